What follows belongs to an exercise in optimizing a design on an open flow for small area and a short achievable clock period; a production flow would make more cautious choices.
RTL that was checked went through simulation tests only; none was proved equivalent to the original.
Runs are listed by start time; runs that overlapped did not see each other's results, and the first one shown may already differ from the original design.
The series may have gaps, and a smaller design here may also do less where the tests do not look.
Only the layout flow was run in runs 1 to 6 and 14; the RTL was not checked for function there.
No activity file was given, so power comes from the tool's default toggle rates.

===== flow/run.sh =====
#!/bin/bash
# synth_recipe.tcl (not shown) runs the flow's synth.tcl, then flattens the netlist and writes it again
# the make line also repeats each setting of config.mk as NAME=value (left out here)
make -C /OpenROAD-flow-scripts/flow DESIGN_CONFIG=/design/flow/config.mk WORK_HOME=/design/flow/orfs CLKGATE_MAP_FILE= SYNTH_SCRIPT=/design/flow/synth_recipe.tcl finish

===== flow/config.mk =====
export PLATFORM = sky130hd
export DESIGN_NAME = FlexiPacketEngine
export DESIGN_NICKNAME = FlexiPacketEngine
export VERILOG_FILES = /design/flow/design.v
export SDC_FILE = /design/flow/constraint.sdc
export NUM_CORES = 4
export LEC_CHECK = 0
export CAP_MARGIN = 20
export CORE_MARGIN = 2
export CORE_UTILIZATION = 20
export PLACE_DENSITY = 0.4
export SLEW_MARGIN = 20

===== flow/constraint.sdc =====
create_clock -name core_clock -period 7.0 [get_ports {clk}]
set_input_delay 1.4000 -clock core_clock [delete_from_list [all_inputs] [get_ports {clk}]]
set_output_delay 1.4000 -clock core_clock [all_outputs]
set_load 0.01 [all_outputs]

===== flow/design.v =====
module FlexiPacketEngine(
input clk,
input resetn,
input validIn,
input [31:0] dataIn,
input lastIn,
output reg validOut,
output reg [31:0] dataOut,
output reg lastOut
);
localparam DEPTH = 100;                
reg [32*DEPTH-1:0] line;               
reg [6:0]  cnt;                        
reg [6:0]  rem;                        
reg [15:0] seq;
reg        st_hdr, st_pay, st_rep1, st_rep2, st_ftr;
reg [99:1] sel;                        
wire rx       = ~(st_hdr | st_pay | st_rep1 | st_rep2 | st_ftr);
wire pay_next = st_hdr | (st_pay & (rem != 7'd1));
always @(posedge clk)
	line <= {line[32*DEPTH-33:0], dataIn};
integer j;
always @(posedge clk) begin
	for (j = 1; j <= 99; j = j + 1)
		sel[j] <= (cnt == j) & pay_next;
end
reg [31:0] tap;
always @(*) begin
	tap = 32'h0;
	for (j = 1; j <= 99; j = j + 1)
		tap = tap | ({32{sel[j]}} & line[32*(j+1)-1 -: 32]);
end
always @(posedge clk or negedge resetn) begin
	if (!resetn) begin
		cnt      <= 7'd0;
		rem      <= 7'd0;
		seq      <= 16'h0001;
		st_hdr   <= 1'b0;
		st_pay   <= 1'b0;
		st_rep1  <= 1'b0;
		st_rep2  <= 1'b0;
		st_ftr   <= 1'b0;
		validOut <= 1'b0;
		lastOut  <= 1'b0;
		dataOut  <= 32'h0;
	end else begin
		if (rx)
			cnt <= validIn ? cnt + 7'd1 : 7'd0;
		if (st_hdr)
			rem <= cnt;
		else if (st_pay)
			rem <= rem - 7'd1;
		if (st_ftr)
			seq <= seq + 16'h0001;
		st_hdr   <= rx & validIn & lastIn;
		st_pay   <= pay_next;
		st_rep1  <= st_pay & (rem == 7'd1);
		st_rep2  <= st_rep1;
		st_ftr   <= st_rep2;
		validOut <= ~rx;
		lastOut  <= st_ftr;
		dataOut  <= ({32{st_hdr}} & {seq, 9'b0, cnt})
		          | ({32{st_pay}} & tap)
		          | ({32{st_rep1 | st_rep2}} & dataOut)
		          | {32{st_ftr}};
	end
end
endmodule

==> qor.yml, run 1 <==
cells_and_area:
  final_cell_mix: "dfxtp_1 (3200), a22oi_1 (783), a22o_1 (397), a221oi_1 (397), clkbuf_16 (355)"
  utilization_pct: 24.6
  drive_gt1_share_pct: 11.7
  synthToLayoutAreaGrowth_pct: 22.8
  n_fill_cell: 44400
  final_common_cell: "dfxtp_1"
  fin_nets: 6279
setup_path:
  path_delay_family: "flip-flops"
  crit_buf_inv: 1
  crit_required_ns: 5.60
  cp.arrival_ns: 2.24
  critPathMaxStageDelay_ns: 0.67
  critPathSlowestCell: "dfrtp_1"
  crit_chain: "clkdlybuf4s50_1"
  crit_path_end_kind: "output port"
  critPathKind: "flip-flop to output port"
  crit_fanout: 2
  cp-start-kind: "flip-flop"
power_and_ir_drop:
  power_leakage_nw: 39.2
  finalPower_mw: 41.3
  vdd_drop_max_mv: 0.215
  power_density_nw_per_um2: 390
clock_tree:
  cts_setup_buffers: 0
  clk_pin_slew_ns: 0.06
  cts_tree: "built"
  root_buffer: "clkbuf_16"
  clk_path_buf_depth: 4
  clk_latency_ns: 0.95
  postCtsHoldBufs: 0
  cts_buffers: 346
  cts_resized: 0
  cts_sinks: 3368
  htreeDepth: 5
routing:
  num_vias: 58700
  drc: 0
  first_iter_violations: 8599
  viasPerCell: 4.80
  ant_nets: 0
  routed_wl_um: 433000
  first_pass_iters: 6
  wl_per_cell_um: 35.4
die:
  die_x_um: 661
  die_h_um: 661
  start_util_pct: 20.0
  core_um2: 430000
  die-area_um2: 437000
  fp-row-count: 241
  design.portCount: 70
grt:
  busiest_layer: "met2"
  grt_pass1_wl_um: 561000
  grt_pass1_vias: 58200
  grtUsageMet2_pct: 30.4
  met1_usage_pct: 24.6
  grtUsageTotal_pct: 19.1
  antenna_found_initial: 37
  grt_max_degree: 50
  grtUsageMet3_pct: 3.81
  grt-ovfl-total: 0
logic_synthesis:
  synth_top_area_cell: "dfxtp_1"
  yosysWarningCount: 1
  ys.flop_type: "dfxtp_1"
  yosys_register_bits: 3368
  synth.net_count: 6084
  synth_edf_count: 0
  synth_area_per_cell_um2: 14.3
  yosys-top-cells-area: "dfxtp_1 (77%), a22oi_1 (6.8%), a221oi_1 (4.0%)"
  synth_cells: 6041
  seq_area_frac_synth_pct: 78.6
  syn_area_um2: 86300
  synthArstFlopShare_pct: 2.05
  synth_cell_types: 42
  yosysTopAreaCellShare_pct: 76.6
sta:
  grt_setup_unrepaired: "false"
  min_period_ns: 3.64
  max_slew.worst_pin.slew_ns: 1.29
  fin_setup_tns_ns: 0
  setup_viol: 0
  finalMaxSlewViolations: 0
  max_slew_margin_pct: 14.2
  hold_viol_final: 0
  finClkSkew_ns: 0.0604
  fmax_ghz: 0.275
  timing.final.crit_share_pct: 52.0
job:
  drv_cap: 0
place:
  gp_congestion: 0.890
  portBuffers: 69
  dp_hpwl_um: 257000
worst_hold_path:
  hold_path.class: "flip-flop to flip-flop"
run_status:
  status: "complete, no violations"
## flip-flops by register name, indices dropped and copies added (netlist names), 7 cells and up
| register | count |
|---|---|
| rem | 7 |
| dataOut | 32 |
| seq | 16 |
| line | 3200 |
| sel | 99 |
| cnt | 7 |
## worst paths after layout
path	from	end	slack (ns)	cells past startpoint
worst max-delay path	dataOut[31]	dataOut[31]	3.36	1
worst max register to register	st_ftr	cnt[4]	4.10	6
worst min register to register	line[27]	line[59]	0.32	0
worst min-delay path	line[27]	line[59]	0.32	0
min in group asynchronous	resetn	dataOut[10]	0.45	1
max in group asynchronous	resetn	st_hdr	5.18	2
## cell families (layout without fill, tap and decap cells)
| kind of cell | Yosys count | count (layout) | synth area share, % |
|---|---|---|---|
| flip-flops | 3368 | 3368 | 78.6 |
| AO/OA/AOI/OAI | 1684 | 1684 | 15.6 |
| AND/OR/NAND/NOR | 624 | 624 | 3.96 |
| buffers and inverters | 334 | 801 | 1.49 |
| XOR/XNOR | 21 | 21 | 0.213 |
| adder cells (fa/ha/maj) | 7 | 7 | 0.102 |
| multiplexers | 3 | 3 | 0.0377 |
| other | 0 | 21 | 0 |
## layout make-up
class | count | area, µm² | share of cell area [%]
sequential | 3368 | 68100 | 64.4
antenna | 21 | 52.6 | 0.0496
multi-input combinational | 2339 | 17200 | 16.2
timing repair buffer | 173 | 1470 | 1.39
clock inverter | 121 | 1690 | 1.59
tap | 5710 | 7140 | 6.75
inverter | 8 | 30.0 | 0.0284
clock buffer | 499 | 10200 | 9.59
## routing by layer
metal	routed length, µm	vias to the layer above
li1	-	23300
met1	177000	30300
met2	193000	4004
met3	37200	1113
met4	25700	2
met5	10	-
## per-stage QoR
| stage | instance area [µm²] | hold WS [ns] | instances | setup slack [ns] |
|---|---|---|---|---|
| global placement | 94000 | 0.316 | 11600 | 4.15 |
| global route | 106000 | 0.320 | 12200 | 3.32 |
| finish | 106000 | 0.318 | 12200 | 3.36 |
| CTS | 106000 | 0.321 | 12200 | 3.32 |
| detailed placement | 94000 | 0.312 | 11600 | 4.18 |
| floorplan | 86300 | 0.310 | 6041 | 5.14 |
## synthesized netlist by cell type, drive strengths merged, types with 2 or more instances
library cell	count
xor2	6
nand4	277
ha	7
dfrtp	68
o31ai	3
a21oi	41
nand2b	3
a21o	2
a31oi	32
o21ai	14
mux2	2
or2	2
nand3	66
nand3b	5
dfxtp	3299
and3	4
nand2	29
nor2	132
nor2b	24
inv	8
a21boi	6
a222oi	9
nor4	58
xnor2	15
a221oi	397
buf	69
a22o	397
clkbuf	257
a22oi	783
nor3	22
## where the power goes
group,switching (mW),internal [mW],total [mW]
clock network,7.98,11.3,19.3
logic,0.967,0.537,1.50
registers,0.775,19.8,20.6
==> run 2, diff against run 1 <==
--- a/flow/config.mk
+++ b/flow/config.mk
@@ -9,4 +9,4 @@
 export CORE_MARGIN = 2
-export CORE_UTILIZATION = 20
-export PLACE_DENSITY = 0.4
+export CORE_UTILIZATION = 60
+export PLACE_DENSITY = 0.7
 export SLEW_MARGIN = 20
==> run 2 against run 1 <==
  * Die area shrank 66%
  * Area after synthesis is the same
  * Clock power shrank about 10%
  * Hold slack lost 0.0043 ns
  * Clock skew shrank 0.017 ns
  * Highest routed layer unchanged
==> qor.yml, run 2 <==
clock_tree:
  cts_resized: 0  # unchanged
  clk_pin_slew_ns: 0.07  # was 0.06 ns
  cts_buffers: 316  # was 346
  cts_setup_buffers: 0  # unchanged
  clk_path_buf_depth: 4  # unchanged
  htreeDepth: 5  # unchanged
  postCtsHoldBufs: 0  # unchanged
  cts_tree: "built"  # unchanged
  cts_sinks: 3368  # unchanged
  root_buffer: "clkbuf_16"  # unchanged
  clk_latency_ns: 0.96  # was 0.95 ns
cells_and_area:
  reg_top3: "line: 3200 flops, sel: 99 flops, dataOut: 32 flops"  # unchanged
  largest_reg_flops: 3200  # unchanged
  final_cell_mix: "dfxtp_1 (3200), a22oi_1 (783), a22o_1 (397), a221oi_1 (397), clkbuf_16 (325)"  # was dfxtp_1 (3200), a22oi_1 (783), a22o_1 (397), a221oi_1 (397), clkbuf_16 (355)
  regMostFlops: "line"  # unchanged
  drive_gt1_share_pct: 10.2  # was 11.7%
  final_cells: 8342  # was 12200
  fin_nets: 6191  # was 6279
  final_common_cell: "dfxtp_1"  # unchanged
  utilization_pct: 69.4  # was 24.6%
  synthToLayoutAreaGrowth_pct: 15.2  # was 22.8%
logic_synthesis:
  synth_top_area_cell: "dfxtp_1"  # unchanged
  synth_area_per_cell_um2: 14.3  # unchanged
  yosysWarningCount: 1  # unchanged
  synth.net_count: 6084  # unchanged
  synth_cell_types: 42  # unchanged
  synth_most_common_cell: "dfxtp_1"  # unchanged
  synth_edf_count: 0  # unchanged
  yosysTopAreaCellShare_pct: 76.6  # unchanged
  syn_area_um2: 86300  # unchanged
  yosys-top-cells-area: "dfxtp_1 (77%), a22oi_1 (6.8%), a221oi_1 (4.0%)"  # unchanged
  ys_top_cells_by_count: "dfxtp_1 (3299), a22oi_1 (783), a221oi_1 (397), a22o_1 (397), nand4_1 (277)"  # unchanged
  yosys_register_bits: 3368  # unchanged
  synthArstFlopShare_pct: 2.05  # unchanged
  ys.flop_type: "dfxtp_1"  # unchanged
  synth_cells: 6041  # unchanged
  seq_area_frac_synth_pct: 78.6  # unchanged
sta:
  grt_setup_unrepaired: "false"  # unchanged
  finalMaxSlewViolations: 0  # unchanged
  setup_viol: 0  # unchanged
  timing.final.crit_share_pct: 50.9  # was 52.0%
  max_slew.worst_pin.slew_ns: 1.37  # was 1.29 ns
  fmax_ghz: 0.281  # was 0.275 GHz
  max_slew_margin_pct: 8.48  # was 14.2%
  finClkSkew_ns: 0.0438  # was 0.0604 ns
  worst_slack_ns: 3.44  # was 3.36 ns
  timing.hold.ws_ns: 0.314  # was 0.318 ns
  hold_viol_final: 0  # unchanged
  min_period_ns: 3.56  # was 3.64 ns
  fin_setup_tns_ns: 0  # unchanged
place:
  pre_cts_ws_ns: 4.21  # was 4.18 ns
  placed_cells: 7730  # was 11600
  gp_congestion: 0.969  # was 0.890
  dp_hpwl_um: 177000  # was 257000 µm
  portBuffers: 69  # unchanged
die:
  fp-row-count: 139  # was 241
  die_x_um: 383  # was 661 µm
  core_um2: 143000  # was 430000 µm²
  die_h_um: 383  # was 661 µm
  die-area_um2: 147000  # was 437000 µm²
  design.portCount: 70  # unchanged
  start_util_pct: 60.3  # was 20.0%
power_and_ir_drop:
  combPwrFrac_pct: 3.6  # about the same
  pwr-share-clk_pct: 44.1  # was 46.6%
  seqPwrFrac_pct: 52.3  # was 49.7%
  internal_power_mw: 30.3  # was 31.6 mW
  power_leakage_nw: 38.2  # was 39.2 nW
  vdd_drop_max_mv: 0.255  # was 0.215 mV
  power_density_nw_per_um2: 394  # was 390 nW/µm²
  power_switching_mw: 8.80  # was 9.72 mW
  swShare_pct: 22.5  # was 23.5%
setup_path:
  critPathKind: "flip-flop to output port"  # unchanged
  crit_required_ns: 5.60  # about the same
  r2r_slack_ns: 3.99  # was 4.10 ns
  cp-start-kind: "flip-flop"  # unchanged
  cp.arrival_ns: 2.16  # was 2.24 ns
  worst_r2r_path_depth: 6  # unchanged
  path_delay_family: "buffers and inverters"  # was flip-flops
  crit_fanout: 2  # unchanged
  critPathMaxStageDelay_ns: 0.63  # was 0.67 ns
  crit_buf_inv: 1  # unchanged
  crit_chain: "clkdlybuf4s50_1"  # unchanged
  critPathSlowestCell: "clkdlybuf4s50_1"  # was dfrtp_1
  cp_num_cells: 1  # unchanged
  crit_path_end_kind: "output port"  # unchanged
routing:
  ant_nets: 0  # unchanged
  first_pass_iters: 12  # was 6
  drc: 0  # unchanged
  num_vias: 61900  # was 58700
  routed_wl_um: 351000  # was 433000 µm
  wl_per_cell_um: 42.0  # was 35.4 µm
  viasPerCell: 7.42  # was 4.80
  first_iter_violations: 12300  # was 8599
grt:
  grtUsageTotal_pct: 46.7  # was 19.1%
  grt-ovfl-total: 0  # unchanged
  antenna_found_initial: 21  # was 37
  grt_max_degree: 51  # was 50
  grt_pass1_wl_um: 465000  # was 561000 µm
  grt_pass1_vias: 58600  # was 58200
worst_hold_path:
  hold_path.class: "flip-flop to flip-flop"  # unchanged
  hold_depth: 0  # unchanged
run_status:
  status: "complete, no violations"  # unchanged
job:
  drv_cap: 0  # unchanged
run 2: cell counts after synthesis:
No cell type changed its count.
run 2: worst paths after layout:
kind,from,end
setup / recovery,dataOut[31],dataOut[31]
hold / removal,line[1888],line[1920]
setup reg to reg,st_ftr,cnt[5]
hold reg to reg,line[1888],line[1920]
max in group asynchronous,resetn,st_ftr
min in group asynchronous,resetn,dataOut[0]
run 2: layer usage:
layer	vias to the layer above	wire length, µm	global-route usage (%)
met3	1826	62900	22.2
li1	23100	-	-
met5	-	115	0.992
met2	6918	139000	62.1
met1	30000	122000	59.9
met4	10	26800	31.1
run 2: cells by family (layout without fill, tap and decap cells):
kind of cell	count (synthesis)	after routing	synth area share, %
XOR/XNOR	21	21	0.213
other	0	54	0
flip-flops	3368	3368	78.6
multiplexers	3	3	0.0377
adder cells (fa/ha/maj)	7	7	0.102
buffers and inverters	334	678	1.49
AO/OA/AOI/OAI	1684	1684	15.6
AND/OR/NAND/NOR	624	624	3.96
run 2: layout make-up:
class	count	area, µm²
diodes	54	135
well taps	1903	2380
multi-input cells	2339	17200
fillers	9588	43800
clock buffers	444	9170
repair buffers	115	1090
clock inverters	111	1210
flip-flops and latches	3368	68100
inverters	8	30.0
run 2: stage by stage:
stage | power [mW] | area (µm²)
after floorplan | 21.2 | 86300
after global placement | 22.1 | 88800
after detailed placement | 22.1 | 88800
after CTS | 38.9 | 99200
after global routing | 39.8 | 99200
final | 39.1 | 99400
run 2: power by group through the flow:
stage	Clock (mW)	Sequential [mW]	Combinational (mW)
floorplan	0	20.5	0.714
global placement	0	20.8	1.30
detailed placement	0	20.8	1.32
CTS	17.1	20.4	1.34
global route	17.9	20.4	1.44
finish	17.3	20.5	1.41
==> run 3, diff against run 2 <==
--- a/flow/design.v
+++ b/flow/design.v
@@ -22,11 +22,25 @@
 integer j;
-always @(posedge clk) begin
+always @(*) begin
 	for (j = 1; j <= 99; j = j + 1)
-		sel[j] <= (cnt == j) & pay_next;
+		sel[j] = (cnt == j) & st_pay;
 end
+wire [32*33-1:0] grp_n;                
+genvar g, b;
+generate
+	for (g = 0; g < 33; g = g + 1) begin : grp
+		for (b = 0; b < 32; b = b + 1) begin : bt
+			FlexiPacketEngine_aoi222 u (
+				.a1(sel[3*g+1]), .a2(line[32*(3*g+1)+b]),
+				.b1(sel[3*g+2]), .b2(line[32*(3*g+2)+b]),
+				.c1(sel[3*g+3]), .c2(line[32*(3*g+3)+b]),
+				.y(grp_n[32*g+b]));
+		end
+	end
+endgenerate
 reg [31:0] tap;
+integer k;
 always @(*) begin
 	tap = 32'h0;
-	for (j = 1; j <= 99; j = j + 1)
-		tap = tap | ({32{sel[j]}} & line[32*(j+1)-1 -: 32]);
+	for (k = 0; k < 33; k = k + 1)
+		tap = tap | ~grp_n[32*k +: 32];
 end
@@ -68 +82,7 @@
 endmodule
+module FlexiPacketEngine_aoi222(
+input a1, input a2, input b1, input b2, input c1, input c2,
+output y
+);
+assign y = ~((a1 & a2) | (b1 & b2) | (c1 & c2));
+endmodule
--- a/flow/config.mk
+++ b/flow/config.mk
@@ -9,4 +9,9 @@
 export CORE_MARGIN = 2
-export CORE_UTILIZATION = 60
-export PLACE_DENSITY = 0.7
+export CORE_UTILIZATION = 55
+export CTS_BUF_LIST = sky130_fd_sc_hd__clkbuf_16
+export CTS_CLUSTER_DIAMETER = 50
+export CTS_CLUSTER_SIZE = 24
+export PLACE_DENSITY = 0.65
 export SLEW_MARGIN = 20
+export SYNTH_HIERARCHICAL = 1
+export SYNTH_MINIMUM_KEEP_SIZE = 0
==> run 3 against run 2 <==
  * Wire length is 34% lower
  * Utilization shrank 6.9 points
  * Worst setup slack got worse by 1.0 ns
  * Still clean
  * Critical path type is now flip-flop to flip-flop
==> qor.yml, run 3 <==
cells_and_area:
  fin_area_um2: 91000  # was 99400 µm²
  final_cell_mix: "dfxtp_1 (3200), a222oi_1 (1056), nand4_1 (230), clkbuf_16 (191), buf_4 (107)"  # was dfxtp_1 (3200), a22oi_1 (783), a22o_1 (397), a221oi_1 (397), clkbuf_16 (325)
  regMostFlops: "line"  # unchanged
  fin_nets: 5422  # was 6191
  synthToLayoutAreaGrowth_pct: 12.9  # was 15.2%
  final_cells: 7451  # was 8342
  final_common_cell: "dfxtp_1"  # unchanged
  largest_reg_flops: 3200  # unchanged
  reg_top3: "line: 3200 flops, dataOut: 32 flops, seq: 16 flops"  # was line: 3200 flops, sel: 99 flops, dataOut: 32 flops
  drive_gt1_share_pct: 9.66  # was 10.2%
power_and_ir_drop:
  combPwrFrac_pct: 3.7  # was 3.6%
  power_leakage_nw: 34.8  # was 38.2 nW
  pwr-share-clk_pct: 36.8  # was 44.1%
  internal_power_mw: 25.3  # was 30.3 mW
  power_switching_mw: 7.67  # was 8.80 mW
  swShare_pct: 23.3  # was 22.5%
  seqPwrFrac_pct: 59.5  # was 52.3%
  power_density_nw_per_um2: 362  # was 394 nW/µm²
  vdd_drop_max_mv: 0.292  # was 0.255 mV
setup_path:
  crit_path_end_kind: "flip-flop"  # was output port
  r2r-start: "cnt[4]"  # was st_ftr
  crit_chain: "nand3b_1, nor2_2, buf_4, a222oi_1, nand4_1, nor4_1, nand3_1, a221o_1"  # was clkdlybuf4s50_1
  reg2reg_to: "dataOut[13]"  # was cnt[5]
  worst_r2r_path_depth: 8  # was 6
  critPathSlowestCell: "nor4_1"  # was clkdlybuf4s50_1
  r2r_slack_ns: 2.42  # was 3.99 ns
  crit_required_ns: 7.73  # was 5.60 ns
  cp.arrival_ns: 5.32  # was 2.16 ns
  critPathMaxStageDelay_ns: 0.94  # was 0.63 ns
  critPathKind: "flip-flop to flip-flop"  # was flip-flop to output port
  cp-start-kind: "flip-flop"  # unchanged
  crit_fanout: 22  # was 2
clock_tree:
  cts_tree: "built"  # unchanged
  cts_resized: 0  # unchanged
  htreeDepth: 4  # was 5
  cts_buffers: 188  # was 316
  postCtsHoldBufs: 0  # unchanged
  root_buffer: "clkbuf_16"  # unchanged
  clk_path_buf_depth: 3  # was 4
  cts_sinks: 3269  # was 3368
  clk_pin_slew_ns: 0.09  # was 0.07 ns
  clk_latency_ns: 0.86  # was 0.96 ns
  cts_setup_buffers: 0  # unchanged
logic_synthesis:
  synth_edf_count: 0  # unchanged
  ys.flop_type: "dfxtp_1"  # unchanged
  yosys_register_bits: 3269  # was 3368
  yosysTopAreaCellShare_pct: 79.5  # was 76.6%
  synth_cells: 5048  # was 6041
  ys_top_cells_by_count: "dfxtp_1 (3200), a222oi_1 (1056), nand4_1 (230), nor2_1 (105), dfrtp_1 (68)"  # was dfxtp_1 (3299), a22oi_1 (783), a221oi_1 (397), a22o_1 (397), nand4_1 (277)
  synth_area_per_cell_um2: 16.0  # was 14.3 µm²
  synth_cell_types: 40  # was 42
  yosysWarningCount: 7  # was 1
  yosys-top-cells-area: "dfxtp_1 (80%), a222oi_1 (13%), dfrtp_1 (2.1%)"  # was dfxtp_1 (77%), a22oi_1 (6.8%), a221oi_1 (4.0%)
  synth_most_common_cell: "dfxtp_1"  # unchanged
  synth.net_count: 5091  # was 6084
  synthArstFlopShare_pct: 2.11  # was 2.05%
  synth_top_area_cell: "dfxtp_1"  # unchanged
  syn_area_um2: 80600  # was 86300 µm²
  seq_area_frac_synth_pct: 81.7  # was 78.6%
routing:
  ant_nets: 0  # unchanged
  num_vias: 49300  # was 61900
  first_iter_violations: 10500  # was 12300
  wl_per_cell_um: 30.9  # was 42.0 µm
  drc: 0  # unchanged
  routed_wl_um: 230000  # was 351000 µm
  first_pass_iters: 13  # was 12
  viasPerCell: 6.62  # was 7.42
place:
  gp_congestion: 0.904  # was 0.969
  portBuffers: 69  # unchanged
  placed_cells: 7106  # was 7730
  pre_cts_ws_ns: 2.68  # was 4.21 ns
  dp_hpwl_um: 151000  # was 177000 µm
  placed_area_um2: 84600  # was 88800 µm²
grt:
  grt_pass1_vias: 45400  # was 58600
  grt_pass1_wl_um: 329000  # was 465000 µm
  grt-ovfl-total: 0  # unchanged
  grt_max_degree: 57  # was 51
  antenna_found_initial: 16  # was 21
  grtUsageTotal_pct: 29.8  # was 46.7%
sta:
  fmax_ghz: 0.218  # was 0.281 GHz
  setup_viol: 0  # unchanged
  max_slew.worst_pin.slew_ns: 1.21  # was 1.37 ns
  grt_setup_unrepaired: "false"  # unchanged
  worst_slack_ns: 2.42  # was 3.44 ns
  finalMaxSlewViolations: 0  # unchanged
  timing.hold.ws_ns: 0.308  # was 0.314 ns
  timing.final.crit_share_pct: 65.5  # was 50.9%
  hold_viol_final: 0  # unchanged
  max_slew_margin_pct: 19.5  # was 8.48%
  min_period_ns: 4.58  # was 3.56 ns
  fin_setup_tns_ns: 0  # unchanged
  finClkSkew_ns: 0.0383  # was 0.0438 ns
worst_hold_path:
  hold_depth: 0  # unchanged
  hold_start: "line[31]"  # was line[1888]
  hold_path.class: "flip-flop to flip-flop"  # unchanged
  hold_end: "line[63]"  # was line[1920]
die:
  core_um2: 146000  # was 143000 µm²
  die_x_um: 387  # was 383 µm
  die_h_um: 387  # was 383 µm
  design.portCount: 70  # unchanged
  start_util_pct: 55.3  # was 60.3%
  fp-row-count: 140  # was 139
  die-area_um2: 150000  # was 147000 µm²
job:
  drv_cap: 0  # unchanged
run_status:
  status: "complete, no violations"  # unchanged
## run 3: cell count changes after synthesis, sizes merged, moves of 31 or more
cell	before	now
dfxtp	3299	3200
a22oi	783	0
buf	69	14
a21oi	41	0
a22o	397	0
a221oi	397	23
nor4	58	23
a31oi	32	1
a222oi	9	1056
or4	0	46
nand4	277	230
clkbuf	257	20
## run 3: worst max-delay path: cells and delay by family, from the launching register on
family,cells,cell delay (ns)
flops,1,0.53
compound gates,2,1.00
buf+inv,1,0.34
simple gates,5,2.58
## run 3: cell type report
| cell class | count | area, µm² |
|---|---|---|
| clock buffer | 191 | 4780 |
| sequential | 3269 | 65800 |
| multi-input combinational | 1737 | 14900 |
| clock inverter | 149 | 1620 |
| fill | 10800 | 54600 |
| inverter | 8 | 30.0 |
| tap | 1917 | 2400 |
| timing repair buffer | 175 | 1480 |
| antenna | 5 | 12.5 |
## run 3: cell families (layout without fill, tap and decap cells)
group           after synthesis  in the layout  synth area share [%]
xor+xnor                     21             21                 0.228
mux                           2              2                0.0280
buf+inv                      42            523                 0.213
other cells                   0              5                     0
flops                      3269           3269                  81.7
fa+ha+maj                     7              7                 0.109
simple gates                574            574                  3.97
compound gates             1133           1133                  13.8
## run 3: worst max-delay path by stage
| stage | startpoint | end | depth (start not counted) |
|---|---|---|---|
| 4_1_cts | cnt[4] | dataOut[13] | 8 |
| 6_report | cnt[4] | dataOut[13] | 8 |
| 3_5_place_dp | cnt[4] | dataOut[13] | 8 |
| 2_1_floorplan | cnt[6] | dataOut[16] | 10 |
| 3_3_place_gp | cnt[4] | dataOut[13] | 8 |
| 5_1_grt | cnt[4] | dataOut[13] | 8 |
## run 3: power groups by stage
stage / sequential, mW / combinational [mW] / clock [mW]
6_report: 19.6 / 1.23 / 12.1
5_1_grt: 19.6 / 1.28 / 13.0
4_1_cts: 19.6 / 1.18 / 12.3
3_5_place_dp: 20.0 / 1.18 / 0
3_3_place_gp: 20.0 / 1.17 / 0
2_1_floorplan: 19.8 / 0.572 / 0
## run 3: per-stage QoR
step	power, mW	util, %
after CTS	33.0	62.5
after floorplan	20.4	-
after global routing	33.9	62.5
after global placement	21.2	58.1
after detailed placement	21.2	58.1
final	32.9	62.5
## run 3: modules after synthesis (local to each module, per instance)
| module | cell area [µm²] | flops+latches | cells inside | times used |
|---|---|---|---|---|
| FlexiPacketEngine | 70000 | 3269 | 3992 | 1 |
| FlexiPacketEngine_aoi222 | 10.0 | 0 | 1 | 1056 |
## run 3: per-layer routing
metal | wire, µm | GRT usage [%] | part of all wire, %
met4 | 4600 | 6.82 | 2.0
met3 | 28700 | 7.84 | 12
met5 | 27 | 0 | 0.012
met1 | 103000 | 46.8 | 45
met2 | 93800 | 40.8 | 41
==> run 4, diff against run 3 <==
--- a/flow/config.mk
+++ b/flow/config.mk
@@ -14,2 +14,3 @@
 export PLACE_DENSITY = 0.65
+export SETUP_SLACK_MARGIN = 4.3
 export SLEW_MARGIN = 20
==> run 4 against run 3 <==
  * Cell count increased by 1.6%
  * Combinational power increased by 42%
  * Synthesized cell count unchanged
  * Sequential share of layout area decreased by 1.8 points
  * Cell area increased by 2.6%
  * Register-to-register slack improved by 0.85 ns
  * Global-route usage about the same
  * Critical endpoint is now dataOut[14]
  * Largest cell class unchanged
  * Largest power group unchanged
==> qor.yml, run 4 <==
logic_synthesis:
  ys_top_cells_by_count: "dfxtp_1 (3200), a222oi_1 (1056), nand4_1 (230), nor2_1 (105), dfrtp_1 (68)"  # unchanged
  synthAdderAreaFrac_pct: 0.109  # unchanged
  synth_edf_count: 0  # unchanged
  seq_area_frac_synth_pct: 81.7  # unchanged
  synth_top_area_cell: "dfxtp_1"  # unchanged
  synthArstFlopShare_pct: 2.11  # unchanged
  yosysWarningCount: 7  # unchanged
  synthMuxAreaShare_pct: 0.0280  # unchanged
  synth_cell_types: 40  # unchanged
  yosys-top-cells-area: "dfxtp_1 (80%), a222oi_1 (13%), dfrtp_1 (2.1%)"  # unchanged
  synth_compound_area_share_pct: 13.8  # unchanged
  synth_simple_gate_area_share_pct: 3.97  # unchanged
  synth_area_per_cell_um2: 16.0  # unchanged
  ys.flop_type: "dfxtp_1"  # unchanged
  syn_area_um2: 80600  # unchanged
  synth_most_common_cell: "dfxtp_1"  # unchanged
  synth-xor-area-share_pct: 0.228  # unchanged
  synth.net_count: 5091  # unchanged
  synth_cells: 5048  # unchanged
  yosys_register_bits: 3269  # unchanged
  yosysTopAreaCellShare_pct: 79.5  # unchanged
  synth_top_family_by_area: "compound AO/OA/AOI/OAI gates"  # unchanged
place:
  dp_hpwl_um: 153000  # was 151000 µm
  portBuffers: 69  # unchanged
  placed_area_um2: 84700  # was 84600 µm²
  gp_congestion: 0.962  # was 0.904
die:
  die-area_um2: 150000  # unchanged
  die_x_um: 387  # unchanged
  core_um2: 146000  # unchanged
  die_h_um: 387  # unchanged
  fp-row-count: 140  # unchanged
  design.portCount: 70  # unchanged
  start_util_pct: 55.3  # unchanged
power_and_ir_drop:
  power_switching_mw: 7.81  # was 7.67 mW
  internal_power_mw: 25.7  # was 25.3 mW
  swShare_pct: 23.3  # about the same
  power_leakage_nw: 35.8  # was 34.8 nW
  seqPwrFrac_pct: 58.4  # was 59.5%
  pwr-share-clk_pct: 36.3  # was 36.8%
  power_density_nw_per_um2: 359  # was 362 nW/µm²
  combPwrFrac_pct: 5.2  # was 3.7%
  vdd_drop_max_mv: 0.272  # was 0.292 mV
routing:
  routed_wl_um: 232000  # was 230000 µm
  first_pass_iters: 11  # was 13
  wl_per_cell_um: 30.7  # was 30.9 µm
  num_vias: 50000  # was 49300
  first_iter_violations: 10900  # was 10500
  drc: 0  # unchanged
  ant_nets: 0  # unchanged
  viasPerCell: 6.60  # was 6.62
cells_and_area:
  utilization_pct: 64.1  # was 62.5%
  fin_nets: 5550  # was 5422
  largest_reg_flops: 3200  # unchanged
  fin_area_um2: 93300  # was 91000 µm²
  reg_top3: "line: 3200 flops, dataOut: 32 flops, seq: 16 flops"  # unchanged
  final_cell_mix: "dfxtp_1 (3200), a222oi_1 (1056), nand4_1 (230), clkbuf_16 (198), buf_4 (151)"  # was dfxtp_1 (3200), a222oi_1 (1056), nand4_1 (230), clkbuf_16 (191), buf_4 (107)
  n_fill_cell: 10500  # was 10800
  synthToLayoutAreaGrowth_pct: 15.8  # was 12.9%
  multi_input_area_um2: 15600  # was 14900 µm²
  final_common_cell: "dfxtp_1"  # unchanged
  drive_gt1_share_pct: 14.4  # was 9.66%
  regMostFlops: "line"  # unchanged
  seqCellArea_um2: 65800  # about the same
sta:
  timing.final.crit_share_pct: 53.4  # was 65.5%
  finalMaxSlewViolations: 0  # unchanged
  finClkSkew_ns: 0.0304  # was 0.0383 ns
  fmax_ghz: 0.268  # was 0.218 GHz
  fin_setup_tns_ns: 0  # unchanged
  max_slew_margin_pct: 11.2  # was 19.5%
  hold_viol_final: 0  # unchanged
  timing.hold.ws_ns: 0.327  # was 0.308 ns
  grt_setup_unrepaired: "true"  # was false
  min_period_ns: 3.74  # was 4.58 ns
  max_slew.worst_pin.slew_ns: 1.33  # was 1.21 ns
  setup_viol: 0  # unchanged
setup_path:
  crit_required_ns: 7.72  # was 7.73 ns
  crit_fanout: 32  # was 22
  critPathSlowestCell: "a222oi_1"  # was nor4_1
  cp_num_cells: 9  # was 8
  r2r_slack_ns: 3.26  # was 2.42 ns
  crit_path_end_kind: "flip-flop"  # unchanged
  cp-start-kind: "flip-flop"  # unchanged
  crit_buf_inv: 2  # was 1
  reg2reg_to: "dataOut[14]"  # was dataOut[13]
  crit_top_cell: "buf_12"
  cp.arrival_ns: 4.45  # was 5.32 ns
  critPathMaxStageDelay_ns: 0.99  # was 0.94 ns
  r2r-start: "cnt[5]"  # was cnt[4]
  path_delay_family: "simple AND/OR/NAND/NOR gates"  # unchanged
  critPathKind: "flip-flop to flip-flop"  # unchanged
  crit_chain: "nand3b_1, buf_12, nor2_2, buf_12, a222oi_1, nand4_1, nor4_4, nand3_1, a221o_1"  # was nand3b_1, nor2_2, buf_4, a222oi_1, nand4_1, nor4_1, nand3_1, a221o_1
  worst_r2r_path_depth: 9  # was 8
grt:
  grt-ovfl-total: 0  # unchanged
  antenna_found_initial: 20  # was 16
  grt_max_degree: 61  # was 57
  grt_pass1_wl_um: 329000  # about the same
  grt_pass1_vias: 46400  # was 45400
  grtUsageTotal_pct: 29.9  # was 29.8%
worst_hold_path:
  hold_path.class: "flip-flop to flip-flop"  # unchanged
  hold_depth: 0  # unchanged
  hold_start: "line[14]"  # was line[31]
  hold_end: "line[46]"  # was line[63]
clock_tree:
  root_buffer: "clkbuf_16"  # unchanged
  postCtsHoldBufs: 0  # unchanged
  cts_sinks: 3269  # unchanged
  clk_path_buf_depth: 3  # unchanged
  clk_pin_slew_ns: 0.09  # about the same
  cts_buffers: 188  # unchanged
  cts_tree: "built"  # unchanged
  clk_latency_ns: 0.83  # was 0.86 ns
  htreeDepth: 4  # unchanged
run_status:
  status: "complete, no violations"  # unchanged
job:
  drv_cap: 0  # unchanged
## run 4: power groups by stage
stage | clock network, mW | registers [mW] | logic (mW)
after floorplan | 0 | 19.8 | 0.594
after global placement | 0 | 20.0 | 1.15
after detailed placement | 0 | 20.0 | 1.17
after CTS | 12.3 | 19.6 | 1.53
after global routing | 13.0 | 19.6 | 1.79
final | 12.2 | 19.6 | 1.75
## run 4: area by class of cell
cell class	count	share of cell area, %
Antenna cell	4	0.0107
Inverter	8	0.0375
Timing Repair Buffer	303	3.30
Tap cell	1917	2.57
Sequential cell	3269	70.5
Clock buffer	195	5.23
Clock inverter	137	1.60
Multi-Input combinational cell	1737	16.7
## run 4: logic make-up after synthesis
kind of cell / Yosys count
AOI/OAI and AO/OA: 1133
xor gates and xnor gates: 21
adders and majority gates: 7
buffers and inverters: 42
DFF: 3269
muxes: 2
and+or+nand+nor: 574
## run 4: worst max path at each step
| stage | start | to | slack [ns] |
|---|---|---|---|
| 6_report | cnt[5] | dataOut[14] | 3.26 |
| 2_1_floorplan | cnt[6] | dataOut[16] | 4.34 |
| 5_1_grt | cnt[1] | dataOut[14] | 3.15 |
| 3_3_place_gp | cnt[5] | dataOut[14] | 2.31 |
| 4_1_cts | cnt[0] | dataOut[14] | 3.49 |
| 3_5_place_dp | st_pay | dataOut[15] | 2.55 |
## run 4: Yosys stat by module (local to each module, per instance)
| module | flops+latches | cell area (µm²) |
|---|---|---|
| FlexiPacketEngine_aoi222 | 0 | 10.0 |
| FlexiPacketEngine | 3269 | 70000 |
## run 4: worst reg2reg max path: cells and delay by family (launching register included)
kind / cells / cell delay, ns
buf+inv: 2 / 0.38
compound gates: 2 / 1.34
flops: 1 / 0.45
simple gates: 5 / 1.46
## run 4: repair_timing
item,4_1_cts,5_1_grt
resized for setup,388,66
endpoints found under the setup margin,67,66
gates cloned,6,3
pin swaps,143,149
setup buffers,83,26
## run 4: metal layers
layer  GRT usage (%)  wire (µm)  up-vias
met5               0         61        -
met4            7.44       6040       12
met3            8.24      29900      367
met2            42.1      96100     2981
met1            45.3     100000    25100
li1                -          -    21600
## run 4: per-stage QoR
step	setup WS, ns	std cells	total power [mW]
2_1_floorplan	4.34	5048	20.4
3_3_place_gp	2.31	7110	21.1
3_5_place_dp	2.55	7113	21.2
4_1_cts	3.49	7534	33.4
5_1_grt	3.15	7566	34.4
6_report	3.26	7570	33.5
==> run 5, diff against run 4 <==
--- a/flow/design.v
+++ b/flow/design.v
@@ -22,5 +22,5 @@
 integer j;
-always @(*) begin
+always @(posedge clk) begin
 	for (j = 1; j <= 99; j = j + 1)
-		sel[j] = (cnt == j) & st_pay;
+		sel[j] <= (cnt == j) & pay_next;
 end
--- a/flow/config.mk
+++ b/flow/config.mk
@@ -14,3 +14,3 @@
 export PLACE_DENSITY = 0.65
-export SETUP_SLACK_MARGIN = 4.3
+export SETUP_SLACK_MARGIN = 3.0
 export SLEW_MARGIN = 20
==> run 5 against run 4 <==
  * Die area increased by 2.6%
  * Global-route usage decreased by 0.63 points
  * First-iteration DRC count decreased by 2.7%
  * Flip-flop and latch count increased by 99
  * Non-clock buffer count decreased by 116
  * Largest power group unchanged
==> qor.yml, run 5 <==
setup_path:
  worst_r2r_path_depth: 6  # was 9
  crit_fanout: 26  # was 32
  r2r-start: "sel[46]"  # was cnt[5]
  crit_start: "sel[46]"  # was cnt[5]
  cp-start-kind: "flip-flop"  # unchanged
  endpoint: "dataOut[20]"  # was dataOut[14]
  critPathKind: "flip-flop to flip-flop"  # unchanged
  crit_path_end_kind: "flip-flop"  # unchanged
  crit_required_ns: 7.68  # was 7.72 ns
  cp.arrival_ns: 4.35  # was 4.45 ns
  reg2reg_to: "dataOut[20]"  # was dataOut[14]
  r2r_slack_ns: 3.34  # was 3.26 ns
sta:
  finalMaxSlewViolations: 0  # unchanged
  fin_setup_tns_ns: 0  # unchanged
  fmax_ghz: 0.273  # was 0.268 GHz
  hold_viol_final: 0  # unchanged
  grt_setup_unrepaired: "false"  # was true
  finClkSkew_ns: 0.0303  # was 0.0304 ns
  timing.final.crit_share_pct: 52.3  # was 53.4%
  min_period_ns: 3.66  # was 3.74 ns
  max_slew.worst_pin.slew_ns: 1.20  # was 1.33 ns
  max_slew_margin_pct: 19.5  # was 11.2%
  setup_viol: 0  # unchanged
logic_synthesis:
  seq_area_frac_synth_pct: 81.9  # was 81.7%
  synth_cells: 5161  # was 5048
  ys.flop_type: "dfxtp_1"  # unchanged
  synth_most_common_cell: "dfxtp_1"  # unchanged
  synth_area_per_cell_um2: 16.0  # about the same
  synth.net_count: 5204  # was 5091
  syn_area_um2: 82700  # was 80600 µm²
  synth_top_area_cell: "dfxtp_1"  # unchanged
  synth_edf_count: 0  # unchanged
  yosysWarningCount: 7  # unchanged
  ys_top_cells_by_count: "dfxtp_1 (3299), a222oi_1 (1056), nand4_1 (228), nor2_1 (82), nand2_1 (79)"  # was dfxtp_1 (3200), a222oi_1 (1056), nand4_1 (230), nor2_1 (105), dfrtp_1 (68)
  synth_cell_types: 46  # was 40
  synthArstFlopShare_pct: 2.05  # was 2.11%
  yosysTopAreaCellShare_pct: 79.9  # was 79.5%
  yosys-top-cells-area: "dfxtp_1 (80%), a222oi_1 (13%), dfrtp_1 (2.1%)"  # unchanged
  yosys_register_bits: 3368  # was 3269
clock_tree:
  clk_path_buf_depth: 3  # unchanged
  clk_latency_ns: 0.84  # was 0.83 ns
  postCtsHoldBufs: 0  # unchanged
  htreeDepth: 4  # unchanged
  root_buffer: "clkbuf_16"  # unchanged
  cts_buffers: 193  # was 188
  cts_sinks: 3368  # was 3269
  cts_resized: 0  # was 388
  cts_setup_buffers: 0  # was 83
  cts_tree: "built"  # unchanged
  clk_pin_slew_ns: 0.08  # was 0.09 ns
cells_and_area:
  reg_top3: "line: 3200 flops, sel: 99 flops, dataOut: 32 flops"  # was line: 3200 flops, dataOut: 32 flops, seq: 16 flops
  synthToLayoutAreaGrowth_pct: 12.6  # was 15.8%
  drive_gt1_share_pct: 8.08  # was 14.4%
  regMostFlops: "line"  # unchanged
  fin_area_um2: 93100  # was 93300 µm²
  largest_reg_flops: 3200  # unchanged
  fin_nets: 5552  # was 5550
  final_cell_mix: "dfxtp_1 (3299), a222oi_1 (1056), nand4_1 (228), clkbuf_16 (196), buf_4 (115)"  # was dfxtp_1 (3200), a222oi_1 (1056), nand4_1 (230), clkbuf_16 (198), buf_4 (151)
  final_common_cell: "dfxtp_1"  # unchanged
power_and_ir_drop:
  power_density_nw_per_um2: 365  # was 359 nW/µm²
  power_switching_mw: 8.01  # was 7.81 mW
  seqPwrFrac_pct: 59.2  # was 58.4%
  combPwrFrac_pct: 4.4  # was 5.2%
  finalPower_mw: 34.0  # was 33.5 mW
  pwr-share-clk_pct: 36.3  # about the same
  power_leakage_nw: 35.7  # was 35.8 nW
  swShare_pct: 23.5  # was 23.3%
  vdd_drop_max_mv: 0.272  # about the same
  internal_power_mw: 26.0  # was 25.7 mW
die:
  fp-row-count: 142  # was 140
  die_x_um: 392  # was 387 µm
  start_util_pct: 55.3  # about the same
  die_h_um: 392  # was 387 µm
  core_um2: 150000  # was 146000 µm²
  die-area_um2: 153000  # was 150000 µm²
  design.portCount: 70  # unchanged
grt:
  grtUsageTotal_pct: 29.2  # was 29.9%
  grt_pass1_vias: 46800  # was 46400
  grt_pass1_wl_um: 328000  # was 329000 µm
  grt-ovfl-total: 0  # unchanged
  grt_max_degree: 54  # was 61
  antenna_found_initial: 27  # was 20
place:
  portBuffers: 69  # unchanged
  dp_hpwl_um: 153000  # about the same
  gp_congestion: 0.922  # was 0.962
  placed_area_um2: 86600  # was 84700 µm²
routing:
  first_pass_iters: 13  # was 11
  first_iter_violations: 10600  # was 10900
  num_vias: 50100  # was 50000
  viasPerCell: 6.52  # was 6.60
  wl_per_cell_um: 29.9  # was 30.7 µm
  ant_nets: 0  # unchanged
  routed_wl_um: 229000  # was 232000 µm
  drc: 0  # unchanged
run_status:
  status: "complete, no violations"  # unchanged
worst_hold_path:
  hold_path.class: "flip-flop to flip-flop"  # unchanged
job:
  drv_cap: 0  # unchanged
-- run 5: layout make-up --
type	count	area, µm²
clock buffer	196	4900
tap	2016	2520
antenna	9	22.5
multi-input combinational	1749	14700
timing repair buffer	187	1570
fill	11200	56500
clock inverter	147	1590
inverter	10	37.5
sequential	3368	67800
-- run 5: how the worst min path moves through the flow --
stage / startpoint / end / slack [ns] / cells past startpoint
after detailed placement: line[6] / line[38] / 0.31 / 0
after CTS: line[6] / line[38] / 0.33 / 0
after global routing: line[16] / line[48] / 0.33 / 0
final: line[10] / line[42] / 0.33 / 0
after floorplan: line[0] / line[32] / 0.31 / 0
after global placement: line[31] / line[63] / 0.31 / 0
-- run 5: metrics by stage --
stage / hold slack (ns) / cells / setup WS, ns / util (%)
2_1_floorplan: 0.310 / 5161 / 5.10 / -
3_3_place_gp: 0.312 / 7325 / 3.44 / 57.9
3_5_place_dp: 0.312 / 7326 / 3.66 / 57.9
4_1_cts: 0.331 / 7669 / 3.61 / 62.2
5_1_grt: 0.331 / 7673 / 3.53 / 62.2
6_report: 0.330 / 7682 / 3.34 / 62.3
-- run 5: Yosys stat by module, one instance, submodules excluded --
module                    cells inside  cell area [µm²]
FlexiPacketEngine                 4105            72100
FlexiPacketEngine_aoi222             1             10.0
-- run 5: routing by layer --
| metal | GRT usage [%] | wire (µm) |
|---|---|---|
| met1 | 44.5 | 100000 |
| met2 | 40.8 | 94000 |
| met3 | 8.55 | 29600 |
| met4 | 7.03 | 5470 |
| met5 | 0 | 55 |
-- run 5: cell families (layout without fill, tap and decap cells) --
logic type               count (synthesis)  in the layout  synth area share, %
adder cells (fa/ha/maj)                  7              7                0.106
AO/OA/AOI/OAI                         1135           1135                 13.5
flip-flops                            3368           3368                 81.9
AND/OR/NAND/NOR                        583            583                 3.92
multiplexers                             3              3               0.0393
buffers and inverters                   44            540                0.286
other                                    0              9                    0
XOR/XNOR                                21             21                0.222
-- run 5: power groups by stage --
stage	clock network, mW	logic, mW	registers (mW)
floorplan	0	0.687	20.5
global placement	0	1.43	20.6
detailed placement	0	1.45	20.6
CTS	12.5	1.45	20.1
global route	13.3	1.55	20.2
finish	12.4	1.51	20.2
-- run 5: worst max-delay path: stages (launching register included) --
cell and delay, ns:
dfxtp_1 0.39, buf_4 0.27, a222oi_1 0.77, nand4_1 0.27, or4_1 0.75, nor3_1 0.89
o21ai_0 0.16
==> run 6, diff against run 5 <==
--- a/flow/config.mk
+++ b/flow/config.mk
@@ -14,3 +14,3 @@
 export PLACE_DENSITY = 0.65
-export SETUP_SLACK_MARGIN = 3.0
+export SETUP_SLACK_MARGIN = 4.0
 export SLEW_MARGIN = 20
==> run 6 against run 5 <==
  * Clock power about the same
  * Flip-flop and latch count is the same
  * Clock skew decreased by 0.00054 ns
  * Worst setup slack better by 0.54 ns
  * Combinational power up 3%
  * Critical path depth unchanged
  * Power rose by 0.16%
  * First-iteration DRC count decreased by 1.7%
  * Non-clock buffer count grew 7
  * Critical path type unchanged
==> qor.yml, run 6 <==
routing:
  routed_wl_um: 229000  # about the same
  first_iter_violations: 10400  # was 10600
  wl_met3_um: 29100  # was 29600 µm
  drc: 0  # unchanged
  num_vias: 50000  # was 50100
  dr_wl_met2_um: 94500  # was 94000 µm
  ant_nets: 0  # unchanged
  viasPerCell: 6.50  # was 6.52
  first_pass_iters: 13  # unchanged
  top_layer_used: "met5"  # unchanged
  drt-met1-wl_um: 101000  # was 100000 µm
  wl_per_cell_um: 29.8  # was 29.9 µm
grt:
  grt-ovfl-total: 0  # unchanged
  grt_pass1_vias: 46800  # about the same
  antenna_found_initial: 26  # was 27
  grt_max_degree: 54  # unchanged
  grt_pass1_wl_um: 328000  # about the same
  grtUsageTotal_pct: 29.3  # was 29.2%
sta:
  min_period_ns: 3.13  # was 3.66 ns
  hold_viol_final: 0  # unchanged
  max_slew_margin_pct: 25.9  # was 19.5%
  setup_viol: 0  # unchanged
  grt_setup_unrepaired: "false"  # unchanged
  fmax_ghz: 0.320  # was 0.273 GHz
  max_slew.worst_pin.slew_ns: 1.11  # was 1.20 ns
  timing.final.crit_share_pct: 44.7  # was 52.3%
  finalMaxSlewViolations: 0  # unchanged
  finClkSkew_ns: 0.0297  # was 0.0303 ns
  fin_setup_tns_ns: 0  # unchanged
clock_tree:
  clk_latency_ns: 0.84  # about the same
  clk_path_buf_depth: 3  # unchanged
  htreeDepth: 4  # unchanged
  cts_buffers: 193  # unchanged
  clk_pin_slew_ns: 0.09  # was 0.08 ns
  cts_tree: "built"  # unchanged
  root_buffer: "clkbuf_16"  # unchanged
  cts_sinks: 3368  # unchanged
setup_path:
  crit_chain: "buf_4, a222oi_1, nand4_1, nor4_1, nand3_1, a221o_1"  # was buf_4, a222oi_1, nand4_1, or4_1, nor3_1, o21ai_0
  crit_fanout: 23  # was 26
  crit_path_end_kind: "flip-flop"  # unchanged
  cp.arrival_ns: 3.86  # was 4.35 ns
  crit_buf_inv: 1  # unchanged
  r2r_slack_ns: 3.87  # was 3.34 ns
  critPathMaxStageDelay_ns: 0.84  # was 0.89 ns
  critPathKind: "flip-flop to flip-flop"  # unchanged
  crit_required_ns: 7.73  # was 7.68 ns
  critPathSlowestCell: "nor4_1"  # was nor3_1
  path_delay_family: "simple AND/OR/NAND/NOR gates"  # unchanged
  cp-start-kind: "flip-flop"  # unchanged
worst_hold_path:
  hold_path.class: "flip-flop to flip-flop"  # unchanged
die:
  fp-row-count: 142  # unchanged
  design.portCount: 70  # unchanged
  core_um2: 150000  # unchanged
  die-area_um2: 153000  # unchanged
  die_h_um: 392  # unchanged
  die_x_um: 392  # unchanged
  start_util_pct: 55.3  # unchanged
logic_synthesis:
  yosysTopAreaCellShare_pct: 79.9  # unchanged
  ys_top_cells_by_count: "dfxtp_1 (3299), a222oi_1 (1056), nand4_1 (228), nor2_1 (82), nand2_1 (79)"  # unchanged
  seq_area_frac_synth_pct: 81.9  # unchanged
  yosysWarningCount: 7  # unchanged
  synthArstFlopShare_pct: 2.05  # unchanged
  syn_area_um2: 82700  # unchanged
  ys.flop_type: "dfxtp_1"  # unchanged
  yosys-top-cells-area: "dfxtp_1 (80%), a222oi_1 (13%), dfrtp_1 (2.1%)"  # unchanged
  synth_most_common_cell: "dfxtp_1"  # unchanged
  synth.net_count: 5204  # unchanged
  synth_cells: 5161  # unchanged
  synth_edf_count: 0  # unchanged
  synth_top_area_cell: "dfxtp_1"  # unchanged
  yosys_register_bits: 3368  # unchanged
  synth_area_per_cell_um2: 16.0  # unchanged
  synth_cell_types: 46  # unchanged
cells_and_area:
  drive_gt1_share_pct: 8.85  # was 8.08%
  final_cell_mix: "dfxtp_1 (3299), a222oi_1 (1056), nand4_1 (228), clkbuf_16 (196), buf_4 (122)"  # was dfxtp_1 (3299), a222oi_1 (1056), nand4_1 (228), clkbuf_16 (196), buf_4 (115)
  largest_reg_flops: 3200  # unchanged
  synthToLayoutAreaGrowth_pct: 12.8  # was 12.6%
  reg_top3: "line: 3200 flops, sel: 99 flops, dataOut: 32 flops"  # unchanged
  fin_nets: 5559  # was 5552
  regMostFlops: "line"  # unchanged
  final_common_cell: "dfxtp_1"  # unchanged
  multi_input_area_um2: 14900  # was 14700 µm²
  n_fill_cell: 11200  # about the same
  seqCellArea_um2: 67800  # about the same
power_and_ir_drop:
  finalPower_mw: 34.1  # was 34.0 mW
  vdd_drop_max_mv: 0.270  # was 0.272 mV
  power_leakage_nw: 35.9  # was 35.7 nW
  power_density_nw_per_um2: 365  # about the same
run_status:
  status: "complete, no violations"  # unchanged
place:
  dp_hpwl_um: 153000  # unchanged
  portBuffers: 69  # unchanged
  gp_congestion: 0.922  # unchanged
job:
  drv_cap: 0  # unchanged
[run 6: cell families after synthesis]
family | share of synthesized area, %
AO/OA/AOI/OAI | 13.5
multiplexers | 0.0393
XOR/XNOR | 0.222
flip-flops | 81.9
buffers and inverters | 0.286
adder cells (fa/ha/maj) | 0.106
AND/OR/NAND/NOR | 3.92
[run 6: timing repair]
item / 4_1_cts / 5_1_grt
gates resized for setup: 80 / 16
pin swaps: 3 / 11
hold buffers: 0 / 0
endpoints found under the hold margin: 0 / 0
buffers inserted: 7 / 1
endpoints found under the setup margin: 45 / 15
[run 6: per-module statistics from Yosys, one instance, submodules excluded]
module                    cells inside  flip-flops and latches
FlexiPacketEngine                 4105                    3368
FlexiPacketEngine_aoi222             1                       0
[run 6: final cells by class]
cell class | instances | share of cell area [%]
Antenna cell | 12 | 0.0322
Multi-Input combinational cell | 1749 | 15.9
Inverter | 10 | 0.0402
Clock inverter | 147 | 1.70
Timing Repair Buffer | 194 | 1.70
Sequential cell | 3368 | 72.6
Clock buffer | 196 | 5.26
Tap cell | 2016 | 2.70
[run 6: metal layers]
layer | up-vias | track usage [%]
met5 | - | 0
met4 | 8 | 7.13
met3 | 274 | 8.57
met2 | 2789 | 40.8
met1 | 25200 | 44.5
li1 | 21700 | -
[run 6: worst paths after layout]
| path | start | depth (start not counted) | to |
|---|---|---|---|
| max | sel[74] | 6 | dataOut[12] |
| min | line[10] | 0 | line[42] |
| max reg2reg | sel[74] | 6 | dataOut[12] |
| min reg2reg | line[10] | 0 | line[42] |
| max in group asynchronous | resetn | 2 | dataOut[22] |
| min in group asynchronous | resetn | 1 | dataOut[12] |
[run 6: through the flow]
stage | utilization (%) | instances | hold WS, ns | setup WS, ns | cell area, µm²
after detailed placement | 57.9 | 7326 | 0.312 | 3.66 | 86600
after global routing | 62.4 | 7680 | 0.331 | 4.00 | 93300
final | 62.4 | 7692 | 0.330 | 3.87 | 93300
after global placement | 57.9 | 7325 | 0.312 | 3.44 | 86600
after floorplan | - | 5161 | 0.310 | 5.10 | 82700
after CTS | 62.3 | 7676 | 0.331 | 3.93 | 93200
[run 6: report_power, final]
| group | switching [mW] | internal [mW] | total [mW] | leakage (nW) |
|---|---|---|---|---|
| combinational | 1.05 | 0.502 | 1.56 | 4.60 |
| sequential | 0.408 | 19.7 | 20.2 | 28.1 |
| clock | 6.58 | 5.80 | 12.4 | 3.14 |
==> run 7, diff against run 6 <==
--- a/flow/design.v
+++ b/flow/design.v
@@ -10,3 +10,3 @@
 );
-localparam DEPTH = 100;                
+localparam DEPTH = 99;                 
 reg [32*DEPTH-1:0] line;               
@@ -16,11 +16,11 @@
 reg        st_hdr, st_pay, st_rep1, st_rep2, st_ftr;
-reg [99:1] sel;                        
+reg [31:0] part0, part1, part2;        
 wire rx       = ~(st_hdr | st_pay | st_rep1 | st_rep2 | st_ftr);
-wire pay_next = st_hdr | (st_pay & (rem != 7'd1));
 always @(posedge clk)
 	line <= {line[32*DEPTH-33:0], dataIn};
+reg [99:1] sel;
 integer j;
-always @(posedge clk) begin
+always @(*) begin
 	for (j = 1; j <= 99; j = j + 1)
-		sel[j] <= (cnt == j) & pay_next;
+		sel[j] = (cnt == j);
 end
@@ -32,5 +32,5 @@
 			FlexiPacketEngine_aoi222 u (
-				.a1(sel[3*g+1]), .a2(line[32*(3*g+1)+b]),
-				.b1(sel[3*g+2]), .b2(line[32*(3*g+2)+b]),
-				.c1(sel[3*g+3]), .c2(line[32*(3*g+3)+b]),
+				.a1(sel[3*g+1]), .a2(line[32*(3*g)+b]),
+				.b1(sel[3*g+2]), .b2(line[32*(3*g+1)+b]),
+				.c1(sel[3*g+3]), .c2(line[32*(3*g+2)+b]),
 				.y(grp_n[32*g+b]));
@@ -39,9 +39,20 @@
 endgenerate
-reg [31:0] tap;
+reg [31:0] or0, or1, or2;
 integer k;
 always @(*) begin
-	tap = 32'h0;
-	for (k = 0; k < 33; k = k + 1)
-		tap = tap | ~grp_n[32*k +: 32];
+	or0 = 32'h0;
+	or1 = 32'h0;
+	or2 = 32'h0;
+	for (k = 0; k < 11; k = k + 1) begin
+		or0 = or0 | ~grp_n[32*k +: 32];
+		or1 = or1 | ~grp_n[32*(k+11) +: 32];
+		or2 = or2 | ~grp_n[32*(k+22) +: 32];
+	end
 end
+always @(posedge clk) begin
+	part0 <= or0;
+	part1 <= or1;
+	part2 <= or2;
+end
+wire [31:0] tap = part0 | part1 | part2;
 always @(posedge clk or negedge resetn) begin
@@ -69,3 +80,3 @@
 		st_hdr   <= rx & validIn & lastIn;
-		st_pay   <= pay_next;
+		st_pay   <= st_hdr | (st_pay & (rem != 7'd1));
 		st_rep1  <= st_pay & (rem == 7'd1);
--- a/flow/config.mk
+++ b/flow/config.mk
@@ -14,3 +14,3 @@
 export PLACE_DENSITY = 0.65
-export SETUP_SLACK_MARGIN = 4.0
+export SETUP_SLACK_MARGIN = 4.3
 export SLEW_MARGIN = 20
==> run 7 against run 6 <==
  * Cell area down 0.47%
  * Area after synthesis down 1.2%
  * Critical endpoint is now dataOut[9]
  * Clock skew up 0.016 ns
  * Wire length down 2.9%
  * Register-to-register slack better by 0.43 ns
==> qor.yml, run 7 <==
run_status:
  status: "complete, no violations"  # unchanged
setup_path:
  critPathSlowestCell: "dfrtp_1"  # was nor4_1
  r2r-start: "cnt[0]"  # was sel[74]
  cp-start-kind: "flip-flop"  # unchanged
  r2r_slack_ns: 4.30  # was 3.87 ns
  worst_r2r_path_depth: 9  # was 6
  critPathMaxStageDelay_ns: 0.45  # was 0.84 ns
  crit_buf_inv: 1  # unchanged
  crit_path_end_kind: "output port"  # was flip-flop
  critPathKind: "flip-flop to output port"  # was flip-flop to flip-flop
  path_delay_family: "flip-flops"  # was simple AND/OR/NAND/NOR gates
  cp.arrival_ns: 1.48  # was 3.86 ns
  crit_required_ns: 5.60  # was 7.73 ns
  crit_fanout: 2  # was 23
  reg2reg_to: "part1[15]"  # was dataOut[12]
  crit_chain: "buf_2"  # was buf_4, a222oi_1, nand4_1, nor4_1, nand3_1, a221o_1
grt:
  grtUsageTotal_pct: 28.7  # was 29.3%
  grt_pass1_wl_um: 323000  # was 328000 µm
  grt-ovfl-total: 0  # unchanged
  grt_max_degree: 70  # was 54
  grt_pass1_vias: 48300  # was 46800
  antenna_found_initial: 6  # was 26
sta:
  finClkSkew_ns: 0.0459  # was 0.0297 ns
  max_slew_margin_pct: 27.5  # was 25.9%
  worst_slack_ns: 4.12  # was 3.87 ns
  finalMaxSlewViolations: 0  # unchanged
  grt_setup_unrepaired: "true"  # was false
  setup_viol: 0  # unchanged
  fmax_ghz: 0.348  # was 0.320 GHz
  hold_viol_final: 0  # unchanged
  min_period_ns: 2.88  # was 3.13 ns
  fin_setup_tns_ns: 0  # unchanged
  timing.final.crit_share_pct: 41.1  # was 44.7%
  max_slew.worst_pin.slew_ns: 1.08  # was 1.11 ns
clock_tree:
  htreeDepth: 4  # unchanged
  clk_path_buf_depth: 3  # unchanged
  cts_buffers: 190  # was 193
  root_buffer: "clkbuf_16"  # unchanged
  clk_latency_ns: 0.86  # was 0.84 ns
  clk_pin_slew_ns: 0.09  # about the same
  cts_tree: "built"  # unchanged
  cts_sinks: 3333  # was 3368
cells_and_area:
  synthToLayoutAreaGrowth_pct: 13.6  # was 12.8%
  regMostFlops: "line"  # unchanged
  drive_gt1_share_pct: 11.0  # was 8.85%
  final_cell_mix: "dfxtp_1 (3264), a222oi_1 (1056), nand4_1 (291), clkbuf_16 (190), nor2_1 (104)"  # was dfxtp_1 (3299), a222oi_1 (1056), nand4_1 (228), clkbuf_16 (196), buf_4 (122)
  fin_nets: 5546  # was 5559
  fin_area_um2: 92900  # was 93300 µm²
  largest_reg_flops: 3168  # was 3200
  n_fill_cell: 10900  # was 11200
  final_cells: 7577  # was 7692
  final_common_cell: "dfxtp_1"  # unchanged
routing:
  viasPerCell: 6.52  # was 6.50
  routed_wl_um: 223000  # was 229000 µm
  drc: 0  # unchanged
  num_vias: 49400  # was 50000
  wl_per_cell_um: 29.4  # was 29.8 µm
  first_iter_violations: 8704  # was 10400
  first_pass_iters: 12  # was 13
  ant_nets: 0  # unchanged
die:
  fp-row-count: 141  # was 142
  design.portCount: 70  # unchanged
  die-area_um2: 152000  # was 153000 µm²
  start_util_pct: 55.3  # about the same
  core_um2: 148000  # was 150000 µm²
  die_x_um: 389  # was 392 µm
  die_h_um: 389  # was 392 µm
logic_synthesis:
  synth.net_count: 5181  # was 5204
  ys.flop_type: "dfxtp_1"  # unchanged
  syn_area_um2: 81700  # was 82700 µm²
  synth_edf_count: 0  # unchanged
  synth_most_common_cell: "dfxtp_1"  # unchanged
  seq_area_frac_synth_pct: 82.1  # was 81.9%
  yosys-top-cells-area: "dfxtp_1 (80%), a222oi_1 (13%), nand4_1 (2.2%)"  # was dfxtp_1 (80%), a222oi_1 (13%), dfrtp_1 (2.1%)
  synth_top_area_cell: "dfxtp_1"  # unchanged
  synthArstFlopShare_pct: 2.07  # was 2.05%
  synth_cells: 5138  # was 5161
  synth_cell_types: 38  # was 46
  yosys_register_bits: 3333  # was 3368
  yosysTopAreaCellShare_pct: 80.0  # was 79.9%
  ys_top_cells_by_count: "dfxtp_1 (3264), a222oi_1 (1056), nand4_1 (291), nor2_1 (204), dfrtp_1 (68)"  # was dfxtp_1 (3299), a222oi_1 (1056), nand4_1 (228), nor2_1 (82), nand2_1 (79)
  yosysWarningCount: 7  # unchanged
  synth_area_per_cell_um2: 15.9  # was 16.0 µm²
worst_hold_path:
  hold_depth: 0  # unchanged
  hold_start: "line[1386]"  # was line[10]
  hold_path.class: "flip-flop to flip-flop"  # unchanged
  hold_end: "line[1418]"  # was line[42]
power_and_ir_drop:
  power_density_nw_per_um2: 364  # was 365 nW/µm²
  vdd_drop_max_mv: 0.246  # was 0.270 mV
  power_leakage_nw: 35.3  # was 35.9 nW
place:
  placed_cells: 7212  # was 7326
  gp_congestion: 0.831  # was 0.922
  pre_cts_ws_ns: 3.91  # was 3.66 ns
  portBuffers: 69  # unchanged
  placed_area_um2: 85900  # was 86600 µm²
  dp_hpwl_um: 122000  # was 153000 µm
job:
  drv_cap: 0  # unchanged
run 7: report_power, final:
group | internal, mW | leakage [nW] | switching, mW
logic | 0.514 | 4.31 | 0.794
clock network | 5.79 | 3.15 | 6.54
registers | 19.7 | 27.8 | 0.527
run 7: logic make-up after synthesis:
| group | Yosys count | share of synthesized area, % |
|---|---|---|
| XOR/XNOR | 21 | 0.225 |
| flip-flops | 3333 | 82.1 |
| AND/OR/NAND/NOR | 595 | 3.79 |
| multiplexers | 2 | 0.0276 |
| AO/OA/AOI/OAI | 1142 | 13.6 |
| adder cells (fa/ha/maj) | 7 | 0.107 |
| buffers and inverters | 38 | 0.193 |
run 7: cell type report:
| cell class | count | area (µm²) | share of cell area (%) |
|---|---|---|---|
| timing repair buffer | 202 | 1780 | 1.92 |
| clock inverter | 142 | 1730 | 1.86 |
| tap | 1930 | 2410 | 2.60 |
| antenna | 4 | 10.0 | 0.0108 |
| clock buffer | 190 | 4750 | 5.12 |
| multi-input combinational | 1767 | 15100 | 16.2 |
| inverter | 9 | 33.8 | 0.0364 |
| sequential | 3333 | 67100 | 72.2 |
run 7: what timing repair did:
action,CTS,global route
gates resized for setup,188,61
setup endpoints to repair,129,130
pin swaps,9,15
hold buffers,0,0
setup buffers,18,11
run 7: how the worst max path moves through the flow:
stage | start | endpoint | cells past startpoint
3_5_place_dp | cnt[4] | part1[8] | 5
4_1_cts | dataOut[12] | dataOut[12] | 1
5_1_grt | dataOut[14] | dataOut[14] | 1
2_1_floorplan | cnt[6] | part0[0] | 7
3_3_place_gp | cnt[4] | part1[13] | 5
6_report | dataOut[9] | dataOut[9] | 1
run 7: stage by stage:
stage / power (mW) / hold slack [ns] / util, %
2_1_floorplan: 21.0 / 0.330 / -
6_report: 33.8 / 0.324 / 62.9
3_3_place_gp: 21.8 / 0.331 / 58.1
4_1_cts: 33.9 / 0.321 / 62.7
3_5_place_dp: 21.8 / 0.335 / 58.1
5_1_grt: 34.8 / 0.332 / 62.9
run 7: per-layer routing:
metal | track usage (%) | part of all wire (%) | vias to the layer above | wire length (µm)
met5 | 0.191 | 0.0036 | - | 8
met3 | 5.19 | 9.7 | 419 | 21600
li1 | - | - | 21600 | -
met2 | 45.3 | 45 | 2409 | 101000
met4 | 10.3 | 3.7 | 2 | 8190
met1 | 39.6 | 41 | 25000 | 92200
run 7: Yosys stat by module (local to each module, per instance):
module,flip-flops and latches,times used
FlexiPacketEngine,3333,1
FlexiPacketEngine_aoi222,0,1056
==> run 8, diff against run 7 <==
==> flow/flow/run.sh (new file) <==
#!/bin/bash
# Standard ORFS layout with three changes: ports buffered with buf_4 (not the
# delay buffer buffer_ports picks by default), timing repair free to change a
# cell's footprint, and clock tree synthesis without dummy loads.
set -euo pipefail
bash standard.sh \
  "BUFFER_PORTS_ARGS=-buffer_cell sky130_fd_sc_hd__buf_4" \
  "MATCH_CELL_FOOTPRINT=0" \
  "CTS_ARGS=-sink_clustering_enable -repair_clock_nets -dont_use_dummy_load -sink_clustering_size 24 -sink_clustering_max_diameter 50 -buf_list sky130_fd_sc_hd__clkbuf_16" \
  finish > standard_flow.log 2>&1
==> flow/standard.sh (new file) <==
#!/bin/bash
# synth_recipe.tcl (not shown) runs the flow's synth.tcl, then flattens the netlist and writes it again
# the make line also repeats each setting of config.mk as NAME=value (left out here)
make -C /OpenROAD-flow-scripts/flow DESIGN_CONFIG=/design/flow/config.mk WORK_HOME=/design/flow/orfs CLKGATE_MAP_FILE= SYNTH_SCRIPT=/design/flow/synth_recipe.tcl "${@:-finish}"
--- a/flow/config.mk
+++ b/flow/config.mk
@@ -10,5 +10,2 @@
 export CORE_UTILIZATION = 55
-export CTS_BUF_LIST = sky130_fd_sc_hd__clkbuf_16
-export CTS_CLUSTER_DIAMETER = 50
-export CTS_CLUSTER_SIZE = 24
 export PLACE_DENSITY = 0.65
removed: flow/run.sh
==> run 8 against run 7 <==
  * Wire length down 0.16%
  * Clock skew up 0.042 ns
  * Clock power down 15%
  * Sequential power about the same
  * Critical endpoint is now dataOut[14]
  * Largest cell class unchanged
  * Largest power group unchanged
==> qor.yml, run 8 <==
run_status:
  status: "complete, no violations"  # unchanged
sta:
  fin_setup_tns_ns: 0  # unchanged
  fmax_ghz: 0.355  # was 0.348 GHz
  hold_viol_final: 0  # unchanged
  min_period_ns: 2.82  # was 2.88 ns
  worst_slack_ns: 4.18  # was 4.12 ns
  setup_viol: 0  # unchanged
  max_slew.worst_pin.slew_ns: 1.22  # was 1.08 ns
  timing.final.crit_share_pct: 40.3  # was 41.1%
  grt_setup_unrepaired: "true"  # unchanged
  finalMaxSlewViolations: 0  # unchanged
  max_slew_margin_pct: 18.2  # was 27.5%
  finClkSkew_ns: 0.0881  # was 0.0459 ns
logic_synthesis:
  yosys_register_bits: 3333  # unchanged
  synth_edf_count: 0  # unchanged
  synthArstFlopShare_pct: 2.07  # unchanged
  synth_cell_types: 38  # unchanged
  synth_area_per_cell_um2: 15.9  # unchanged
  synth_most_common_cell: "dfxtp_1"  # unchanged
  ys_top_cells_by_count: "dfxtp_1 (3264), a222oi_1 (1056), nand4_1 (291), nor2_1 (204), dfrtp_1 (68)"  # unchanged
  yosysWarningCount: 7  # unchanged
  yosysTopAreaCellShare_pct: 80.0  # unchanged
  synth_top_area_cell: "dfxtp_1"  # unchanged
  yosys-top-cells-area: "dfxtp_1 (80%), a222oi_1 (13%), nand4_1 (2.2%)"  # unchanged
  synth_cells: 5138  # unchanged
  ys.flop_type: "dfxtp_1"  # unchanged
  synth.net_count: 5181  # unchanged
  syn_area_um2: 81700  # unchanged
  seq_area_frac_synth_pct: 82.1  # unchanged
worst_hold_path:
  hold_start: "line[2919]"  # was line[1386]
  hold_path.class: "flip-flop to flip-flop"  # unchanged
clock_tree:
  cts_tree: "built"  # unchanged
  htreeDepth: 4  # unchanged
  cts_sinks: 3333  # unchanged
  clk_pin_slew_ns: 0.09  # about the same
  clk_latency_ns: 0.84  # was 0.86 ns
  clk_path_buf_depth: 3  # unchanged
  postCtsHoldBufs: 0  # unchanged
  root_buffer: "clkbuf_16"  # unchanged
  cts_buffers: 192  # was 190
grt:
  grtUsageTotal_pct: 28.7  # about the same
  antenna_found_initial: 4  # was 6
  grt-ovfl-total: 0  # unchanged
  grt_max_degree: 50  # was 70
  grt_pass1_vias: 48100  # was 48300
  grt_pass1_wl_um: 323000  # about the same
setup_path:
  crit_fanout: 2  # unchanged
  crit_buf_inv: 1  # unchanged
  cp.arrival_ns: 1.42  # was 1.48 ns
  r2r-start: "cnt[5]"  # was cnt[0]
  crit_path_end_kind: "output port"  # unchanged
  crit_chain: "buf_6"  # was buf_2
  critPathKind: "flip-flop to output port"  # unchanged
  path_delay_family: "flip-flops"  # unchanged
  critPathSlowestCell: "dfrtp_2"  # was dfrtp_1
  critPathMaxStageDelay_ns: 0.47  # was 0.45 ns
  crit_start: "dataOut[14]"  # was dataOut[9]
  cp-start-kind: "flip-flop"  # unchanged
  crit_required_ns: 5.60  # about the same
cells_and_area:
  antennaDiodeCount: 0  # was 4
  final_common_cell: "dfxtp_1"  # unchanged
  synthToLayoutAreaGrowth_pct: 11.8  # was 13.6%
  drive_gt1_share_pct: 9.91  # was 11.0%
  final_cell_mix: "dfxtp_1 (3264), a222oi_1 (1056), nand4_1 (291), clkbuf_16 (192), buf_4 (140)"  # was dfxtp_1 (3264), a222oi_1 (1056), nand4_1 (291), clkbuf_16 (190), nor2_1 (104)
  n_fill_cell: 11000  # was 10900
  largest_reg_flops: 3168  # unchanged
  regMostFlops: "line"  # unchanged
  fin_nets: 5564  # was 5546
power_and_ir_drop:
  power_density_nw_per_um2: 351  # was 364 nW/µm²
  vdd_drop_max_mv: 0.260  # was 0.246 mV
  finalPower_mw: 32.1  # was 33.8 mW
  power_leakage_nw: 34.6  # was 35.3 nW
routing:
  wl_per_cell_um: 29.9  # was 29.4 µm
  viasPerCell: 6.61  # was 6.52
  ant_nets: 0  # unchanged
  routed_wl_um: 222000  # was 223000 µm
  first_iter_violations: 9082  # was 8704
  top_layer_used: "met5"  # unchanged
  wl_met3_um: 21200  # was 21600 µm
  dr_wl_met2_um: 101000  # about the same
  first_pass_iters: 11  # was 12
  drt-met1-wl_um: 92300  # was 92200 µm
  drc: 0  # unchanged
  num_vias: 49200  # was 49400
die:
  fp-row-count: 141  # unchanged
  die_h_um: 389  # unchanged
  die-area_um2: 152000  # unchanged
  start_util_pct: 55.3  # unchanged
  core_um2: 148000  # unchanged
  die_x_um: 389  # unchanged
  design.portCount: 70  # unchanged
job:
  drv_cap: 0  # unchanged
place:
  portBuffers: 69  # unchanged
  pre_cts_ws_ns: 3.77  # was 3.91 ns
  dp_hpwl_um: 124000  # was 122000 µm
  gp_congestion: 0.827  # was 0.831
## run 8: cell counts after synthesis
No cell type changed its count.
## run 8: final cells by class
cell class	instances	area [µm²]	share of cell area, %
tap	1930	2410	2.64
inverter	9	33.8	0.0370
sequential	3333	67100	73.4
clock buffer	192	4800	5.26
timing repair buffer	218	1930	2.12
multi-input combinational	1767	15100	16.5
## run 8: per-layer routing
metal	up-vias	track usage (%)
met5	-	0
met4	2	9.90
li1	21400	-
met2	2363	45.3
met1	25000	39.7
met3	452	5.50
## run 8: per-module statistics from Yosys (local to each module, per instance)
module | cells | times used | flops+latches | area [µm²]
FlexiPacketEngine_aoi222 | 1 | 1056 | 0 | 10.0
FlexiPacketEngine | 4082 | 1 | 3333 | 71200
## run 8: cell families (layout without fill, tap and decap cells)
family          count (synthesis)  count (layout)  synth area share [%]
buf+inv                        38             419                 0.193
mux                             2               2                0.0276
compound gates               1142            1142                  13.6
fa+ha+maj                       7               7                 0.107
xor+xnor                       21              21                 0.225
flops                        3333            3333                  82.1
simple gates                  595             595                  3.79
## run 8: worst register-to-register path, cell delays in order, from the launching register on
cell and delay, ns:
dfrtp_1 0.59, nor2_1 0.14, nand2_4 0.33, nor2_2 0.09, buf_6 0.26, a222oi_1 0.61, nand4_1 0.18, nor2_1 0.18
nand4_1 0.13
## run 8: through the flow
step	utilization, %	hold slack [ns]	instance area, µm²	instances
2_1_floorplan	-	0.330	81800	5138
3_3_place_gp	58.1	0.331	85700	7218
3_5_place_dp	58.1	0.335	85700	7218
4_1_cts	61.6	0.269	91000	7428
5_1_grt	61.9	0.269	91400	7449
6_report	61.9	0.271	91400	7449
## run 8: what timing repair did
action | CTS | global route
pin swaps | 4 | 21
resized for setup | 90 | 43
buffers inserted | 18 | 20
endpoints found under the setup margin | 130 | 130
## run 8: path summary, 6_finish.rpt
kind                                    end  slack (ns)  cells past startpoint
worst max-delay path            dataOut[14]        4.18                      1
worst min-delay path             line[2951]        0.27                      0
worst max register to register    part2[13]        4.29                      8
worst min register to register   line[2951]        0.27                      0
max in group asynchronous            cnt[0]        5.43                      2
min in group asynchronous            seq[2]        0.50                      1
## run 8: power by group
| group | internal, mW | switching (mW) | leakage, nW |
|---|---|---|---|
| sequential | 19.7 | 0.504 | 27.8 |
| combinational | 0.595 | 0.849 | 4.41 |
| clock | 4.85 | 5.63 | 2.37 |
| total | 25.1 | 6.99 | 34.6 |
==> run 9, diff against run 8 <==
--- a/flow/config.mk
+++ b/flow/config.mk
@@ -11,3 +11,3 @@
 export PLACE_DENSITY = 0.65
-export SETUP_SLACK_MARGIN = 4.3
+export SETUP_SLACK_MARGIN = 4.7
 export SLEW_MARGIN = 20
==> run 9 against run 8 <==
  * Non-clock buffer count rose by 204
  * Highest routed layer unchanged
  * Via count rose by 4.8%
  * Cell count rose by 2.8%
  * Sequential power barely moved
  * First-iteration DRC count rose by 8.9%
  * Still clean on timing, DRC and antenna
  * Largest power group unchanged
  * Sequential share of layout area fell by 3.0 points
  * Worst setup slack got worse by 0.024 ns
  * Utilization rose by 2.6 points
  * Die area did not move
==> qor.yml, run 9 <==
clock_tree:
  clk_latency_ns: 0.82  # was 0.84 ns
  clk_pin_slew_ns: 0.08  # was 0.09 ns
  root_buffer: "clkbuf_16"  # unchanged
  cts_tree: "built"  # unchanged
  cts_sinks: 3333  # unchanged
  clk_path_buf_depth: 3  # unchanged
  htreeDepth: 4  # unchanged
  cts_buffers: 188  # was 192
grt:
  grtUsageMet2_pct: 47.1  # was 45.3%
  busiest_layer: "met2"  # unchanged
  grtUsageMet3_pct: 5.08  # was 5.50%
  grt_max_degree: 53  # was 50
  grt_pass1_wl_um: 332000  # was 323000 µm
  antenna_found_initial: 5  # was 4
  grt_pass1_vias: 49200  # was 48100
  grt-ovfl-total: 0  # unchanged
  met1_usage_pct: 40.5  # was 39.7%
  grtUsageTotal_pct: 29.6  # was 28.7%
routing:
  num_vias: 51600  # was 49200
  drc: 0  # unchanged
  wl_per_cell_um: 32.4  # was 29.9 µm
  first_iter_violations: 9887  # was 9082
  routed_wl_um: 248000  # was 222000 µm
  first_pass_iters: 10  # was 11
  viasPerCell: 6.74  # was 6.61
  ant_nets: 0  # unchanged
sta:
  setup_viol: 0  # unchanged
  grt_setup_unrepaired: "true"  # unchanged
  timing.final.crit_share_pct: 40.6  # was 40.3%
  finClkSkew_ns: 0.0882  # was 0.0881 ns
  min_period_ns: 2.84  # was 2.82 ns
  fmax_ghz: 0.352  # was 0.355 GHz
  hold_viol_final: 0  # unchanged
  worst_slack_ns: 4.16  # was 4.18 ns
  finalMaxSlewViolations: 0  # unchanged
  timing.hold.ws_ns: 0.269  # was 0.271 ns
  fin_setup_tns_ns: 0  # unchanged
  max_slew.worst_pin.slew_ns: 1.08  # was 1.22 ns
  max_slew_margin_pct: 27.3  # was 18.2%
logic_synthesis:
  ys_top_cells_by_count: "dfxtp_1 (3264), a222oi_1 (1056), nand4_1 (291), nor2_1 (204), dfrtp_1 (68)"  # unchanged
  yosysTopAreaCellShare_pct: 80.0  # unchanged
  yosys-top-cells-area: "dfxtp_1 (80%), a222oi_1 (13%), nand4_1 (2.2%)"  # unchanged
  yosys_register_bits: 3333  # unchanged
  synth_top_area_cell: "dfxtp_1"  # unchanged
  synth_cells: 5138  # unchanged
  ys.flop_type: "dfxtp_1"  # unchanged
  synth_cell_types: 38  # unchanged
  syn_area_um2: 81700  # unchanged
  synth_area_per_cell_um2: 15.9  # unchanged
  synth_edf_count: 0  # unchanged
  synth.net_count: 5181  # unchanged
  yosysWarningCount: 7  # unchanged
  synthArstFlopShare_pct: 2.07  # unchanged
  seq_area_frac_synth_pct: 82.1  # unchanged
  synth_most_common_cell: "dfxtp_1"  # unchanged
worst_hold_path:
  hold_path.class: "flip-flop to flip-flop"  # unchanged
power_and_ir_drop:
  power_density_nw_per_um2: 341  # was 351 nW/µm²
  power_leakage_nw: 36.1  # was 34.6 nW
  finalPower_mw: 32.5  # was 32.1 mW
  vdd_drop_max_mv: 0.286  # was 0.260 mV
cells_and_area:
  regMostFlops: "line"  # unchanged
  fin_nets: 5766  # was 5564
  fin_area_um2: 95300  # was 91400 µm²
  final_common_cell: "dfxtp_1"  # unchanged
  synthToLayoutAreaGrowth_pct: 16.6  # was 11.8%
  largest_reg_flops: 3168  # unchanged
  final_cell_mix: "dfxtp_1 (3264), a222oi_1 (1056), nand4_1 (291), clkbuf_16 (223), buf_4 (169)"  # was dfxtp_1 (3264), a222oi_1 (1056), nand4_1 (291), clkbuf_16 (192), buf_4 (140)
  drive_gt1_share_pct: 13.5  # was 9.91%
setup_path:
  cp.arrival_ns: 1.44  # was 1.42 ns
  cp-start-kind: "flip-flop"  # unchanged
  path_delay_family: "flip-flops"  # unchanged
  crit_chain: "buf_6"  # unchanged
  critPathSlowestCell: "dfrtp_2"  # unchanged
  crit_fanout: 2  # unchanged
  critPathKind: "flip-flop to output port"  # unchanged
  crit_buf_inv: 1  # unchanged
  crit_path_end_kind: "output port"  # unchanged
  crit_required_ns: 5.60  # about the same
  critPathMaxStageDelay_ns: 0.45  # was 0.47 ns
die:
  design.portCount: 70  # unchanged
  core_um2: 148000  # unchanged
  die_x_um: 389  # unchanged
  die-area_um2: 152000  # unchanged
  fp-row-count: 141  # unchanged
  die_h_um: 389  # unchanged
  start_util_pct: 55.3  # unchanged
place:
  portBuffers: 69  # unchanged
  placed_area_um2: 86000  # was 85700 µm²
  pre_cts_ws_ns: 3.81  # was 3.77 ns
  dp_hpwl_um: 124000  # about the same
  gp_congestion: 0.832  # was 0.827
run_status:
  status: "complete, no violations"  # unchanged
job:
  drv_cap: 0  # unchanged
==> run 9: cell counts after synthesis <==
No cell type changed its count.
==> run 9: cell families after synthesis <==
logic type / synth area share, %
fa+ha+maj: 0.107
buf+inv: 0.193
compound gates: 13.6
simple gates: 3.79
flops: 82.1
xor+xnor: 0.225
mux: 0.0276
==> run 9: per-module statistics from Yosys (local to each module, per instance) <==
module | area, µm² | copies in the design | cells | flip-flops and latches
FlexiPacketEngine | 71200 | 1 | 4082 | 3333
FlexiPacketEngine_aoi222 | 10.0 | 1056 | 1 | 0
==> run 9: worst register-to-register path, delay by kind of cell (launching register included) <==
family | cells | cell delay (ns)
buf+inv | 2 | 0.30
fa+ha+maj | 1 | 0.21
compound gates | 1 | 0.89
flops | 1 | 0.43
simple gates | 5 | 0.63
==> run 9: power by group <==
part / switching [mW] / internal (mW)
Combinational: 1.00 / 0.831
Sequential: 0.550 / 19.7
Clock: 5.69 / 4.75
==> run 9: cell type report <==
class | instances | area (µm²)
Sequential cell | 3333 | 67100
Antenna cell | 4 | 10.0
Inverter | 9 | 38.8
Multi-Input combinational cell | 1769 | 15500
Tap cell | 1930 | 2410
Fill cell | 10400 | 52400
Clock buffer | 188 | 4700
Timing Repair Buffer | 422 | 5470
==> run 9: layer usage <==
metal  up-vias  part of all wire (%)
met2      3054                    44
li1      21900                     -
met4         6                   5.4
met3       599                    11
met5         -                 0.084
met1     26100                    39
==> run 9: repair_timing <==
| item | in CTS | in global routing |
|---|---|---|
| setup endpoints to repair | 130 | 130 |
| cloned | 7 | 40 |
| gates resized for setup | 301 | 185 |
| buffers inserted | 106 | 92 |
| pin swaps | 125 | 342 |
| hold buffers | 0 | 0 |
| endpoints found under the hold margin | 0 | 0 |
==> run 9: metrics by stage <==
stage / instances / utilization [%]
floorplan: 5138 / -
global placement: 7216 / 58.2
detailed placement: 7218 / 58.2
CTS: 7519 / 62.9
global route: 7651 / 64.5
finish: 7655 / 64.5
==> run 9: worst paths after layout <==
path                              from          end  slack [ns]  depth (start not counted)
max in group asynchronous       resetn       cnt[3]        5.42                          2
setup / recovery           dataOut[13]  dataOut[13]        4.16                          1
hold / removal              line[1063]   line[1095]        0.27                          0
hold reg to reg             line[1063]   line[1095]        0.27                          0
min in group asynchronous       resetn  dataOut[13]        0.48                          1
setup reg to reg                cnt[1]     part2[7]        4.40                          9
==> run 10, diff against run 9 <==
--- a/flow/config.mk
+++ b/flow/config.mk
@@ -9,5 +9,5 @@
 export CORE_MARGIN = 2
-export CORE_UTILIZATION = 55
-export PLACE_DENSITY = 0.65
-export SETUP_SLACK_MARGIN = 4.7
+export CORE_UTILIZATION = 65
+export PLACE_DENSITY = 0.75
+export SETUP_SLACK_MARGIN = 4.3
 export SLEW_MARGIN = 20
==> run 10 against run 9 <==
  * Non-clock buffer count shrank 195
  * Hold slack gained 0.033 ns
  * Sequential share of layout area grew 3.4 points
  * Synthesized cell count is the same
  * Cell count shrank 6.3%
  * Flip-flop and latch count is the same
  * Worst setup slack gained 0.0086 ns
  * Critical path depth is the same
  * Sequential power is essentially flat
  * Global-route usage grew 2.6 points
==> qor.yml, run 10 <==
logic_synthesis:
  synth.net_count: 5181  # unchanged
  synth_top_area_cell: "dfxtp_1"  # unchanged
  yosys_register_bits: 3333  # unchanged
  syn_area_um2: 81700  # unchanged
  synth_edf_count: 0  # unchanged
  synth_area_per_cell_um2: 15.9  # unchanged
  synth_cell_types: 38  # unchanged
  synthArstFlopShare_pct: 2.07  # unchanged
  synth_most_common_cell: "dfxtp_1"  # unchanged
  yosysTopAreaCellShare_pct: 80.0  # unchanged
  synth_cells: 5138  # unchanged
  seq_area_frac_synth_pct: 82.1  # unchanged
  ys_top_cells_by_count: "dfxtp_1 (3264), a222oi_1 (1056), nand4_1 (291), nor2_1 (204), dfrtp_1 (68)"  # unchanged
  yosys-top-cells-area: "dfxtp_1 (80%), a222oi_1 (13%), nand4_1 (2.2%)"  # unchanged
  yosysWarningCount: 7  # unchanged
  ys.flop_type: "dfxtp_1"  # unchanged
place:
  gp_congestion: 0.852  # was 0.832
  placed_cells: 6934  # was 7218
  dp_hpwl_um: 121000  # was 124000 µm
  portBuffers: 69  # unchanged
setup_path:
  path_delay_family: "flip-flops"  # unchanged
  crit_start: "dataOut[15]"  # was dataOut[13]
  cp.arrival_ns: 1.43  # was 1.44 ns
  crit_chain: "buf_6"  # unchanged
  crit_path_end_kind: "output port"  # unchanged
  crit_buf_inv: 1  # unchanged
  crit_fanout: 2  # unchanged
  r2r-start: "cnt[0]"  # was cnt[1]
  critPathSlowestCell: "dfrtp_2"  # unchanged
  critPathMaxStageDelay_ns: 0.47  # was 0.45 ns
  crit_required_ns: 5.60  # about the same
  critPathKind: "flip-flop to output port"  # unchanged
  cp-start-kind: "flip-flop"  # unchanged
sta:
  max_slew.worst_pin.slew_ns: 0.995  # was 1.08 ns
  fmax_ghz: 0.353  # was 0.352 GHz
  finalMaxSlewViolations: 0  # unchanged
  grt_setup_unrepaired: "true"  # unchanged
  timing.final.crit_share_pct: 40.5  # was 40.6%
  hold_viol_final: 0  # unchanged
  fin_setup_tns_ns: 0  # unchanged
  max_slew_margin_pct: 33.1  # was 27.3%
  setup_viol: 0  # unchanged
  finClkSkew_ns: 0.0567  # was 0.0882 ns
  min_period_ns: 2.83  # was 2.84 ns
cells_and_area:
  largest_reg_flops: 3168  # unchanged
  drive_gt1_share_pct: 10.1  # was 13.5%
  fin_nets: 5565  # was 5766
  final_common_cell: "dfxtp_1"  # unchanged
  regMostFlops: "line"  # unchanged
  synthToLayoutAreaGrowth_pct: 11.2  # was 16.6%
  final_cell_mix: "dfxtp_1 (3264), a222oi_1 (1056), nand4_1 (291), clkbuf_16 (182), buf_4 (166)"  # was dfxtp_1 (3264), a222oi_1 (1056), nand4_1 (291), clkbuf_16 (223), buf_4 (169)
  final_cells: 7171  # was 7655
  n_fill_cell: 7942  # was 10400
routing:
  routed_wl_um: 213000  # was 248000 µm
  ant_nets: 0  # unchanged
  drc: 0  # unchanged
  first_iter_violations: 10000  # was 9887
  first_pass_iters: 13  # was 10
  viasPerCell: 6.95  # was 6.74
  num_vias: 49800  # was 51600
  wl_per_cell_um: 29.7  # was 32.4 µm
clock_tree:
  clk_path_buf_depth: 3  # unchanged
  root_buffer: "clkbuf_16"  # unchanged
  clk_latency_ns: 0.82  # about the same
  cts_buffers: 182  # was 188
  clk_pin_slew_ns: 0.09  # was 0.08 ns
  postCtsHoldBufs: 0  # unchanged
  cts_tree: "built"  # unchanged
  cts_sinks: 3333  # unchanged
  htreeDepth: 4  # unchanged
die:
  start_util_pct: 65.2  # was 55.3%
  die_x_um: 359  # was 389 µm
  die-area_um2: 129000  # was 152000 µm²
  die_h_um: 359  # was 389 µm
  fp-row-count: 130  # was 141
  design.portCount: 70  # unchanged
  core_um2: 125000  # was 148000 µm²
grt:
  antenna_found_initial: 2  # was 5
  grt_pass1_wl_um: 309000  # was 332000 µm
  grt_max_degree: 70  # was 53
  grtUsageTotal_pct: 32.2  # was 29.6%
  grt-ovfl-total: 0  # unchanged
  grt_pass1_vias: 48600  # was 49200
power_and_ir_drop:
  vdd_drop_max_mv: 0.298  # was 0.286 mV
  power_leakage_nw: 34.5  # was 36.1 nW
  power_density_nw_per_um2: 350  # was 341 nW/µm²
run_status:
  status: "complete, no violations"  # unchanged
job:
  drv_cap: 0  # unchanged
worst_hold_path:
  hold_start: "line[2008]"  # was line[1063]
  hold_path.class: "flip-flop to flip-flop"  # unchanged
run 10: path summary, 6_finish.rpt:
check / endpoint / slack, ns / cells past startpoint
setup / recovery: dataOut[15] / 4.17 / 1
hold / removal: line[2040] / 0.30 / 0
setup reg to reg: part2[14] / 4.24 / 8
hold reg to reg: line[2040] / 0.30 / 0
max in group asynchronous: cnt[6] / 5.80 / 2
min in group asynchronous: dataOut[16] / 0.54 / 1
run 10: cells by family after synthesis:
kind of cell | count (synthesis) | share of synthesized area (%)
xor+xnor | 21 | 0.225
flops | 3333 | 82.1
simple gates | 595 | 3.79
compound gates | 1142 | 13.6
mux | 2 | 0.0276
buf+inv | 38 | 0.193
fa+ha+maj | 7 | 0.107
run 10: cell type report:
type | instances | area, µm² | area share (%)
antenna | 1 | 2.50 | 0.00275
clock buffer | 182 | 4550 | 5.01
inverter | 9 | 33.8 | 0.0372
multi-input combinational | 1769 | 15100 | 16.6
sequential | 3333 | 67100 | 73.8
tap | 1650 | 2060 | 2.27
timing repair buffer | 227 | 2000 | 2.20
run 10: what timing repair did:
item	in CTS	in global routing
gates cloned	1	1
setup buffers	26	25
pin swaps	10	15
endpoints found under the setup margin	130	110
endpoints found under the hold margin	0	0
gates resized for setup	105	19
run 10: stage by stage:
step | instance area (µm²) | hold WS, ns | worst slack [ns] | total power [mW] | util (%)
after floorplan | 81800 | 0.330 | 4.31 | 21.0 | -
after global placement | 85400 | 0.331 | 3.79 | 21.7 | 68.2
after detailed placement | 85400 | 0.335 | 3.66 | 21.8 | 68.2
after CTS | 90600 | 0.300 | 4.13 | 31.7 | 72.3
after global routing | 90900 | 0.310 | 4.13 | 32.6 | 72.5
final | 90900 | 0.303 | 4.17 | 31.8 | 72.5
run 10: Yosys stat by module, one instance, submodules excluded:
| module | cells | area [µm²] |
|---|---|---|
| FlexiPacketEngine_aoi222 | 1 | 10.0 |
| FlexiPacketEngine | 4082 | 71200 |
run 10: per-layer routing:
metal	global-route usage (%)	routed length [µm]	vias to the layer above
li1	-	-	21400
met1	43.7	82900	24800
met2	50.2	95000	2996
met3	7.06	25000	555
met4	14.0	9760	4
met5	0	26	-
run 10: power by group:
group | internal [mW] | switching [mW] | leakage (nW)
Clock | 4.61 | 5.52 | 2.24
Combinational | 0.594 | 0.833 | 4.49
Sequential | 19.7 | 0.546 | 27.8
Total | 24.9 | 6.90 | 34.5
==> run 11, diff against run 10 <==
--- a/flow/flow/run.sh
+++ b/flow/flow/run.sh
@@ -8,3 +8,3 @@
   "MATCH_CELL_FOOTPRINT=0" \
-  "CTS_ARGS=-sink_clustering_enable -repair_clock_nets -dont_use_dummy_load -sink_clustering_size 24 -sink_clustering_max_diameter 50 -buf_list sky130_fd_sc_hd__clkbuf_16" \
+  "CTS_ARGS=-sink_clustering_enable -repair_clock_nets -dont_use_dummy_load -sink_clustering_size 32 -sink_clustering_max_diameter 60 -buf_list sky130_fd_sc_hd__clkbuf_16" \
   finish > standard_flow.log 2>&1
--- a/flow/config.mk
+++ b/flow/config.mk
@@ -9,4 +9,4 @@
 export CORE_MARGIN = 2
-export CORE_UTILIZATION = 65
-export PLACE_DENSITY = 0.75
+export CORE_UTILIZATION = 55
+export PLACE_DENSITY = 0.65
 export SETUP_SLACK_MARGIN = 4.3
==> run 11 against run 10 <==
  * Cell area fell by 0.68%
  * Global-route usage fell by 3.8 points
  * Area after synthesis did not move
  * Non-clock buffer count fell by 7
  * Combinational power rose by 5%
  * Worst setup slack got worse by 0.0055 ns
  * Utilization fell by 11 points
  * Flip-flop and latch count did not move
==> qor.yml, run 11 <==
run_status:
  status: "complete, no violations"  # unchanged
cells_and_area:
  final_cells: 7404  # was 7171
  synthToLayoutAreaGrowth_pct: 10.4  # was 11.2%
  fin_nets: 5518  # was 5565
  largest_reg_flops: 3168  # unchanged
  final_common_cell: "dfxtp_1"  # unchanged
  drive_gt1_share_pct: 9.21  # was 10.1%
  utilization_pct: 61.1  # was 72.5%
  final_cell_mix: "dfxtp_1 (3264), a222oi_1 (1056), nand4_1 (291), clkbuf_16 (144), buf_4 (136)"  # was dfxtp_1 (3264), a222oi_1 (1056), nand4_1 (291), clkbuf_16 (182), buf_4 (166)
  regMostFlops: "line"  # unchanged
  fin_area_um2: 90200  # was 90900 µm²
place:
  dp_hpwl_um: 124000  # was 121000 µm
  portBuffers: 69  # unchanged
  gp_congestion: 0.827  # was 0.852
  placed_area_um2: 85700  # was 85400 µm²
  placed_cells: 7218  # was 6934
die:
  die_h_um: 389  # was 359 µm
  die_x_um: 389  # was 359 µm
  fp-row-count: 141  # was 130
  die-area_um2: 152000  # was 129000 µm²
  start_util_pct: 55.3  # was 65.2%
  design.portCount: 70  # unchanged
  core_um2: 148000  # was 125000 µm²
logic_synthesis:
  synthArstFlopShare_pct: 2.07  # unchanged
  synth_top_area_cell: "dfxtp_1"  # unchanged
  ys.flop_type: "dfxtp_1"  # unchanged
  ys_top_cells_by_count: "dfxtp_1 (3264), a222oi_1 (1056), nand4_1 (291), nor2_1 (204), dfrtp_1 (68)"  # unchanged
  synth_cells: 5138  # unchanged
  yosys-top-cells-area: "dfxtp_1 (80%), a222oi_1 (13%), nand4_1 (2.2%)"  # unchanged
  seq_area_frac_synth_pct: 82.1  # unchanged
  yosysTopAreaCellShare_pct: 80.0  # unchanged
  yosys_register_bits: 3333  # unchanged
  synth.net_count: 5181  # unchanged
  yosysWarningCount: 7  # unchanged
  synth_most_common_cell: "dfxtp_1"  # unchanged
  synth_edf_count: 0  # unchanged
  synth_cell_types: 38  # unchanged
  syn_area_um2: 81700  # unchanged
  synth_area_per_cell_um2: 15.9  # unchanged
grt:
  grt-ovfl-total: 0  # unchanged
  grtUsageTotal_pct: 28.4  # was 32.2%
  met1_usage_pct: 39.3  # was 43.7%
  grt_pass1_vias: 47400  # was 48600
  grt_pass1_wl_um: 319000  # was 309000 µm
  grtUsageMet2_pct: 45.1  # was 50.2%
  grtUsageMet3_pct: 5.53  # was 7.06%
  grt_max_degree: 50  # was 70
  busiest_layer: "met2"  # unchanged
  antenna_found_initial: 3  # was 2
setup_path:
  crit_buf_inv: 1  # unchanged
  cp.arrival_ns: 1.44  # was 1.43 ns
  crit_required_ns: 5.60  # about the same
  crit_chain: "buf_6"  # unchanged
  critPathSlowestCell: "dfrtp_2"  # unchanged
  critPathMaxStageDelay_ns: 0.49  # was 0.47 ns
  crit_path_end_kind: "output port"  # unchanged
  crit_fanout: 2  # unchanged
  crit_start: "dataOut[14]"  # was dataOut[15]
  r2r-start: "cnt[0]"  # unchanged
  critPathKind: "flip-flop to output port"  # unchanged
  cp-start-kind: "flip-flop"  # unchanged
  path_delay_family: "flip-flops"  # unchanged
routing:
  wl_per_cell_um: 29.9  # was 29.7 µm
  first_iter_violations: 9046  # was 10000
  first_pass_iters: 10  # was 13
  drc: 0  # unchanged
  viasPerCell: 6.61  # was 6.95
  routed_wl_um: 221000  # was 213000 µm
  ant_nets: 0  # unchanged
  num_vias: 49000  # was 49800
power_and_ir_drop:
  power_switching_mw: 6.73  # was 6.90 mW
  combPwrFrac_pct: 4.9  # was 4.5%
  swShare_pct: 21.9  # was 21.7%
  seqPwrFrac_pct: 65.6  # was 63.6%
  pwr-share-clk_pct: 29.5  # was 31.9%
  internal_power_mw: 24.0  # was 24.9 mW
  finalPower_mw: 30.7  # was 31.8 mW
  power_density_nw_per_um2: 340  # was 350 nW/µm²
  power_leakage_nw: 34.0  # was 34.5 nW
  vdd_drop_max_mv: 0.275  # was 0.298 mV
clock_tree:
  cts_buffers: 144  # was 182
  root_buffer: "clkbuf_16"  # unchanged
  htreeDepth: 4  # unchanged
  cts_tree: "built"  # unchanged
  clk_path_buf_depth: 3  # unchanged
  clk_pin_slew_ns: 0.11  # was 0.09 ns
  postCtsHoldBufs: 0  # unchanged
  clk_latency_ns: 0.82  # about the same
  cts_sinks: 3333  # unchanged
sta:
  max_slew_margin_pct: 16.0  # was 33.1%
  fin_setup_tns_ns: 0  # unchanged
  min_period_ns: 2.84  # was 2.83 ns
  timing.final.crit_share_pct: 40.6  # was 40.5%
  max_slew.worst_pin.slew_ns: 1.25  # was 0.995 ns
  finalMaxSlewViolations: 0  # unchanged
  hold_viol_final: 0  # unchanged
  setup_viol: 0  # unchanged
  fmax_ghz: 0.352  # was 0.353 GHz
  finClkSkew_ns: 0.0802  # was 0.0567 ns
  grt_setup_unrepaired: "true"  # unchanged
worst_hold_path:
  hold_path.class: "flip-flop to flip-flop"  # unchanged
  hold_start: "line[2350]"  # was line[2008]
job:
  drv_cap: 0  # unchanged
run 11: cell counts after synthesis:
Identical to the previous run, type by type.
run 11: modules after synthesis, one instance, submodules excluded:
| module | cell area [µm²] | flip-flops and latches |
|---|---|---|
| FlexiPacketEngine | 71200 | 3333 |
| FlexiPacketEngine_aoi222 | 10.0 | 0 |
run 11: cell type report:
type	instances	area, µm²
sequential	3333	67100
fill	11200	57400
multi-input combinational	1767	15100
clock buffer	144	3600
tap	1930	2410
timing repair buffer	220	2000
inverter	9	33.8
antenna	1	2.50
run 11: path summary, 6_finish.rpt:
path | cells after the start | slack (ns) | endpoint
setup reg to reg | 9 | 4.35 | part0[11]
hold reg to reg | 0 | 0.29 | line[2382]
setup / recovery | 1 | 4.16 | dataOut[14]
min in group asynchronous | 1 | 0.51 | dataOut[19]
max in group asynchronous | 2 | 5.45 | dataOut[1]
hold / removal | 0 | 0.29 | line[2382]
run 11: cell families (layout without fill, tap and decap cells):
group | Yosys count | in the layout | synth area share, %
adders and majority gates | 7 | 7 | 0.107
other | 0 | 1 | 0
buffers and inverters | 38 | 373 | 0.193
DFF | 3333 | 3333 | 82.1
AOI/OAI and AO/OA | 1142 | 1142 | 13.6
muxes | 2 | 2 | 0.0276
xor gates and xnor gates | 21 | 21 | 0.225
and+or+nand+nor | 595 | 595 | 3.79
run 11: what timing repair did:
action / CTS / global route
gates cloned: 0 / 0
setup endpoints to repair: 130 / 129
hold endpoints to repair: 0 / 0
gates resized for setup: 90 / 57
pin swaps: 4 / 19
setup buffers: 20 / 21
run 11: power by group through the flow:
stage	Sequential [mW]	Combinational, mW	Clock [mW]
3_3_place_gp	20.5	1.24	0
2_1_floorplan	20.4	0.614	0
6_report	20.2	1.50	9.07
5_1_grt	20.2	1.59	9.85
4_1_cts	20.1	1.41	9.20
3_5_place_dp	20.6	1.25	0
run 11: layer usage:
layer | vias up | part of all wire [%]
met3 | 378 | 9.7
met4 | 2 | 3.3
met2 | 2336 | 45
met1 | 24900 | 41
met5 | - | 0.0068
li1 | 21300 | -
run 11: stage by stage:
stage / setup slack (ns) / hold WS, ns
after global placement: 3.79 / 0.331
after floorplan: 4.31 / 0.330
after global routing: 4.10 / 0.280
after CTS: 4.13 / 0.279
final: 4.16 / 0.292
after detailed placement: 3.77 / 0.335
==> run 12, diff against run 11 <==
--- a/flow/config.mk
+++ b/flow/config.mk
@@ -11,3 +11,3 @@
 export PLACE_DENSITY = 0.65
-export SETUP_SLACK_MARGIN = 4.3
+export SETUP_SLACK_MARGIN = 3.8
 export SLEW_MARGIN = 20
==> run 12 against run 11 <==
  * Area after synthesis did not move
  * Worst setup slack got worse by 0.23 ns
  * Clock power rose by 1%
  * Largest power group unchanged
  * Highest routed layer unchanged
==> qor.yml, run 12 <==
die:
  die-area_um2: 152000  # unchanged
  design.portCount: 70  # unchanged
  die_x_um: 389  # unchanged
  start_util_pct: 55.3  # unchanged
  die_h_um: 389  # unchanged
  fp-row-count: 141  # unchanged
  core_um2: 148000  # unchanged
grt:
  grtUsageTotal_pct: 28.4  # about the same
  met1_usage_pct: 40.4  # was 39.3%
  grt_pass1_vias: 47600  # was 47400
  grt_pass1_wl_um: 320000  # was 319000 µm
  grt-ovfl-total: 0  # unchanged
  grtUsageMet2_pct: 44.6  # was 45.1%
  grt_max_degree: 70  # was 50
  grtUsageMet3_pct: 4.53  # was 5.53%
  antenna_found_initial: 7  # was 3
  busiest_layer: "met2"  # unchanged
routing:
  first_iter_violations: 9261  # was 9046
  first_pass_iters: 13  # was 10
  wl_per_cell_um: 30.0  # was 29.9 µm
  drc: 0  # unchanged
  viasPerCell: 6.65  # was 6.61
  routed_wl_um: 221000  # about the same
  ant_nets: 0  # unchanged
  num_vias: 48900  # was 49000
logic_synthesis:
  yosys_register_bits: 3333  # unchanged
  seq_area_frac_synth_pct: 82.1  # unchanged
  synth_cells: 5138  # unchanged
  yosys-top-cells-area: "dfxtp_1 (80%), a222oi_1 (13%), nand4_1 (2.2%)"  # unchanged
  syn_area_um2: 81700  # unchanged
  synth_area_per_cell_um2: 15.9  # unchanged
  ys.flop_type: "dfxtp_1"  # unchanged
  synth_most_common_cell: "dfxtp_1"  # unchanged
  synth_edf_count: 0  # unchanged
  synth_cell_types: 38  # unchanged
  synth.net_count: 5181  # unchanged
  ys_top_cells_by_count: "dfxtp_1 (3264), a222oi_1 (1056), nand4_1 (291), nor2_1 (204), dfrtp_1 (68)"  # unchanged
  yosysTopAreaCellShare_pct: 80.0  # unchanged
  synth_top_area_cell: "dfxtp_1"  # unchanged
  yosysWarningCount: 7  # unchanged
  synthArstFlopShare_pct: 2.07  # unchanged
cells_and_area:
  fin_nets: 5477  # was 5518
  n_fill_cell: 11100  # was 11200
  regMostFlops: "line"  # unchanged
  synthToLayoutAreaGrowth_pct: 9.45  # was 10.4%
  final_common_cell: "dfxtp_1"  # unchanged
  largest_reg_flops: 3168  # unchanged
  final_cell_mix: "dfxtp_1 (3264), a222oi_1 (1056), nand4_1 (291), buf_4 (175), clkbuf_16 (147)"  # was dfxtp_1 (3264), a222oi_1 (1056), nand4_1 (291), clkbuf_16 (144), buf_4 (136)
  final_cells: 7364  # was 7404
  drive_gt1_share_pct: 7.93  # was 9.21%
place:
  portBuffers: 69  # unchanged
  gp_congestion: 0.857  # was 0.827
  pre_cts_ws_ns: 3.83  # was 3.77 ns
  placed_cells: 7214  # was 7218
  dp_hpwl_um: 125000  # was 124000 µm
sta:
  max_slew.worst_pin.slew_ns: 1.14  # was 1.25 ns
  finalMaxSlewViolations: 0  # unchanged
  min_period_ns: 3.07  # was 2.84 ns
  max_slew_margin_pct: 24.0  # was 16.0%
  timing.final.crit_share_pct: 43.8  # was 40.6%
  timing.hold.ws_ns: 0.279  # was 0.292 ns
  setup_viol: 0  # unchanged
  fmax_ghz: 0.326  # was 0.352 GHz
  hold_viol_final: 0  # unchanged
  fin_setup_tns_ns: 0  # unchanged
  finClkSkew_ns: 0.0948  # was 0.0802 ns
  worst_slack_ns: 3.93  # was 4.16 ns
  grt_setup_unrepaired: "false"  # was true
power_and_ir_drop:
  vdd_drop_max_mv: 0.277  # was 0.275 mV
  power_density_nw_per_um2: 342  # was 340 nW/µm²
  power_leakage_nw: 33.7  # was 34.0 nW
clock_tree:
  cts_buffers: 147  # was 144
  cts_setup_buffers: 0  # was 20
  postCtsHoldBufs: 0  # unchanged
  htreeDepth: 4  # unchanged
  clk_path_buf_depth: 3  # unchanged
  cts_sinks: 3333  # unchanged
  cts_resized: 0  # was 90
  root_buffer: "clkbuf_16"  # unchanged
  clk_pin_slew_ns: 0.11  # about the same
  cts_tree: "built"  # unchanged
  clk_latency_ns: 0.83  # was 0.82 ns
setup_path:
  cp.arrival_ns: 3.78  # was 1.44 ns
  critPathKind: "flip-flop to flip-flop"  # was flip-flop to output port
  crit_required_ns: 7.71  # was 5.60 ns
  crit_path_end_kind: "flip-flop"  # was output port
  crit_fanout: 20  # was 2
  cp-start-kind: "flip-flop"  # unchanged
worst_hold_path:
  hold_path.class: "flip-flop to flip-flop"  # unchanged
run_status:
  status: "complete, no violations"  # unchanged
job:
  drv_cap: 0  # unchanged
run 12: kinds of logic after synthesis:
| logic type | after synthesis | share of synthesized area, % |
|---|---|---|
| muxes | 2 | 0.0276 |
| buffers and inverters | 38 | 0.193 |
| adders and majority gates | 7 | 0.107 |
| AOI/OAI and AO/OA | 1142 | 13.6 |
| xor gates and xnor gates | 21 | 0.225 |
| and+or+nand+nor | 595 | 3.79 |
| DFF | 3333 | 82.1 |
run 12: power breakdown:
| part | internal (mW) | leakage (nW) | switching [mW] |
|---|---|---|---|
| registers | 19.7 | 27.8 | 0.517 |
| clock network | 3.77 | 1.81 | 5.41 |
| logic | 0.457 | 4.07 | 0.780 |
run 12: critical path, cell delays in order, from the launching register on:
cell      delay, ns
dfrtp_1        0.44
inv_1          0.12
ha_1           0.23
nand3_1        0.38
nor2_2         1.02
buf_4          0.50
a222oi_1       0.16
nand4_1        0.15
run 12: metrics by stage:
| stage | power (mW) | util [%] | area [µm²] |
|---|---|---|---|
| 2_1_floorplan | 21.0 | - | 81700 |
| 3_3_place_gp | 21.8 | 58.1 | 85700 |
| 3_5_place_dp | 21.8 | 58.1 | 85700 |
| 4_1_cts | 30.7 | 60.5 | 89400 |
| 5_1_grt | 31.5 | 60.6 | 89400 |
| 6_report | 30.6 | 60.6 | 89400 |
run 12: per-layer routing:
layer | vias up | routed length (µm)
met1 | 25000 | 91900
met2 | 2373 | 99900
met4 | 4 | 7390
li1 | 21300 | -
met3 | 335 | 21900
met5 | - | 27
run 12: path summary, 6_finish.rpt:
| path | start | endpoint | slack [ns] | cells after the start |
|---|---|---|---|---|
| min | line[875] | line[907] | 0.28 | 0 |
| min reg2reg | line[875] | line[907] | 0.28 | 0 |
| max in group asynchronous | resetn | dataOut[9] | 5.88 | 2 |
| max | cnt[1] | part2[3] | 3.93 | 7 |
| max reg2reg | cnt[1] | part2[3] | 3.93 | 7 |
| min in group asynchronous | resetn | dataOut[17] | 0.48 | 1 |
run 12: area by class of cell:
class | count | area (µm²) | share of cell area (%)
tap | 1930 | 2410 | 2.70
inverter | 9 | 33.8 | 0.0378
sequential | 3333 | 67100 | 75.0
timing repair buffer | 176 | 1340 | 1.50
clock buffer | 147 | 3680 | 4.11
multi-input combinational | 1767 | 14900 | 16.7
antenna | 2 | 5.00 | 0.00560
run 12: modules after synthesis, one instance, submodules excluded:
module | cell area [µm²] | copies in the design
FlexiPacketEngine_aoi222 | 10.0 | 1056
FlexiPacketEngine | 71200 | 1
==> run 13, diff against run 12 <==
--- a/flow/flow/run.sh
+++ b/flow/flow/run.sh
@@ -8,3 +8,3 @@
   "MATCH_CELL_FOOTPRINT=0" \
-  "CTS_ARGS=-sink_clustering_enable -repair_clock_nets -dont_use_dummy_load -sink_clustering_size 32 -sink_clustering_max_diameter 60 -buf_list sky130_fd_sc_hd__clkbuf_16" \
+  "CTS_ARGS=-sink_clustering_enable -repair_clock_nets -dont_use_dummy_load -sink_clustering_size 20 -sink_clustering_max_diameter 45 -buf_list sky130_fd_sc_hd__clkbuf_16 -sink_clustering_buffer sky130_fd_sc_hd__clkbuf_8" \
   finish > standard_flow.log 2>&1
--- a/flow/config.mk
+++ b/flow/config.mk
@@ -11,3 +11,3 @@
 export PLACE_DENSITY = 0.65
-export SETUP_SLACK_MARGIN = 3.8
+export SETUP_SLACK_MARGIN = 4.3
 export SLEW_MARGIN = 20
==> run 13 against run 12 <==
  * Clock-buffer cell count grew 65
  * Global-route usage increased by 0.11 points
  * Critical path depth shrank 6
  * Non-clock buffer count rose by 44
  * Fmax grew 9.1%
  * Area after synthesis did not move
  * Via count is 0.43% higher
  * Largest power group unchanged
  * Still clean on timing, DRC and antenna
  * Die area unchanged
  * Hold slack worse by 0.0010 ns
==> qor.yml, run 13 <==
die:
  die_x_um: 389  # unchanged
  core_um2: 148000  # unchanged
  design.portCount: 70  # unchanged
  die-area_um2: 152000  # unchanged
  die_h_um: 389  # unchanged
  start_util_pct: 55.3  # unchanged
  fp-row-count: 141  # unchanged
place:
  portBuffers: 69  # unchanged
  gp_congestion: 0.827  # was 0.857
  dp_hpwl_um: 124000  # was 125000 µm
sta:
  fmax_ghz: 0.356  # was 0.326 GHz
  timing.hold.ws_ns: 0.278  # was 0.279 ns
  setup_viol: 0  # unchanged
  finClkSkew_ns: 0.0854  # was 0.0948 ns
  hold_viol_final: 0  # unchanged
  grt_setup_unrepaired: "true"  # was false
  fin_setup_tns_ns: 0  # unchanged
  timing.final.crit_share_pct: 40.1  # was 43.8%
  max_slew.worst_pin.slew_ns: 1.23  # was 1.14 ns
  finalMaxSlewViolations: 0  # unchanged
  max_slew_margin_pct: 17.5  # was 24.0%
  min_period_ns: 2.81  # was 3.07 ns
logic_synthesis:
  yosys_register_bits: 3333  # unchanged
  ys.flop_type: "dfxtp_1"  # unchanged
  synth.net_count: 5181  # unchanged
  synth_edf_count: 0  # unchanged
  synthArstFlopShare_pct: 2.07  # unchanged
  yosysWarningCount: 7  # unchanged
  synth_cells: 5138  # unchanged
  synth_area_per_cell_um2: 15.9  # unchanged
  synth_top_area_cell: "dfxtp_1"  # unchanged
  seq_area_frac_synth_pct: 82.1  # unchanged
  ys_top_cells_by_count: "dfxtp_1 (3264), a222oi_1 (1056), nand4_1 (291), nor2_1 (204), dfrtp_1 (68)"  # unchanged
  synth_cell_types: 38  # unchanged
  yosys-top-cells-area: "dfxtp_1 (80%), a222oi_1 (13%), nand4_1 (2.2%)"  # unchanged
  yosysTopAreaCellShare_pct: 80.0  # unchanged
  syn_area_um2: 81700  # unchanged
  synth_most_common_cell: "dfxtp_1"  # unchanged
setup_path:
  critPathKind: "flip-flop to output port"  # was flip-flop to flip-flop
  crit_chain: "buf_6"  # was inv_1, ha_1, nand3_1, nor2_2, buf_4, a222oi_1, nand4_1
  crit_start: "dataOut[14]"  # was cnt[1]
  crit_required_ns: 5.60  # was 7.71 ns
  cp-start-kind: "flip-flop"  # unchanged
  worst_r2r_path_depth: 9  # was 7
  crit_buf_inv: 1  # was 2
  cp.arrival_ns: 1.41  # was 3.78 ns
  r2r_slack_ns: 4.27  # was 3.93 ns
  crit_fanout: 2  # was 20
  crit_path_end_kind: "output port"  # was flip-flop
  reg2reg_to: "part1[20]"  # was part2[3]
  path_delay_family: "flip-flops"  # was simple AND/OR/NAND/NOR gates
  r2r-start: "cnt[2]"  # was cnt[1]
  cp_num_cells: 1  # was 7
  critPathMaxStageDelay_ns: 0.48  # was 1.02 ns
  critPathSlowestCell: "dfrtp_2"  # was nor2_2
clock_tree:
  cts_tree: "built"  # unchanged
  clk_path_buf_depth: 3  # unchanged
  cts_sinks: 3333  # unchanged
  clk_latency_ns: 0.81  # was 0.83 ns
  postCtsHoldBufs: 0  # unchanged
  root_buffer: "clkbuf_16"  # unchanged
  clk_pin_slew_ns: 0.11  # about the same
  htreeDepth: 4  # unchanged
  cts_buffers: 212  # was 147
routing:
  drc: 0  # unchanged
  top_layer_used: "met5"  # unchanged
  num_vias: 49200  # was 48900
  wl_per_cell_um: 29.6  # was 30.0 µm
  first_iter_violations: 8913  # was 9261
  wl_met3_um: 21400  # was 21900 µm
  first_pass_iters: 8  # was 13
  drt-met1-wl_um: 92500  # was 91900 µm
  routed_wl_um: 221000  # about the same
  viasPerCell: 6.58  # was 6.65
  dr_wl_met2_um: 99800  # was 99900 µm
  ant_nets: 0  # unchanged
power_and_ir_drop:
  finalPower_mw: 30.0  # was 30.6 mW
  power_leakage_nw: 33.9  # was 33.7 nW
  power_density_nw_per_um2: 334  # was 342 nW/µm²
  vdd_drop_max_mv: 0.273  # was 0.277 mV
worst_hold_path:
  hold_start: "line[1903]"  # was line[875]
  hold_path.class: "flip-flop to flip-flop"  # unchanged
  hold_depth: 0  # unchanged
  hold_end: "line[1935]"  # was line[907]
cells_and_area:
  n_fill_cell: 11200  # was 11100
  drive_gt1_share_pct: 10.3  # was 7.93%
  largest_reg_flops: 3168  # unchanged
  synthToLayoutAreaGrowth_pct: 9.80  # was 9.45%
  fin_nets: 5586  # was 5477
  regMostFlops: "line"  # unchanged
  final_cell_mix: "dfxtp_1 (3264), a222oi_1 (1056), nand4_1 (291), clkbuf_8 (195), buf_4 (137)"  # was dfxtp_1 (3264), a222oi_1 (1056), nand4_1 (291), buf_4 (175), clkbuf_16 (147)
  final_common_cell: "dfxtp_1"  # unchanged
grt:
  grt_pass1_wl_um: 321000  # was 320000 µm
  antenna_found_initial: 3  # was 7
  grt_pass1_vias: 48000  # was 47600
  grt_max_degree: 50  # was 70
  grtUsageTotal_pct: 28.5  # was 28.4%
  grt-ovfl-total: 0  # unchanged
job:
  drv_cap: 0  # unchanged
run_status:
  status: "complete, no violations"  # unchanged
-- run 13: cell counts after synthesis --
Identical to the previous run, type by type.
-- run 13: worst max-delay path by stage --
stage             endpoint
5_1_grt         dataOut[2]
3_3_place_gp     part2[28]
3_5_place_dp     part2[31]
4_1_cts         dataOut[2]
6_report       dataOut[14]
2_1_floorplan     part0[0]
-- run 13: where the power goes --
group | total [mW] | switching, mW | internal [mW]
sequential | 20.2 | 0.501 | 19.7
clock | 8.34 | 5.39 | 2.95
combinational | 1.45 | 0.851 | 0.600
-- run 13: area by class of cell --
| cell class | instances | area [µm²] | share of cell area (%) |
|---|---|---|---|
| antenna | 2 | 5.00 | 0.00558 |
| clock buffer | 212 | 3110 | 3.47 |
| inverter | 9 | 33.8 | 0.0376 |
| multi-input combinational | 1767 | 15100 | 16.8 |
| sequential | 3333 | 67100 | 74.8 |
| tap | 1930 | 2410 | 2.69 |
| timing repair buffer | 220 | 1990 | 2.22 |
-- run 13: what timing repair did --
action	in CTS	in global routing
pin swaps	6	22
setup endpoints to repair	130	129
resized for setup	85	58
buffers inserted	19	22
-- run 13: metal layers --
metal  up-vias  GRT usage, %
met2      2366          45.0
met4         4          9.31
met5         -             0
met3       404          5.52
li1      21400             -
met1     24900          39.6
-- run 13: per-module statistics from Yosys, one instance, submodules excluded --
module	copies in the design	cells	flip-flops and latches	cell area, µm²
FlexiPacketEngine	1	4082	3333	71200
FlexiPacketEngine_aoi222	1056	1	0	10.0
-- run 13: kinds of logic (layout without fill, tap and decap cells) --
family / after synthesis / in the layout / synth area share, %
buffers and inverters: 38 / 441 / 0.193
other: 0 / 2 / 0
adder cells (fa/ha/maj): 7 / 7 / 0.107
flip-flops: 3333 / 3333 / 82.1
XOR/XNOR: 21 / 21 / 0.225
AND/OR/NAND/NOR: 595 / 595 / 3.79
multiplexers: 2 / 2 / 0.0276
AO/OA/AOI/OAI: 1142 / 1142 / 13.6
-- run 13: stage by stage --
step | utilization (%) | setup WS [ns] | instance area, µm² | std cells
floorplan | - | 4.31 | 81800 | 5138
global placement | 58.1 | 3.79 | 85700 | 7218
detailed placement | 58.1 | 3.77 | 85700 | 7218
CTS | 60.5 | 4.14 | 89300 | 7449
global route | 60.8 | 4.14 | 89700 | 7471
finish | 60.8 | 4.19 | 89700 | 7473
==> run 14, diff against run 13 <==
--- a/flow/design.v
+++ b/flow/design.v
@@ -16,3 +16,5 @@
 reg        st_hdr, st_pay, st_rep1, st_rep2, st_ftr;
-reg [31:0] part0, part1, part2;        
+reg [31:0] part0, part1;               
+reg [7:0]  cnt_hi;                     
+reg [15:0] cnt_lo;                     
 wire rx       = ~(st_hdr | st_pay | st_rep1 | st_rep2 | st_ftr);
@@ -24,3 +26,3 @@
 	for (j = 1; j <= 99; j = j + 1)
-		sel[j] = (cnt == j);
+		sel[j] = cnt_hi[j >> 4] & cnt_lo[j & 15];
 end
@@ -39,3 +41,3 @@
 endgenerate
-reg [31:0] or0, or1, or2;
+reg [31:0] or0, or1;
 integer k;
@@ -44,8 +46,6 @@
 	or1 = 32'h0;
-	or2 = 32'h0;
-	for (k = 0; k < 11; k = k + 1) begin
+	for (k = 0; k < 17; k = k + 1)
 		or0 = or0 | ~grp_n[32*k +: 32];
-		or1 = or1 | ~grp_n[32*(k+11) +: 32];
-		or2 = or2 | ~grp_n[32*(k+22) +: 32];
-	end
+	for (k = 17; k < 33; k = k + 1)
+		or1 = or1 | ~grp_n[32*k +: 32];
 end
@@ -54,5 +54,5 @@
 	part1 <= or1;
-	part2 <= or2;
 end
-wire [31:0] tap = part0 | part1 | part2;
+wire [31:0] tap = part0 | part1;
+wire [6:0] cnt_next = rx ? (validIn ? cnt + 7'd1 : 7'd0) : cnt;
 always @(posedge clk or negedge resetn) begin
@@ -60,2 +60,4 @@
 		cnt      <= 7'd0;
+		cnt_hi   <= 8'd0;
+		cnt_lo   <= 16'd0;
 		rem      <= 7'd0;
@@ -71,4 +73,5 @@
 	end else begin
-		if (rx)
-			cnt <= validIn ? cnt + 7'd1 : 7'd0;
+		cnt      <= cnt_next;
+		cnt_hi   <= 8'd1 << cnt_next[6:4];
+		cnt_lo   <= 16'd1 << cnt_next[3:0];
 		if (st_hdr)
--- a/flow/flow/run.sh
+++ b/flow/flow/run.sh
@@ -8,3 +8,3 @@
   "MATCH_CELL_FOOTPRINT=0" \
-  "CTS_ARGS=-sink_clustering_enable -repair_clock_nets -dont_use_dummy_load -sink_clustering_size 20 -sink_clustering_max_diameter 45 -buf_list sky130_fd_sc_hd__clkbuf_16 -sink_clustering_buffer sky130_fd_sc_hd__clkbuf_8" \
+  "CTS_ARGS=-sink_clustering_enable -repair_clock_nets -dont_use_dummy_load -sink_clustering_size 32 -sink_clustering_max_diameter 60 -buf_list sky130_fd_sc_hd__clkbuf_16" \
   finish > standard_flow.log 2>&1
==> run 14 against run 13 <==
  * Critical path type unchanged
  * Cell count shrank 1.4%
  * Critical path depth is the same
  * Clock skew shrank 0.018 ns
  * Fmax shrank 2.2%
  * Non-clock buffer count shrank 38
==> qor.yml, run 14 <==
run_status:
  status: "complete, no violations"  # unchanged
place:
  placed_cells: 7215  # was 7218
  pre_cts_ws_ns: 3.92  # was 3.77 ns
  gp_congestion: 0.848  # was 0.827
  portBuffers: 69  # unchanged
  placed_area_um2: 85700  # about the same
  dp_hpwl_um: 125000  # was 124000 µm
power_and_ir_drop:
  power_switching_mw: 6.81  # was 6.75 mW
  vdd_drop_max_mv: 0.234  # was 0.273 mV
  seqPwrFrac_pct: 65.7  # was 67.3%
  internal_power_mw: 24.0  # was 23.2 mW
  finalPower_mw: 30.8  # was 30.0 mW
  swShare_pct: 22.1  # was 22.5%
  combPwrFrac_pct: 5.0  # was 4.8%
  power_density_nw_per_um2: 343  # was 334 nW/µm²
  pwr-share-clk_pct: 29.3  # was 27.9%
  power_leakage_nw: 34.5  # was 33.9 nW
setup_path:
  worst_r2r_path_depth: 6  # was 9
  critPathKind: "flip-flop to output port"  # unchanged
  cp_num_cells: 1  # unchanged
  reg2reg_to: "part0[5]"  # was part1[20]
  crit_chain: "buf_6"  # unchanged
  critPathSlowestCell: "dfrtp_2"  # unchanged
  r2r-start: "cnt_lo[1]"  # was cnt[2]
  crit_buf_inv: 1  # unchanged
  cp-start-kind: "flip-flop"  # unchanged
  path_delay_family: "flip-flops"  # unchanged
  critPathMaxStageDelay_ns: 0.50  # was 0.48 ns
  r2r_slack_ns: 4.20  # was 4.27 ns
  crit_required_ns: 5.60  # about the same
  crit_path_end_kind: "output port"  # unchanged
  cp.arrival_ns: 1.47  # was 1.41 ns
  crit_fanout: 2  # unchanged
logic_synthesis:
  seq_area_frac_synth_pct: 81.6  # was 82.1%
  ys_top_cells_by_count: "dfxtp_1 (3232), a222oi_1 (1056), nand4_1 (259), and2_1 (105), dfrtp_1 (91)"  # was dfxtp_1 (3264), a222oi_1 (1056), nand4_1 (291), nor2_1 (204), dfrtp_1 (68)
  synth_simple_gate_area_share_pct: 4.40  # was 3.79%
  synth-xor-area-share_pct: 0.256  # was 0.225%
  synth_cell_types: 51  # was 38
  synthAdderAreaFrac_pct: 0.0609  # was 0.107%
  synth_edf_count: 0  # unchanged
  synth_compound_area_share_pct: 13.5  # was 13.6%
  yosysWarningCount: 7  # unchanged
  synth.net_count: 5181  # unchanged
  synth_cells: 5141  # was 5138
  yosys_register_bits: 3324  # was 3333
  synth_most_common_cell: "dfxtp_1"  # unchanged
  synthMuxAreaShare_pct: 0.0518  # was 0.0276%
  ys.flop_type: "dfxtp_1"  # unchanged
  synth_top_area_cell: "dfxtp_1"  # unchanged
  syn_area_um2: 82200  # was 81700 µm²
  yosysTopAreaCellShare_pct: 78.8  # was 80.0%
  yosys-top-cells-area: "dfxtp_1 (79%), a222oi_1 (13%), dfrtp_1 (2.8%)"  # was dfxtp_1 (80%), a222oi_1 (13%), nand4_1 (2.2%)
  synthArstFlopShare_pct: 2.77  # was 2.07%
  synth_top_family_by_area: "compound AO/OA/AOI/OAI gates"  # unchanged
  synth_area_per_cell_um2: 16.0  # was 15.9 µm²
sta:
  max_slew_margin_pct: 40.4  # was 17.5%
  fmax_ghz: 0.348  # was 0.356 GHz
  fin_setup_tns_ns: 0  # unchanged
  min_period_ns: 2.87  # was 2.81 ns
  timing.final.crit_share_pct: 41.0  # was 40.1%
  setup_viol: 0  # unchanged
  finClkSkew_ns: 0.0673  # was 0.0854 ns
  finalMaxSlewViolations: 0  # unchanged
  timing.hold.ws_ns: 0.284  # was 0.278 ns
  worst_slack_ns: 4.13  # was 4.19 ns
  grt_setup_unrepaired: "true"  # unchanged
  max_slew.worst_pin.slew_ns: 0.893  # was 1.23 ns
  hold_viol_final: 0  # unchanged
die:
  start_util_pct: 55.5  # was 55.3%
  die-area_um2: 152000  # about the same
  core_um2: 148000  # about the same
  design.portCount: 70  # unchanged
  fp-row-count: 141  # unchanged
  die_x_um: 390  # was 389 µm
  die_h_um: 390  # was 389 µm
routing:
  num_vias: 48200  # was 49200
  drc: 0  # unchanged
  first_pass_iters: 9  # was 8
  first_iter_violations: 8737  # was 8913
  ant_nets: 0  # unchanged
  routed_wl_um: 209000  # was 221000 µm
  viasPerCell: 6.54  # was 6.58
  wl_per_cell_um: 28.3  # was 29.6 µm
cells_and_area:
  synthToLayoutAreaGrowth_pct: 9.32  # was 9.80%
  final_cells: 7370  # was 7473
  regMostFlops: "line"  # unchanged
  largest_reg_flops: 3168  # unchanged
  final_cell_mix: "dfxtp_1 (3232), a222oi_1 (1056), nand4_1 (259), clkbuf_16 (144), buf_4 (144)"  # was dfxtp_1 (3264), a222oi_1 (1056), nand4_1 (291), clkbuf_8 (195), buf_4 (137)
  utilization_pct: 60.7  # was 60.8%
  drive_gt1_share_pct: 7.48  # was 10.3%
  fin_area_um2: 89800  # was 89700 µm²
  multi_input_area_um2: 15200  # was 15100 µm²
  final_common_cell: "dfxtp_1"  # unchanged
  fin_nets: 5481  # was 5586
  n_fill_cell: 11200  # about the same
  seqCellArea_um2: 67000  # was 67100 µm²
grt:
  met1_usage_pct: 38.8  # was 39.6%
  grt_pass1_vias: 46700  # was 48000
  grtUsageMet2_pct: 41.1  # was 45.0%
  grt_pass1_wl_um: 306000  # was 321000 µm
  grt_max_degree: 77  # was 50
  antenna_found_initial: 6  # was 3
  grt-ovfl-total: 0  # unchanged
  grtUsageTotal_pct: 26.7  # was 28.5%
  grtUsageMet3_pct: 5.32  # was 5.52%
  busiest_layer: "met2"  # unchanged
clock_tree:
  clk_latency_ns: 0.81  # about the same
  cts_tree: "built"  # unchanged
  cts_sinks: 3324  # was 3333
  root_buffer: "clkbuf_16"  # unchanged
  clk_pin_slew_ns: 0.11  # about the same
  cts_buffers: 144  # was 212
  clk_path_buf_depth: 3  # unchanged
  postCtsHoldBufs: 0  # unchanged
  htreeDepth: 4  # unchanged
worst_hold_path:
  hold_depth: 0  # unchanged
  hold_path.class: "flip-flop to flip-flop"  # unchanged
  hold_end: "line[1374]"  # was line[1935]
  hold_start: "line[1342]"  # was line[1903]
job:
  drv_cap: 0  # unchanged
==> run 14: changes by cell type in the layout (fill, tap and decap cells not counted), moves of 41 or more <==
cell	before	now
and2_1	1	93
buf_6	79	38
clkbuf_16	17	144
clkbuf_8	195	0
nand2_1	17	89
nor2_1	104	15
nor2_2	64	0
==> run 14: power by group through the flow <==
stage,combinational (mW),clock [mW],sequential [mW]
finish,1.54,9.02,20.2
floorplan,0.708,0,20.3
global placement,1.33,0,20.6
global route,1.64,9.84,20.3
detailed placement,1.35,0,20.6
CTS,1.44,9.18,20.2
==> run 14: layout make-up <==
| cell class | count | share of cell area (%) |
|---|---|---|
| flip-flops and latches | 3324 | 74.6 |
| multi-input cells | 1776 | 16.9 |
| clock buffers | 144 | 4.01 |
| well taps | 1930 | 2.69 |
| inverters | 13 | 0.0543 |
| diodes | 1 | 0.00279 |
| repair buffers | 182 | 1.68 |
==> run 14: worst max path at each step <==
stage,start,end,slack (ns)
after floorplan,validIn,cnt_hi[3],4.40
after global placement,cnt_hi[3],part0[5],3.99
after detailed placement,cnt_hi[3],part0[5],3.92
after CTS,dataOut[22],dataOut[22],4.09
after global routing,dataOut[17],dataOut[17],4.07
final,dataOut[22],dataOut[22],4.13
==> run 14: kinds of logic after synthesis <==
logic type / Yosys count
xor+xnor: 24
simple gates: 609
flops: 3324
buf+inv: 41
compound gates: 1135
mux: 4
fa+ha+maj: 4
==> run 14: timing repair <==
item,4_1_cts,5_1_grt
gates resized for setup,69,35
setup endpoints to repair,47,89
buffers inserted,7,3
pin swaps,6,16
hold endpoints to repair,0,0
==> run 14: Yosys stat by module, one instance, submodules excluded <==
module                    cells  flip-flops and latches  area, µm²  times used
FlexiPacketEngine          4085                    3324      71600           1
FlexiPacketEngine_aoi222      1                       0       10.0        1056
==> run 14: per-layer routing <==
metal | vias up | share of wire [%]
met4 | 4 | 2.4
li1 | 21300 | -
met1 | 24400 | 44
met2 | 2145 | 44
met3 | 343 | 9.8
met5 | - | 0.013
==> run 15, diff against run 14 <==
--- a/flow/design.v
+++ b/flow/design.v
@@ -16,5 +16,3 @@
 reg        st_hdr, st_pay, st_rep1, st_rep2, st_ftr;
-reg [31:0] part0, part1;               
-reg [7:0]  cnt_hi;                     
-reg [15:0] cnt_lo;                     
+reg [31:0] part0, part1, part2;        
 wire rx       = ~(st_hdr | st_pay | st_rep1 | st_rep2 | st_ftr);
@@ -26,3 +24,3 @@
 	for (j = 1; j <= 99; j = j + 1)
-		sel[j] = cnt_hi[j >> 4] & cnt_lo[j & 15];
+		sel[j] = (cnt == j);
 end
@@ -41,3 +39,3 @@
 endgenerate
-reg [31:0] or0, or1;
+reg [31:0] or0, or1, or2;
 integer k;
@@ -46,6 +44,8 @@
 	or1 = 32'h0;
-	for (k = 0; k < 17; k = k + 1)
+	or2 = 32'h0;
+	for (k = 0; k < 11; k = k + 1) begin
 		or0 = or0 | ~grp_n[32*k +: 32];
-	for (k = 17; k < 33; k = k + 1)
-		or1 = or1 | ~grp_n[32*k +: 32];
+		or1 = or1 | ~grp_n[32*(k+11) +: 32];
+		or2 = or2 | ~grp_n[32*(k+22) +: 32];
+	end
 end
@@ -54,5 +54,5 @@
 	part1 <= or1;
+	part2 <= or2;
 end
-wire [31:0] tap = part0 | part1;
-wire [6:0] cnt_next = rx ? (validIn ? cnt + 7'd1 : 7'd0) : cnt;
+wire [31:0] tap = part0 | part1 | part2;
 always @(posedge clk or negedge resetn) begin
@@ -60,4 +60,2 @@
 		cnt      <= 7'd0;
-		cnt_hi   <= 8'd0;
-		cnt_lo   <= 16'd0;
 		rem      <= 7'd0;
@@ -73,5 +71,4 @@
 	end else begin
-		cnt      <= cnt_next;
-		cnt_hi   <= 8'd1 << cnt_next[6:4];
-		cnt_lo   <= 16'd1 << cnt_next[3:0];
+		if (rx)
+			cnt <= validIn ? cnt + 7'd1 : 7'd0;
 		if (st_hdr)
==> flow/flow/run.sh (replaced) <==
#!/bin/bash
# Standard ORFS layout with three changes: ports buffered with buf_4 (not the
# delay buffer buffer_ports picks by default), timing repair free to change a
# cell's footprint, and clock tree synthesis without dummy loads, with clkbuf_8
# sink buffers over small clusters.
set -euo pipefail
bash standard.sh \
  "BUFFER_PORTS_ARGS=-buffer_cell sky130_fd_sc_hd__buf_4" \
  "MATCH_CELL_FOOTPRINT=0" \
  "CTS_ARGS=-sink_clustering_enable -repair_clock_nets -dont_use_dummy_load -sink_clustering_size 20 -sink_clustering_max_diameter 45 -buf_list sky130_fd_sc_hd__clkbuf_16 -sink_clustering_buffer sky130_fd_sc_hd__clkbuf_8" \
  finish > standard_flow.log 2>&1
==> run 15 against run 14 <==
  * Clock-buffer cell count increased by 68
  * Clock skew increased by 0.018 ns
  * Combinational power decreased by 6%
  * Hold slack got worse by 0.0052 ns
  * Largest cell class unchanged
==> qor.yml, run 15 <==
cells_and_area:
  regMostFlops: "line"  # unchanged
  drive_gt1_share_pct: 10.3  # was 7.48%
  final_cells: 7473  # was 7370
  largest_reg_flops: 3168  # unchanged
  fin_nets: 5586  # was 5481
  final_common_cell: "dfxtp_1"  # unchanged
  synthToLayoutAreaGrowth_pct: 9.80  # was 9.32%
  final_cell_mix: "dfxtp_1 (3264), a222oi_1 (1056), nand4_1 (291), clkbuf_8 (195), buf_4 (137)"  # was dfxtp_1 (3232), a222oi_1 (1056), nand4_1 (259), clkbuf_16 (144), buf_4 (144)
sta:
  finClkSkew_ns: 0.0854  # was 0.0673 ns
  hold_viol_final: 0  # unchanged
  max_slew_margin_pct: 17.5  # was 40.4%
  max_slew.worst_pin.slew_ns: 1.23  # was 0.893 ns
  grt_setup_unrepaired: "true"  # unchanged
  fmax_ghz: 0.356  # was 0.348 GHz
  finalMaxSlewViolations: 0  # unchanged
  setup_viol: 0  # unchanged
  min_period_ns: 2.81  # was 2.87 ns
  fin_setup_tns_ns: 0  # unchanged
  timing.final.crit_share_pct: 40.1  # was 41.0%
logic_synthesis:
  yosysTopAreaCellShare_pct: 80.0  # was 78.8%
  synth.net_count: 5181  # unchanged
  synth_most_common_cell: "dfxtp_1"  # unchanged
  synth_cell_types: 38  # was 51
  synth_edf_count: 0  # unchanged
  synth_cells: 5138  # was 5141
  yosysWarningCount: 7  # unchanged
  synth_area_per_cell_um2: 15.9  # was 16.0 µm²
  seq_area_frac_synth_pct: 82.1  # was 81.6%
  ys.flop_type: "dfxtp_1"  # unchanged
  synthArstFlopShare_pct: 2.07  # was 2.77%
  synth_top_area_cell: "dfxtp_1"  # unchanged
  syn_area_um2: 81700  # was 82200 µm²
  yosys-top-cells-area: "dfxtp_1 (80%), a222oi_1 (13%), nand4_1 (2.2%)"  # was dfxtp_1 (79%), a222oi_1 (13%), dfrtp_1 (2.8%)
  ys_top_cells_by_count: "dfxtp_1 (3264), a222oi_1 (1056), nand4_1 (291), nor2_1 (204), dfrtp_1 (68)"  # was dfxtp_1 (3232), a222oi_1 (1056), nand4_1 (259), and2_1 (105), dfrtp_1 (91)
  yosys_register_bits: 3333  # was 3324
die:
  die-area_um2: 152000  # about the same
  core_um2: 148000  # about the same
  die_x_um: 389  # was 390 µm
  design.portCount: 70  # unchanged
  start_util_pct: 55.3  # was 55.5%
  die_h_um: 389  # was 390 µm
  fp-row-count: 141  # unchanged
clock_tree:
  cts_sinks: 3333  # was 3324
  root_buffer: "clkbuf_16"  # unchanged
  cts_tree: "built"  # unchanged
  clk_path_buf_depth: 3  # unchanged
  clk_latency_ns: 0.81  # about the same
  cts_buffers: 212  # was 144
  clk_pin_slew_ns: 0.11  # about the same
  htreeDepth: 4  # unchanged
place:
  placed_cells: 7218  # was 7215
  dp_hpwl_um: 124000  # was 125000 µm
  gp_congestion: 0.827  # was 0.848
  portBuffers: 69  # unchanged
worst_hold_path:
  hold_end: "line[1935]"  # was line[1374]
  hold_path.class: "flip-flop to flip-flop"  # unchanged
  hold_start: "line[1903]"  # was line[1342]
  hold_depth: 0  # unchanged
routing:
  routed_wl_um: 221000  # was 209000 µm
  wl_per_cell_um: 29.6  # was 28.3 µm
  first_pass_iters: 8  # was 9
  num_vias: 49200  # was 48200
  ant_nets: 0  # unchanged
  drc: 0  # unchanged
  viasPerCell: 6.58  # was 6.54
  first_iter_violations: 8913  # was 8737
job:
  drv_cap: 0  # unchanged
setup_path:
  cp.arrival_ns: 1.41  # was 1.47 ns
  crit_required_ns: 5.60  # about the same
  critPathMaxStageDelay_ns: 0.48  # was 0.50 ns
  critPathSlowestCell: "dfrtp_2"  # unchanged
  crit_path_end_kind: "output port"  # unchanged
  cp_num_cells: 1  # unchanged
  worst_r2r_path_depth: 9  # was 6
  critPathKind: "flip-flop to output port"  # unchanged
  crit_fanout: 2  # unchanged
  crit_chain: "buf_6"  # unchanged
  r2r-start: "cnt[2]"  # was cnt_lo[1]
  crit_buf_inv: 1  # unchanged
  cp-start-kind: "flip-flop"  # unchanged
  r2r_slack_ns: 4.27  # was 4.20 ns
  path_delay_family: "flip-flops"  # unchanged
  reg2reg_to: "part1[20]"  # was part0[5]
run_status:
  status: "complete, no violations"  # unchanged
power_and_ir_drop:
  vdd_drop_max_mv: 0.273  # was 0.234 mV
  power_leakage_nw: 33.9  # was 34.5 nW
  finalPower_mw: 30.0  # was 30.8 mW
  power_density_nw_per_um2: 334  # was 343 nW/µm²
grt:
  antenna_found_initial: 3  # was 6
  grt_pass1_wl_um: 321000  # was 306000 µm
  grtUsageTotal_pct: 28.5  # was 26.7%
  grt-ovfl-total: 0  # unchanged
  grt_pass1_vias: 48000  # was 46700
  grt_max_degree: 50  # was 77
[run 15: metrics by stage]
| step | utilization, % | worst slack [ns] | hold WS, ns | cell area, µm² |
|---|---|---|---|---|
| 2_1_floorplan | - | 4.31 | 0.330 | 81800 |
| 3_3_place_gp | 58.1 | 3.79 | 0.331 | 85700 |
| 5_1_grt | 60.8 | 4.14 | 0.282 | 89700 |
| 6_report | 60.8 | 4.19 | 0.278 | 89700 |
| 4_1_cts | 60.5 | 4.14 | 0.274 | 89300 |
| 3_5_place_dp | 58.1 | 3.77 | 0.335 | 85700 |
[run 15: modules after synthesis (local to each module, per instance)]
module / cells / times used / flip-flops and latches
FlexiPacketEngine: 4082 / 1 / 3333
FlexiPacketEngine_aoi222: 1 / 1056 / 0
[run 15: where the power goes]
part           switching [mW]  internal, mW
registers               0.501          19.7
logic                   0.851         0.600
clock network            5.39          2.95
total                    6.75          23.2
[run 15: final cells by class]
class / instances / area [µm²]
clock buffers: 212 / 3110
well taps: 1930 / 2410
inverters: 9 / 33.8
flip-flops and latches: 3333 / 67100
diodes: 2 / 5.00
fillers: 11200 / 57900
multi-input cells: 1767 / 15100
repair buffers: 220 / 1990
[run 15: routing by layer]
layer | global-route usage [%] | up-vias | wire length (µm)
met5 | 0 | - | 27
met2 | 45.0 | 2366 | 99800
met1 | 39.6 | 24900 | 92500
met4 | 9.31 | 4 | 7630
met3 | 5.52 | 404 | 21400
li1 | - | 21400 | -
[run 15: worst max path at each step]
stage	end	start	slack, ns
floorplan	part0[0]	cnt[6]	4.31
global placement	part2[28]	cnt[4]	3.79
detailed placement	part2[31]	cnt[4]	3.77
CTS	dataOut[2]	dataOut[2]	4.14
global route	dataOut[2]	dataOut[2]	4.14
finish	dataOut[14]	dataOut[14]	4.19
[run 15: repair_timing]
item	CTS	global route
buffers inserted	19	22
resized for setup	85	58
endpoints found under the setup margin	130	129
hold buffers	0	0
pin swaps	6	22
[run 15: logic make-up after synthesis]
| kind of cell | synth area share (%) |
|---|---|
| flops | 82.1 |
| compound gates | 13.6 |
| simple gates | 3.79 |
| buf+inv | 0.193 |
| xor+xnor | 0.225 |
| fa+ha+maj | 0.107 |
| mux | 0.0276 |
==> run 16, diff against run 15 <==
--- a/flow/flow/run.sh
+++ b/flow/flow/run.sh
@@ -9,3 +9,3 @@
   "MATCH_CELL_FOOTPRINT=0" \
-  "CTS_ARGS=-sink_clustering_enable -repair_clock_nets -dont_use_dummy_load -sink_clustering_size 20 -sink_clustering_max_diameter 45 -buf_list sky130_fd_sc_hd__clkbuf_16 -sink_clustering_buffer sky130_fd_sc_hd__clkbuf_8" \
+  "CTS_ARGS=-sink_clustering_enable -repair_clock_nets -dont_use_dummy_load -sink_clustering_size 18 -sink_clustering_max_diameter 40 -buf_list sky130_fd_sc_hd__clkbuf_16 -sink_clustering_buffer sky130_fd_sc_hd__clkbuf_8" \
   finish > standard_flow.log 2>&1
==> run 16 against run 15 <==
  * Wire length rose by 1.3%
  * Fmax is 3.7% lower
  * Sequential share of layout area down 1.3 points
  * Area after synthesis did not move
  * Critical path depth did not move
  * Flip-flop and latch count unchanged
  * Power up 6.3%
  * First-iteration DRC count shrank 3.5%
  * Clock power increased by 22%
  * Cell area grew 1.7%
  * Hold slack got worse by 0.0080 ns
  * Critical endpoint unchanged
==> qor.yml, run 16 <==
logic_synthesis:
  yosysWarningCount: 7  # unchanged
  synth_area_per_cell_um2: 15.9  # unchanged
  yosysTopAreaCellShare_pct: 80.0  # unchanged
  ys_top_cells_by_count: "dfxtp_1 (3264), a222oi_1 (1056), nand4_1 (291), nor2_1 (204), dfrtp_1 (68)"  # unchanged
  syn_area_um2: 81700  # unchanged
  synth_cell_types: 38  # unchanged
  ys.flop_type: "dfxtp_1"  # unchanged
  synth_cells: 5138  # unchanged
  synth_top_area_cell: "dfxtp_1"  # unchanged
  yosys-top-cells-area: "dfxtp_1 (80%), a222oi_1 (13%), nand4_1 (2.2%)"  # unchanged
  synthArstFlopShare_pct: 2.07  # unchanged
  seq_area_frac_synth_pct: 82.1  # unchanged
  synth.net_count: 5181  # unchanged
  yosys_register_bits: 3333  # unchanged
  synth_edf_count: 0  # unchanged
  synth_most_common_cell: "dfxtp_1"  # unchanged
die:
  fp-row-count: 141  # unchanged
  core_um2: 148000  # unchanged
  die_x_um: 389  # unchanged
  design.portCount: 70  # unchanged
  die_h_um: 389  # unchanged
  start_util_pct: 55.3  # unchanged
  die-area_um2: 152000  # unchanged
sta:
  timing.final.crit_share_pct: 41.7  # was 40.1%
  max_slew.worst_pin.slew_ns: 1.18  # was 1.23 ns
  min_period_ns: 2.92  # was 2.81 ns
  finClkSkew_ns: 0.0938  # was 0.0854 ns
  timing.hold.ws_ns: 0.270  # was 0.278 ns
  worst_slack_ns: 4.08  # was 4.19 ns
  setup_viol: 0  # unchanged
  fin_setup_tns_ns: 0  # unchanged
  fmax_ghz: 0.343  # was 0.356 GHz
  grt_setup_unrepaired: "true"  # unchanged
  finalMaxSlewViolations: 0  # unchanged
  hold_viol_final: 0  # unchanged
  max_slew_margin_pct: 21.0  # was 17.5%
place:
  pre_cts_ws_ns: 3.77  # unchanged
  gp_congestion: 0.827  # unchanged
  placed_cells: 7218  # unchanged
  placed_area_um2: 85700  # unchanged
  portBuffers: 69  # unchanged
  dp_hpwl_um: 124000  # unchanged
cells_and_area:
  n_fill_cell: 11100  # was 11200
  final_cell_mix: "dfxtp_1 (3264), a222oi_1 (1056), nand4_1 (291), clkbuf_8 (251), buf_4 (132)"  # was dfxtp_1 (3264), a222oi_1 (1056), nand4_1 (291), clkbuf_8 (195), buf_4 (137)
  utilization_pct: 61.8  # was 60.8%
  synthToLayoutAreaGrowth_pct: 11.7  # was 9.80%
  final_cells: 7558  # was 7473
  regMostFlops: "line"  # unchanged
  final_common_cell: "dfxtp_1"  # unchanged
  drive_gt1_share_pct: 11.6  # was 10.3%
  fin_area_um2: 91300  # was 89700 µm²
  largest_reg_flops: 3168  # unchanged
  fin_nets: 5672  # was 5586
clock_tree:
  clk_path_buf_depth: 4  # was 3
  htreeDepth: 5  # was 4
  cts_buffers: 300  # was 212
  clk_pin_slew_ns: 0.10  # was 0.11 ns
  root_buffer: "clkbuf_16"  # unchanged
  clk_latency_ns: 0.91  # was 0.81 ns
  cts_tree: "built"  # unchanged
  cts_sinks: 3333  # unchanged
grt:
  grt-ovfl-total: 0  # unchanged
  antenna_found_initial: 3  # unchanged
  grt_pass1_vias: 48900  # was 48000
  grt_max_degree: 50  # unchanged
  grtUsageTotal_pct: 28.9  # was 28.5%
  grt_pass1_wl_um: 325000  # was 321000 µm
run_status:
  status: "complete, no violations"  # unchanged
setup_path:
  crit_required_ns: 5.60  # about the same
  crit_fanout: 2  # unchanged
  crit_start: "dataOut[14]"  # unchanged
  critPathSlowestCell: "dfrtp_2"  # unchanged
  cp-start-kind: "flip-flop"  # unchanged
  crit_chain: "buf_6"  # unchanged
  critPathMaxStageDelay_ns: 0.48  # about the same
  r2r-start: "cnt[2]"  # unchanged
  crit_buf_inv: 1  # unchanged
  crit_path_end_kind: "output port"  # unchanged
  critPathKind: "flip-flop to output port"  # unchanged
  path_delay_family: "flip-flops"  # unchanged
  cp.arrival_ns: 1.52  # was 1.41 ns
routing:
  viasPerCell: 6.59  # was 6.58
  wl_per_cell_um: 29.7  # was 29.6 µm
  first_pass_iters: 11  # was 8
  drc: 0  # unchanged
  num_vias: 49800  # was 49200
  ant_nets: 0  # unchanged
  first_iter_violations: 8601  # was 8913
  routed_wl_um: 224000  # was 221000 µm
power_and_ir_drop:
  power_leakage_nw: 34.7  # was 33.9 nW
  vdd_drop_max_mv: 0.279  # was 0.273 mV
  power_density_nw_per_um2: 349  # was 334 nW/µm²
  finalPower_mw: 31.8  # was 30.0 mW
worst_hold_path:
  hold_start: "line[1839]"  # was line[1903]
  hold_path.class: "flip-flop to flip-flop"  # unchanged
job:
  drv_cap: 0  # unchanged
## run 16: cell counts after synthesis
Identical to the previous run, type by type.
## run 16: power breakdown
group | internal [mW] | switching [mW]
combinational | 0.612 | 0.853
clock | 4.46 | 5.74
sequential | 19.7 | 0.502
## run 16: path summary, 6_finish.rpt
kind                               endpoint  slack, ns  depth (start not counted)
worst max-delay path            dataOut[14]       4.08                          1
worst min-delay path             line[1871]       0.27                          0
worst max register to register     part1[9]       4.32                          8
worst min register to register   line[1871]       0.27                          0
max in group asynchronous            cnt[2]       5.51                          2
min in group asynchronous            seq[5]       0.44                          1
## run 16: cell families (layout without fill, tap and decap cells)
family / Yosys count / after routing / share of synthesized area [%]
muxes: 2 / 2 / 0.0276
other: 0 / 1 / 0
xor gates and xnor gates: 21 / 21 / 0.225
adders and majority gates: 7 / 7 / 0.107
buffers and inverters: 38 / 527 / 0.193
AOI/OAI and AO/OA: 1142 / 1142 / 13.6
and+or+nand+nor: 595 / 595 / 3.79
DFF: 3333 / 3333 / 82.1
## run 16: Yosys stat by module (local to each module, per instance)
module / flops+latches / cells / copies in the design / area, µm²
FlexiPacketEngine: 3333 / 4082 / 1 / 71200
FlexiPacketEngine_aoi222: 0 / 1 / 1056 / 10.0
## run 16: layout make-up
class | instances | area [µm²] | share of cell area [%]
Timing Repair Buffer | 218 | 1970 | 2.16
Antenna cell | 1 | 2.50 | 0.00274
Sequential cell | 3333 | 67100 | 73.5
Tap cell | 1930 | 2410 | 2.65
Multi-Input combinational cell | 1767 | 15100 | 16.5
Inverter | 9 | 33.8 | 0.0370
Clock buffer | 300 | 4680 | 5.13
## run 16: worst reg2reg max path: cells and delay by family (launching register included)
kind	cells	cell delay (ns)
simple gates	6	1.25
compound gates	1	0.27
flops	1	0.58
buf+inv	1	0.55
## run 16: repair_timing
item	in CTS	in global routing
hold buffers	0	0
endpoints found under the hold margin	0	0
setup buffers	19	20
cloned	0	0
resized for setup	82	62
pin swaps	4	17
endpoints found under the setup margin	130	130
## run 16: routing by layer
layer  track usage (%)  vias up  wire (µm)
met5                 0        -         13
met4              11.6        2       8810
met3              5.54      484      21400
met2              45.2     2519     101000
met1              39.7    25200      92600
li1                  -    21600          -

## static timing again, ports no longer ideal
How much do the figures lean on ideal ports? The routed layouts below were timed once more, with nothing changed but the port constraints.
Step 1 (the two cells are an assumption about what drives the block):
set clk [get_ports {clk}]
set_driving_cell -lib_cell sky130_fd_sc_hd__clkbuf_16 $clk
set_driving_cell -lib_cell sky130_fd_sc_hd__buf_2 [delete_from_list [all_inputs] $clk]
Step 2 adds t to the input delays and takes it off the output delays; t is the mean of the earliest and latest rising clock arrival at the registers after step 1. Input paths then give back, and output paths get back, about the clock's delay inside the block.
Three values: no drivers, after step 1, after step 2; two values: the first two.
| run | t, ns | setup WS [ns] | worst slew at a driven data input, ns |
|---|---|---|---|
| run 1 | 1.008 | 3.358 / 3.268 / 4.003 | 0.26 |
| run 2 | 1.010 | 3.440 / 3.359 / 3.986 | 0.06 |
| run 3 | 0.917 | 2.415 / 2.415 / 2.415 | 0.04 |
| run 4 | 0.892 | 3.263 / 3.263 / 3.263 | 0.07 |
| run 5 | 0.905 | 3.336 / 3.336 / 3.336 | 0.05 |
| run 6 | 0.905 | 3.871 / 3.871 / 3.871 | 0.05 |
| run 7 | 0.911 | 4.125 / 4.047 / 4.225 | 0.05 |
| run 8 | 0.879 | 4.181 / 4.094 / 4.286 | 0.05 |
| run 9 | 0.885 | 4.157 / 4.071 / 4.400 | 0.05 |
| run 10 | 0.863 | 4.165 / 4.089 / 4.242 | 0.05 |
| run 11 | 0.860 | 4.160 / 4.085 / 4.351 | 0.05 |
| run 12 | 0.864 | 3.935 / 3.935 / 3.935 | 0.05 |
| run 13 | 0.860 | 4.190 / 4.106 / 4.273 | 0.05 |
| run 14 | 0.859 | 4.128 / 4.045 / 3.873 | 0.16 |
| run 15 | 0.860 | 4.190 / 4.106 / 4.273 | 0.05 |
| run 16 | 0.955 | 4.083 / 3.993 / 4.318 | 0.05 |
After both steps setup and hold are still met in every run listed. The setup slack of run 14, which loses most, moves by -0.083 ns with the drivers and by -0.255 ns with both steps.
